From an optimization exercise on the open Yosys and OpenROAD flow, aimed at small area; shortcuts taken in it are not production practice.
Where RTL was checked, it was by simulation tests only, not by an equivalence proof against the original.
Runs are listed by start time; runs that overlapped did not see each other's results, and the first one shown may already differ from the original design.
Some runs may be left out. An edit can pass the tests and still lose a function that they never use.
Function not checked in runs 1 and 3: the RTL went through the layout flow alone.
No driver is modelled on the clock port, so clocking that relies on it looks cheaper here than on a real chip.
Power is estimated from default activity; no workload was simulated.

[flow/config.mk]
export PLATFORM = sky130hd
export DESIGN_NAME = axi_apb_bridge_top
export DESIGN_NICKNAME = axi_apb_bridge_top
export VERILOG_FILES = /design/flow/design.v
export SDC_FILE = /design/flow/constraint.sdc
export NUM_CORES = 4
export LEC_CHECK = 0
export CAP_MARGIN = 20
export CORE_AREA = 10 10 280 280
export DIE_AREA = 0 0 290 290
export SLEW_MARGIN = 20
[flow/constraint.sdc]
create_clock -name core_clock -period 6.0 [get_ports {s_axi_clk}]
set_input_delay 1.2000 -clock core_clock [delete_from_list [all_inputs] [get_ports {s_axi_clk}]]
set_output_delay 1.2000 -clock core_clock [all_outputs]
set_load 0.01 [all_outputs]
[flow/design.v]
module flop #(parameter width = 1) (
    input  wire               clk,
    input  wire               rst,
    input  wire [width-1 : 0] d,
    output reg  [width-1 : 0] q
);
always@(posedge clk or negedge rst) begin
    if(!rst)
        q <= 'b0;
    else
        q <= d;
end
endmodule
module address_decoder
	#(parameter c_apb_num_slaves = 1,
	  parameter [32*c_apb_num_slaves-1 : 0] memory_regions1 = 0,
	  parameter [32*c_apb_num_slaves-1 : 0] memory_regions2  = 64 
	)
	(
	input 	[31:0] 			input_address,
	output 	[c_apb_num_slaves-1:0]	slave_sel
	);
genvar i;
generate
	for(i=32;i<=c_apb_num_slaves*32;i=i+32) assign slave_sel[(i-32)/32] = (input_address >= memory_regions1[i-1:(i-32)]) & (input_address <= memory_regions2[i-1:(i-32)]) ;
endgenerate
endmodule
module read_data_mux
	#(parameter c_apb_num_slaves = 1
	)
	(
	input [c_apb_num_slaves-1:0]	m_apb_psel,
	input [31:0]			m_apb_prdata,
	input [31:0]			m_apb_prdata2,
	input [31:0]			m_apb_prdata3,
	input [31:0]			m_apb_prdata4,
	input [31:0]			m_apb_prdata5,
	input [31:0]			m_apb_prdata6,
	input [31:0]			m_apb_prdata7,
	input [31:0]			m_apb_prdata8,
	input [31:0]			m_apb_prdata9,
	input [31:0]			m_apb_prdata10,
	input [31:0]			m_apb_prdata11,
	input [31:0]			m_apb_prdata12,
	input [31:0]			m_apb_prdata13,
	input [31:0]			m_apb_prdata14,
	input [31:0]			m_apb_prdata15,
	input [31:0]			m_apb_prdata16,               
	output[31:0] 	read_data
	);
assign read_data	 = {32{(m_apb_psel == 16'h0001)}} & m_apb_prdata  |
                          {32{(m_apb_psel == 16'h0002)}} & m_apb_prdata2  |
                          {32{(m_apb_psel == 16'h0004)}} & m_apb_prdata3  |
                          {32{(m_apb_psel == 16'h0008)}} & m_apb_prdata4  |
                          {32{(m_apb_psel == 16'h0010)}} & m_apb_prdata5  |
                          {32{(m_apb_psel == 16'h0020)}} & m_apb_prdata6  |
                          {32{(m_apb_psel == 16'h0040)}} & m_apb_prdata7  |
                          {32{(m_apb_psel == 16'h0080)}} & m_apb_prdata8  |
                          {32{(m_apb_psel == 16'h0100)}} & m_apb_prdata9  |
                          {32{(m_apb_psel == 16'h0200)}} & m_apb_prdata10 |
                          {32{(m_apb_psel == 16'h0400)}} & m_apb_prdata11 |
                          {32{(m_apb_psel == 16'h0800)}} & m_apb_prdata12 |
                          {32{(m_apb_psel == 16'h1000)}} & m_apb_prdata13 |
                          {32{(m_apb_psel == 16'h2000)}} & m_apb_prdata14 |
                          {32{(m_apb_psel == 16'h4000)}} & m_apb_prdata15 |
                          {32{(m_apb_psel == 16'h8000)}} & m_apb_prdata16;
endmodule
module apb_master
	#(parameter c_apb_num_slaves = 1)
	( PCLK,PRESETn,
	  STREQ,SWRT,SSEL,SADDR,SWDATA,WSTRB,SRDATA,
	  PADDR,PPROT,PSELx,PENABLE,PWRITE,PWDATA,PSTRB,
	  PREADY,PRDATA,PSLVERR,
	  m_apb_prdata2,m_apb_prdata3,m_apb_prdata4,m_apb_prdata5,m_apb_prdata6,m_apb_prdata7,
	  m_apb_prdata8,m_apb_prdata9,m_apb_prdata10,m_apb_prdata11,m_apb_prdata12,m_apb_prdata13,
	  m_apb_prdata14,m_apb_prdata15,m_apb_prdata16,
	  Out_State
	);
input       			   PCLK;
input       			   PRESETn;
input	     			   STREQ;
input	     			   SWRT;
input[c_apb_num_slaves-1:0] 	   SSEL;
input[31:0]  			   SADDR;
input[31:0]  			   SWDATA;
input[3:0]                         WSTRB;
output[31:0] 			   SRDATA;
output[31:0] 			   PADDR;
output[2:0]  			   PPROT;
output[c_apb_num_slaves-1:0] 	   PSELx;
output	     			   PENABLE;
output       			   PWRITE;
output[31:0] 			   PWDATA;
output[3:0]  			   PSTRB;
input[c_apb_num_slaves-1:0] 	   PREADY;
input[31:0]  			   PRDATA;
input[31:0] 			   m_apb_prdata2;
input[31:0] 			   m_apb_prdata3;
input[31:0] 			   m_apb_prdata4;
input[31:0] 			   m_apb_prdata5;
input[31:0] 			   m_apb_prdata6;
input[31:0] 			   m_apb_prdata7;
input[31:0] 			   m_apb_prdata8;
input[31:0] 			   m_apb_prdata9;
input[31:0] 			   m_apb_prdata10;
input[31:0] 			   m_apb_prdata11;
input[31:0] 			   m_apb_prdata12;
input[31:0] 			   m_apb_prdata13;
input[31:0] 			   m_apb_prdata14;
input[31:0] 			   m_apb_prdata15;
input[31:0] 			   m_apb_prdata16;
input[c_apb_num_slaves-1:0]        PSLVERR;
output[1:0]  			   Out_State;
parameter Idle   = 'd 0;
parameter Setup  = 'd 1;
parameter Access = 'd 2;
reg[1:0]  state;
always @ (posedge PCLK)
begin
	if (!PRESETn)
	state <= Idle;
	else if (state == Idle)
	begin
		if (STREQ)
		  state <= Setup;
		else
		  state <= Idle;
	end
	else if (state == Setup)
		state <= Access;
	else if (state == Access)
	begin
		if ((|(PSELx & PREADY)) && STREQ)
		  state <= Setup;
		else if ((|(PSELx & PREADY)) && ~STREQ)
		  state <= Idle;
		else if (~(|(PSELx & PREADY)))
		  state <= Access;
		else
		  state <= Idle;   
	end
	else state <= Idle;
end 
assign PENABLE   = (state == Access) ? 1'b1 : 1'b0;
assign PWRITE    = SWRT;
assign PSELx     = SSEL;
assign PADDR     = SADDR;
assign PWDATA    = SWDATA;
assign SRDATA    = PRDATA;
assign Out_State = state;
assign PSTRB     = WSTRB;
endmodule
module axi_apb_bridge
	#(parameter c_apb_num_slaves = 1,
	  parameter [32*c_apb_num_slaves-1 : 0] memory_regions1 = 0,
	  parameter [32*c_apb_num_slaves-1 : 0] memory_regions2  = 64,
	  parameter timeout_val       = 1,
	  parameter APB_Protocol      = 3
	)
	(
		input                         s_axi_clk,
		input                         s_axi_aresetn,
		input [31:0]                  s_axi_awaddr,
		input                         s_axi_awvalid,
		output                        s_axi_awready,
		input  [31:0]                 s_axi_wdata,
		input                         s_axi_wvalid,
		input  [3:0]                  s_axi_wstrb,
		output                        s_axi_wready,
		output [1:0]                  s_axi_bresp,
		output                        s_axi_bvalid,
		input                         s_axi_bready,
		input  [31:0]                 s_axi_araddr,
		input                         s_axi_arvalid,
		output                        s_axi_arready,
		output [1:0]                  s_axi_rresp,
		output                        s_axi_rvalid,
		output [31:0]                 s_axi_rdata,
		input                         s_axi_rready,
		input  [2:0]                  s_axi_arprot,
		input  [2:0]                  s_axi_awprot,
		output [31:0]                 m_apb_paddr,
		output [2:0]                  m_apb_pprot,
		output [c_apb_num_slaves-1:0] m_apb_psel,
		output                        m_apb_penable,
		output                        m_apb_pwrite,
		output [31:0]                 m_apb_pwdata,
		output [3:0]                  m_apb_pstrb,
		input [c_apb_num_slaves-1:0]  m_apb_pready,
		input [31:0]                  m_apb_prdata,
		input [31:0]                  m_apb_prdata2,
		input [31:0]                  m_apb_prdata3,
		input [31:0]                  m_apb_prdata4,
		input [31:0]                  m_apb_prdata5,
		input [31:0]                  m_apb_prdata6,
		input [31:0]                  m_apb_prdata7,
		input [31:0]                  m_apb_prdata8,
		input [31:0]                  m_apb_prdata9,
		input [31:0]                  m_apb_prdata10,
		input [31:0]                  m_apb_prdata11,
		input [31:0]                  m_apb_prdata12,
		input [31:0]                  m_apb_prdata13,
		input [31:0]                  m_apb_prdata14,
		input [31:0]                  m_apb_prdata15,
		input [31:0]                  m_apb_prdata16,
		input [c_apb_num_slaves-1:0]  m_apb_pslverr
	);
localparam Idle   = 'd 0;
localparam Setup  = 'd 1;
localparam Access = 'd 2;
localparam Bridge_Idle              = 'd 0;
localparam axi_read  	            = 'd 1;
localparam axi_write                = 'd 2;
localparam axi_write_data_wait      = 'd 3;
localparam axi_write_address_wait   = 'd 4;
localparam axi_read_response_wait   = 'd 5;
wire[31:0] axi_write_data_reg;
wire[31:0] axi_write_data_nxt;
flop#(.width(32))
 axi_write_data_ff(s_axi_clk,s_axi_aresetn,axi_write_data_nxt,axi_write_data_reg);
wire       write_happened;
wire       write_happened_nxt;
flop#(.width(1))
 write_happened_ff(s_axi_clk,s_axi_aresetn,write_happened_nxt,write_happened);
wire       read_valid_reg;
wire	   read_valid_nxt;
flop#(.width(1))
 read_valid_ff(s_axi_clk,s_axi_aresetn,read_valid_nxt,read_valid_reg);
wire       write_resp_valid_reg;
wire	   write_resp_valid_nxt;
flop#(.width(1))
 write_resp_valid_ff(s_axi_clk,s_axi_aresetn,write_resp_valid_nxt,write_resp_valid_reg);
wire[31:0] read_data_reg;
wire[31:0] read_data_nxt;
flop#(.width(32))
 read_data_ff(s_axi_clk,s_axi_aresetn,read_data_nxt,read_data_reg);
wire[31:0] captured_addr;
wire[31:0] captured_addr_nxt;
flop#(.width(32))
 captured_addr_ff(s_axi_clk,s_axi_aresetn,captured_addr_nxt,captured_addr);
wire[1:0] read_resp;
wire[1:0] read_resp_nxt;
flop#(.width(2))
 read_resp_ff(s_axi_clk,s_axi_aresetn,read_resp_nxt,read_resp);
wire[1:0] write_resp;
wire[1:0] write_resp_nxt;
flop#(.width(2))
 write_resp_ff(s_axi_clk,s_axi_aresetn,write_resp_nxt,write_resp);
wire[31:0] timeout_counter;
wire[31:0] timeout_counter_nxt;
flop#(.width(32))
 timeout_counter_ff(s_axi_clk,s_axi_aresetn,timeout_counter_nxt,timeout_counter);
wire[2:0] apb_pprot_reg;
wire[2:0] apb_pprot_nxt;
flop#(.width(3))
 apb_pprot_ff(s_axi_clk,s_axi_aresetn,apb_pprot_nxt,apb_pprot_reg);
wire[3:0] wstrb_reg;
wire[3:0] wstrb_nxt;
flop#(.width(4))
 wstrb_ff(s_axi_clk,s_axi_aresetn,wstrb_nxt,wstrb_reg);
reg[2:0]  bridge_state;
wire      apb_transfer_req;
wire      write_req;
wire [2:0]  apb_pprot_unused;
wire [c_apb_num_slaves-1:0] SSEL;
wire [1:0]                  state;
wire                        SWRT;
wire [31:0]                 SWDATA;
wire [3:0]		    WSTRB;
wire [31:0]                 SRDATA;
wire [31:0]                 sel_m_apb_prdata;
wire [31:0]                 SADDR;
wire                        apb_reset;
wire                        STREQ;
wire[c_apb_num_slaves-1:0] ssel_addr_decoder;
apb_master #(.c_apb_num_slaves(c_apb_num_slaves))
		UUT (s_axi_clk, apb_reset, STREQ, SWRT, SSEL,SADDR,SWDATA,WSTRB,SRDATA, m_apb_paddr, apb_pprot_unused, m_apb_psel, m_apb_penable,
                m_apb_pwrite, m_apb_pwdata, m_apb_pstrb, m_apb_pready, m_apb_prdata, m_apb_pslverr, m_apb_prdata2, m_apb_prdata3,
                m_apb_prdata4, m_apb_prdata5, m_apb_prdata6, m_apb_prdata7, m_apb_prdata8, m_apb_prdata9, m_apb_prdata10,
                m_apb_prdata11, m_apb_prdata12, m_apb_prdata13, m_apb_prdata14, m_apb_prdata15, m_apb_prdata16, state);
address_decoder 
	   #(.c_apb_num_slaves(c_apb_num_slaves),
	     .memory_regions1(memory_regions1),
	     .memory_regions2(memory_regions2))
	   addr_decoder (captured_addr,ssel_addr_decoder);
read_data_mux 
	   #(.c_apb_num_slaves(c_apb_num_slaves))
	   read_data_mux_ (
		m_apb_psel,
		m_apb_prdata,
		m_apb_prdata2,
		m_apb_prdata3,
		m_apb_prdata4,
		m_apb_prdata5,
		m_apb_prdata6,
		m_apb_prdata7,
		m_apb_prdata8,
		m_apb_prdata9,
		m_apb_prdata10,
		m_apb_prdata11,
		m_apb_prdata12,
		m_apb_prdata13,
		m_apb_prdata14,
		m_apb_prdata15,
		m_apb_prdata16,
		sel_m_apb_prdata
	     );
wire condition1_state_Idle  = (bridge_state == Bridge_Idle) & ((write_happened && s_axi_bready)||(!write_happened));
wire condition2_state_Idle  = (bridge_state == Bridge_Idle) & (write_happened && !s_axi_bready);
wire condition3_state_Idle  = (bridge_state == Bridge_Idle) ;
wire condition11_state_Idle = condition1_state_Idle & (s_axi_arvalid) && ((state == Idle) | (state == Access));
wire condition12_state_Idle = condition1_state_Idle & (s_axi_awvalid) && (s_axi_wvalid) && (state == Idle);
wire condition13_state_Idle = condition1_state_Idle & (!(s_axi_awvalid) && (s_axi_wvalid) && (state == Idle));
wire condition14_state_Idle = condition1_state_Idle & ((s_axi_awvalid) && !(s_axi_wvalid) && (state == Idle));
wire condition1_state_axi_read  = (bridge_state == axi_read) & ((state == Access) & (|(m_apb_psel & m_apb_pready)));
wire condition2_state_axi_read  = (bridge_state == axi_read) & ((state == Access) & !(|(m_apb_psel & m_apb_pready)));
wire condition3_state_axi_read  = (bridge_state == axi_read) & (state == Setup);
wire condition4_state_axi_read  = (bridge_state == axi_read) & (state == Idle);
wire condition11_state_axi_read = condition1_state_axi_read & (s_axi_rready);
wire condition12_state_axi_read = condition1_state_axi_read & !(s_axi_rready);
wire condition22_state_axi_read = condition2_state_axi_read & (timeout_counter == 32'h00000000) ;
wire condition111_state_axi_read = condition11_state_axi_read & (s_axi_arvalid);
wire condition112_state_axi_read = condition11_state_axi_read & ((s_axi_awvalid) && (s_axi_wvalid));
wire condition113_state_axi_read = condition11_state_axi_read & ((s_axi_awvalid) && (!s_axi_wvalid));
wire condition114_state_axi_read = condition11_state_axi_read & ((!s_axi_awvalid) && (s_axi_wvalid));
wire condition1_state_axi_write = (bridge_state == axi_write) & ((state == Access) & (|(m_apb_psel & m_apb_pready)));
wire condition2_state_axi_write = (bridge_state == axi_write) & ((state == Access) & !(|(m_apb_psel & m_apb_pready)));
wire condition3_state_axi_write = (bridge_state == axi_write) & (state == Setup);
wire condition22_state_axi_write = condition2_state_axi_write & (timeout_counter == 32'h00000000) ;
wire condition1_state_axi_read_response_wait   = (bridge_state == axi_read_response_wait) & (s_axi_rready);
wire condition2_state_axi_read_response_wait   = (bridge_state == axi_read_response_wait) & (!s_axi_rready);
wire condition11_state_axi_read_response_wait  = condition1_state_axi_read_response_wait & (s_axi_arvalid);
wire condition12_state_axi_read_response_wait  = condition1_state_axi_read_response_wait & ((s_axi_awvalid) && (s_axi_wvalid));
wire condition13_state_axi_read_response_wait  = condition1_state_axi_read_response_wait & ((s_axi_awvalid) && (!s_axi_wvalid));
wire condition14_state_axi_read_response_wait  = condition1_state_axi_read_response_wait & ((!s_axi_awvalid) && (s_axi_wvalid));
wire condition1_state_axi_write_address_wait   = (bridge_state == axi_write_address_wait) & (s_axi_awvalid);
wire condition2_state_axi_write_address_wait   = (bridge_state == axi_write_address_wait) & (!s_axi_awvalid);
wire condition1_state_axi_write_data_wait  = (bridge_state == axi_write_data_wait) & (s_axi_wvalid);
wire condition2_state_axi_write_data_wait  = (bridge_state == axi_write_data_wait) & (!s_axi_wvalid);
assign apb_pprot_nxt    = (APB_Protocol == 4) ? 
			  condition11_state_Idle | condition111_state_axi_read ? s_axi_arprot : 
			  condition12_state_Idle | condition13_state_Idle | condition112_state_axi_read | condition114_state_axi_read |
			  condition1_state_axi_write_data_wait ? s_axi_awprot : apb_pprot_reg : 3'b000 ;
assign wstrb_nxt        = (APB_Protocol == 4) ? 
			  condition12_state_Idle | condition13_state_Idle | condition112_state_axi_read | condition114_state_axi_read |
			  condition1_state_axi_write_data_wait ? s_axi_wstrb : wstrb_reg : 4'b1111 ;
assign WSTRB            = wstrb_reg;
assign m_apb_pprot      = apb_pprot_reg;
assign apb_reset        = condition22_state_axi_read | condition22_state_axi_write ? 0 : s_axi_aresetn;
assign apb_transfer_req = condition11_state_Idle                  | condition12_state_Idle |
			  condition111_state_axi_read             | condition112_state_axi_read |
			  condition1_state_axi_write_address_wait | condition1_state_axi_write_data_wait |
			  condition11_state_axi_read_response_wait| condition12_state_axi_read_response_wait;
assign s_axi_arready    = condition11_state_Idle      | condition111_state_axi_read | condition11_state_axi_read_response_wait ;
assign s_axi_awready    = condition12_state_Idle      | condition14_state_Idle      | 
			  condition112_state_axi_read | condition113_state_axi_read |
			  (bridge_state == axi_write_address_wait)                  | 
			  (condition12_state_axi_read_response_wait)                | condition13_state_axi_read_response_wait ;
assign s_axi_wready     = condition12_state_Idle | condition13_state_Idle | 
			  (bridge_state == axi_write_data_wait)           |
			  (condition12_state_axi_read_response_wait)      | condition14_state_axi_read_response_wait ;	
assign write_req        = (bridge_state == axi_write) | condition2_state_Idle | ((bridge_state == Bridge_Idle) & (write_happened && s_axi_bready)) ;
assign read_valid_nxt	= ((state == Access) & |(m_apb_psel & m_apb_pready) & !write_req)| (condition2_state_axi_read_response_wait) | 
				(condition22_state_axi_read) ;
assign read_resp_nxt    = condition1_state_axi_read ? {|(m_apb_psel&m_apb_pslverr),1'b0} :
				condition22_state_axi_read ? 2'b10 :
				condition2_state_axi_read_response_wait ? read_resp : 2'b00;
assign read_data_nxt    = ((state == Access) & |(m_apb_psel & m_apb_pready) & !write_req) ? sel_m_apb_prdata :
				condition22_state_axi_read ? 32'h00000000 : 
			        (condition2_state_axi_read_response_wait) ? read_data_reg : 32'h00000000;	 		  
assign axi_write_data_nxt  = condition12_state_Idle                   | condition13_state_Idle |
				condition112_state_axi_read              | condition114_state_axi_read |
				condition1_state_axi_write_data_wait     | condition12_state_axi_read_response_wait |
				condition14_state_axi_read_response_wait  
			 	? s_axi_wdata : (bridge_state == axi_write_address_wait) | condition2_state_axi_write |condition3_state_axi_write
			        ? axi_write_data_reg : 32'h00000000;
assign write_resp_valid_nxt= condition2_state_Idle | condition1_state_axi_write | condition22_state_axi_write ;
assign write_resp_nxt 	   = condition1_state_axi_write  ? {|(m_apb_psel&m_apb_pslverr),1'b0} :
				     condition22_state_axi_write ? 2'b10 :
				     condition2_state_Idle ? write_resp  : 2'b00;
assign captured_addr_nxt   = condition11_state_Idle | condition111_state_axi_read | condition11_state_axi_read_response_wait ? s_axi_araddr :
				condition12_state_Idle | condition14_state_Idle | condition112_state_axi_read | condition113_state_axi_read |
				condition1_state_axi_write_address_wait | condition12_state_axi_read_response_wait
				| condition13_state_axi_read_response_wait ? s_axi_awaddr : condition2_state_axi_read | condition3_state_axi_read |
				(bridge_state == axi_write) | (bridge_state == axi_write_data_wait ) ? captured_addr : 32'h00000000;
assign timeout_counter_nxt = (condition2_state_axi_read | condition2_state_axi_write) & (timeout_counter > 32'h00000000) ?
				 timeout_counter-1 : condition3_state_Idle | condition1_state_axi_read | condition1_state_axi_write ?
				 timeout_val       : timeout_counter;
assign write_happened_nxt  = (!s_axi_aresetn) ? 1'b0 : (bridge_state == axi_write) ? 1'b1 : condition2_state_Idle ? write_happened : 1'b0;
assign s_axi_rdata      = read_data_reg;
assign s_axi_bresp      = write_resp;
assign s_axi_rresp      = read_resp ;
assign s_axi_bvalid     = write_resp_valid_reg;
assign s_axi_rvalid     = read_valid_reg;
assign SADDR            = captured_addr; 
assign STREQ            = apb_transfer_req;
assign SWRT             = write_req;
assign SWDATA           = axi_write_data_reg;
always@(posedge s_axi_clk or negedge s_axi_aresetn) begin
	if(!s_axi_aresetn) begin
		bridge_state	    <= Bridge_Idle;
	end
	else if(bridge_state == Bridge_Idle)begin
		if(condition1_state_Idle) begin
			if ((s_axi_arvalid) && ((state == Idle) || (state == Access))) 			 bridge_state <= axi_read;
			else if((s_axi_awvalid) &&  (s_axi_wvalid) && (state == Idle | state == Access)) bridge_state <= axi_write;
			else if(!(s_axi_awvalid) && (s_axi_wvalid) && (state == Idle | state == Access)) bridge_state <= axi_write_address_wait;
			else if((s_axi_awvalid) && !(s_axi_wvalid) && (state == Idle | state == Access)) bridge_state <= axi_write_data_wait;
			else 										 bridge_state <= Bridge_Idle;
		end
		else if(condition2_state_Idle) bridge_state <= Bridge_Idle;
		else begin
			bridge_state 	     <= Bridge_Idle;
		end
	end
	else if(bridge_state == axi_read) begin
		if (condition1_state_axi_read)begin
			if (s_axi_rready) begin
				if (s_axi_arvalid)			    bridge_state  <= axi_read;
				else if ((s_axi_awvalid) && (s_axi_wvalid)) bridge_state  <= axi_write;
				else if ((s_axi_awvalid) && (!s_axi_wvalid))bridge_state  <= axi_write_data_wait;
				else if ((!s_axi_awvalid) && (s_axi_wvalid))bridge_state  <= axi_write_address_wait;
				else 					    bridge_state  <= Bridge_Idle;
			end
			else bridge_state   <= axi_read_response_wait;
		end
		else if (condition2_state_axi_read) begin
			if(timeout_counter > 32'h00000000) bridge_state  <= axi_read;		
			else 				   bridge_state  <= axi_read_response_wait;	
		end
		else if (state == Setup) bridge_state <= axi_read;
		else if (state == Idle)  bridge_state <= Bridge_Idle;	
	end
	else if(bridge_state == axi_write) begin
		if ((state == Access) && (|(m_apb_psel & m_apb_pready))) begin
			bridge_state         <= Bridge_Idle;
		end
		else if ((state == Access) && (!(|(m_apb_psel & m_apb_pready)))) begin
			if(timeout_counter > 32'h00000000) bridge_state <= axi_write;
			else 				   bridge_state <= Bridge_Idle;
		end
		else if (state == Setup) bridge_state <= axi_write;
		else if (state == Idle)  bridge_state <= Bridge_Idle;
	end
	else if(bridge_state == axi_write_data_wait) begin
		if(s_axi_wvalid) bridge_state <= axi_write;
		else 		 bridge_state <= axi_write_data_wait;
	end
	else if(bridge_state == axi_write_address_wait) begin
		if(s_axi_awvalid) bridge_state 	   <= axi_write;
		else 		  bridge_state	   <= axi_write_address_wait;
	end
	else if(bridge_state == axi_read_response_wait) begin
		if (s_axi_rready) begin
			if (s_axi_arvalid) 			     bridge_state <= axi_read; 
			else if ((s_axi_awvalid) && (s_axi_wvalid))  bridge_state <= axi_write;	          
			else if ((s_axi_awvalid) && (!s_axi_wvalid)) bridge_state <= axi_write_data_wait;				
			else if ((!s_axi_awvalid) && (s_axi_wvalid)) bridge_state <= axi_write_address_wait;
			else 					     bridge_state <= Bridge_Idle;
		end
		else bridge_state <= axi_read_response_wait;
	end
end
assign SSEL   = ssel_addr_decoder & {c_apb_num_slaves{(((state == Access)|(state == Setup)))}};
endmodule
module axi_apb_bridge_top (
    input         s_axi_clk,
    input         s_axi_aresetn,
    input  [31:0] s_axi_awaddr,
    input         s_axi_awvalid,
    output        s_axi_awready,
    input  [31:0] s_axi_wdata,
    input         s_axi_wvalid,
    input  [3:0]  s_axi_wstrb,
    output        s_axi_wready,
    output [1:0]  s_axi_bresp,
    output        s_axi_bvalid,
    input         s_axi_bready,
    input  [31:0] s_axi_araddr,
    input         s_axi_arvalid,
    output        s_axi_arready,
    output [1:0]  s_axi_rresp,
    output        s_axi_rvalid,
    output [31:0] s_axi_rdata,
    input         s_axi_rready,
    input  [2:0]  s_axi_arprot,
    input  [2:0]  s_axi_awprot,
    output [31:0] m_apb_paddr,
    output [2:0]  m_apb_pprot,
    output [15:0] m_apb_psel,
    output        m_apb_penable,
    output        m_apb_pwrite,
    output [31:0] m_apb_pwdata,
    output [3:0]  m_apb_pstrb,
    input  [15:0] m_apb_pready,
    input  [31:0] m_apb_prdata,
    input  [31:0] m_apb_prdata2,
    input  [31:0] m_apb_prdata3,
    input  [31:0] m_apb_prdata4,
    input  [31:0] m_apb_prdata5,
    input  [31:0] m_apb_prdata6,
    input  [31:0] m_apb_prdata7,
    input  [31:0] m_apb_prdata8,
    input  [31:0] m_apb_prdata9,
    input  [31:0] m_apb_prdata10,
    input  [31:0] m_apb_prdata11,
    input  [31:0] m_apb_prdata12,
    input  [31:0] m_apb_prdata13,
    input  [31:0] m_apb_prdata14,
    input  [31:0] m_apb_prdata15,
    input  [31:0] m_apb_prdata16,
    input  [15:0] m_apb_pslverr
);
localparam [32*16-1:0] REGION_START = {
    32'hF000_0000, 32'h8000_0100, 32'h8000_0000, 32'h4001_0000,
    32'h4000_2000, 32'h4000_1000, 32'h4000_0000, 32'h2000_0000,
    32'h1000_0040, 32'h1000_0000, 32'h0002_0000, 32'h0001_0100,
    32'h0001_0000, 32'h0000_2000, 32'h0000_1000, 32'h0000_0000};
localparam [32*16-1:0] REGION_END = {
    32'hFFFF_FFFE, 32'h8000_01FF, 32'h8000_0003, 32'h4001_7FFF,
    32'h4000_2FFF, 32'h4000_1FFF, 32'h4000_0FFF, 32'h2FFF_FFFF,
    32'h1000_007F, 32'h1000_003F, 32'h0002_FFFF, 32'h0001_01FF,
    32'h0001_00FF, 32'h0000_3FFF, 32'h0000_1FFF, 32'h0000_0FFF};
axi_apb_bridge #(
    .c_apb_num_slaves(16),
    .memory_regions1(REGION_START),
    .memory_regions2(REGION_END),
    .timeout_val(16),
    .APB_Protocol(4)
) bridge (
    s_axi_clk, s_axi_aresetn,
    s_axi_awaddr, s_axi_awvalid, s_axi_awready,
    s_axi_wdata, s_axi_wvalid, s_axi_wstrb, s_axi_wready,
    s_axi_bresp, s_axi_bvalid, s_axi_bready,
    s_axi_araddr, s_axi_arvalid, s_axi_arready,
    s_axi_rresp, s_axi_rvalid, s_axi_rdata, s_axi_rready,
    s_axi_arprot, s_axi_awprot,
    m_apb_paddr, m_apb_pprot, m_apb_psel, m_apb_penable, m_apb_pwrite,
    m_apb_pwdata, m_apb_pstrb, m_apb_pready,
    m_apb_prdata, m_apb_prdata2, m_apb_prdata3, m_apb_prdata4,
    m_apb_prdata5, m_apb_prdata6, m_apb_prdata7, m_apb_prdata8,
    m_apb_prdata9, m_apb_prdata10, m_apb_prdata11, m_apb_prdata12,
    m_apb_prdata13, m_apb_prdata14, m_apb_prdata15, m_apb_prdata16,
    m_apb_pslverr
);
endmodule
[flow/run.sh]
#!/bin/bash
# synth_recipe.tcl (not shown) runs the flow's synth.tcl, then flattens the netlist and writes it again
# the make line also repeats each setting of config.mk as NAME=value (left out here)
make -C /OpenROAD-flow-scripts/flow DESIGN_CONFIG=/design/flow/config.mk WORK_HOME=/design/flow/orfs CLKGATE_MAP_FILE= SYNTH_SCRIPT=/design/flow/synth_recipe.tcl finish
==> key figures, run 1 <==
Worst setup path
  • First element of the critical path: bridge.UUT.state[1]
  • Max stage delay cell, worst path: a211oi_1
  • Worst setup slack for register-to-register paths: 1.44 ns
  • Maximum fanout along the worst path: 7
  • Path depth of the worst reg2reg path: 11
  • Sequence of cells on the critical path: inv_1, ha_1, nor2b_1, nand4_1, a211oi_1, a2111oi_1, a31oi_2, o21a_1, nand2b_1, clkdlybuf4s50_1
  • Launching element type of the critical path: flip-flop
  • Capture point of the critical path: s_axi_awready
  • Worst R2R End: bridge.timeout_counter_ff.q[20]
  • Critical path data required time: 4.80 ns
  • Critical Path End Type: primary output
  • Max stage delay on crit path: 0.61 ns
  • Arrival time of the worst setup path: 4.47 ns
  • Reg-to-reg critical path startpoint: bridge.UUT.state[1]
  • Worst Setup Path Type: flip-flop to primary output

STA
  • Max Clock Freq: 176 MHz
  • Fin Setup TNS: 0 ns
  • Pins over their slew limit: 0
  • Number of hold-slack violations in the final timing report: 0
  • Measured slew at the worst slew-check pin: 1.01 ns
  • Unrepaired setup endpoints after global routing: false
  • Tightest hold margin: 0.478 ns
  • Shortest period the worst path allows: 5.67 ns
  • Setup clock skew after layout: 0.0120 ns
  • Endpoints failing setup: 0
  • Worst path setup slack after routing: 0.330 ns
  • Relative slew margins: 31.8%
  • Period Utilization, post-route: 94.5%

Clock network
  • TritonCTS clock tree: done
  • Number of instances resized during post-cts repair: 0
  • Total number of H-tree levels: 4
  • Clock tree buffer depth: 2
  • Cell at the root of the clock tree: clkbuf_16
  • Clock sinks: 145
  • Clk Latency, worst-skew pair: 0.48 ns
  • TritonCTS buffer count: 17
  • Post-CTS setup buffer count: 0
  • Post-CTS Hold Fix Bufs: 0
  • Reg clk slew, reported paths: 0.08 ns

Logic synthesis
  • Synth unique cells: 71
  • Most frequently used flop master after synthesis: dfrtp_1
  • Cell type with the largest total area after synthesis: dfrtp_1
  • Proportion of register bits with asynchronous set or reset after synthesis: 98.6%
  • Yosys top cell area share: 34.7%
  • Dominant cells by area after synthesis: dfrtp_1 35%, a22o_1 6.5%, a22oi_1 5.5%
  • Synth Instances: 1132
  • Number of synthesized flops with an enable pin: 0
  • Synth Warn #: 7
  • Seq/Total Area, Yosys: 35.1%
  • Most instantiated library cell after synthesis: dfrtp_1
  • Commonest cells in the synthesized netlist: 143 x dfrtp_1, 76 x a22o_1, 76 x a22oi_1
  • Avg Synthesized Cell Area: 9.10 um2
  • Seq cells post-synth: 145
  • Netlist Area Pre-Place: 0.0103 mm2

Layout
  • Ratio of cells with drive above 1 in the final layout: 7.21%
  • Final standard cell count with taps included and fillers excluded: 2861
  • Fillcell total: 7625
  • Final core utilization: 27.9%
  • Area Overhead vs Synth: 94.8%
  • Combined flip-flop and latch cell area: 0.00362 mm2
  • Number of nets in the layout: 2550
  • Area of the multi-input gates: 0.00634 mm2
  • Cell area after layout: 0.0201 mm2

Routing
  • Routed vias/inst: 4.97
  • Final antenna-violating net count: 0
  • First-pass detailed-route iteration total: 5
  • Mean routed wirelength per cell: 33.8 um
  • Drt total wl: 96.8 mm
  • Number of violations reported at the end of detailed-routing iteration 0: 1380
  • Post-detailed-route DRC marker count: 0
  • Via count of the routed design: 14200

Place
  • Post-place setup slack: 0.791 ns
  • Global placement routability congestion: 0.971
  • Final HPWL from detailed placement: 80.9 mm
  • Count of placed standard cells including taps: 2819
  • Dpl cell area: 0.0194 mm2
  • Total of buffers placed on input and output ports: 784

Floorplan
  • Site row count: 98
  • DIE AREA: 0.0841 mm2
  • Ports: 787
  • Die width: 290 um
  • Die Y-Extent: 290 um
  • Starting utilization of the core area: 14.3%
  • Core outline area: 0.0719 mm2

Run
  • # Max-Cap Violations: 0

Hold path
  • Worst hold stages: 1
  • Path class of the lowest-slack min-delay path: flip-flop to flip-flop

Global route
  • Aggregate global routing overflow: 0
  • Initial antenna violation count: 46
  • Wire length of the first global-routing pass: 129 mm
  • Via count of the first global-routing pass: 14600
  • Pin count of the biggest net entering global routing: 66
  • GRT Total Usage: 21.8%

Power and ir drop
  • Pwr Density: 251 mW/mm2
  • VDD IR-drop max: 0.242 mV
  • Final Power: 5.05 mW
  • Static Leak: 7.31 nW

Status
  • Status: complete, no violations
kinds of logic (layout without fill, tap and decap cells):
kind of cell	Yosys count	count (layout)	synth area share, %
AOI/OAI and AO/OA	454	454	35.2
and+or+nand+nor	374	374	20.0
DFF	145	145	35.1
buffers and inverters	107	875	4.50
muxes	44	44	4.33
adders and majority gates	6	6	0.705
other	1	12	0.0364
xor gates and xnor gates	1	1	0.0851
power by group:
group          switching (mW)  internal [mW]
sequential              0.240           1.17
clock                   0.575          0.600
combinational            1.26           1.21
total                    2.07           2.97
layer usage:
metal | up-vias | routed length (um) | GRT usage (%)
li1 | 6158 | - | -
met1 | 7047 | 36500 | 24.2
met2 | 823 | 47900 | 38.1
met3 | 156 | 9300 | 8.43
met4 | 28 | 2880 | 6.33
met5 | - | 183 | 0
final cells by class:
cell class / instances / area share [%]
timing repair buffer: 831 / 41.0
multi-input combinational: 881 / 31.6
sequential: 145 / 18.0
tap: 950 / 5.92
clock buffer: 17 / 2.12
clock inverter: 15 / 0.967
inverter: 12 / 0.224
antenna: 10 / 0.125
placed cells by master (no fill, tap or decap), types with 7 or more instances in the layout:
master,instances
nand4_1,19
inv_1,12
or3_1,13
nor3_2,10
or4_1,8
nor2b_1,8
nor4_1,22
buf_4,44
clkbuf_16,17
a21oi_1,18
a31o_2,10
a221oi_1,54
a22o_1,76
nor3_1,23
mux2i_1,40
nand3_1,71
o21ai_0,60
and3_1,12
nand2_1,73
and2_1,38
a222oi_1,13
a31oi_1,12
a211oi_1,26
dfrtp_1,142
o31ai_1,8
clkdlybuf4s50_1,783
a22oi_1,76
nor2_1,32
or2_2,8
o311ai_0,7
diode_2,10
a221o_1,54
how the worst min path moves through the flow:
stage,from,endpoint,slack (ns)
after global placement,bridge.timeout_counter_ff.q[26],bridge.timeout_counter_ff.q[26],0.46
final,bridge.timeout_counter_ff.q[28],bridge.timeout_counter_ff.q[28],0.48
after floorplan,bridge.timeout_counter_ff.q[26],bridge.timeout_counter_ff.q[26],0.44
after CTS,bridge.timeout_counter_ff.q[28],bridge.timeout_counter_ff.q[28],0.48
after detailed placement,bridge.timeout_counter_ff.q[28],bridge.timeout_counter_ff.q[28],0.47
after global routing,bridge.axi_write_data_ff.q[1],bridge.axi_write_data_ff.q[1],0.52
flip-flops by register name (all words and copies together), names as in the netlist:
signal and flops:
bridge.UUT.state 2, bridge.apb_pprot_ff.q 3, bridge.axi_write_data_ff.q 32, bridge.bridge_state 3, bridge.captured_addr_ff.q 32, bridge.read_data_ff.q 32, bridge.read_resp_ff.q 1, bridge.read_valid_ff.q 1
bridge.timeout_counter_ff.q 32, bridge.write_happened_ff.q 1, bridge.write_resp_ff.q 1, bridge.write_resp_valid_ff.q 1, bridge.wstrb_ff.q 4
worst max-delay path: cells and delay by family, from the launching register on:
| kind | cells | cell delay [ns] |
|---|---|---|
| buffers and inverters | 2 | 0.69 |
| AND/OR/NAND/NOR | 3 | 1.15 |
| AO/OA/AOI/OAI | 4 | 1.38 |
| adder cells (fa/ha/maj) | 1 | 0.36 |
| flip-flops | 1 | 0.39 |
==> run 2, diff against run 1 <==
==> flow/design.v (replaced) <==
module axi_apb_bridge_top (
    input         s_axi_clk,
    input         s_axi_aresetn,
    input  [31:0] s_axi_awaddr,
    input         s_axi_awvalid,
    output        s_axi_awready,
    input  [31:0] s_axi_wdata,
    input         s_axi_wvalid,
    input  [3:0]  s_axi_wstrb,
    output        s_axi_wready,
    output [1:0]  s_axi_bresp,
    output        s_axi_bvalid,
    input         s_axi_bready,
    input  [31:0] s_axi_araddr,
    input         s_axi_arvalid,
    output        s_axi_arready,
    output [1:0]  s_axi_rresp,
    output        s_axi_rvalid,
    output [31:0] s_axi_rdata,
    input         s_axi_rready,
    input  [2:0]  s_axi_arprot,
    input  [2:0]  s_axi_awprot,
    output [31:0] m_apb_paddr,
    output [2:0]  m_apb_pprot,
    output [15:0] m_apb_psel,
    output        m_apb_penable,
    output        m_apb_pwrite,
    output [31:0] m_apb_pwdata,
    output [3:0]  m_apb_pstrb,
    input  [15:0] m_apb_pready,
    input  [31:0] m_apb_prdata,
    input  [31:0] m_apb_prdata2,
    input  [31:0] m_apb_prdata3,
    input  [31:0] m_apb_prdata4,
    input  [31:0] m_apb_prdata5,
    input  [31:0] m_apb_prdata6,
    input  [31:0] m_apb_prdata7,
    input  [31:0] m_apb_prdata8,
    input  [31:0] m_apb_prdata9,
    input  [31:0] m_apb_prdata10,
    input  [31:0] m_apb_prdata11,
    input  [31:0] m_apb_prdata12,
    input  [31:0] m_apb_prdata13,
    input  [31:0] m_apb_prdata14,
    input  [31:0] m_apb_prdata15,
    input  [31:0] m_apb_prdata16,
    input  [15:0] m_apb_pslverr
);
localparam [2:0] S_IDLE  = 3'b000;   
localparam [2:0] S_RRESP = 3'b001;   
localparam [2:0] S_WDW   = 3'b010;   
localparam [2:0] S_WAW   = 3'b011;   
localparam [2:0] S_RS    = 3'b100;   
localparam [2:0] S_RA    = 3'b101;   
localparam [2:0] S_WS    = 3'b110;   
localparam [2:0] S_WA    = 3'b111;   
reg  [2:0]  state;
reg         rvalid, bvalid;
reg         resp;            
reg  [4:0]  tcnt;            
reg  [31:0] addr, wdat, rdat;
reg  [2:0]  prot;
reg  [3:0]  strb;
wire st_idle  = state == S_IDLE;
wire st_rresp = state == S_RRESP;
wire st_wdw   = state == S_WDW;
wire st_waw   = state == S_WAW;
wire st_rs    = state == S_RS;
wire st_ra    = state == S_RA;
wire st_ws    = state == S_WS;
wire st_acc   = state[2] & state[0];
wire [15:0] dec;
assign dec[0]  = addr[31:12] == 20'h00000;
assign dec[1]  = addr[31:12] == 20'h00001;
assign dec[2]  = addr[31:13] == 19'h00001;
assign dec[3]  = addr[31:8]  == 24'h000100;
assign dec[4]  = addr[31:8]  == 24'h000101;
assign dec[5]  = addr[31:16] == 16'h0002;
assign dec[6]  = addr[31:6]  == 26'h0400000;
assign dec[7]  = addr[31:6]  == 26'h0400001;
assign dec[8]  = addr[31:28] == 4'h2;
assign dec[9]  = addr[31:12] == 20'h40000;
assign dec[10] = addr[31:12] == 20'h40001;
assign dec[11] = addr[31:12] == 20'h40002;
assign dec[12] = addr[31:15] == 17'h08002;
assign dec[13] = addr[31:2]  == 30'h20000000;
assign dec[14] = addr[31:8]  == 24'h800001;
assign dec[15] = (addr[31:28] == 4'hF) & ~(&addr[27:0]);
wire [15:0] psel  = dec & {16{state[2]}};
wire [15:0] pdone = psel & m_apb_pready;
wire        done  = |pdone;
wire        serr  = |(psel & m_apb_pslverr);
wire        tzero = tcnt == 5'd0;
wire go_idle  = st_idle & (~bvalid | s_axi_bready);
wire go_rresp = st_rresp & s_axi_rready;
wire go_read  = st_ra & done & s_axi_rready;
wire go       = go_idle | go_rresp | go_read;
assign s_axi_arready = go & s_axi_arvalid;
assign s_axi_awready = (go & s_axi_awvalid) | st_waw;
assign s_axi_wready  = ((go_idle | go_rresp) & s_axi_wvalid) | st_wdw;
wire [2:0] dispatch = s_axi_arvalid                 ? S_RS  :
                      s_axi_awvalid & s_axi_wvalid  ? S_WS  :
                      s_axi_awvalid                 ? S_WDW :
                      s_axi_wvalid                  ? S_WAW : S_IDLE;
reg [2:0] state_nxt;
always @* begin
    case (state)
    S_IDLE:  state_nxt = go_idle ? dispatch : S_IDLE;
    S_RRESP: state_nxt = s_axi_rready ? dispatch : S_RRESP;
    S_WDW:   state_nxt = s_axi_wvalid ? S_WS : S_WDW;
    S_WAW:   state_nxt = s_axi_awvalid ? S_WS : S_WAW;
    S_RS:    state_nxt = S_RA;
    S_RA:    state_nxt = done ? (s_axi_rready ? dispatch : S_RRESP) : (tzero ? S_RRESP : S_RA);
    S_WS:    state_nxt = S_WA;
    default: state_nxt = (done | tzero) ? S_IDLE : S_WA;
    endcase
end
wire ld_ar = (go_idle | go_read) & s_axi_arvalid;
wire ld_aw = (go_idle | go_read | st_wdw) & s_axi_wvalid;
always @(posedge s_axi_clk or negedge s_axi_aresetn) begin
    if (!s_axi_aresetn) begin
        state  <= S_IDLE;
        rvalid <= 1'b0;
        bvalid <= 1'b0;
        strb   <= 4'b0;
    end else begin
        state  <= state_nxt;
        rvalid <= (st_ra & (done | tzero)) | (st_rresp & ~s_axi_rready);
        bvalid <= (st_idle & bvalid & ~s_axi_bready) | (state == S_WA & (done | tzero));
        if (ld_aw) strb <= s_axi_wstrb;
    end
end
wire addr_hold = st_rs | st_ws | st_wdw | (state == S_WA) | (st_ra & ~done);
wire wdat_hold = st_waw | st_ws | (state == S_WA);
wire [31:0] rsel =
    ({32{pdone[0]}}  & m_apb_prdata)   | ({32{pdone[1]}}  & m_apb_prdata2)  |
    ({32{pdone[2]}}  & m_apb_prdata3)  | ({32{pdone[3]}}  & m_apb_prdata4)  |
    ({32{pdone[4]}}  & m_apb_prdata5)  | ({32{pdone[5]}}  & m_apb_prdata6)  |
    ({32{pdone[6]}}  & m_apb_prdata7)  | ({32{pdone[7]}}  & m_apb_prdata8)  |
    ({32{pdone[8]}}  & m_apb_prdata9)  | ({32{pdone[9]}}  & m_apb_prdata10) |
    ({32{pdone[10]}} & m_apb_prdata11) | ({32{pdone[11]}} & m_apb_prdata12) |
    ({32{pdone[12]}} & m_apb_prdata13) | ({32{pdone[13]}} & m_apb_prdata14) |
    ({32{pdone[14]}} & m_apb_prdata15) | ({32{pdone[15]}} & m_apb_prdata16) |
    ({32{st_rresp}}  & rdat);
always @(posedge s_axi_clk) begin
    rdat <= rsel;
    if (st_acc) resp <= serr | ~done;
    if (st_idle | (st_acc & done)) tcnt <= 5'd16;
    else if (st_acc & ~tzero)      tcnt <= tcnt - 5'd1;
    if (!addr_hold) addr <= (s_axi_arvalid & ~st_waw) ? s_axi_araddr : s_axi_awaddr;
    if (!wdat_hold) wdat <= s_axi_wdata;
    if (ld_ar)      prot <= s_axi_arprot;
    else if (ld_aw) prot <= s_axi_awprot;
end
assign s_axi_rvalid  = rvalid;
assign s_axi_rdata   = rdat;
assign s_axi_rresp   = {resp, 1'b0};
assign s_axi_bvalid  = bvalid;
assign s_axi_bresp   = {resp, 1'b0};
assign m_apb_psel    = psel;
assign m_apb_penable = st_acc;
assign m_apb_pwrite  = state[1];
assign m_apb_paddr   = addr;
assign m_apb_pwdata  = wdat;
assign m_apb_pstrb   = strb;
assign m_apb_pprot   = prot;
endmodule
==> flow/flow/run.sh (new file) <==
#!/bin/bash
set -euo pipefail
export BUFFER_PORTS_ARGS="-buffer_cell sky130_fd_sc_hd__buf_1"
bash standard.sh "BUFFER_PORTS_ARGS=$BUFFER_PORTS_ARGS" finish > standard_flow.log 2>&1
==> flow/standard.sh (new file) <==
#!/bin/bash
# synth_recipe.tcl (not shown) runs the flow's synth.tcl, then flattens the netlist and writes it again
# the make line also repeats each setting of config.mk as NAME=value (left out here)
make -C /OpenROAD-flow-scripts/flow DESIGN_CONFIG=/design/flow/config.mk WORK_HOME=/design/flow/orfs CLKGATE_MAP_FILE= SYNTH_SCRIPT=/design/flow/synth_recipe.tcl "${@:-finish}"
--- a/flow/config.mk
+++ b/flow/config.mk
@@ -7,2 +7,3 @@
 export LEC_CHECK = 0
+export ABC_AREA = 1
 export CAP_MARGIN = 20
removed: flow/run.sh
==> key figures, run 2 <==
Status
  • Status: complete, no violations

Logic synthesis
  • Cell type with the largest total area after synthesis: edfxtp_1
  • Yosys top cell area share: 24.3% (-10 points)
  • Seq cells post-synth: 114 (-21%)
  • Netlist Area Pre-Place: 0.00840 mm2 (-18%)
  • Commonest cells in the synthesized netlist: 447 x nand2_1, 109 x nor2_1, 91 x nand3_1
  • Dominant cells by area after synthesis: edfxtp_1 24%, nand2_1 20%, a221oi_1 9.0%
  • Synth Instances: 1186 (+4.8%)
  • Avg Synthesized Cell Area: 7.09 um2 (-22%)
  • Synth unique cells: 41 (-42%)
  • Number of synthesized flops with an enable pin: 68 (+68)
  • Synth Warn #: 1 (-6)
  • Seq/Total Area, Yosys: 35.8% (+0.65 points)
  • Most frequently used flop master after synthesis: edfxtp_1
  • Most instantiated library cell after synthesis: nand2_1
  • Proportion of register bits with asynchronous set or reset after synthesis: 7.89% (-91 points)

STA
  • Max Clock Freq: 230 MHz (+30%)
  • Worst path setup slack after routing: 1.65 ns (+1.32 ns)
  • Shortest period the worst path allows: 4.35 ns (-1.32 ns)
  • Pins over their slew limit: 0 (unchanged)
  • Number of hold-slack violations in the final timing report: 0 (unchanged)
  • Period Utilization, post-route: 72.5% (-22 points)
  • Setup clock skew after layout: 0.0171 ns (+0.00505 ns)
  • Unrepaired setup endpoints after global routing: false
  • Relative slew margins: 27.3% (-4.6 points)
  • Fin Setup TNS: 0 ns (unchanged)
  • Endpoints failing setup: 0 (unchanged)
  • Measured slew at the worst slew-check pin: 1.09 ns (+0.0759 ns)
  • Tightest hold margin: 0.479 ns (+0.000195 ns)

Place
  • Dpl cell area: 0.0124 mm2 (-36%)
  • Post-place setup slack: 2.18 ns (+1.38 ns)
  • Count of placed standard cells including taps: 2881 (+2.2%)
  • Final HPWL from detailed placement: 59.4 mm (-27%)
  • Global placement routability congestion: 0.974 (+0.34%)
  • Total of buffers placed on input and output ports: 784 (unchanged)

Layout
  • Number of nets in the layout: 2608 (+2.3%)
  • Area of the multi-input gates: 0.00472 mm2 (-26%)
  • Area Overhead vs Synth: 54.7%
  • Leading registers by flop count: addr: 32 flops, rdat: 32 flops, wdat: 32 flops
  • Commonest cells after routing, fill and taps aside: 784 x buf_1, 447 x nand2_1, 108 x nor2_1
  • Most common cell after layout, fill and taps aside: buf_1
  • Fillcell total: 8418 (+10%)
  • Combined flip-flop and latch cell area: 0.00301 mm2 (-17%)
  • Ratio of cells with drive above 1 in the final layout: 6.62% (-0.58 points)
  • Final standard cell count with taps included and fillers excluded: 2916 (+1.9%)
  • Cell area after layout: 0.0130 mm2 (-35%)
  • Final core utilization: 18.1% (-9.8 points)

Routing
  • First-pass detailed-route iteration total: 5 (unchanged)
  • Final antenna-violating net count: 0 (unchanged)
  • Drt total wl: 72.7 mm (-25%)
  • Via count of the routed design: 12300 (-13%)
  • Routed vias/inst: 4.23 (-15%)
  • Post-detailed-route DRC marker count: 0 (unchanged)
  • Mean routed wirelength per cell: 24.9 um (-26%)
  • Number of violations reported at the end of detailed-routing iteration 0: 909 (-34%)

Floorplan
  • Starting utilization of the core area: 11.7% (-2.6 points)
  • Core outline area: 0.0719 mm2 (unchanged)
  • Site row count: 98 (unchanged)
  • DIE AREA: 0.0841 mm2 (unchanged)
  • Ports: 787 (unchanged)
  • Die Y-Extent: 290 um (unchanged)
  • Die width: 290 um (unchanged)

Worst setup path
  • Arrival time of the worst setup path: 3.15 ns (-1.32 ns)
  • Critical Path End Type: primary output
  • Capture point of the critical path: s_axi_awready
  • Maximum fanout along the worst path: 22 (+15)
  • Path depth of the worst reg2reg path: 7 (-4)
  • Reg-to-reg critical path startpoint: state[2]
  • Worst R2R End: rdat[29]
  • Worst Setup Path Type: flip-flop to primary output
  • Critical path data required time: 4.80 ns (about the same)
  • First element of the critical path: state[2]
  • Worst setup slack for register-to-register paths: 2.55 ns (+1.11 ns)
  • Launching element type of the critical path: flip-flop

Global route
  • Via count of the first global-routing pass: 12900 (-12%)
  • GRT Total Usage: 16.3% (-5.5 points)
  • Aggregate global routing overflow: 0 (unchanged)
  • Wire length of the first global-routing pass: 97.7 mm (-24%)
  • Initial antenna violation count: 9 (-80%)
  • Pin count of the biggest net entering global routing: 33 (-50%)

Clock network
  • TritonCTS clock tree: done
  • Clock tree buffer depth: 2 (unchanged)
  • Total number of H-tree levels: 4 (unchanged)
  • TritonCTS buffer count: 17 (unchanged)
  • Clock sinks: 114 (-21%)
  • Cell at the root of the clock tree: clkbuf_16
  • Post-CTS Hold Fix Bufs: 0 (unchanged)
  • Post-CTS setup buffer count: 0 (unchanged)
  • Number of instances resized during post-cts repair: 0 (unchanged)
  • Clk Latency, worst-skew pair: 0.47 ns (about the same)
  • Reg clk slew, reported paths: 0.06 ns (-0.02 ns)

Run
  • # Max-Cap Violations: 0 (unchanged)

Power and ir drop
  • VDD IR-drop max: 0.145 mV (-40%)
  • Static Leak: 5.00 nW (-32%)
  • Final Power: 3.84 mW (-24%)
  • Pwr Density: 295 mW/mm2 (+17%)

Hold path
  • Path class of the lowest-slack min-delay path: flip-flop to flip-flop
==> run 2: cell types whose count changed after synthesis, moves of 63 or more <==
cell and change:
nand2_1 +374, dfrtp_1 -134, inv_1 +78, nor2_1 +74, a22oi_1 -73, edfxtp_1 +68
a22o_1 -63
==> run 2: worst min path at each step <==
| stage | start | endpoint | slack (ns) | cells past startpoint |
|---|---|---|---|---|
| 5_1_grt | strb[2] | strb[2] | 0.50 | 2 |
| 3_3_place_gp | tcnt[0] | tcnt[0] | 0.45 | 2 |
| 3_5_place_dp | strb[2] | strb[2] | 0.46 | 2 |
| 4_1_cts | strb[2] | strb[2] | 0.48 | 2 |
| 6_report | strb[2] | strb[2] | 0.48 | 2 |
| 2_1_floorplan | tcnt[0] | tcnt[0] | 0.44 | 2 |
==> run 2: layout make-up <==
class / count / share of cell area, %
multi-input combinational: 913 / 36.3
clock inverter: 14 / 1.21
clock buffer: 18 / 3.30
sequential: 114 / 23.1
tap: 950 / 9.14
timing repair buffer: 810 / 24.1
antenna: 3 / 0.0578
inverter: 94 / 2.71
==> run 2: worst max-delay path, cell delays in order, from the launching register on <==
cell and delay (ns):
dfrtp_1 0.59, inv_2 0.60, nor2_1 0.21, nand4_1 0.19
nand2_1 0.06, nor2_1 0.13, nand3_2 0.16, o21bai_4 0.26
nand2_1 0.14, nand2_1 0.08, nand2_1 0.08, buf_1 0.15
==> run 2: cell families after synthesis <==
logic type               count (synthesis)  share of synthesized area [%]
AO/OA/AOI/OAI                          152                           14.8
XOR/XNOR                                 2                          0.208
adder cells (fa/ha/maj)                  1                          0.149
buffers and inverters                  160                           8.32
flip-flops                             114                           35.8
multiplexers                            32                           4.29
other                                    1                         0.0446
AND/OR/NAND/NOR                        724                           36.4
==> run 2: metal layers <==
| layer | vias up | GRT usage, % | routed length (um) | share of wire, % |
|---|---|---|---|---|
| li1 | 5629 | - | - | - |
| met1 | 5717 | 19.2 | 28900 | 40 |
| met2 | 858 | 27.2 | 34300 | 47 |
| met3 | 129 | 5.30 | 6910 | 9.5 |
| met4 | 8 | 6.12 | 2540 | 3.5 |
| met5 | - | 0 | 55 | 0.076 |
==> run 2: report_power, final <==
group	switching, mW	internal (mW)	total (mW)
combinational	0.956	0.422	1.38
sequential	0.198	1.17	1.37
clock	0.474	0.617	1.09
total	1.63	2.21	3.84
==> run 3, diff against run 2 <==
--- a/flow/design.v
+++ b/flow/design.v
@@ -1 +1,7 @@
+module bridge_aoi222 (input a0, input a1, input b0, input b1, input c0, input c1, output y);
+assign y = ~((a0 & a1) | (b0 & b1) | (c0 & c1));
+endmodule
+module bridge_aoi22 (input a0, input a1, input b0, input b1, output y);
+assign y = ~((a0 & a1) | (b0 & b1));
+endmodule
 module axi_apb_bridge_top (
@@ -133,13 +139,43 @@
 wire addr_hold = st_rs | st_ws | st_wdw | (state == S_WA) | (st_ra & ~done);
+wire addr_ar = ~addr_hold & s_axi_arvalid & ~st_waw;
+wire addr_aw = ~addr_hold & ~(s_axi_arvalid & ~st_waw);
+wire [31:0] addr_nxt_n;
+wire [31:0] addr_nxt = ~addr_nxt_n;
+wire prot_aw = ld_aw & ~ld_ar;
+wire prot_hold = ~ld_ar & ~ld_aw;
+wire [2:0] prot_nxt_n;
+wire [2:0] prot_nxt = ~prot_nxt_n;
+genvar a;
+generate
+for (a = 0; a < 32; a = a + 1) begin : abit
+    bridge_aoi222 g (addr_ar, s_axi_araddr[a], addr_aw, s_axi_awaddr[a], addr_hold, addr[a], addr_nxt_n[a]);
+end
+for (a = 0; a < 3; a = a + 1) begin : pbit
+    bridge_aoi222 g (ld_ar, s_axi_arprot[a], prot_aw, s_axi_awprot[a], prot_hold, prot[a], prot_nxt_n[a]);
+end
+endgenerate
 wire wdat_hold = st_waw | st_ws | (state == S_WA);
-wire [31:0] rsel =
-    ({32{pdone[0]}}  & m_apb_prdata)   | ({32{pdone[1]}}  & m_apb_prdata2)  |
-    ({32{pdone[2]}}  & m_apb_prdata3)  | ({32{pdone[3]}}  & m_apb_prdata4)  |
-    ({32{pdone[4]}}  & m_apb_prdata5)  | ({32{pdone[5]}}  & m_apb_prdata6)  |
-    ({32{pdone[6]}}  & m_apb_prdata7)  | ({32{pdone[7]}}  & m_apb_prdata8)  |
-    ({32{pdone[8]}}  & m_apb_prdata9)  | ({32{pdone[9]}}  & m_apb_prdata10) |
-    ({32{pdone[10]}} & m_apb_prdata11) | ({32{pdone[11]}} & m_apb_prdata12) |
-    ({32{pdone[12]}} & m_apb_prdata13) | ({32{pdone[13]}} & m_apb_prdata14) |
-    ({32{pdone[14]}} & m_apb_prdata15) | ({32{pdone[15]}} & m_apb_prdata16) |
-    ({32{st_rresp}}  & rdat);
+wire [31:0] prd [0:15];
+assign prd[0]  = m_apb_prdata;   assign prd[1]  = m_apb_prdata2;
+assign prd[2]  = m_apb_prdata3;  assign prd[3]  = m_apb_prdata4;
+assign prd[4]  = m_apb_prdata5;  assign prd[5]  = m_apb_prdata6;
+assign prd[6]  = m_apb_prdata7;  assign prd[7]  = m_apb_prdata8;
+assign prd[8]  = m_apb_prdata9;  assign prd[9]  = m_apb_prdata10;
+assign prd[10] = m_apb_prdata11; assign prd[11] = m_apb_prdata12;
+assign prd[12] = m_apb_prdata13; assign prd[13] = m_apb_prdata14;
+assign prd[14] = m_apb_prdata15; assign prd[15] = m_apb_prdata16;
+wire [31:0] rsel;
+genvar b;
+generate
+for (b = 0; b < 32; b = b + 1) begin : rbit
+    wire [5:0] t;
+    bridge_aoi222 g0 (pdone[0],  prd[0][b],  pdone[1],  prd[1][b],  pdone[2],  prd[2][b],  t[0]);
+    bridge_aoi222 g1 (pdone[3],  prd[3][b],  pdone[4],  prd[4][b],  pdone[5],  prd[5][b],  t[1]);
+    bridge_aoi222 g2 (pdone[6],  prd[6][b],  pdone[7],  prd[7][b],  pdone[8],  prd[8][b],  t[2]);
+    bridge_aoi222 g3 (pdone[9],  prd[9][b],  pdone[10], prd[10][b], pdone[11], prd[11][b], t[3]);
+    bridge_aoi222 g4 (pdone[12], prd[12][b], pdone[13], prd[13][b], pdone[14], prd[14][b], t[4]);
+    bridge_aoi22  g5 (pdone[15], prd[15][b], st_rresp,  rdat[b],    t[5]);
+    assign rsel[b] = ~&t;
+end
+endgenerate
 always @(posedge s_axi_clk) begin
@@ -149,6 +185,5 @@
     else if (st_acc & ~tzero)      tcnt <= tcnt - 5'd1;
-    if (!addr_hold) addr <= (s_axi_arvalid & ~st_waw) ? s_axi_araddr : s_axi_awaddr;
+    addr <= addr_nxt;
     if (!wdat_hold) wdat <= s_axi_wdata;
-    if (ld_ar)      prot <= s_axi_arprot;
-    else if (ld_aw) prot <= s_axi_awprot;
+    prot <= prot_nxt;
 end
==> flow/flow/run.sh (replaced) <==
#!/bin/bash
# The standard layout (standard.sh) with three changes:
#  - synthesis keeps the small AND-OR-invert modules of rtl/read_data_mux.v as
#    their own modules while mapping (SYNTH_HIERARCHICAL 1), then flattens as usual;
#  - ABC maps with an area-oriented script (flow/area.abc) instead of ORFS's;
#  - the port buffers are the smallest buffer cell (sky130_fd_sc_hd__buf_1).
# Synthesis is otherwise the standard flow's own script (synth_recipe.tcl), so the registers
# and their names are those of the standard synthesis.
set -euo pipefail
here=$(pwd)
{
  echo 'proc abc {args} {'
  echo '  set i [lsearch -exact $args -script]'
  echo '  if {$i >= 0} { lset args [expr {$i + 1}] $::env(MY_ABC_SCRIPT) }'
  echo '  yosys abc {*}$args'
  echo '}'
  cat synth_recipe.tcl
} > my_synth.tcl
export MY_ABC_SCRIPT=$here/flow/area.abc
bash standard.sh SYNTH_SCRIPT=$here/my_synth.tcl SYNTH_HIERARCHICAL=1 \
  "BUFFER_PORTS_ARGS=-buffer_cell sky130_fd_sc_hd__buf_1" finish > standard_flow.log 2>&1
==> flow/flow/area.abc (new file) <==
strash; dc2; &get -n; &dch -f; &nf -a -R 1000; &put
==> key figures, run 3 <==
Routing
  • Post-detailed-route DRC marker count: 0 (unchanged)
  • Mean routed wirelength per cell: 28.6 um (+15%)
  • Drt total wl: 69.1 mm (-4.9%)
  • Routed vias/inst: 4.60 (+8.8%)
  • First-pass detailed-route iteration total: 10 (+5)
  • Number of violations reported at the end of detailed-routing iteration 0: 1792 (+97%)
  • Final antenna-violating net count: 0 (unchanged)
  • Via count of the routed design: 11100 (-9.8%)

Place
  • Dpl cell area: 0.0108 mm2 (-13%)
  • Final HPWL from detailed placement: 56.6 mm (-4.8%)
  • Global placement routability congestion: 0.947 (-2.9%)
  • Total of buffers placed on input and output ports: 784 (unchanged)

Layout
  • Combined flip-flop and latch cell area: 0.00266 mm2 (-12%)
  • Number of nets in the layout: 2103 (-19%)
  • Most common cell after layout, fill and taps aside: buf_1
  • Leading registers by flop count: addr: 32 flops, rdat: 32 flops, wdat: 32 flops
  • Cell area after layout: 0.0114 mm2 (-12%)
  • Area Overhead vs Synth: 75.9%
  • Commonest cells after routing, fill and taps aside: 784 x buf_1, 197 x a222oi_1, 72 x dfxtp_1
  • Area of the multi-input gates: 0.00368 mm2 (-22%)
  • Ratio of cells with drive above 1 in the final layout: 4.80% (-1.8 points)
  • Fillcell total: 8282 (-1.6%)

Floorplan
  • Site row count: 98 (unchanged)
  • Starting utilization of the core area: 9.00% (-2.7 points)
  • Core outline area: 0.0719 mm2 (unchanged)
  • Ports: 787 (unchanged)
  • Die width: 290 um (unchanged)
  • Die Y-Extent: 290 um (unchanged)
  • DIE AREA: 0.0841 mm2 (unchanged)

Clock network
  • Cell at the root of the clock tree: clkbuf_16
  • Total number of H-tree levels: 4 (unchanged)
  • Reg clk slew, reported paths: 0.07 ns (about the same)
  • TritonCTS clock tree: done
  • Post-CTS Hold Fix Bufs: 0 (unchanged)
  • Number of instances resized during post-cts repair: 0 (unchanged)
  • Clock tree buffer depth: 2 (unchanged)
  • TritonCTS buffer count: 17 (unchanged)
  • Clk Latency, worst-skew pair: 0.45 ns (-0.02 ns)
  • Post-CTS setup buffer count: 0 (unchanged)
  • Clock sinks: 114 (unchanged)

Logic synthesis
  • Avg Synthesized Cell Area: 10.3 um2 (+46%)
  • Synth Instances: 626 (-47%)
  • Cell type with the largest total area after synthesis: a222oi_1
  • Seq/Total Area, Yosys: 41.1% (+5.3 points)
  • Commonest cells in the synthesized netlist: 197 x a222oi_1, 72 x dfxtp_1, 40 x clkinv_1, 40 x nand4_1
  • Netlist Area Pre-Place: 0.00647 mm2 (-23%)
  • Most frequently used flop master after synthesis: dfxtp_1
  • Seq cells post-synth: 114 (unchanged)
  • Proportion of register bits with asynchronous set or reset after synthesis: 7.89% (unchanged)
  • Number of synthesized flops with an enable pin: 33 (-51%)
  • Yosys top cell area share: 30.5% (+6.2 points)
  • Synth unique cells: 45 (+9.8%)
  • Dominant cells by area after synthesis: a222oi_1 30%, dfxtp_1 22%, edfxtp_1 15%
  • Most instantiated library cell after synthesis: a222oi_1
  • Synth Warn #: 7 (+6)

Global route
  • Wire length of the first global-routing pass: 91.4 mm (-6.5%)
  • Initial antenna violation count: 26 (+17)
  • GRT Total Usage: 15.3% (-1.0 points)
  • Aggregate global routing overflow: 0 (unchanged)
  • Via count of the first global-routing pass: 11600 (-10%)
  • Pin count of the biggest net entering global routing: 35 (+6.1%)

Worst setup path
  • Max stage delay on crit path: 0.55 ns (-0.05 ns)
  • Path depth of the worst reg2reg path: 15 (+8)
  • Worst Setup Path Type: flip-flop to primary output
  • Max stage delay cell, worst path: or4_1
  • Arrival time of the worst setup path: 4.21 ns (+1.06 ns)
  • Reg-to-reg critical path startpoint: addr[16]
  • Critical Path End Type: primary output
  • Maximum fanout along the worst path: 33 (+50%)
  • Critical path data required time: 4.80 ns (about the same)
  • Most numerous cell on the critical path: nor4_1
  • Worst R2R End: addr[3]
  • Sequence of cells on the critical path: nand4_1, or4_1, nor4_1, nor3_1, and2_2, nor4_1, nand3_1, nand2_1, o31ai_1, a21oi_1, o21ai_0, buf_1
  • Worst setup slack for register-to-register paths: 1.18 ns (-1.37 ns)
  • Launching element type of the critical path: flip-flop

STA
  • Measured slew at the worst slew-check pin: 1.09 ns (-0.00150 ns)
  • Period Utilization, post-route: 90.2% (+18 points)
  • Pins over their slew limit: 0 (unchanged)
  • Number of hold-slack violations in the final timing report: 0 (unchanged)
  • Shortest period the worst path allows: 5.41 ns (+1.06 ns)
  • Relative slew margins: 27.4% (+0.10 points)
  • Endpoints failing setup: 0 (unchanged)
  • Setup clock skew after layout: 0.0110 ns (-0.00607 ns)
  • Unrepaired setup endpoints after global routing: false
  • Max Clock Freq: 185 MHz (-20%)
  • Fin Setup TNS: 0 ns (unchanged)

Hold path
  • Endpoint of the worst hold path: tcnt[4]
  • Path class of the lowest-slack min-delay path: flip-flop to flip-flop
  • Worst Min Path Start: tcnt[4]
  • Worst hold stages: 2 (unchanged)

Run
  • # Max-Cap Violations: 0 (unchanged)

Power and ir drop
  • Static Leak: 3.27 nW (-35%)
  • VDD IR-drop max: 0.227 mV (+57%)
  • Pwr Density: 351 mW/mm2 (+19%)

Status
  • Status: complete, no violations
==> run 3: modules after synthesis, one instance, submodules excluded <==
| module | cell area, um2 | cells | times used | flip-flops and latches |
|---|---|---|---|---|
| axi_apb_bridge_top | 4280 | 399 | 1 | 114 |
| bridge_aoi222 | 10.0 | 1 | 195 | 0 |
| bridge_aoi22 | 7.51 | 1 | 32 | 0 |
==> run 3: area by class of cell <==
class                           instances  area share [%]
Inverter                               40            1.32
Multi-Input combinational cell        469            32.3
Sequential cell                       114            23.4
Clock inverter                         11           0.968
Antenna cell                           10           0.220
Tap cell                              950            10.4
Clock buffer                           21            4.23
Timing Repair Buffer                  803            27.1
==> run 3: metrics by stage <==
stage                     setup WS [ns]  total power, mW  hold WS [ns]  utilization, %  cells
final                             0.586             3.99         0.476            15.8   2418
after global routing              0.313             4.26         0.498            15.8   2413
after CTS                         0.570             4.07         0.478            15.8   2408
after detailed placement           1.10             2.93         0.465            15.0   2376
after global placement             1.19             2.91         0.456            15.0   2376
after floorplan                   0.563             2.11         0.444               -    627
==> run 3: worst max-delay path: cells and delay by family (launching register included) <==
family          cells  cell delay (ns)
flops               1             0.51
compound gates      3             0.48
buf+inv             1             0.15
simple gates        8             2.62
==> run 3: where the power goes <==
group,switching [mW],internal [mW]
Sequential,0.272,1.11
Clock,0.457,0.626
Combinational,1.01,0.524
==> run 3: worst max path at each step <==
| stage | startpoint | to | slack, ns | depth (start not counted) |
|---|---|---|---|---|
| global placement | addr[16] | s_axi_awready | 1.19 | 12 |
| finish | addr[16] | s_axi_awready | 0.59 | 12 |
| detailed placement | addr[16] | s_axi_awready | 1.10 | 12 |
| global route | addr[16] | s_axi_awready | 0.31 | 12 |
| floorplan | addr[20] | addr[0] | 0.56 | 13 |
| CTS | addr[16] | s_axi_awready | 0.57 | 12 |
==> run 3: logic make-up (layout without fill, tap and decap cells) <==
family,after synthesis,in the layout,share of synthesized area [%]
xor gates and xnor gates,2,2,0.271
muxes,4,4,0.696
DFF,114,114,41.1
adders and majority gates,1,1,0.193
and+or+nand+nor,202,202,17.6
other,1,12,0.0580
AOI/OAI and AO/OA,258,258,37.3
buffers and inverters,44,875,2.78
==> run 3: routing by layer <==
metal | routed length (um) | vias to the layer above | global-route usage (%)
met5 | 37 | - | 0
li1 | - | 4641 | -
met2 | 34400 | 1008 | 27.0
met4 | 3200 | 6 | 7.23
met1 | 23100 | 5296 | 15.5
met3 | 8410 | 179 | 6.48
==> run 4, diff against run 3 <==
--- a/flow/design.v
+++ b/flow/design.v
@@ -77,20 +77,35 @@
 wire st_acc   = state[2] & state[0];
-wire [15:0] dec;
-assign dec[0]  = addr[31:12] == 20'h00000;
-assign dec[1]  = addr[31:12] == 20'h00001;
-assign dec[2]  = addr[31:13] == 19'h00001;
-assign dec[3]  = addr[31:8]  == 24'h000100;
-assign dec[4]  = addr[31:8]  == 24'h000101;
-assign dec[5]  = addr[31:16] == 16'h0002;
-assign dec[6]  = addr[31:6]  == 26'h0400000;
-assign dec[7]  = addr[31:6]  == 26'h0400001;
-assign dec[8]  = addr[31:28] == 4'h2;
-assign dec[9]  = addr[31:12] == 20'h40000;
-assign dec[10] = addr[31:12] == 20'h40001;
-assign dec[11] = addr[31:12] == 20'h40002;
-assign dec[12] = addr[31:15] == 17'h08002;
-assign dec[13] = addr[31:2]  == 30'h20000000;
-assign dec[14] = addr[31:8]  == 24'h800001;
-assign dec[15] = (addr[31:28] == 4'hF) & ~(&addr[27:0]);
-wire [15:0] psel  = dec & {16{state[2]}};
+wire [31:0] ad = addr;
+wire t0 = state[2] & (ad[31:28] == 4'h0);
+wire t1 = state[2] & (ad[31:28] == 4'h1);
+wire t2 = state[2] & (ad[31:28] == 4'h2);
+wire t4 = state[2] & (ad[31:28] == 4'h4);
+wire t8 = state[2] & (ad[31:28] == 4'h8);
+wire tf = state[2] & (ad[31:28] == 4'hF);
+wire z27_18 = ~|ad[27:18];
+wire z27_17 = z27_18 & ~ad[17];
+wire z27_16 = z27_17 & ~ad[16];
+wire z27_14 = z27_16 & ~|ad[15:14];
+wire z27_13 = z27_14 & ~ad[13];
+wire z27_12 = z27_13 & ~ad[12];
+wire z27_9  = z27_12 & ~|ad[11:9];
+wire z27_7  = z27_9 & ~|ad[8:7];
+wire z27_2  = z27_7 & ~|ad[6:2];
+wire [15:0] psel;
+assign psel[0]  = t0 & z27_12;                           
+assign psel[1]  = t0 & z27_13 & ad[12];                   
+assign psel[2]  = t0 & z27_14 & ad[13];                   
+assign psel[3]  = t0 & z27_17 & ad[16] & ~|ad[15:8];       
+assign psel[4]  = t0 & z27_17 & ad[16] & ~|ad[15:9] & ad[8];  
+assign psel[5]  = t0 & z27_18 & ad[17] & ~ad[16];          
+assign psel[6]  = t1 & z27_7 & ~ad[6];                    
+assign psel[7]  = t1 & z27_7 & ad[6];                     
+assign psel[8]  = t2;                                    
+assign psel[9]  = t4 & z27_12;                           
+assign psel[10] = t4 & z27_13 & ad[12];                   
+assign psel[11] = t4 & z27_14 & ad[13] & ~ad[12];          
+assign psel[12] = t4 & z27_17 & ad[16] & ~ad[15];          
+assign psel[13] = t8 & z27_2;                            
+assign psel[14] = t8 & z27_9 & ad[8];                     
+assign psel[15] = tf & ~&ad[27:0];                        
 wire [15:0] pdone = psel & m_apb_pready;
--- a/flow/flow/run.sh
+++ b/flow/flow/run.sh
@@ -5,3 +5,5 @@
 #  - ABC maps with an area-oriented script (flow/area.abc) instead of ORFS's;
-#  - the port buffers are the smallest buffer cell (sky130_fd_sc_hd__buf_1).
+#  - the port buffers are the smallest buffer cell (sky130_fd_sc_hd__buf_1);
+#  - clock tree synthesis builds its tree of sky130_fd_sc_hd__clkbuf_8 only and
+#    adds no dummy loads.
 # Synthesis is otherwise the standard flow's own script (synth_recipe.tcl), so the registers
@@ -19,2 +21,3 @@
 export MY_ABC_SCRIPT=$here/flow/area.abc
+export CTS_ARGS="-sink_clustering_enable -repair_clock_nets -dont_use_dummy_load -buf_list sky130_fd_sc_hd__clkbuf_8"
 bash standard.sh SYNTH_SCRIPT=$here/my_synth.tcl SYNTH_HIERARCHICAL=1 \
==> key figures, run 4 <==
Status
  • Status: complete, no violations

Logic synthesis
  • Most frequently used flop master after synthesis: dfxtp_1
  • Seq/Total Area, Yosys: 41.8% (+0.74 points)
  • Most instantiated library cell after synthesis: a222oi_1
  • Dominant combinational cell family by area after synthesis: compound AO/OA/AOI/OAI gates
  • Fraction of the mapped netlist area in simple logic gates: 16.0% (-1.7 points)
  • Xor/xnor share of the synthesized area: 0.276% (+0.0048 points)
  • Seq cells post-synth: 114 (unchanged)
  • Commonest cells in the synthesized netlist: 197 x a222oi_1, 72 x dfxtp_1, 43 x clkinv_1
  • Fraction of synthesized area in multiplexers: 0.709% (+0.012 points)
  • Synth Area in Adders: 0.197% (+0.0035 points)
  • Netlist Area Pre-Place: 0.00636 mm2 (-1.8%)
  • Avg Synthesized Cell Area: 10.5 um2 (+1.3%)
  • Yosys top cell area share: 31.0% (+0.55 points)
  • Synth Warn #: 7 (unchanged)
  • Number of synthesized flops with an enable pin: 33 (unchanged)
  • Compound-Gate Fraction of Synth Area: 37.9% (+0.55 points)
  • Cell type with the largest total area after synthesis: a222oi_1
  • Synth Instances: 607 (-3.0%)
  • Synth unique cells: 37 (-18%)
  • Dominant cells by area after synthesis: a222oi_1 31%, dfxtp_1 23%, edfxtp_1 16%
  • Proportion of register bits with asynchronous set or reset after synthesis: 7.89% (unchanged)

STA
  • Unrepaired setup endpoints after global routing: false
  • Worst path setup slack after routing: 0.322 ns (-0.264 ns)
  • Endpoints failing setup: 0 (unchanged)
  • Pins over their slew limit: 0 (unchanged)
  • Relative slew margins: 38.6% (+11 points)
  • Period Utilization, post-route: 94.6% (+4.4 points)
  • Max Clock Freq: 176 MHz (-4.6%)
  • Measured slew at the worst slew-check pin: 0.918 ns (-0.171 ns)
  • Shortest period the worst path allows: 5.68 ns (+0.264 ns)
  • Setup clock skew after layout: 0.0469 ns (+0.0359 ns)
  • Tightest hold margin: 0.485 ns (+0.00904 ns)
  • Number of hold-slack violations in the final timing report: 0 (unchanged)
  • Fin Setup TNS: 0 ns (unchanged)

Power and ir drop
  • Static Leak: 3.11 nW (-5.0%)
  • Pwr Density: 317 mW/mm2 (-9.7%)
  • VDD IR-drop max: 0.216 mV (-4.9%)
  • Final Power: 3.46 mW (-13%)

Clock network
  • Post-CTS Hold Fix Bufs: 0 (unchanged)
  • Reg clk slew, reported paths: 0.06 ns (about the same)
  • Cell at the root of the clock tree: clkbuf_8
  • TritonCTS buffer count: 17 (unchanged)
  • Clock sinks: 114 (unchanged)
  • Total number of H-tree levels: 4 (unchanged)
  • Number of instances resized during post-cts repair: 0 (unchanged)
  • Clock tree buffer depth: 2 (unchanged)
  • Post-CTS setup buffer count: 0 (unchanged)
  • Clk Latency, worst-skew pair: 0.53 ns (+0.08 ns)
  • TritonCTS clock tree: done

Layout
  • Final standard cell count with taps included and fillers excluded: 2383 (-1.4%)
  • Final core utilization: 15.2% (-0.64 points)
  • Commonest cells after routing, fill and taps aside: 784 x buf_1, 197 x a222oi_1, 72 x dfxtp_1
  • Cell area after layout: 0.0109 mm2 (-4.1%)
  • Most common cell after layout, fill and taps aside: buf_1
  • Number of nets in the layout: 2086 (-0.81%)
  • Fillcell total: 8346 (+0.77%)
  • Area Overhead vs Synth: 71.8%
  • Ratio of cells with drive above 1 in the final layout: 4.28% (-0.52 points)
  • Leading registers by flop count: addr: 32 flops, rdat: 32 flops, wdat: 32 flops

Floorplan
  • Starting utilization of the core area: 8.85% (-0.16 points)
  • DIE AREA: 0.0841 mm2 (unchanged)
  • Site row count: 98 (unchanged)
  • Die Y-Extent: 290 um (unchanged)
  • Die width: 290 um (unchanged)
  • Core outline area: 0.0719 mm2 (unchanged)
  • Ports: 787 (unchanged)

Routing
  • Top routing layer used: met5
  • Final antenna-violating net count: 0 (unchanged)
  • Mean routed wirelength per cell: 30.1 um (+5.2%)
  • M1 WL: 24.2 mm (+4.8%)
  • Routed vias/inst: 4.55 (-1.3%)
  • Routed length on met3: 9.69 mm (+15%)
  • Post-detailed-route DRC marker count: 0 (unchanged)
  • Number of violations reported at the end of detailed-routing iteration 0: 1785 (-0.39%)
  • Met2 Wirelength: 34.6 mm (+0.39%)
  • Drt total wl: 71.7 mm (+3.7%)
  • Via count of the routed design: 10800 (-2.7%)
  • First-pass detailed-route iteration total: 10 (unchanged)

Worst setup path
  • Critical path data required time: 4.80 ns (about the same)
  • Maximum fanout along the worst path: 16 (-52%)
  • Arrival time of the worst setup path: 4.48 ns (+0.27 ns)
  • Worst Setup Path Type: flip-flop to primary output
  • Path depth of the worst reg2reg path: 15 (unchanged)
  • Launching element type of the critical path: flip-flop
  • Critical Path End Type: primary output

Run
  • # Max-Cap Violations: 0 (unchanged)

Global route
  • Via count of the first global-routing pass: 11000 (-4.8%)
  • GRT Total Usage: 15.9% (+0.55 points)
  • Pin count of the biggest net entering global routing: 34 (-2.9%)
  • Aggregate global routing overflow: 0 (unchanged)
  • Wire length of the first global-routing pass: 93.4 mm (+2.2%)
  • Initial antenna violation count: 26 (unchanged)

Hold path
  • Path class of the lowest-slack min-delay path: flip-flop to flip-flop
  • Worst hold stages: 2 (unchanged)

Place
  • Global placement routability congestion: 0.943 (-0.34%)
  • Count of placed standard cells including taps: 2359 (-0.72%)
  • Total of buffers placed on input and output ports: 784 (unchanged)
  • Final HPWL from detailed placement: 58.8 mm (+4.0%)
  • Dpl cell area: 0.0107 mm2 (-0.89%)
  • Post-place setup slack: 0.711 ns (-0.393 ns)
==> run 4: cell types whose count changed after synthesis, sizes merged, moves of 4 or more <==
cell,previous run,this run
nor2b,5,1
nor3,14,9
nand3,12,4
and3,31,35
nor2,33,21
o21ai,5,10
or3,1,5
==> run 4: final cells by class <==
cell class | instances | area, um2 | area share, %
sequential | 114 | 2660 | 24.3
multi-input combinational | 446 | 3550 | 32.5
tap | 950 | 1190 | 10.9
clock buffer | 17 | 234 | 2.14
inverter | 43 | 161 | 1.48
timing repair buffer | 806 | 3110 | 28.5
antenna | 7 | 17.5 | 0.160
==> run 4: where the power goes <==
part / internal [mW] / switching (mW) / total (mW)
Sequential: 1.10 / 0.253 / 1.35
Clock: 0.249 / 0.363 / 0.612
Combinational: 0.500 / 0.994 / 1.49
Total: 1.85 / 1.61 / 3.46
==> run 4: final timing paths <==
| path | startpoint | to | slack [ns] |
|---|---|---|---|
| worst min register to register | tcnt[4] | tcnt[4] | 0.49 |
| max in group asynchronous | s_axi_aresetn | rvalid | 4.97 |
| worst max-delay path | state[2] | s_axi_arready | 0.32 |
| worst min-delay path | tcnt[4] | tcnt[4] | 0.49 |
| worst max register to register | state[2] | addr[24] | 1.02 |
| min in group asynchronous | s_axi_aresetn | strb[0] | 0.67 |
==> run 4: logic make-up after synthesis <==
kind of cell,Yosys count
buffers and inverters,48
other,1
adder cells (fa/ha/maj),1
XOR/XNOR,2
AND/OR/NAND/NOR,176
multiplexers,4
flip-flops,114
AO/OA/AOI/OAI,261
==> run 4: per-layer routing <==
layer	vias up	track usage, %
met1	5132	16.1
met2	993	27.2
met4	14	6.82
met5	-	0
li1	4540	-
met3	152	7.95
==> run 4: critical path, stage by stage, from the launching register on <==
cell and delay (ns):
dfrtp_1 0.60, nor3b_1 0.28, nand2_1 0.17, nor4b_1 0.10, and2_2 0.21, or4_1 0.53, or4_1 0.41, nor4_1 0.24
nor4b_2 0.79, o21bai_1 0.30, and2_0 0.23, buf_1 0.12
==> run 4: modules after synthesis (local to each module, per instance) <==
module              flops+latches  cells inside  times used  area [um2]
axi_apb_bridge_top            114           380           1        4160
bridge_aoi222                   0             1         195        10.0
bridge_aoi22                    0             1          32        7.51
==> run 5, diff against run 4 <==
--- a/flow/design.v
+++ b/flow/design.v
@@ -112,3 +112,2 @@
 wire        done  = |pdone;
-wire        serr  = |(psel & m_apb_pslverr);
 wire        tzero = tcnt == 5'd0;
@@ -195,7 +194,15 @@
 endgenerate
+wire [5:0] et;
+bridge_aoi222 e0 (psel[0],  m_apb_pslverr[0],  psel[1],  m_apb_pslverr[1],  psel[2],  m_apb_pslverr[2],  et[0]);
+bridge_aoi222 e1 (psel[3],  m_apb_pslverr[3],  psel[4],  m_apb_pslverr[4],  psel[5],  m_apb_pslverr[5],  et[1]);
+bridge_aoi222 e2 (psel[6],  m_apb_pslverr[6],  psel[7],  m_apb_pslverr[7],  psel[8],  m_apb_pslverr[8],  et[2]);
+bridge_aoi222 e3 (psel[9],  m_apb_pslverr[9],  psel[10], m_apb_pslverr[10], psel[11], m_apb_pslverr[11], et[3]);
+bridge_aoi222 e4 (psel[12], m_apb_pslverr[12], psel[13], m_apb_pslverr[13], psel[14], m_apb_pslverr[14], et[4]);
+assign et[5] = ~((psel[15] & m_apb_pslverr[15]) | ~done);
+wire resp_nxt = ~&et;
 always @(posedge s_axi_clk) begin
     rdat <= rsel;
-    if (st_acc) resp <= serr | ~done;
-    if (st_idle | (st_acc & done)) tcnt <= 5'd16;
-    else if (st_acc & ~tzero)      tcnt <= tcnt - 5'd1;
+    if (st_acc) resp <= resp_nxt;
+    if (st_idle | (st_acc & done)) tcnt <= 5'b01011;
+    else if (st_acc & ~tzero)      tcnt <= {tcnt[3:0], ~(tcnt[4] ^ tcnt[2])};
     addr <= addr_nxt;
--- a/flow/flow/run.sh
+++ b/flow/flow/run.sh
@@ -1,3 +1,3 @@
 #!/bin/bash
-# The standard layout (standard.sh) with three changes:
+# The standard layout (standard.sh) with four changes:
 #  - synthesis keeps the small AND-OR-invert modules of rtl/read_data_mux.v as
==> key figures, run 5 <==
Status
  • Status: complete, no violations

Worst setup path
  • Arrival time of the worst setup path: 4.15 ns (-0.33 ns)
  • Max stage delay on crit path: 0.61 ns (-0.18 ns)
  • Reg-to-reg critical path startpoint: addr[15]
  • Max stage delay cell, worst path: or4_1
  • Launching element type of the critical path: flip-flop
  • Worst Setup Path Type: flip-flop to primary output
  • Sequence of cells on the critical path: or4_1, or4_1, nor4_1, nand4b_1, nor2_1, and2_2, nor4_1, nand4b_1, nor4_1, buf_4, nand3b_1, nand3_1, nand2_1, nand2_1, buf_1
  • Worst setup slack for register-to-register paths: 1.54 ns (+0.52 ns)
  • Most numerous cell on the critical path: nor4_1
  • Path depth of the worst reg2reg path: 16 (+1)
  • Maximum fanout along the worst path: 6 (-10)
  • Critical path data required time: 4.80 ns (about the same)
  • Critical Path End Type: primary output
  • Worst R2R End: prot[2]

Logic synthesis
  • Avg Synthesized Cell Area: 10.4 um2 (-0.25%)
  • Netlist Area Pre-Place: 0.00633 mm2 (-0.41%)
  • Fraction of synthesized area in multiplexers: 0.712% (+0.0029 points)
  • Synth unique cells: 33 (-11%)
  • Commonest cells in the synthesized netlist: 200 x a222oi_1, 72 x dfxtp_1, 40 x clkinv_1, 40 x nand4_1, 35 x and3_1
  • Cell type with the largest total area after synthesis: a222oi_1
  • Synth Warn #: 7 (unchanged)
  • Number of synthesized flops with an enable pin: 33 (unchanged)
  • Proportion of register bits with asynchronous set or reset after synthesis: 7.89% (unchanged)
  • Fraction of the mapped netlist area in simple logic gates: 17.0% (+1.1 points)
  • Compound-Gate Fraction of Synth Area: 37.3% (-0.59 points)
  • Synth Instances: 606 (-0.16%)
  • Synth Area in Adders: 0% (-0.20 points)
  • Dominant cells by area after synthesis: a222oi_1 32%, dfxtp_1 23%, edfxtp_1 16%
  • Yosys top cell area share: 31.6% (+0.60 points)
  • Dominant combinational cell family by area after synthesis: compound AO/OA/AOI/OAI gates
  • Seq/Total Area, Yosys: 42.0% (+0.17 points)
  • Most frequently used flop master after synthesis: dfxtp_1
  • Most instantiated library cell after synthesis: a222oi_1
  • Xor/xnor share of the synthesized area: 0% (-0.28 points)
  • Seq cells post-synth: 114 (unchanged)

Power and ir drop
  • Pwr Density: 300 mW/mm2 (-5.3%)
  • VDD IR-drop max: 0.154 mV (-29%)
  • Portion of total power attributed to the clock network: 18.6% (+0.9 points)
  • Internal power summed over all cells: 1.78 mW (-3.6%)
  • Static Leak: 3.13 nW (+0.56%)
  • Fraction of power spent switching nets: 45.5% (-1.1 points)
  • Combinational power share: 40.5% (-2.7 points)
  • Part of the total power dissipated in sequential elements: 40.9% (+1.8 points)
  • Total net switching power: 1.49 mW (-7.7%)

Clock network
  • Reg clk slew, reported paths: 0.07 ns (about the same)
  • Cell at the root of the clock tree: clkbuf_8
  • Clk Latency, worst-skew pair: 0.53 ns (about the same)
  • TritonCTS buffer count: 17 (unchanged)
  • TritonCTS clock tree: done
  • Post-CTS Hold Fix Bufs: 0 (unchanged)
  • Post-CTS setup buffer count: 0 (unchanged)
  • Clock tree buffer depth: 2 (unchanged)
  • Total number of H-tree levels: 4 (unchanged)
  • Clock sinks: 114 (unchanged)
  • Number of instances resized during post-cts repair: 0 (unchanged)

Layout
  • Fillcell total: 8356 (+0.12%)
  • Number of nets in the layout: 2085 (-0.048%)
  • Leading registers by flop count: addr: 32 flops, rdat: 32 flops, wdat: 32 flops
  • Area Overhead vs Synth: 72.1%
  • Combined flip-flop and latch cell area: 0.00266 mm2 (unchanged)
  • Commonest cells after routing, fill and taps aside: 784 x buf_1, 200 x a222oi_1, 72 x dfxtp_1
  • Ratio of cells with drive above 1 in the final layout: 4.21% (-0.070 points)
  • Area of the multi-input gates: 0.00353 mm2 (-0.70%)
  • Most common cell after layout, fill and taps aside: buf_1

Global route
  • Aggregate global routing overflow: 0 (unchanged)
  • Wire length of the first global-routing pass: 97.7 mm (+4.6%)
  • Via count of the first global-routing pass: 11300 (+2.8%)
  • GRT Total Usage: 16.6% (+0.73 points)
  • Initial antenna violation count: 17 (-35%)
  • Pin count of the biggest net entering global routing: 35 (+2.9%)

Hold path
  • Path class of the lowest-slack min-delay path: flip-flop to flip-flop
  • Endpoint of the worst hold path: tcnt[0]
  • Worst hold stages: 2 (unchanged)
  • Worst Min Path Start: tcnt[0]

Floorplan
  • DIE AREA: 0.0841 mm2 (unchanged)
  • Die Y-Extent: 290 um (unchanged)
  • Die width: 290 um (unchanged)
  • Core outline area: 0.0719 mm2 (unchanged)
  • Site row count: 98 (unchanged)
  • Starting utilization of the core area: 8.81% (-0.037 points)
  • Ports: 787 (unchanged)

STA
  • Measured slew at the worst slew-check pin: 0.970 ns (+0.0515 ns)
  • Fin Setup TNS: 0 ns (unchanged)
  • Number of hold-slack violations in the final timing report: 0 (unchanged)
  • Setup clock skew after layout: 0.0444 ns (-0.00254 ns)
  • Endpoints failing setup: 0 (unchanged)
  • Tightest hold margin: 0.464 ns (-0.0217 ns)
  • Relative slew margins: 35.3% (-3.3 points)
  • Max Clock Freq: 187 MHz (+6.0%)
  • Shortest period the worst path allows: 5.35 ns (-0.324 ns)
  • Pins over their slew limit: 0 (unchanged)
  • Unrepaired setup endpoints after global routing: false
  • Period Utilization, post-route: 89.2% (-5.4 points)

Routing
  • Via count of the routed design: 11000 (+1.8%)
  • Number of violations reported at the end of detailed-routing iteration 0: 1843 (+3.2%)
  • Mean routed wirelength per cell: 31.4 um (+4.5%)
  • Drt total wl: 75.0 mm (+4.6%)
  • Final antenna-violating net count: 0 (unchanged)
  • Post-detailed-route DRC marker count: 0 (unchanged)
  • First-pass detailed-route iteration total: 10 (unchanged)
  • Routed vias/inst: 4.63 (+1.8%)

Place
  • Total of buffers placed on input and output ports: 784 (unchanged)
  • Global placement routability congestion: 0.930 (-1.5%)
  • Final HPWL from detailed placement: 59.4 mm (+0.94%)

Run
  • # Max-Cap Violations: 0 (unchanged)
[run 5: power groups by stage]
stage / Clock, mW / Sequential, mW / Combinational, mW
global route: 0.684 / 1.37 / 1.44
detailed placement: 0 / 1.34 / 1.33
global placement: 0 / 1.32 / 1.33
CTS: 0.673 / 1.33 / 1.33
floorplan: 0 / 1.39 / 0.511
finish: 0.609 / 1.34 / 1.32
[run 5: logic make-up (layout without fill, tap and decap cells)]
logic type      Yosys count  count (layout)
buf+inv                  45             864
mux                       4               4
compound gates          253             253
flops                   114             114
other cells               1              10
simple gates            189             189
[run 5: area by class of cell]
class,instances,share of cell area [%]
Inverter,40,1.38
Timing Repair Buffer,807,28.6
Tap cell,950,10.9
Sequential cell,114,24.4
Antenna cell,8,0.184
Multi-Input combinational cell,448,32.4
Clock buffer,17,2.15
[run 5: how the worst max path moves through the flow]
stage          cells past startpoint      from            end
2_1_floorplan                     15  addr[15]        addr[0]
3_3_place_gp                      14  addr[15]  s_axi_arready
6_report                          15  addr[15]  s_axi_awready
5_1_grt                           15  addr[15]  s_axi_awready
4_1_cts                           15  addr[15]  s_axi_awready
3_5_place_dp                      15  addr[15]  s_axi_awready
[run 5: per-stage QoR]
stage               utilization [%]  area (um2)  cells  setup WS, ns  total power [mW]
detailed placement             14.8       10600   2359          1.31              2.67
global placement               14.8       10600   2359          1.39              2.66
finish                         15.2       10900   2384         0.645              3.27
global route                   15.1       10900   2378         0.354              3.49
CTS                            15.1       10900   2376         0.710              3.33
floorplan                         -        6330    607         0.341              1.90
[run 5: per-module statistics from Yosys, one instance, submodules excluded]
module              cells inside  cell area (um2)  flip-flops and latches  copies in the design
bridge_aoi22                   1             7.51                       0                    32
bridge_aoi222                  1             10.0                       0                   200
axi_apb_bridge_top           374             4090                     114                     1
[run 5: layer usage]
layer	global-route usage (%)	routed length (um)	part of all wire, %
met3	6.74	9320	12
met4	6.21	2240	3.0
met1	19.9	29600	40
met5	0	89	0.12
met2	26.3	33700	45
[run 5: worst max-delay path, delay by kind of cell, from the launching register on]
family	cells	cell delay (ns)
simple gates	13	2.99
flops	1	0.36
buf+inv	2	0.32
==> run 6, diff against run 5 <==
--- a/flow/flow/run.sh
+++ b/flow/flow/run.sh
@@ -7,3 +7,4 @@
 #  - clock tree synthesis builds its tree of sky130_fd_sc_hd__clkbuf_8 only and
-#    adds no dummy loads.
+#    adds no dummy loads; after it, flow/post_cts.tcl makes each clock buffer
+#    sky130_fd_sc_hd__clkbuf_4 where the clock-pin slew stays low.
 # Synthesis is otherwise the standard flow's own script (synth_recipe.tcl), so the registers
@@ -21,2 +22,3 @@
 export MY_ABC_SCRIPT=$here/flow/area.abc
+export POST_CTS_TCL=$here/flow/post_cts.tcl
 export CTS_ARGS="-sink_clustering_enable -repair_clock_nets -dont_use_dummy_load -buf_list sky130_fd_sc_hd__clkbuf_8"
==> flow/flow/post_cts.tcl (new file) <==
set limit 0.100
proc max_clk_slew {pins} {
  set mx 0
  foreach p $pins {
    set s [get_property $p slew_max]
    if {$s > $mx} { set mx $s }
  }
  return $mx
}
estimate_parasitics -placement
set all_clk [get_pins -hierarchical */CLK]
set m0 [max_clk_slew $all_clk]
puts "post_cts: max clock-pin slew before: $m0"
set bufs {}
foreach inst [[ord::get_db_block] getInsts] {
  if {[[$inst getMaster] getName] eq "sky130_fd_sc_hd__clkbuf_8"} { lappend bufs [$inst getName] }
}
set n 0
foreach b $bufs {
  set out [get_pins -of_objects [get_cells $b] -filter "direction==output"]
  set sinks [get_pins -of_objects [get_nets -of_objects $out] -filter "direction==input"]
  set clk_sinks {}
  foreach p $sinks { if {[get_property $p lib_pin_name] eq "CLK"} { lappend clk_sinks $p } }
  if {[llength $clk_sinks] == 0} continue
  replace_cell [get_cells $b] sky130_fd_sc_hd__clkbuf_4
  estimate_parasitics -placement
  if {[max_clk_slew $clk_sinks] > $limit || [max_clk_slew $all_clk] > $m0 + 0.001} {
    replace_cell [get_cells $b] sky130_fd_sc_hd__clkbuf_8
    estimate_parasitics -placement
  } else {
    incr n
  }
}
puts "post_cts: $n of [llength $bufs] clock buffers made clkbuf_4; max clock-pin slew after: [max_clk_slew $all_clk]"
detailed_placement
check_placement -verbose
==> key figures, run 6 <==
Status
  • Status: complete, no violations

Floorplan
  • Starting utilization of the core area: 8.81% (unchanged)
  • Site row count: 98 (unchanged)
  • DIE AREA: 0.0841 mm2 (unchanged)
  • Die Y-Extent: 290 um (unchanged)
  • Ports: 787 (unchanged)
  • Die width: 290 um (unchanged)
  • Core outline area: 0.0719 mm2 (unchanged)

Logic synthesis
  • Seq/Total Area, Yosys: 42.0% (unchanged)
  • Dominant cells by area after synthesis: a222oi_1 32%, dfxtp_1 23%, edfxtp_1 16%
  • Proportion of register bits with asynchronous set or reset after synthesis: 7.89% (unchanged)
  • Commonest cells in the synthesized netlist: 200 x a222oi_1, 72 x dfxtp_1, 40 x clkinv_1, 40 x nand4_1, 35 x and3_1
  • Yosys top cell area share: 31.6% (unchanged)
  • Number of synthesized flops with an enable pin: 33 (unchanged)
  • Avg Synthesized Cell Area: 10.4 um2 (unchanged)
  • Seq cells post-synth: 114 (unchanged)
  • Most instantiated library cell after synthesis: a222oi_1
  • Netlist Area Pre-Place: 0.00633 mm2 (unchanged)
  • Most frequently used flop master after synthesis: dfxtp_1
  • Synth unique cells: 33 (unchanged)
  • Cell type with the largest total area after synthesis: a222oi_1
  • Synth Warn #: 7 (unchanged)
  • Synth Instances: 606 (unchanged)

Layout
  • Leading registers by flop count: addr: 32 flops, rdat: 32 flops, wdat: 32 flops
  • Most common cell after layout, fill and taps aside: buf_1
  • Ratio of cells with drive above 1 in the final layout: 4.21% (unchanged)
  • Number of nets in the layout: 2085 (unchanged)
  • Fillcell total: 8362 (+0.072%)
  • Cell area after layout: 0.0109 mm2 (-0.28%)
  • Area Overhead vs Synth: 71.6%
  • Commonest cells after routing, fill and taps aside: 784 x buf_1, 200 x a222oi_1, 72 x dfxtp_1

Routing
  • Final antenna-violating net count: 0 (unchanged)
  • Via count of the routed design: 11100 (+0.33%)
  • Post-detailed-route DRC marker count: 0 (unchanged)
  • Mean routed wirelength per cell: 31.4 um (about the same)
  • First-pass detailed-route iteration total: 8 (-2)
  • Routed vias/inst: 4.64 (+0.41%)
  • Number of violations reported at the end of detailed-routing iteration 0: 1774 (-3.7%)
  • Drt total wl: 74.8 mm (-0.17%)

STA
  • Number of hold-slack violations in the final timing report: 0 (unchanged)
  • Pins over their slew limit: 0 (unchanged)
  • Endpoints failing setup: 0 (unchanged)
  • Setup clock skew after layout: 0.0413 ns (-0.00314 ns)
  • Tightest hold margin: 0.462 ns (-0.00133 ns)
  • Relative slew margins: 36.7% (+1.4 points)
  • Measured slew at the worst slew-check pin: 0.949 ns (-0.0208 ns)
  • Unrepaired setup endpoints after global routing: false
  • Fin Setup TNS: 0 ns (unchanged)
  • Max Clock Freq: 187 MHz (about the same)
  • Shortest period the worst path allows: 5.35 ns (+0.000136 ns)
  • Worst path setup slack after routing: 0.645 ns (-0.000136 ns)
  • Period Utilization, post-route: 89.2% (about the same)

Clock network
  • Clk Latency, worst-skew pair: 0.51 ns (-0.02 ns)
  • Clock sinks: 114 (unchanged)
  • TritonCTS clock tree: done
  • Reg clk slew, reported paths: 0.09 ns (+0.02 ns)

Worst setup path
  • Reg-to-reg critical path startpoint: addr[15]
  • Worst Setup Path Type: flip-flop to primary output
  • First element of the critical path: addr[15]
  • Sequence of cells on the critical path: or4_1, or4_1, nor4_1, nand4b_1, nor2_1, and2_2, nor4_1, nand4b_1, nor4_1, buf_4, nand3b_1, nand3_1, nand2_1, nand2_1, buf_1
  • Max stage delay cell, worst path: or4_1
  • Max stage delay on crit path: 0.60 ns (about the same)
  • Critical Path End Type: primary output
  • Worst R2R End: prot[2]
  • Worst setup slack for register-to-register paths: 1.53 ns (about the same)
  • Launching element type of the critical path: flip-flop
  • Capture point of the critical path: s_axi_awready
  • Maximum fanout along the worst path: 6 (unchanged)
  • Path depth of the worst reg2reg path: 16 (unchanged)
  • Arrival time of the worst setup path: 4.15 ns (about the same)
  • Most numerous cell on the critical path: nor4_1
  • Critical path data required time: 4.80 ns (about the same)

Global route
  • Global routing usage on met3: 6.72% (-0.015 points)
  • Pin count of the biggest net entering global routing: 35 (unchanged)
  • Most Used Layer, Global Route: met2
  • Initial antenna violation count: 17 (unchanged)
  • GRT Total Usage: 16.6% (about the same)
  • GR Layer Usage met2: 26.3% (about the same)
  • GR Layer Usage met1: 19.9% (about the same)
  • Aggregate global routing overflow: 0 (unchanged)
  • Via count of the first global-routing pass: 11300 (+0.026%)
  • Wire length of the first global-routing pass: 97.7 mm (about the same)

Power and ir drop
  • Pwr Density: 298 mW/mm2 (-0.74%)
  • Static Leak: 3.12 nW (-0.33%)
  • VDD IR-drop max: 0.153 mV (-0.16%)
  • Final Power: 3.24 mW (-1.0%)

Run
  • # Max-Cap Violations: 0 (unchanged)

Place
  • Final HPWL from detailed placement: 59.4 mm (unchanged)
  • Post-place setup slack: 1.31 ns (unchanged)
  • Total of buffers placed on input and output ports: 784 (unchanged)
  • Dpl cell area: 0.0106 mm2 (unchanged)
  • Global placement routability congestion: 0.930 (unchanged)

Hold path
  • Path class of the lowest-slack min-delay path: flip-flop to flip-flop
## run 6: worst max-delay path: cells and delay by family (launching register included)
family | cells | cell delay [ns]
AND/OR/NAND/NOR | 13 | 2.95
buffers and inverters | 2 | 0.33
flip-flops | 1 | 0.37
## run 6: layout make-up
class                      instances  area, um2  area share (%)
timing repair buffer             807       3120            28.7
sequential                       114       2660            24.5
clock buffer                      17        209            1.92
antenna                            6       15.0           0.138
multi-input combinational        448       3530            32.5
inverter                          40        150            1.38
tap                              950       1190            10.9
## run 6: power breakdown
group / internal, mW / leakage, nW / switching (mW)
registers: 1.09 / 1.03 / 0.248
clock network: 0.222 / 0.112 / 0.356
logic: 0.446 / 1.98 / 0.877
## run 6: worst min path at each step
stage,from,end,slack [ns],cells after the start
detailed placement,tcnt[0],tcnt[0],0.45,2
finish,tcnt[0],tcnt[0],0.46,2
floorplan,tcnt[0],tcnt[0],0.43,2
global route,prot[1],prot[1],0.49,2
global placement,tcnt[0],tcnt[0],0.44,2
## run 6: stage by stage
step	cells	util [%]
6_report	2382	15.1
5_1_grt	2378	15.1
3_5_place_dp	2359	14.8
3_3_place_gp	2359	14.8
2_1_floorplan	607	-
## run 6: Yosys stat by module, one instance, submodules excluded
| module | cells inside | times used |
|---|---|---|
| axi_apb_bridge_top | 374 | 1 |
| bridge_aoi22 | 1 | 32 |
| bridge_aoi222 | 1 | 200 |
## run 6: logic make-up (layout without fill, tap and decap cells)
| group | Yosys count | count (layout) | share of synthesized area [%] |
|---|---|---|---|
| other cells | 1 | 8 | 0.0592 |
| buf+inv | 45 | 864 | 2.97 |
| compound gates | 253 | 253 | 37.3 |
| flops | 114 | 114 | 42.0 |
| simple gates | 189 | 189 | 17.0 |
| mux | 4 | 4 | 0.712 |
## run 6: per-layer routing
layer | part of all wire (%) | vias to the layer above | wire (um)
met4 | 3.0 | 12 | 2260
met2 | 45 | 1038 | 33600
met1 | 39 | 5335 | 29400
li1 | - | 4539 | -
met3 | 13 | 140 | 9470
met5 | 0.12 | - | 89
==> run 7, diff against run 6 <==
--- a/flow/config.mk
+++ b/flow/config.mk
@@ -11,2 +11,3 @@
 export DIE_AREA = 0 0 290 290
+export PLACE_DENSITY = 0.85
 export SLEW_MARGIN = 20
==> key figures, run 7 <==
Status
  • Status: complete, no violations

Routing
  • Via count of the routed design: 11100 (+0.76%)
  • Mean routed wirelength per cell: 31.5 um (+0.23%)
  • Number of violations reported at the end of detailed-routing iteration 0: 2037 (+15%)
  • Post-detailed-route DRC marker count: 0 (unchanged)
  • Routed vias/inst: 4.67 (+0.55%)
  • Drt total wl: 75.2 mm (+0.44%)
  • First-pass detailed-route iteration total: 13 (+5)
  • Final antenna-violating net count: 0 (unchanged)

STA
  • Max Clock Freq: 192 MHz (+2.7%)
  • Setup clock skew after layout: 0.0472 ns (+0.00592 ns)
  • Number of hold-slack violations in the final timing report: 0 (unchanged)
  • Endpoints failing setup: 0 (unchanged)
  • Worst path setup slack after routing: 0.787 ns (+0.141 ns)
  • Unrepaired setup endpoints after global routing: false
  • Measured slew at the worst slew-check pin: 0.945 ns (-0.00373 ns)
  • Relative slew margins: 37.0% (+0.25 points)
  • Period Utilization, post-route: 86.9% (-2.4 points)
  • Shortest period the worst path allows: 5.21 ns (-0.141 ns)
  • Fin Setup TNS: 0 ns (unchanged)
  • Pins over their slew limit: 0 (unchanged)

Worst setup path
  • Worst setup slack for register-to-register paths: 1.48 ns (-0.05 ns)
  • Path depth of the worst reg2reg path: 16 (unchanged)
  • Worst Setup Path Type: flip-flop to primary output
  • Arrival time of the worst setup path: 4.01 ns (-0.14 ns)
  • Critical path data required time: 4.80 ns (about the same)
  • Maximum fanout along the worst path: 6 (unchanged)
  • Reg-to-reg critical path startpoint: addr[15]
  • Critical Path End Type: primary output
  • Launching element type of the critical path: flip-flop
  • Worst R2R End: addr[28]

Logic synthesis
  • Number of synthesized flops with an enable pin: 33 (unchanged)
  • Avg Synthesized Cell Area: 10.4 um2 (unchanged)
  • Most instantiated library cell after synthesis: a222oi_1
  • Proportion of register bits with asynchronous set or reset after synthesis: 7.89% (unchanged)
  • Cell type with the largest total area after synthesis: a222oi_1
  • Commonest cells in the synthesized netlist: 200 x a222oi_1, 72 x dfxtp_1, 40 x clkinv_1, 40 x nand4_1, 35 x and3_1
  • Seq/Total Area, Yosys: 42.0% (unchanged)
  • Synth Instances: 606 (unchanged)
  • Most frequently used flop master after synthesis: dfxtp_1
  • Yosys top cell area share: 31.6% (unchanged)
  • Netlist Area Pre-Place: 0.00633 mm2 (unchanged)
  • Synth Warn #: 7 (unchanged)
  • Seq cells post-synth: 114 (unchanged)
  • Dominant cells by area after synthesis: a222oi_1 32%, dfxtp_1 23%, edfxtp_1 16%
  • Synth unique cells: 33 (unchanged)

Run
  • # Max-Cap Violations: 0 (unchanged)

Layout
  • Leading registers by flop count: addr: 32 flops, rdat: 32 flops, wdat: 32 flops
  • Ratio of cells with drive above 1 in the final layout: 4.07% (-0.13 points)
  • Commonest cells after routing, fill and taps aside: 784 x buf_1, 200 x a222oi_1, 72 x dfxtp_1
  • Area Overhead vs Synth: 71.5% (about the same)
  • Most common cell after layout, fill and taps aside: buf_1
  • Number of nets in the layout: 2083 (-0.096%)

Global route
  • Via count of the first global-routing pass: 11600 (+2.1%)
  • Initial antenna violation count: 35 (+18)
  • Wire length of the first global-routing pass: 97.9 mm (+0.23%)
  • Pin count of the biggest net entering global routing: 35 (unchanged)
  • GRT Total Usage: 16.7% (+0.081 points)
  • Aggregate global routing overflow: 0 (unchanged)

Place
  • Post-place setup slack: 1.37 ns (+0.0580 ns)
  • Total of buffers placed on input and output ports: 784 (unchanged)
  • Final HPWL from detailed placement: 61.2 mm (+3.0%)
  • Global placement routability congestion: 0.997 (+7.3%)

Hold path
  • Worst Min Path Start: tcnt[1]
  • Worst hold stages: 2 (unchanged)
  • Path class of the lowest-slack min-delay path: flip-flop to flip-flop
  • Endpoint of the worst hold path: tcnt[2]

Clock network
  • TritonCTS clock tree: done
  • Clk Latency, worst-skew pair: 0.50 ns (about the same)
  • Reg clk slew, reported paths: 0.09 ns (about the same)
  • Clock sinks: 114 (unchanged)

Floorplan
  • Site row count: 98 (unchanged)
  • Die width: 290 um (unchanged)
  • DIE AREA: 0.0841 mm2 (unchanged)
  • Starting utilization of the core area: 8.81% (unchanged)
  • Die Y-Extent: 290 um (unchanged)
  • Ports: 787 (unchanged)
  • Core outline area: 0.0719 mm2 (unchanged)

Power and ir drop
  • Fraction of power spent switching nets: 46.4% (+0.64 points)
  • Total net switching power: 1.51 mW (+1.7%)
  • VDD IR-drop max: 0.180 mV (+17%)
  • Static Leak: 3.10 nW (-0.45%)
  • Portion of total power attributed to the clock network: 17.4% (-0.4 points)
  • Internal power summed over all cells: 1.74 mW (-0.87%)
  • Pwr Density: 299 mW/mm2 (+0.37%)
  • Part of the total power dissipated in sequential elements: 41.7% (+0.4 points)
  • Combinational power share: 40.9% (about the same)
==> run 7: cell counts after synthesis <==
Identical to the previous run, type by type.
==> run 7: worst max path at each step <==
stage	to	startpoint	cells after the start	slack [ns]
2_1_floorplan	addr[0]	addr[15]	15	0.34
3_3_place_gp	addr[0]	addr[15]	16	1.42
3_5_place_dp	s_axi_awready	addr[15]	15	1.37
5_1_grt	s_axi_awready	addr[15]	15	0.39
6_report	s_axi_awready	addr[15]	15	0.79
==> run 7: modules after synthesis, one instance, submodules excluded <==
module              times used  flip-flops and latches  cells inside  cell area, um2
bridge_aoi222              200                       0             1            10.0
axi_apb_bridge_top           1                     114           374            4090
bridge_aoi22                32                       0             1            7.51
==> run 7: layer usage <==
| metal | track usage, % | share of wire (%) |
|---|---|---|
| met4 | 9.88 | 5.9 |
| met5 | 0 | 0.18 |
| met2 | 26.7 | 45 |
| met1 | 17.4 | 34 |
| met3 | 8.39 | 14 |
==> run 7: worst max-delay path, cell delays in order, from the launching register on <==
cell	delay [ns]
dfxtp_1	0.39
or4_1	0.60
or4_1	0.50
nor4_1	0.40
nand4b_1	0.20
nor2_1	0.25
and2_2	0.20
nor4_1	0.05
nand4b_1	0.09
nor4_1	0.06
buf_4	0.16
nand3b_1	0.17
nand3_1	0.14
nand2_1	0.07
nand2_1	0.07
buf_1	0.16
==> run 7: stage by stage <==
step | utilization [%] | total power, mW | instance area, um2 | cells | hold slack, ns
final | 15.1 | 3.25 | 10900 | 2387 | 0.483
after global routing | 15.1 | 3.46 | 10800 | 2381 | 0.513
after floorplan | - | 1.90 | 6330 | 607 | 0.426
after global placement | 14.8 | 2.64 | 10600 | 2357 | 0.441
after detailed placement | 14.8 | 2.68 | 10600 | 2357 | 0.469
==> run 7: layout make-up <==
cell class                 instances  area [um2]
timing repair buffer             805        3100
multi-input combinational        448        3530
antenna                           13        32.5
fill                            8260       61000
clock buffer                      17         196
sequential                       114        2660
tap                              950        1190
inverter                          40         150
==> run 7: power groups by stage <==
stage / Combinational, mW / Clock, mW / Sequential [mW]
final: 1.33 / 0.565 / 1.35
after global routing: 1.44 / 0.636 / 1.38
after detailed placement: 1.33 / 0 / 1.35
after global placement: 1.32 / 0 / 1.33
after floorplan: 0.511 / 0 / 1.39
==> run 7: cell families after synthesis <==
kind of cell           synth area share [%]
AO/OA/AOI/OAI                          37.3
buffers and inverters                  2.97
flip-flops                             42.0
multiplexers                          0.712
other                                0.0592
AND/OR/NAND/NOR                        17.0
==> run 8, diff against run 7 <==
==> flow/flow/area.abc (replaced) <==
strash; &get -n; &deepsyn -I 4 -J 50; &put; dc2; &get -n; &dch -f; &nf -a -R 1000; &put
==> key figures, run 8 <==
STA
  • Max Clock Freq: 176 MHz (-8.3%)
  • Number of hold-slack violations in the final timing report: 0 (unchanged)
  • Fin Setup TNS: 0 ns (unchanged)
  • Unrepaired setup endpoints after global routing: false
  • Period Utilization, post-route: 94.8% (+7.9 points)
  • Setup clock skew after layout: 0.0331 ns (-0.0141 ns)
  • Measured slew at the worst slew-check pin: 0.856 ns (-0.0894 ns)
  • Endpoints failing setup: 0 (unchanged)
  • Relative slew margins: 42.1% (+5.2 points)
  • Pins over their slew limit: 0 (unchanged)
  • Shortest period the worst path allows: 5.69 ns (+0.473 ns)
  • Tightest hold margin: 0.448 ns (-0.0353 ns)

Worst setup path
  • Critical Path End Type: primary output
  • First element of the critical path: state[2]
  • Worst Setup Path Type: flip-flop to primary output
  • Launching element type of the critical path: flip-flop
  • Arrival time of the worst setup path: 4.49 ns (+0.48 ns)
  • Worst R2R End: addr[17]
  • Worst setup slack for register-to-register paths: 1.34 ns (-0.14 ns)
  • Critical path data required time: 4.80 ns (about the same)
  • Capture point of the critical path: s_axi_arready
  • Maximum fanout along the worst path: 14 (+8)
  • Path depth of the worst reg2reg path: 16 (unchanged)
  • Reg-to-reg critical path startpoint: state[2]

Layout
  • Number of nets in the layout: 2077 (-0.29%)
  • Fillcell total: 8281 (+0.25%)
  • Commonest cells after routing, fill and taps aside: 784 x buf_1, 200 x a222oi_1, 72 x dfxtp_1
  • Ratio of cells with drive above 1 in the final layout: 4.37% (+0.30 points)
  • Area Overhead vs Synth: 72.3%
  • Most common cell after layout, fill and taps aside: buf_1
  • Leading registers by flop count: addr: 32 flops, rdat: 32 flops, wdat: 32 flops

Place
  • Global placement routability congestion: 0.974 (-2.3%)
  • Total of buffers placed on input and output ports: 784 (unchanged)
  • Final HPWL from detailed placement: 62.4 mm (+2.1%)

Logic synthesis
  • Synth unique cells: 35 (+6.1%)
  • Netlist Area Pre-Place: 0.00631 mm2 (-0.32%)
  • Avg Synthesized Cell Area: 10.6 um2 (+1.2%)
  • Proportion of register bits with asynchronous set or reset after synthesis: 7.89% (unchanged)
  • Commonest cells in the synthesized netlist: 200 x a222oi_1, 72 x dfxtp_1, 41 x clkinv_1, 41 x nand4_1, 39 x and3_1
  • Synth Instances: 597 (-1.5%)
  • Number of synthesized flops with an enable pin: 33 (unchanged)
  • Most instantiated library cell after synthesis: a222oi_1
  • Dominant cells by area after synthesis: a222oi_1 32%, dfxtp_1 23%, edfxtp_1 16%
  • Cell type with the largest total area after synthesis: a222oi_1
  • Yosys top cell area share: 31.7% (+0.10 points)
  • Seq/Total Area, Yosys: 42.1% (+0.13 points)
  • Synth Warn #: 7 (unchanged)
  • Most frequently used flop master after synthesis: dfxtp_1
  • Seq cells post-synth: 114 (unchanged)

Power and ir drop
  • Total net switching power: 1.44 mW (-4.7%)
  • Portion of total power attributed to the clock network: 18.0% (+0.6 points)
  • Combinational power share: 41.0% (about the same)
  • Static Leak: 3.15 nW (+1.7%)
  • Final Power: 3.12 mW (-3.8%)
  • Part of the total power dissipated in sequential elements: 41.0% (-0.7 points)
  • Fraction of power spent switching nets: 46.0% (-0.42 points)
  • VDD IR-drop max: 0.150 mV (-17%)
  • Pwr Density: 287 mW/mm2 (-3.9%)
  • Internal power summed over all cells: 1.69 mW (-3.1%)

Routing
  • Drt total wl: 75.8 mm (+0.92%)
  • Post-detailed-route DRC marker count: 0 (unchanged)
  • Mean routed wirelength per cell: 31.8 um (+1.0%)
  • Routed vias/inst: 4.63 (-0.90%)
  • Number of violations reported at the end of detailed-routing iteration 0: 2137 (+4.9%)
  • First-pass detailed-route iteration total: 9 (-4)
  • Final antenna-violating net count: 0 (unchanged)
  • Via count of the routed design: 11000 (-0.99%)

Floorplan
  • Starting utilization of the core area: 8.78% (-0.028 points)
  • Core outline area: 0.0719 mm2 (unchanged)
  • Die Y-Extent: 290 um (unchanged)
  • Site row count: 98 (unchanged)
  • Ports: 787 (unchanged)
  • DIE AREA: 0.0841 mm2 (unchanged)
  • Die width: 290 um (unchanged)

Global route
  • Aggregate global routing overflow: 0 (unchanged)
  • Pin count of the biggest net entering global routing: 34 (-2.9%)
  • Via count of the first global-routing pass: 11500 (-0.43%)
  • Initial antenna violation count: 37 (+5.7%)
  • Wire length of the first global-routing pass: 98.6 mm (+0.70%)
  • GRT Total Usage: 16.9% (+0.24 points)

Clock network
  • Clk Latency, worst-skew pair: 0.50 ns (about the same)
  • Reg clk slew, reported paths: 0.10 ns (about the same)
  • Clock sinks: 114 (unchanged)
  • TritonCTS clock tree: done

Status
  • Status: complete, no violations

Run
  • # Max-Cap Violations: 0 (unchanged)

Hold path
  • Path class of the lowest-slack min-delay path: flip-flop to flip-flop
-- run 8: kinds of logic after synthesis --
group                  Yosys count  synth area share, %
AOI/OAI and AO/OA              259                 38.1
buffers and inverters           46                 3.03
DFF                            114                 42.1
muxes                            4                0.714
other                            1               0.0594
and+or+nand+nor                173                 16.0
-- run 8: worst max-delay path, cell delays in order (launching register included) --
cell and delay (ns):
dfrtp_1 0.37, buf_4 0.20, nor3b_1 0.19, and3_1 0.26, and3_1 0.25, and2_2 0.23, or4_1 0.51, or4_1 0.39
or4_1 0.59, nand3_1 0.23, clkinv_1 0.11, a22oi_1 0.24, nand2_1 0.11, and2_0 0.18, buf_1 0.14
-- run 8: layout make-up --
cell class | instances | area [um2] | area share, %
Timing Repair Buffer | 808 | 3120 | 28.7
Tap cell | 950 | 1190 | 10.9
Clock buffer | 17 | 196 | 1.81
Inverter | 41 | 154 | 1.42
Sequential cell | 114 | 2660 | 24.5
Multi-Input combinational cell | 438 | 3510 | 32.3
Antenna cell | 17 | 42.5 | 0.391
-- run 8: through the flow --
step / instance area, um2 / setup slack (ns) / utilization, % / instances
after floorplan: 6310 / 0.141 / - / 598
after global placement: 10600 / 0.874 / 14.8 / 2351
after detailed placement: 10600 / 0.868 / 14.8 / 2351
after global routing: 10800 / 0.0130 / 15.1 / 2377
final: 10900 / 0.313 / 15.1 / 2385
-- run 8: layer usage --
layer,vias to the layer above,GRT usage (%),wire [um]
met4,14,9.08,3790
met2,1033,27.3,35200
met1,5272,17.2,25900
li1,4532,-,-
met5,-,0,83
met3,187,9.57,10900
-- run 8: modules after synthesis (local to each module, per instance) --
module              flops+latches  cells inside  copies in the design  cell area (um2)
axi_apb_bridge_top            114           365                     1             4070
bridge_aoi222                   0             1                   200             10.0
bridge_aoi22                    0             1                    32             7.51
-- run 8: power groups by stage --
stage | clock network (mW) | registers, mW | logic, mW
global placement | 0 | 1.25 | 1.28
global route | 0.637 | 1.31 | 1.40
floorplan | 0 | 1.33 | 0.479
detailed placement | 0 | 1.28 | 1.29
finish | 0.562 | 1.28 | 1.28
-- run 8: worst min-delay path by stage --
stage	from	end	slack, ns	cells past startpoint
after global routing	tcnt[0]	tcnt[1]	0.47	2
after detailed placement	prot[0]	prot[0]	0.46	2
after global placement	tcnt[0]	tcnt[1]	0.45	2
after floorplan	tcnt[0]	tcnt[1]	0.43	2
final	tcnt[0]	tcnt[1]	0.45	2
==> run 9, diff against run 8 <==
--- a/flow/flow/run.sh
+++ b/flow/flow/run.sh
@@ -7,4 +7,4 @@
 #  - clock tree synthesis builds its tree of sky130_fd_sc_hd__clkbuf_8 only and
-#    adds no dummy loads; after it, flow/post_cts.tcl makes each clock buffer
-#    sky130_fd_sc_hd__clkbuf_4 where the clock-pin slew stays low.
+#    adds no dummy loads; after it, flow/post_cts.tcl downsizes clock buffers
+#    and logic cells where slews, capacitances and timing keep their margins.
 # Synthesis is otherwise the standard flow's own script (synth_recipe.tcl), so the registers
==> flow/flow/post_cts.tcl (replaced) <==
# After clock tree synthesis, recover area by downsizing:
#  2. each other logic cell to the smallest drive strength of its own cell
#     family that keeps every slew and capacitance at least 20% under the
#     library's limits (as ORFS's repair aims) and the setup slack >= 0.3 ns
#     (or no worse than before, where already closer than that).
set clk_limit 0.100
proc max_clk_slew {pins} {
  set mx 0
  foreach p $pins {
    set s [get_property $p slew_max]
    if {$s > $mx} { set mx $s }
  }
  return $mx
}
proc drc_ok {} {

  expr {[sta::max_slew_check_slack_limit] >= [lindex $::lim 0] && [sta::max_capacitance_check_slack_limit] >= [lindex $::lim 1]
        && [sta::worst_slack_cmd max] >= [lindex $::lim 2] && [sta::worst_slack_cmd min] >= [lindex $::lim 3]}
}
proc min2 {a b} { expr {$a < $b ? $a : $b} }
estimate_parasitics -placement
set all_clk [get_pins -hierarchical */CLK]
set m0 [max_clk_slew $all_clk]
puts "post_cts: max clock-pin slew before: $m0; area before: [rsz::design_area]"
set n 0; set nb 0
foreach inst [[ord::get_db_block] getInsts] {
  if {[[$inst getMaster] getName] ne "sky130_fd_sc_hd__clkbuf_8"} continue
  incr nb
  set b [$inst getName]
  set out [get_pins -of_objects [get_cells $b] -filter "direction==output"]
  set clk_sinks {}
  foreach p [get_pins -of_objects [get_nets -of_objects $out] -filter "direction==input"] {
    if {[get_property $p lib_pin_name] eq "CLK"} { lappend clk_sinks $p }
  }
  if {[llength $clk_sinks] == 0} continue
  replace_cell [get_cells $b] sky130_fd_sc_hd__clkbuf_4
  estimate_parasitics -placement
  if {[max_clk_slew $clk_sinks] > $clk_limit || [max_clk_slew $all_clk] > $m0 + 0.001} {
    replace_cell [get_cells $b] sky130_fd_sc_hd__clkbuf_8
    estimate_parasitics -placement
  } else {
    incr n
  }
}
puts "post_cts: $n of $nb clock buffers made clkbuf_4"
set m1 [max_clk_slew $all_clk]
set nd 0
puts "post_cts: slew [sta::max_slew_check_slack_limit] cap [sta::max_capacitance_check_slack_limit] wns [sta::worst_slack_cmd max] whs [sta::worst_slack_cmd min]"
set ::lim [list [min2 0.2 [sta::max_slew_check_slack_limit]] [min2 0.2 [sta::max_capacitance_check_slack_limit]] \
  [min2 0.3e-9 [sta::worst_slack_cmd max]] [min2 0.05e-9 [sta::worst_slack_cmd min]]]
if {1} {
  foreach inst [[ord::get_db_block] getInsts] {
    set name [[$inst getMaster] getName]
    if {![regexp {^sky130_fd_sc_hd__(.+)_([0-9]+)$} $name -> fam sz]} continue
    if {[regexp {^(df|edf|sdf|dl|clkbuf|clkinv|conb|tap|fill|decap|diode|lpflow|probe)} $fam]} continue
    if {[$inst isFixed]} continue
    set sizes {}
    foreach lc [get_lib_cells sky130_fd_sc_hd__${fam}_*] {
      set ln [get_name $lc]
      if {[regexp "^sky130_fd_sc_hd__${fam}_(\[0-9\]+)\$" $ln -> s] && $s < $sz} { lappend sizes $s }
    }
    set cur $name
    foreach s [lsort -integer $sizes] {
      set cand sky130_fd_sc_hd__${fam}_$s
      replace_cell [get_cells [$inst getName]] $cand
      estimate_parasitics -placement
      if {[drc_ok] && [max_clk_slew $all_clk] <= $m1 + 0.001} { set cur $cand; incr nd; break }
      replace_cell [get_cells [$inst getName]] $name
      estimate_parasitics -placement
    }
  }
}
puts "post_cts: $nd logic cells downsized; max clock-pin slew [max_clk_slew $all_clk]; area after: [rsz::design_area]"
detailed_placement
check_placement -verbose
==> key figures, run 9 <==
STA
  • Fin Setup TNS: 0 ns (unchanged)
  • Endpoints failing setup: 0 (unchanged)
  • Setup clock skew after layout: 0.0338 ns (+0.000714 ns)
  • Max Clock Freq: 176 MHz (+0.21%)
  • Measured slew at the worst slew-check pin: 1.20 ns (+0.344 ns)
  • Unrepaired setup endpoints after global routing: false
  • Shortest period the worst path allows: 5.67 ns (-0.0119 ns)
  • Pins over their slew limit: 0 (unchanged)
  • Tightest hold margin: 0.452 ns (+0.00410 ns)
  • Number of hold-slack violations in the final timing report: 0 (unchanged)
  • Period Utilization, post-route: 94.6% (-0.20 points)
  • Relative slew margins: 20.0% (-22 points)

Logic synthesis
  • Cell type with the largest total area after synthesis: a222oi_1
  • Commonest cells in the synthesized netlist: 200 x a222oi_1, 72 x dfxtp_1, 41 x clkinv_1, 41 x nand4_1, 39 x and3_1
  • Dominant cells by area after synthesis: a222oi_1 32%, dfxtp_1 23%, edfxtp_1 16%
  • Synth unique cells: 35 (unchanged)
  • Number of synthesized flops with an enable pin: 33 (unchanged)
  • Synth Warn #: 7 (unchanged)
  • Most instantiated library cell after synthesis: a222oi_1
  • Avg Synthesized Cell Area: 10.6 um2 (unchanged)
  • Most frequently used flop master after synthesis: dfxtp_1
  • Seq cells post-synth: 114 (unchanged)
  • Proportion of register bits with asynchronous set or reset after synthesis: 7.89% (unchanged)
  • Yosys top cell area share: 31.7% (unchanged)
  • Netlist Area Pre-Place: 0.00631 mm2 (unchanged)
  • Synth Instances: 597 (unchanged)
  • Seq/Total Area, Yosys: 42.1% (unchanged)

Floorplan
  • Ports: 787 (unchanged)
  • Site row count: 98 (unchanged)
  • Die width: 290 um (unchanged)
  • Starting utilization of the core area: 8.78% (unchanged)
  • Die Y-Extent: 290 um (unchanged)
  • Core outline area: 0.0719 mm2 (unchanged)
  • DIE AREA: 0.0841 mm2 (unchanged)

Worst setup path
  • Path depth of the worst reg2reg path: 16 (unchanged)
  • Maximum fanout along the worst path: 14 (unchanged)
  • Critical path data required time: 4.80 ns (about the same)
  • Worst path depth: 15 (+1)
  • Reg-to-reg critical path startpoint: state[2]
  • Cell family with the largest share of critical-path delay: simple AND/OR/NAND/NOR gates
  • Worst Setup Path Type: flip-flop to primary output
  • Most numerous cell on the critical path: or4_1
  • Max stage delay cell, worst path: or4_1
  • Arrival time of the worst setup path: 4.47 ns (-0.02 ns)
  • Max stage delay on crit path: 0.59 ns (about the same)
  • CP Buf/Inv Count: 3 (unchanged)
  • Worst setup slack for register-to-register paths: 1.01 ns (-0.33 ns)
  • Critical Path End Type: primary output
  • Launching element type of the critical path: flip-flop
  • Sequence of cells on the critical path: buf_2, nor3b_1, and3_1, and3_1, and2_0, or4_1, or4_1, or4_1, nand3_1, clkinv_1, a22oi_1, nand2_1, nand2_1, o21ai_0, buf_1
  • Worst R2R End: addr[29]

Clock network
  • TritonCTS clock tree: done
  • Reg clk slew, reported paths: 0.10 ns (about the same)
  • Clock sinks: 114 (unchanged)
  • Clk Latency, worst-skew pair: 0.50 ns (about the same)

Place
  • Final HPWL from detailed placement: 62.4 mm (unchanged)
  • Dpl cell area: 0.0106 mm2 (unchanged)
  • Global placement routability congestion: 0.974 (unchanged)
  • Total of buffers placed on input and output ports: 784 (unchanged)

Layout
  • Number of nets in the layout: 2077 (unchanged)
  • Ratio of cells with drive above 1 in the final layout: 2.89% (-1.5 points)
  • Leading registers by flop count: addr: 32 flops, rdat: 32 flops, wdat: 32 flops
  • Most common cell after layout, fill and taps aside: buf_1
  • Area Overhead vs Synth: 70.8%
  • Cell area after layout: 0.0108 mm2 (-0.83%)
  • Commonest cells after routing, fill and taps aside: 785 x buf_1, 200 x a222oi_1, 72 x dfxtp_1

Routing
  • First-pass detailed-route iteration total: 9 (unchanged)
  • Routed vias/inst: 4.66 (+0.63%)
  • Mean routed wirelength per cell: 31.8 um (about the same)
  • Post-detailed-route DRC marker count: 0 (unchanged)
  • Drt total wl: 75.9 mm (about the same)
  • Via count of the routed design: 11100 (+0.67%)
  • Number of violations reported at the end of detailed-routing iteration 0: 1985 (-7.1%)
  • Final antenna-violating net count: 0 (unchanged)

Power and ir drop
  • Pwr Density: 288 mW/mm2 (+0.19%)
  • Static Leak: 3.13 nW (-0.93%)
  • VDD IR-drop max: 0.148 mV (-1.7%)

Hold path
  • Worst hold stages: 2 (unchanged)
  • Endpoint of the worst hold path: tcnt[1]
  • Worst Min Path Start: tcnt[0]
  • Path class of the lowest-slack min-delay path: flip-flop to flip-flop

Global route
  • Pin count of the biggest net entering global routing: 34 (unchanged)
  • Via count of the first global-routing pass: 11500 (-0.23%)
  • GRT Total Usage: 16.9% (about the same)
  • Initial antenna violation count: 37 (unchanged)
  • Aggregate global routing overflow: 0 (unchanged)
  • Wire length of the first global-routing pass: 98.5 mm (about the same)

Status
  • Status: complete, no violations

Run
  • # Max-Cap Violations: 0 (unchanged)
run 9: cell counts after synthesis:
Identical to the previous run, type by type.
run 9: layout make-up:
type                            count  area (um2)
Fill cell                        8308       61100
Timing Repair Buffer              808        3070
Inverter                           41         154
Sequential cell                   114        2660
Tap cell                          950        1190
Antenna cell                       18        45.0
Multi-Input combinational cell    438        3470
Clock buffer                       17         196
run 9: through the flow:
| stage | power, mW | setup slack (ns) | instances | util, % |
|---|---|---|---|---|
| final | 3.10 | 0.325 | 2386 | 15.0 |
| after global routing | 3.32 | 0.0114 | 2377 | 15.0 |
| after detailed placement | 2.57 | 0.868 | 2351 | 14.8 |
| after global placement | 2.54 | 0.874 | 2351 | 14.8 |
| after floorplan | 1.81 | 0.141 | 598 | - |
run 9: worst max-delay path by stage:
stage | from | end | slack (ns)
floorplan | m_apb_pready[2] | addr[0] | 0.14
global route | addr[17] | s_axi_awready | 0.01
finish | state[2] | s_axi_awready | 0.33
global placement | m_apb_pready[3] | s_axi_awready | 0.87
detailed placement | m_apb_pready[3] | s_axi_arready | 0.87
run 9: routing by layer:
| layer | vias up | wire length (um) | part of all wire (%) | GRT usage (%) |
|---|---|---|---|---|
| met5 | - | 83 | 0.11 | 0 |
| met4 | 14 | 3840 | 5.1 | 9.17 |
| met3 | 183 | 11300 | 15 | 9.59 |
| met2 | 1077 | 35100 | 46 | 27.3 |
| met1 | 5306 | 25600 | 34 | 17.2 |
| li1 | 4532 | - | - | - |
run 9: modules after synthesis (local to each module, per instance):
| module | area (um2) | flip-flops and latches | cells inside |
|---|---|---|---|
| axi_apb_bridge_top | 4070 | 114 | 365 |
| bridge_aoi222 | 10.0 | 0 | 1 |
| bridge_aoi22 | 7.51 | 0 | 1 |
run 9: kinds of logic (layout without fill, tap and decap cells):
logic type | count (synthesis) | count (layout) | synth area share (%)
compound gates | 259 | 259 | 38.1
simple gates | 173 | 173 | 16.0
flops | 114 | 114 | 42.1
buf+inv | 46 | 866 | 3.03
mux | 4 | 4 | 0.714
other cells | 1 | 20 | 0.0594
run 9: tightest hold or removal path, stage by stage (launching register included):
cell	delay, ns
dfxtp_1	0.32
clkinv_1	0.06
a21oi_1	0.05
run 9: report_power, final:
part           switching (mW)  leakage, nW  total [mW]  internal [mW]
clock                   0.355        0.107       0.563          0.208
combinational           0.845         1.97        1.26          0.417
sequential              0.230         1.05        1.28           1.05
==> run 10, diff against run 9 <==
--- a/flow/config.mk
+++ b/flow/config.mk
@@ -11,2 +11,3 @@
 export DIE_AREA = 0 0 290 290
+export GPL_TIMING_DRIVEN = 0
 export PLACE_DENSITY = 0.85
==> key figures, run 10 <==
STA
  • Endpoints failing setup: 0 (unchanged)
  • Shortest period the worst path allows: 5.74 ns (+0.0620 ns)
  • Fin Setup TNS: 0 ns (unchanged)
  • Unrepaired setup endpoints after global routing: false
  • Setup clock skew after layout: 0.0264 ns (-0.00738 ns)
  • Period Utilization, post-route: 95.6% (+1.0 points)
  • Relative slew margins: 34.1% (+14 points)
  • Number of hold-slack violations in the final timing report: 0 (unchanged)
  • Measured slew at the worst slew-check pin: 0.975 ns (-0.225 ns)
  • Max Clock Freq: 174 MHz (-1.1%)
  • Pins over their slew limit: 0 (unchanged)

Place
  • Dpl cell area: 0.0107 mm2 (+0.41%)
  • Global placement routability congestion: 0.951 (-2.4%)
  • Total of buffers placed on input and output ports: 784 (unchanged)
  • Final HPWL from detailed placement: 60.4 mm (-3.2%)

Logic synthesis
  • Fraction of the mapped netlist area in simple logic gates: 16.0% (unchanged)
  • Seq cells post-synth: 114 (unchanged)
  • Cell type with the largest total area after synthesis: a222oi_1
  • Fraction of synthesized area in multiplexers: 0.714% (unchanged)
  • Number of synthesized flops with an enable pin: 33 (unchanged)
  • Synth Area in Adders: 0% (unchanged)
  • Synth Warn #: 7 (unchanged)
  • Xor/xnor share of the synthesized area: 0% (unchanged)
  • Avg Synthesized Cell Area: 10.6 um2 (unchanged)
  • Commonest cells in the synthesized netlist: 200 x a222oi_1, 72 x dfxtp_1, 41 x clkinv_1, 41 x nand4_1, 39 x and3_1
  • Yosys top cell area share: 31.7% (unchanged)
  • Most instantiated library cell after synthesis: a222oi_1
  • Compound-Gate Fraction of Synth Area: 38.1% (unchanged)
  • Synth unique cells: 35 (unchanged)
  • Synth Instances: 597 (unchanged)
  • Seq/Total Area, Yosys: 42.1% (unchanged)
  • Proportion of register bits with asynchronous set or reset after synthesis: 7.89% (unchanged)
  • Dominant cells by area after synthesis: a222oi_1 32%, dfxtp_1 23%, edfxtp_1 16%
  • Most frequently used flop master after synthesis: dfxtp_1
  • Dominant combinational cell family by area after synthesis: compound AO/OA/AOI/OAI gates
  • Netlist Area Pre-Place: 0.00631 mm2 (unchanged)

Global route
  • Initial antenna violation count: 48 (+30%)
  • Aggregate global routing overflow: 0 (unchanged)
  • Pin count of the biggest net entering global routing: 34 (unchanged)
  • Wire length of the first global-routing pass: 101 mm (+2.5%)
  • Via count of the first global-routing pass: 11600 (+0.33%)
  • GRT Total Usage: 17.6% (+0.66 points)

Worst setup path
  • Worst path depth: 14 (-1)
  • Launching element type of the critical path: flip-flop
  • Path depth of the worst reg2reg path: 15 (-1)
  • Critical Path End Type: primary output
  • Cell family with the largest share of critical-path delay: simple AND/OR/NAND/NOR gates
  • Arrival time of the worst setup path: 4.54 ns (+0.07 ns)
  • Sequence of cells on the critical path: nor3b_1, and3_1, and3_4, and2_4, or4_1, or4_1, or4_4, nand3_1, clkinv_1, a22oi_1, nand2_1, nand2_1, o21ai_0, buf_1
  • CP Buf/Inv Count: 2 (-1)
  • Max stage delay cell, worst path: dfrtp_4
  • Critical path data required time: 4.80 ns (about the same)
  • Maximum fanout along the worst path: 14 (unchanged)
  • Max stage delay on crit path: 0.60 ns (about the same)
  • Worst Setup Path Type: flip-flop to primary output

Routing
  • Final antenna-violating net count: 0 (unchanged)
  • Routed vias/inst: 4.78 (+2.7%)
  • Number of violations reported at the end of detailed-routing iteration 0: 2168 (+9.2%)
  • First-pass detailed-route iteration total: 12 (+3)
  • Drt total wl: 81.9 mm (+8.0%)
  • Post-detailed-route DRC marker count: 0 (unchanged)
  • Mean routed wirelength per cell: 34.3 um (+7.9%)
  • Via count of the routed design: 11400 (+2.8%)

Clock network
  • Clk Latency, worst-skew pair: 0.51 ns (about the same)
  • Clock sinks: 114 (unchanged)
  • Reg clk slew, reported paths: 0.10 ns (about the same)
  • TritonCTS clock tree: done

Layout
  • Commonest cells after routing, fill and taps aside: 789 x buf_1, 200 x a222oi_1, 69 x dfxtp_1
  • Most common cell after layout, fill and taps aside: buf_1
  • Ratio of cells with drive above 1 in the final layout: 4.46% (+1.6 points)
  • Number of nets in the layout: 2072 (-0.24%)
  • Cell area after layout: 0.0109 mm2 (+1.3%)
  • Area Overhead vs Synth: 73.1%
  • Leading registers by flop count: addr: 32 flops, rdat: 32 flops, wdat: 32 flops

Floorplan
  • Die width: 290 um (unchanged)
  • Core outline area: 0.0719 mm2 (unchanged)
  • DIE AREA: 0.0841 mm2 (unchanged)
  • Site row count: 98 (unchanged)
  • Ports: 787 (unchanged)
  • Die Y-Extent: 290 um (unchanged)
  • Starting utilization of the core area: 8.78% (unchanged)

Power and ir drop
  • Final Power: 3.20 mW (+3.1%)
  • Pwr Density: 293 mW/mm2 (+1.7%)
  • VDD IR-drop max: 0.153 mV (+3.9%)
  • Static Leak: 3.12 nW (-0.29%)

Hold path
  • Worst hold stages: 2 (unchanged)
  • Path class of the lowest-slack min-delay path: flip-flop to flip-flop

Run
  • # Max-Cap Violations: 0 (unchanged)

Status
  • Status: complete, no violations
-- run 10: cell counts after synthesis --
Identical to the previous run, type by type.
-- run 10: worst paths after layout --
| check | from | end | slack, ns |
|---|---|---|---|
| min in group asynchronous | s_axi_aresetn | state[1] | 0.62 |
| worst min register to register | tcnt[0] | tcnt[1] | 0.48 |
| worst max register to register | addr[25] | addr[18] | 1.28 |
| worst max-delay path | state[2] | s_axi_awready | 0.26 |
| max in group asynchronous | s_axi_aresetn | state[2] | 5.01 |
| worst min-delay path | tcnt[0] | tcnt[1] | 0.48 |
-- run 10: modules after synthesis (local to each module, per instance) --
module              cell area (um2)  times used  flops+latches
axi_apb_bridge_top             4070           1            114
bridge_aoi22                   7.51          32              0
bridge_aoi222                  10.0         200              0
-- run 10: per-stage QoR --
| step | hold slack, ns | std cells | utilization (%) | worst slack (ns) |
|---|---|---|---|---|
| finish | 0.478 | 2389 | 15.2 | 0.263 |
| global route | 0.512 | 2378 | 15.2 | 0.0173 |
| detailed placement | 0.455 | 2337 | 14.9 | 0.321 |
| global placement | 0.445 | 2332 | 14.5 | -3.42 |
| floorplan | 0.434 | 598 | - | 0.141 |
-- run 10: cells by family (layout without fill, tap and decap cells) --
logic type             after synthesis  after routing
other                                1             28
AO/OA/AOI/OAI                      259            259
AND/OR/NAND/NOR                    173            178
buffers and inverters               46            856
flip-flops                         114            114
multiplexers                         4              4
-- run 10: power breakdown --
part | switching (mW) | internal (mW) | total, mW
logic | 0.799 | 0.424 | 1.22
clock network | 0.372 | 0.222 | 0.594
registers | 0.328 | 1.05 | 1.38
total | 1.50 | 1.70 | 3.20
-- run 10: layer usage --
layer,track usage [%],vias to the layer above,wire length (um)
li1,-,4540,-
met1,18.3,5429,28700
met2,26.1,1197,35200
met3,10.5,243,12700
met4,12.3,14,5230
met5,0,-,91
-- run 10: final cells by class --
cell class / count / area (um2)
diodes: 26 / 65.1
plain buffers: 5 / 18.8
clock buffers: 17 / 209
fillers: 8255 / 60900
inverters: 41 / 154
multi-input cells: 443 / 3630
flip-flops and latches: 114 / 2670
well taps: 950 / 1190
repair buffers: 793 / 2990
-- run 10: worst min-delay path, delay by kind of cell (launching register included) --
family | cells | cell delay, ns
DFF | 1 | 0.33
buffers and inverters | 1 | 0.06
AOI/OAI and AO/OA | 1 | 0.05
==> run 11, diff against run 10 <==
--- a/flow/config.mk
+++ b/flow/config.mk
@@ -11,4 +11,3 @@
 export DIE_AREA = 0 0 290 290
-export GPL_TIMING_DRIVEN = 0
-export PLACE_DENSITY = 0.85
+export PLACE_DENSITY = 0.95
 export SLEW_MARGIN = 20
==> key figures, run 11 <==
Logic synthesis
  • Proportion of register bits with asynchronous set or reset after synthesis: 7.89% (unchanged)
  • Commonest cells in the synthesized netlist: 200 x a222oi_1, 72 x dfxtp_1, 41 x clkinv_1, 41 x nand4_1, 39 x and3_1
  • Most instantiated library cell after synthesis: a222oi_1
  • Most frequently used flop master after synthesis: dfxtp_1
  • Synth Warn #: 7 (unchanged)
  • Seq/Total Area, Yosys: 42.1% (unchanged)
  • Dominant cells by area after synthesis: a222oi_1 32%, dfxtp_1 23%, edfxtp_1 16%
  • Netlist Area Pre-Place: 0.00631 mm2 (unchanged)
  • Cell type with the largest total area after synthesis: a222oi_1
  • Yosys top cell area share: 31.7% (unchanged)
  • Synth Instances: 597 (unchanged)
  • Number of synthesized flops with an enable pin: 33 (unchanged)
  • Seq cells post-synth: 114 (unchanged)
  • Synth unique cells: 35 (unchanged)
  • Avg Synthesized Cell Area: 10.6 um2 (unchanged)

Floorplan
  • DIE AREA: 0.0841 mm2 (unchanged)
  • Die Y-Extent: 290 um (unchanged)
  • Starting utilization of the core area: 8.78% (unchanged)
  • Die width: 290 um (unchanged)
  • Ports: 787 (unchanged)
  • Site row count: 98 (unchanged)
  • Core outline area: 0.0719 mm2 (unchanged)

Routing
  • Number of violations reported at the end of detailed-routing iteration 0: 2022 (-6.7%)
  • Final antenna-violating net count: 0 (unchanged)
  • Drt total wl: 72.5 mm (-11%)
  • Routed vias/inst: 4.69 (-2.0%)
  • Mean routed wirelength per cell: 30.5 um (-11%)
  • First-pass detailed-route iteration total: 9 (-3)
  • Post-detailed-route DRC marker count: 0 (unchanged)
  • Via count of the routed design: 11200 (-2.3%)

STA
  • Fin Setup TNS: 0 ns (unchanged)
  • Number of hold-slack violations in the final timing report: 0 (unchanged)
  • Setup clock skew after layout: 0.0386 ns (+0.0122 ns)
  • Max Clock Freq: 177 MHz (+1.7%)
  • Period Utilization, post-route: 94.0% (-1.6 points)
  • Unrepaired setup endpoints after global routing: false
  • Measured slew at the worst slew-check pin: 1.20 ns (+0.226 ns)
  • Tightest hold margin: 0.457 ns (-0.0209 ns)
  • Relative slew margins: 20.0% (-14 points)
  • Shortest period the worst path allows: 5.64 ns (-0.0953 ns)
  • Pins over their slew limit: 0 (unchanged)
  • Worst path setup slack after routing: 0.359 ns (+0.0953 ns)
  • Endpoints failing setup: 0 (unchanged)

Run
  • # Max-Cap Violations: 0 (unchanged)

Layout
  • Most common cell after layout, fill and taps aside: buf_1
  • Cell area after layout: 0.0108 mm2 (-1.4%)
  • Ratio of cells with drive above 1 in the final layout: 2.89% (-1.6 points)
  • Area Overhead vs Synth: 70.7%
  • Final core utilization: 15.0% (-0.21 points)
  • Final standard cell count with taps included and fillers excluded: 2381 (-0.33%)
  • Commonest cells after routing, fill and taps aside: 786 x buf_1, 200 x a222oi_1, 72 x dfxtp_1
  • Leading registers by flop count: addr: 32 flops, rdat: 32 flops, wdat: 32 flops
  • Number of nets in the layout: 2077 (+0.24%)

Worst setup path
  • Max stage delay on crit path: 0.51 ns (-0.09 ns)
  • CP Buf/Inv Count: 3 (+1)
  • Critical path data required time: 4.80 ns (about the same)
  • Launching element type of the critical path: flip-flop
  • Max stage delay cell, worst path: or4_1
  • Maximum fanout along the worst path: 14 (unchanged)
  • Worst setup slack for register-to-register paths: 1.10 ns (-0.18 ns)
  • Sequence of cells on the critical path: buf_2, nor3b_1, and3_1, and3_1, and2_0, or4_1, or4_1, or4_4, nand3_1, clkinv_1, a22oi_1, nand2_1, nand2_1, o21ai_0, buf_1
  • Worst Setup Path Type: flip-flop to primary output
  • Critical Path End Type: primary output
  • Arrival time of the worst setup path: 4.44 ns (-0.10 ns)
  • Cell family with the largest share of critical-path delay: simple AND/OR/NAND/NOR gates

Place
  • Post-place setup slack: 0.829 ns (+0.508 ns)
  • Total of buffers placed on input and output ports: 784 (unchanged)
  • Count of placed standard cells including taps: 2351 (+0.60%)
  • Dpl cell area: 0.0106 mm2 (-0.41%)
  • Final HPWL from detailed placement: 59.7 mm (-1.2%)
  • Global placement routability congestion: 0.987 (+3.8%)

Global route
  • Pin count of the biggest net entering global routing: 34 (unchanged)
  • GRT Total Usage: 16.0% (-1.5 points)
  • Aggregate global routing overflow: 0 (unchanged)
  • Via count of the first global-routing pass: 11500 (-0.35%)
  • Initial antenna violation count: 32 (-33%)
  • Wire length of the first global-routing pass: 94.8 mm (-6.2%)

Power and ir drop
  • VDD IR-drop max: 0.149 mV (-3.1%)
  • Static Leak: 3.12 nW (+0.20%)
  • Final Power: 3.06 mW (-4.2%)
  • Pwr Density: 284 mW/mm2 (-2.9%)

Status
  • Status: complete, no violations

Clock network
  • Clock sinks: 114 (unchanged)
  • Clk Latency, worst-skew pair: 0.50 ns (about the same)
  • TritonCTS clock tree: done
  • Reg clk slew, reported paths: 0.11 ns (about the same)

Hold path
  • Path class of the lowest-slack min-delay path: flip-flop to flip-flop
## run 11: changes by cell type in the layout (fill, tap and decap cells not counted), moves of 5 or more
| cell | previous run | this run |
|---|---|---|
| diode_2 | 26 | 13 |
| buf_2 | 6 | 20 |
| and3_4 | 5 | 0 |
| and2_0 | 5 | 17 |
| and2_4 | 10 | 0 |
| and2_2 | 7 | 0 |
## run 11: kinds of logic after synthesis
| group | after synthesis | synth area share, % |
|---|---|---|
| AOI/OAI and AO/OA | 259 | 38.1 |
| DFF | 114 | 42.1 |
| muxes | 4 | 0.714 |
| other | 1 | 0.0594 |
| and+or+nand+nor | 173 | 16.0 |
| buffers and inverters | 46 | 3.03 |
## run 11: final timing paths
check                                   start       endpoint  cells past startpoint
min in group asynchronous       s_axi_aresetn       state[2]                      1
max in group asynchronous       s_axi_aresetn        strb[0]                      1
worst max register to register       state[2]       addr[26]                     16
worst min register to register        tcnt[0]        tcnt[1]                      2
worst max-delay path                 state[2]  s_axi_awready                     15
worst min-delay path                  tcnt[0]        tcnt[1]                      2
## run 11: modules after synthesis, one instance, submodules excluded
module | copies in the design | cells inside | flip-flops and latches
bridge_aoi222 | 200 | 1 | 0
bridge_aoi22 | 32 | 1 | 0
axi_apb_bridge_top | 1 | 365 | 114
## run 11: final cells by class
type | instances | area [um2]
multi-input combinational | 438 | 3470
inverter | 41 | 154
clock buffer | 17 | 203
fill | 8327 | 61100
sequential | 114 | 2660
antenna | 13 | 32.5
tap | 950 | 1190
timing repair buffer | 808 | 3070
## run 11: worst reg2reg max path: cells and delay by family, from the launching register on
family / cells / cell delay (ns)
simple gates: 9 / 2.59
compound gates: 3 / 0.56
buf+inv: 4 / 1.23
flops: 1 / 0.38
## run 11: report_power, final
group / switching [mW] / leakage, nW / internal, mW
clock: 0.345 / 0.109 / 0.215
sequential: 0.226 / 1.05 / 1.05
combinational: 0.810 / 1.97 / 0.418
total: 1.38 / 3.12 / 1.68
## run 11: layer usage
layer	GRT usage (%)	routed length, um
met1	17.5	26300
met2	25.9	32800
met3	6.26	8730
met4	10.1	4630
met5	0	105
==> run 12, diff against run 11 <==
--- a/flow/flow/post_cts.tcl
+++ b/flow/flow/post_cts.tcl
@@ -5,3 +5,3 @@
 #     (or no worse than before, where already closer than that).
-set clk_limit 0.100
+set clk_limit 0.110
 proc max_clk_slew {pins} {
--- a/flow/config.mk
+++ b/flow/config.mk
@@ -11,3 +11,3 @@
 export DIE_AREA = 0 0 290 290
-export PLACE_DENSITY = 0.95
+export PLACE_DENSITY = 0.85
 export SLEW_MARGIN = 20
==> key figures, run 12 <==
STA
  • Number of hold-slack violations in the final timing report: 0 (unchanged)
  • Setup clock skew after layout: 0.0298 ns (-0.00879 ns)
  • Measured slew at the worst slew-check pin: 1.20 ns (-0.00113 ns)
  • Pins over their slew limit: 0 (unchanged)
  • Fin Setup TNS: 0 ns (unchanged)
  • Period Utilization, post-route: 94.4% (+0.42 points)
  • Relative slew margins: 20.0% (+0.075 points)
  • Max Clock Freq: 176 MHz (-0.45%)
  • Tightest hold margin: 0.452 ns (-0.00527 ns)
  • Endpoints failing setup: 0 (unchanged)
  • Shortest period the worst path allows: 5.67 ns (+0.0252 ns)
  • Unrepaired setup endpoints after global routing: false

Logic synthesis
  • Dominant cells by area after synthesis: a222oi_1 32%, dfxtp_1 23%, edfxtp_1 16%
  • Synth Instances: 597 (unchanged)
  • Cell type with the largest total area after synthesis: a222oi_1
  • Most frequently used flop master after synthesis: dfxtp_1
  • Seq/Total Area, Yosys: 42.1% (unchanged)
  • Commonest cells in the synthesized netlist: 200 x a222oi_1, 72 x dfxtp_1, 41 x clkinv_1, 41 x nand4_1, 39 x and3_1
  • Avg Synthesized Cell Area: 10.6 um2 (unchanged)
  • Synth unique cells: 35 (unchanged)
  • Synth Warn #: 7 (unchanged)
  • Proportion of register bits with asynchronous set or reset after synthesis: 7.89% (unchanged)
  • Most instantiated library cell after synthesis: a222oi_1
  • Number of synthesized flops with an enable pin: 33 (unchanged)
  • Yosys top cell area share: 31.7% (unchanged)
  • Netlist Area Pre-Place: 0.00631 mm2 (unchanged)
  • Seq cells post-synth: 114 (unchanged)

Worst setup path
  • Critical Path End Type: primary output
  • Max stage delay on crit path: 0.59 ns (+0.08 ns)
  • Worst Setup Path Type: flip-flop to primary output
  • Max stage delay cell, worst path: or4_1
  • CP Buf/Inv Count: 3 (unchanged)
  • Maximum fanout along the worst path: 14 (unchanged)
  • Sequence of cells on the critical path: buf_2, nor3b_1, and3_1, and3_1, and2_0, or4_1, or4_1, or4_1, nand3_1, clkinv_1, a22oi_1, nand2_1, nand2_1, o21ai_0, buf_1
  • Arrival time of the worst setup path: 4.47 ns (+0.03 ns)
  • Most numerous cell on the critical path: or4_1
  • Launching element type of the critical path: flip-flop
  • Cell family with the largest share of critical-path delay: simple AND/OR/NAND/NOR gates
  • Critical path data required time: 4.80 ns (about the same)

Power and ir drop
  • Total net switching power: 1.43 mW (+3.2%)
  • Part of the total power dissipated in sequential elements: 41.5% (about the same)
  • Static Leak: 3.12 nW (-0.16%)
  • Portion of total power attributed to the clock network: 17.5% (-0.8 points)
  • Pwr Density: 286 mW/mm2 (+0.58%)
  • Fraction of power spent switching nets: 46.3% (+1.2 points)
  • VDD IR-drop max: 0.148 mV (-0.63%)
  • Combinational power share: 41.0% (+0.9 points)
  • Internal power summed over all cells: 1.65 mW (-1.7%)

Routing
  • Via count of the routed design: 11100 (-0.30%)
  • Met2 Wirelength: 35.1 mm (+7.0%)
  • Routed vias/inst: 4.66 (-0.50%)
  • Number of violations reported at the end of detailed-routing iteration 0: 1990 (-1.6%)
  • Routed length on met3: 11.4 mm (+31%)
  • Final antenna-violating net count: 0 (unchanged)
  • First-pass detailed-route iteration total: 10 (+1)
  • Mean routed wirelength per cell: 31.8 um (+4.4%)
  • M1 WL: 25.4 mm (-3.4%)
  • Post-detailed-route DRC marker count: 0 (unchanged)
  • Top routing layer used: met5
  • Drt total wl: 75.9 mm (+4.6%)

Global route
  • Aggregate global routing overflow: 0 (unchanged)
  • Wire length of the first global-routing pass: 98.5 mm (+4.0%)
  • Initial antenna violation count: 37 (+16%)
  • Pin count of the biggest net entering global routing: 34 (unchanged)
  • Via count of the first global-routing pass: 11500 (+0.017%)
  • GRT Total Usage: 16.9% (+0.88 points)

Run
  • # Max-Cap Violations: 0 (unchanged)

Clock network
  • Reg clk slew, reported paths: 0.10 ns (about the same)
  • Clock sinks: 114 (unchanged)
  • TritonCTS clock tree: done
  • Clk Latency, worst-skew pair: 0.49 ns (about the same)

Layout
  • Combined flip-flop and latch cell area: 0.00266 mm2 (unchanged)
  • Most common cell after layout, fill and taps aside: buf_1
  • Area of the multi-input gates: 0.00347 mm2 (-0.11%)
  • Area Overhead vs Synth: 70.5% (about the same)
  • Final standard cell count with taps included and fillers excluded: 2386 (+0.21%)
  • Ratio of cells with drive above 1 in the final layout: 2.89% (unchanged)
  • Commonest cells after routing, fill and taps aside: 785 x buf_1, 200 x a222oi_1, 72 x dfxtp_1
  • Leading registers by flop count: addr: 32 flops, rdat: 32 flops, wdat: 32 flops
  • Cell area after layout: 0.0108 mm2 (about the same)
  • Number of nets in the layout: 2077 (unchanged)
  • Fillcell total: 8309 (-0.22%)

Place
  • Dpl cell area: 0.0106 mm2 (unchanged)
  • Final HPWL from detailed placement: 62.4 mm (+4.5%)
  • Count of placed standard cells including taps: 2351 (unchanged)
  • Global placement routability congestion: 0.974 (-1.3%)
  • Total of buffers placed on input and output ports: 784 (unchanged)

Floorplan
  • Site row count: 98 (unchanged)
  • Ports: 787 (unchanged)
  • DIE AREA: 0.0841 mm2 (unchanged)
  • Core outline area: 0.0719 mm2 (unchanged)
  • Die width: 290 um (unchanged)
  • Starting utilization of the core area: 8.78% (unchanged)
  • Die Y-Extent: 290 um (unchanged)

Hold path
  • Path class of the lowest-slack min-delay path: flip-flop to flip-flop

Status
  • Status: complete, no violations
-- run 12: cell counts after synthesis --
No cell type changed its count.
-- run 12: kinds of logic (layout without fill, tap and decap cells) --
logic type / Yosys count / in the layout / synth area share, %
AO/OA/AOI/OAI: 259 / 259 / 38.1
AND/OR/NAND/NOR: 173 / 173 / 16.0
flip-flops: 114 / 114 / 42.1
buffers and inverters: 46 / 866 / 3.03
multiplexers: 4 / 4 / 0.714
other: 1 / 20 / 0.0594
-- run 12: layout make-up --
| cell class | count | share of cell area (%) |
|---|---|---|
| Multi-Input combinational cell | 438 | 32.2 |
| Timing Repair Buffer | 808 | 28.5 |
| Sequential cell | 114 | 24.7 |
| Tap cell | 950 | 11.0 |
| Clock buffer | 17 | 1.65 |
| Inverter | 41 | 1.43 |
| Antenna cell | 18 | 0.419 |
-- run 12: path summary, 6_finish.rpt --
kind	slack [ns]	end	depth (start not counted)	start
worst min-delay path	0.45	tcnt[1]	2	tcnt[0]
worst min register to register	0.45	tcnt[1]	2	tcnt[0]
min in group asynchronous	0.66	strb[1]	1	s_axi_aresetn
worst max register to register	1.00	addr[29]	16	state[2]
worst max-delay path	0.33	s_axi_awready	15	state[2]
max in group asynchronous	4.94	state[2]	1	s_axi_aresetn
-- run 12: Yosys stat by module (local to each module, per instance) --
| module | times used | cells | flops+latches | area [um2] |
|---|---|---|---|---|
| bridge_aoi222 | 200 | 1 | 0 | 10.0 |
| bridge_aoi22 | 32 | 1 | 0 | 7.51 |
| axi_apb_bridge_top | 1 | 365 | 114 | 4070 |
-- run 12: layer usage --
layer / GRT usage, % / vias to the layer above
li1: - / 4534
met1: 17.2 / 5254
met2: 27.3 / 1136
met3: 9.59 / 185
met4: 9.17 / 14
met5: 0 / -
-- run 12: power groups by stage --
stage | Sequential, mW | Clock (mW) | Combinational (mW)
2_1_floorplan | 1.33 | 0 | 0.479
3_3_place_gp | 1.25 | 0 | 1.28
3_5_place_dp | 1.28 | 0 | 1.29
5_1_grt | 1.30 | 0.613 | 1.37
6_report | 1.28 | 0.538 | 1.26
-- run 12: through the flow --
step	worst slack (ns)	total power [mW]	utilization (%)
5_1_grt	0.0199	3.29	14.9
3_3_place_gp	0.874	2.54	14.8
6_report	0.333	3.08	15.0
3_5_place_dp	0.868	2.57	14.8
2_1_floorplan	0.141	1.81	-
-- run 12: tightest hold or removal path: stages, from the launching register on --
cell      delay [ns]
dfxtp_1         0.32
clkinv_1        0.06
a21oi_1         0.05
==> run 13, diff against run 12 <==
--- a/flow/config.mk
+++ b/flow/config.mk
@@ -11,3 +11,3 @@
 export DIE_AREA = 0 0 290 290
-export PLACE_DENSITY = 0.85
+export PLACE_DENSITY = 0.75
 export SLEW_MARGIN = 20
==> key figures, run 13 <==
Status
  • Status: complete, no violations

STA
  • Tightest hold margin: 0.460 ns (+0.00838 ns)
  • Setup clock skew after layout: 0.0289 ns (-0.000978 ns)
  • Measured slew at the worst slew-check pin: 1.16 ns (-0.0434 ns)
  • Unrepaired setup endpoints after global routing: false
  • Number of hold-slack violations in the final timing report: 0 (unchanged)
  • Endpoints failing setup: 0 (unchanged)
  • Worst path setup slack after routing: 0.434 ns (+0.101 ns)
  • Relative slew margins: 22.9% (+2.9 points)
  • Pins over their slew limit: 0 (unchanged)
  • Period Utilization, post-route: 92.8% (-1.7 points)
  • Max Clock Freq: 180 MHz (+1.8%)
  • Fin Setup TNS: 0 ns (unchanged)
  • Shortest period the worst path allows: 5.57 ns (-0.101 ns)

Routing
  • Via count of the routed design: 11000 (-1.0%)
  • Final antenna-violating net count: 0 (unchanged)
  • Routed vias/inst: 4.62 (-0.83%)
  • Mean routed wirelength per cell: 30.3 um (-4.7%)
  • Drt total wl: 72.2 mm (-4.9%)
  • First-pass detailed-route iteration total: 8 (-2)
  • Number of violations reported at the end of detailed-routing iteration 0: 2025 (+1.8%)
  • Post-detailed-route DRC marker count: 0 (unchanged)

Power and ir drop
  • Portion of total power attributed to the clock network: 17.6% (about the same)
  • Combinational power share: 40.7% (-0.3 points)
  • Static Leak: 3.13 nW (+0.39%)
  • Part of the total power dissipated in sequential elements: 41.7% (+0.2 points)
  • Total net switching power: 1.39 mW (-2.3%)
  • Fraction of power spent switching nets: 45.6% (-0.72 points)
  • Pwr Density: 283 mW/mm2 (-0.94%)
  • Final Power: 3.05 mW (-0.80%)
  • Internal power summed over all cells: 1.66 mW (+0.53%)
  • VDD IR-drop max: 0.154 mV (+4.2%)

Global route
  • Aggregate global routing overflow: 0 (unchanged)
  • GRT Total Usage: 16.0% (-0.95 points)
  • Initial antenna violation count: 31 (-16%)
  • Via count of the first global-routing pass: 11500 (-0.36%)
  • Pin count of the biggest net entering global routing: 34 (unchanged)
  • Wire length of the first global-routing pass: 93.7 mm (-4.9%)

Layout
  • Area Overhead vs Synth: 70.8%
  • Fillcell total: 8280 (-0.35%)
  • Leading registers by flop count: addr: 32 flops, rdat: 32 flops, wdat: 32 flops
  • Ratio of cells with drive above 1 in the final layout: 3.24% (+0.35 points)
  • Number of nets in the layout: 2079 (+0.096%)
  • Commonest cells after routing, fill and taps aside: 787 x buf_1, 200 x a222oi_1, 72 x dfxtp_1
  • Most common cell after layout, fill and taps aside: buf_1
  • Final standard cell count with taps included and fillers excluded: 2381 (-0.21%)

Worst setup path
  • Critical Path End Type: primary output
  • Launching element type of the critical path: flip-flop
  • Sequence of cells on the critical path: nor4_1, nand3_1, nor2_1, and3_1, and3_1, and2_2, or4_1, or4_1, or4_4, nand3_1, clkinv_1, a22oi_1, nand2_1, nand2_1, o21ai_0, buf_1
  • Critical path data required time: 4.80 ns (about the same)
  • Worst Setup Path Type: flip-flop to primary output
  • Worst setup slack for register-to-register paths: 1.15 ns (+0.15 ns)
  • Cell family with the largest share of critical-path delay: simple AND/OR/NAND/NOR gates
  • Arrival time of the worst setup path: 4.37 ns (-0.10 ns)
  • Max stage delay on crit path: 0.55 ns (-0.04 ns)
  • CP Buf/Inv Count: 2 (-1)
  • Max stage delay cell, worst path: or4_1
  • Maximum fanout along the worst path: 7 (-7)

Place
  • Global placement routability congestion: 0.941 (-3.4%)
  • Final HPWL from detailed placement: 58.8 mm (-5.8%)
  • Post-place setup slack: 0.766 ns (-0.101 ns)
  • Total of buffers placed on input and output ports: 784 (unchanged)
  • Count of placed standard cells including taps: 2352 (+0.043%)

Logic synthesis
  • Proportion of register bits with asynchronous set or reset after synthesis: 7.89% (unchanged)
  • Most frequently used flop master after synthesis: dfxtp_1
  • Cell type with the largest total area after synthesis: a222oi_1
  • Avg Synthesized Cell Area: 10.6 um2 (unchanged)
  • Synth Instances: 597 (unchanged)
  • Synth Warn #: 7 (unchanged)
  • Dominant cells by area after synthesis: a222oi_1 32%, dfxtp_1 23%, edfxtp_1 16%
  • Most instantiated library cell after synthesis: a222oi_1
  • Seq cells post-synth: 114 (unchanged)
  • Commonest cells in the synthesized netlist: 200 x a222oi_1, 72 x dfxtp_1, 41 x clkinv_1, 41 x nand4_1, 39 x and3_1
  • Netlist Area Pre-Place: 0.00631 mm2 (unchanged)
  • Synth unique cells: 35 (unchanged)
  • Yosys top cell area share: 31.7% (unchanged)
  • Number of synthesized flops with an enable pin: 33 (unchanged)
  • Seq/Total Area, Yosys: 42.1% (unchanged)

Clock network
  • Clk Latency, worst-skew pair: 0.50 ns (about the same)
  • TritonCTS clock tree: done
  • Reg clk slew, reported paths: 0.09 ns (about the same)
  • Clock sinks: 114 (unchanged)

Run
  • # Max-Cap Violations: 0 (unchanged)

Floorplan
  • Core outline area: 0.0719 mm2 (unchanged)
  • Starting utilization of the core area: 8.78% (unchanged)
  • Die Y-Extent: 290 um (unchanged)
  • DIE AREA: 0.0841 mm2 (unchanged)
  • Site row count: 98 (unchanged)
  • Die width: 290 um (unchanged)
  • Ports: 787 (unchanged)

Hold path
  • Path class of the lowest-slack min-delay path: flip-flop to flip-flop
==> run 13: path summary, 6_finish.rpt <==
kind | to | cells past startpoint | startpoint
max | s_axi_awready | 16 | addr[18]
min | tcnt[1] | 2 | tcnt[0]
max reg2reg | addr[10] | 17 | addr[18]
min reg2reg | tcnt[1] | 2 | tcnt[0]
max in group asynchronous | rvalid | 1 | s_axi_aresetn
min in group asynchronous | state[2] | 1 | s_axi_aresetn
==> run 13: routing by layer <==
metal	part of all wire (%)	routed length, um	global-route usage, %
met1	34	24700	16.3
met2	47	33600	26.2
met3	15	10700	8.87
met4	4.2	3060	7.81
met5	0.20	145	0
==> run 13: kinds of logic after synthesis <==
group | Yosys count | synth area share (%)
AO/OA/AOI/OAI | 259 | 38.1
buffers and inverters | 46 | 3.03
other | 1 | 0.0594
AND/OR/NAND/NOR | 173 | 16.0
flip-flops | 114 | 42.1
multiplexers | 4 | 0.714
==> run 13: per-module statistics from Yosys, one instance, submodules excluded <==
module	cell area [um2]	flip-flops and latches	times used
bridge_aoi22	7.51	0	32
bridge_aoi222	10.0	0	200
axi_apb_bridge_top	4070	114	1
==> run 13: power by group through the flow <==
| stage | combinational [mW] | sequential, mW | clock [mW] |
|---|---|---|---|
| floorplan | 0.479 | 1.33 | 0 |
| detailed placement | 1.26 | 1.28 | 0 |
| global placement | 1.26 | 1.25 | 0 |
| global route | 1.35 | 1.30 | 0.617 |
| finish | 1.24 | 1.27 | 0.538 |
==> run 13: layout make-up <==
| class | count | area (um2) | area share (%) |
|---|---|---|---|
| multi-input cells | 438 | 3480 | 32.3 |
| diodes | 11 | 27.5 | 0.255 |
| inverters | 41 | 154 | 1.43 |
| repair buffers | 810 | 3090 | 28.6 |
| well taps | 950 | 1190 | 11.0 |
| flip-flops and latches | 114 | 2660 | 24.7 |
| clock buffers | 17 | 184 | 1.71 |
==> run 13: stage by stage <==
step | instance area, um2 | utilization (%)
floorplan | 6310 | -
global placement | 10600 | 14.8
detailed placement | 10600 | 14.8
global route | 10800 | 15.0
finish | 10800 | 15.0
==> run 13: tightest hold or removal path, cell delays in order, from the launching register on <==
cell and delay [ns]:
dfxtp_1 0.32, clkinv_1 0.05, a21oi_1 0.05
==> run 14, diff against run 13 <==
--- a/flow/config.mk
+++ b/flow/config.mk
@@ -11,3 +11,3 @@
 export DIE_AREA = 0 0 290 290
-export PLACE_DENSITY = 0.75
+export PLACE_DENSITY = 0.9
 export SLEW_MARGIN = 20
==> key figures, run 14 <==
Logic synthesis
  • Seq/Total Area, Yosys: 42.1% (unchanged)
  • Synth Instances: 597 (unchanged)
  • Commonest cells in the synthesized netlist: 200 x a222oi_1, 72 x dfxtp_1, 41 x clkinv_1, 41 x nand4_1, 39 x and3_1
  • Number of synthesized flops with an enable pin: 33 (unchanged)
  • Most frequently used flop master after synthesis: dfxtp_1
  • Synth unique cells: 35 (unchanged)
  • Yosys top cell area share: 31.7% (unchanged)
  • Synth Warn #: 7 (unchanged)
  • Dominant cells by area after synthesis: a222oi_1 32%, dfxtp_1 23%, edfxtp_1 16%
  • Cell type with the largest total area after synthesis: a222oi_1
  • Proportion of register bits with asynchronous set or reset after synthesis: 7.89% (unchanged)
  • Avg Synthesized Cell Area: 10.6 um2 (unchanged)
  • Netlist Area Pre-Place: 0.00631 mm2 (unchanged)
  • Most instantiated library cell after synthesis: a222oi_1
  • Seq cells post-synth: 114 (unchanged)

Floorplan
  • Starting utilization of the core area: 8.78% (unchanged)
  • Core outline area: 0.0719 mm2 (unchanged)
  • Ports: 787 (unchanged)
  • DIE AREA: 0.0841 mm2 (unchanged)
  • Die width: 290 um (unchanged)
  • Site row count: 98 (unchanged)
  • Die Y-Extent: 290 um (unchanged)

Routing
  • Via count of the routed design: 11000 (-0.064%)
  • Routed vias/inst: 4.63 (+0.19%)
  • Number of violations reported at the end of detailed-routing iteration 0: 1895 (-6.4%)
  • Final antenna-violating net count: 0 (unchanged)
  • Mean routed wirelength per cell: 29.9 um (-1.4%)
  • Post-detailed-route DRC marker count: 0 (unchanged)
  • Drt total wl: 70.9 mm (-1.7%)
  • First-pass detailed-route iteration total: 10 (+2)

Hold path
  • Worst Min Path Start: tcnt[0]
  • Path class of the lowest-slack min-delay path: flip-flop to flip-flop
  • Endpoint of the worst hold path: tcnt[1]
  • Worst hold stages: 2 (unchanged)

Clock network
  • Reg clk slew, reported paths: 0.08 ns (about the same)
  • TritonCTS clock tree: done
  • Clock sinks: 114 (unchanged)
  • Clk Latency, worst-skew pair: 0.49 ns (about the same)

STA
  • Unrepaired setup endpoints after global routing: false
  • Relative slew margins: 21.2% (-1.7 points)
  • Measured slew at the worst slew-check pin: 1.18 ns (+0.0259 ns)
  • Worst path setup slack after routing: 0.482 ns (+0.0479 ns)
  • Setup clock skew after layout: 0.0346 ns (+0.00574 ns)
  • Endpoints failing setup: 0 (unchanged)
  • Number of hold-slack violations in the final timing report: 0 (unchanged)
  • Period Utilization, post-route: 92.0% (-0.80 points)
  • Shortest period the worst path allows: 5.52 ns (-0.0479 ns)
  • Max Clock Freq: 181 MHz (+0.87%)
  • Pins over their slew limit: 0 (unchanged)
  • Fin Setup TNS: 0 ns (unchanged)

Worst setup path
  • Worst setup slack for register-to-register paths: 1.15 ns (about the same)
  • Critical path data required time: 4.80 ns (about the same)
  • Critical Path End Type: primary output
  • Sequence of cells on the critical path: nor2_1, nand3_1, nor2_1, and3_1, and3_1, and2_0, or4_1, or4_1, or4_1, nand3_1, clkinv_1, a22oi_1, nand2_1, nand2_1, o21ai_0, buf_1
  • Worst Setup Path Type: flip-flop to primary output
  • Reg-to-reg critical path startpoint: addr[20]
  • Launching element type of the critical path: flip-flop
  • Arrival time of the worst setup path: 4.32 ns (-0.05 ns)
  • Max stage delay on crit path: 0.58 ns (+0.03 ns)
  • Maximum fanout along the worst path: 6 (-1)
  • Worst R2R End: addr[13]
  • Path depth of the worst reg2reg path: 17 (unchanged)
  • Max stage delay cell, worst path: or4_1
  • Most numerous cell on the critical path: or4_1

Global route
  • Via count of the first global-routing pass: 11600 (+1.5%)
  • Wire length of the first global-routing pass: 92.9 mm (-0.78%)
  • Aggregate global routing overflow: 0 (unchanged)
  • Initial antenna violation count: 27 (-13%)
  • Pin count of the biggest net entering global routing: 34 (unchanged)
  • GRT Total Usage: 15.7% (-0.25 points)

Status
  • Status: complete, no violations

Place
  • Global placement routability congestion: 0.969 (+3.0%)
  • Total of buffers placed on input and output ports: 784 (unchanged)
  • Final HPWL from detailed placement: 57.7 mm (-1.8%)
  • Post-place setup slack: 0.839 ns (+0.0729 ns)

Power and ir drop
  • VDD IR-drop max: 0.140 mV (-9.1%)
  • Internal power summed over all cells: 1.65 mW (-0.47%)
  • Total net switching power: 1.39 mW (about the same)
  • Fraction of power spent switching nets: 45.7% (+0.12 points)
  • Static Leak: 3.11 nW (-0.60%)
  • Pwr Density: 284 mW/mm2 (+0.20%)
  • Portion of total power attributed to the clock network: 17.1% (-0.5 points)
  • Part of the total power dissipated in sequential elements: 42.3% (+0.6 points)
  • Combinational power share: 40.6% (about the same)

Layout
  • Commonest cells after routing, fill and taps aside: 786 x buf_1, 200 x a222oi_1, 72 x dfxtp_1
  • Fillcell total: 8280 (unchanged)
  • Leading registers by flop count: addr: 32 flops, rdat: 32 flops, wdat: 32 flops
  • Most common cell after layout, fill and taps aside: buf_1
  • Number of nets in the layout: 2076 (-0.14%)
  • Area Overhead vs Synth: 70.0%
  • Combined flip-flop and latch cell area: 0.00266 mm2 (unchanged)
  • Ratio of cells with drive above 1 in the final layout: 2.68% (-0.56 points)
  • Area of the multi-input gates: 0.00346 mm2 (-0.40%)

Run
  • # Max-Cap Violations: 0 (unchanged)
-- run 14: cell types whose count changed in the layout (fill, tap and decap cells not counted), moves of 2 or more --
cell / before / now
and3_1: 37 / 39
and2_2: 2 / 0
and2_0: 15 / 17
diode_2: 11 / 8
and3_2: 2 / 0
-- run 14: metrics by stage --
step	power (mW)	hold WS, ns	cells	utilization, %	area, um2
final	3.05	0.463	2375	14.9	10700
after global routing	3.25	0.496	2369	14.9	10700
after detailed placement	2.55	0.454	2350	14.8	10600
after global placement	2.51	0.448	2350	14.8	10600
after floorplan	1.81	0.434	598	-	6310
-- run 14: worst max path at each step --
stage / from / to / slack [ns] / depth (start not counted)
after floorplan: m_apb_pready[2] / addr[0] / 0.14 / 10
after global placement: m_apb_pready[2] / s_axi_awready / 0.85 / 12
after detailed placement: m_apb_pready[2] / s_axi_arready / 0.84 / 11
after global routing: addr[17] / s_axi_arready / 0.16 / 14
final: addr[20] / s_axi_awready / 0.48 / 16
-- run 14: final cells by class --
| cell class | count | area share (%) |
|---|---|---|
| timing repair buffer | 807 | 28.6 |
| clock buffer | 17 | 1.66 |
| sequential | 114 | 24.8 |
| tap | 950 | 11.1 |
| antenna | 8 | 0.187 |
| inverter | 41 | 1.43 |
| multi-input combinational | 438 | 32.3 |
-- run 14: logic make-up after synthesis --
| group | share of synthesized area [%] |
|---|---|
| compound gates | 38.1 |
| simple gates | 16.0 |
| flops | 42.1 |
| buf+inv | 3.03 |
| mux | 0.714 |
| other cells | 0.0594 |
-- run 14: critical path, delay by kind of cell, from the launching register on --
kind,cells,cell delay (ns)
and+or+nand+nor,12,2.85
DFF,1,0.41
AOI/OAI and AO/OA,2,0.32
buffers and inverters,2,0.26
-- run 14: modules after synthesis, one instance, submodules excluded --
module,area (um2),times used
axi_apb_bridge_top,4070,1
bridge_aoi222,10.0,200
bridge_aoi22,7.51,32
-- run 14: metal layers --
layer	part of all wire [%]	wire length, um	vias to the layer above	track usage, %
met5	0.11	81	-	0
met4	5.0	3580	14	8.05
met3	14	10300	198	7.71
met2	45	32200	1138	25.5
met1	35	24800	5132	16.8
li1	-	-	4519	-
-- run 14: power by group through the flow --
stage | clock network [mW] | registers, mW | logic [mW]
finish | 0.520 | 1.29 | 1.24
global route | 0.590 | 1.31 | 1.35
detailed placement | 0 | 1.29 | 1.25
global placement | 0 | 1.27 | 1.25
floorplan | 0 | 1.33 | 0.479

static timing again, ports no longer ideal:
In the flow no input, the clock included, has a driving cell. The finished layouts below were timed again as built, in two steps.
Step 1 (the two cells are an assumption about what drives the block):
set clk [get_ports {s_axi_clk}]
set_driving_cell -lib_cell sky130_fd_sc_hd__clkbuf_16 $clk
set_driving_cell -lib_cell sky130_fd_sc_hd__buf_2 [delete_from_list [all_inputs] $clk]
Step 2 moves the port delays by t, midway between the first and last clock arrival at a register: inputs arrive t later, outputs are due t later. That takes back most of the time a late clock gives input paths.
Three values: no drivers, after step 1, after step 2; two values: the first two.
| run | shift t [ns] | slack for setup (ns) | clock arrival spread, ns | pins driven straight from the clock port |
|---|---|---|---|---|
| run 1 | 0.533 | 0.330 / 0.274 / 0.732 | 0.013 / 0.014 | 1 |
| run 2 | 0.509 | 1.649 / 1.600 / 2.109 | 0.017 / 0.018 | 1 |
| run 3 | 0.495 | 0.586 / 0.538 / 1.033 | 0.014 / 0.014 | 1 |
| run 4 | 0.549 | 0.322 / 0.275 / 0.588 | 0.057 / 0.057 | 1 |
| run 5 | 0.542 | 0.645 / 0.603 / 1.145 | 0.053 / 0.053 | 1 |
| run 6 | 0.537 | 0.645 / 0.603 / 1.140 | 0.044 / 0.044 | 1 |
| run 7 | 0.524 | 0.787 / 0.740 / 1.263 | 0.047 / 0.047 | 1 |
| run 8 | 0.531 | 0.313 / 0.267 / 0.798 | 0.034 / 0.034 | 1 |
| run 9 | 0.530 | 0.325 / 0.278 / 0.808 | 0.038 / 0.038 | 1 |
| run 10 | 0.543 | 0.263 / 0.215 / 0.502 | 0.031 / 0.030 | 1 |
| run 11 | 0.534 | 0.359 / 0.310 / 0.792 | 0.039 / 0.038 | 1 |
| run 12 | 0.526 | 0.333 / 0.286 / 0.813 | 0.041 / 0.041 | 1 |
| run 13 | 0.528 | 0.434 / 0.389 / 0.848 | 0.031 / 0.031 | 1 |
| run 14 | 0.525 | 0.482 / 0.435 / 0.853 | 0.035 / 0.034 | 1 |
After both steps setup and hold are still met in every run listed.
